Source: an optimization exercise on an open RTL-to-GDS flow (aim: small area). Production flows keep margins and buffers that such runs may drop.
Function was checked by simulation only, so behaviour that the tests miss may differ from the original.
The runs stand in the order in which they began. Some may have run side by side, so a run need not build on the results above it, and the first need not be the original design.
Not every run is shown, and edits may drop behaviour that the tests do not exercise.

==> run.sh <==
#!/bin/bash
# synth_recipe.tcl (not shown) runs the flow's synth.tcl, then flattens the netlist and writes it again
# the make line also repeats each setting of config.mk as NAME=value (left out here)
make -C /OpenROAD-flow-scripts/flow DESIGN_CONFIG=/design/flow/config.mk WORK_HOME=/design/flow/orfs CLKGATE_MAP_FILE= SYNTH_SCRIPT=/design/flow/synth_recipe.tcl finish
==> config.mk <==
export PLATFORM = sky130hd
export DESIGN_NAME = memoria_fpga_top
export DESIGN_NICKNAME = memoria_fpga_top
export VERILOG_FILES = /design/flow/design.v
export SDC_FILE = /design/flow/constraint.sdc
export NUM_CORES = 4
export LEC_CHECK = 0
export CAP_MARGIN = 20
export CORE_MARGIN = 2
export CORE_UTILIZATION = 40
export SLEW_MARGIN = 20
==> constraint.sdc <==
create_clock -name core_clock -period 80.0 [get_ports {clk50}]
set_input_delay 16.0000 -clock core_clock [delete_from_list [all_inputs] [get_ports {clk50}]]
set_output_delay 16.0000 -clock core_clock [all_outputs]
set_load 0.01 [all_outputs]
==> design.v <==
module hex7seg_active_low (
    input  logic [3:0] hex,
    output logic [6:0] seg    
);
    always_comb begin
        unique case (hex)
            4'h0: seg = 7'b100_0000;
            4'h1: seg = 7'b111_1001;
            4'h2: seg = 7'b010_0100;
            4'h3: seg = 7'b011_0000;
            4'h4: seg = 7'b001_1001;
            4'h5: seg = 7'b001_0010;
            4'h6: seg = 7'b000_0010;
            4'h7: seg = 7'b111_1000;
            4'h8: seg = 7'b000_0000;
            4'h9: seg = 7'b001_0000;
            4'hA: seg = 7'b000_1000;
            4'hB: seg = 7'b000_0011;
            4'hC: seg = 7'b100_0110;
            4'hD: seg = 7'b010_0001;
            4'hE: seg = 7'b000_0110;
            4'hF: seg = 7'b000_1110;
            default: seg = 7'b111_1111;  
        endcase
    end
endmodule
module btn_debouncer #(
  parameter integer CNTR_BITS = 18        
)(
  input  logic clk,
  input  logic rst_n,
  input  logic btn_n_raw,                 
  output logic level,                     
  output logic rising_edge                
);
  logic        btn_sync0, btn_sync1;
  logic [CNTR_BITS-1:0] cnt_q;
  logic        stable_q;
  always_ff @(posedge clk or negedge rst_n) begin
    if (!rst_n) begin
      btn_sync0 <= 1'b1;
      btn_sync1 <= 1'b1;
    end else begin
      btn_sync0 <= btn_n_raw;
      btn_sync1 <= btn_sync0;
    end
  end
  always_ff @(posedge clk or negedge rst_n) begin
    if (!rst_n) begin
      cnt_q    <= '0;
      stable_q <= 1'b1;
    end else begin
      if (btn_sync1 != stable_q) begin
        cnt_q <= cnt_q + 1'b1;
        if (&cnt_q) begin
          stable_q <= btn_sync1;
          cnt_q    <= '0;
        end
      end else begin
        cnt_q <= '0;
      end
    end
  end
  logic level_q, level_d;
  always_comb level_d = ~stable_q;
  always_ff @(posedge clk or negedge rst_n) begin
    if (!rst_n) begin
      level_q <= 1'b0;
    end else begin
      level_q <= level_d;
    end
  end
  assign level       = level_q;
  assign rising_edge = level_d & ~level_q;  
endmodule
module turn_leds #(
  parameter int DIV_BITS = 26
) (
  input  logic clk,
  input  logic rst_n,
  input  logic game_active,      
  input  logic current_player,   
  output logic led_p1,
  output logic led_p2
);
  logic [DIV_BITS-1:0] div_q;   
  logic        blink;
  always_ff @(posedge clk or negedge rst_n) begin
    if (!rst_n) div_q <= '0;
    else        div_q <= div_q + 1'b1;
  end
  assign blink = div_q[DIV_BITS-1];
  always_comb begin
    led_p1 = 1'b0;
    led_p2 = 1'b0;
    if (game_active) begin
      if (current_player == 1'b0) led_p1 = blink;
      else                        led_p2 = blink;
    end
  end
endmodule
module scoreboard_pairs (
  input  logic       clk,
  input  logic       rst_n,
  input  logic       start_game,        
  input  logic       update_score,      
  input  logic       current_player,    
  input  logic       show_winner,       
  output logic [3:0] p1_pairs,
  output logic [3:0] p2_pairs
);
  always_ff @(posedge clk or negedge rst_n) begin
    if (!rst_n) begin
      p1_pairs <= 4'd0;
      p2_pairs <= 4'd0;
    end else begin
      if (start_game) begin
        p1_pairs <= 4'd0;
        p2_pairs <= 4'd0;
      end else begin
        if (update_score && !show_winner) begin
          if (!current_player) begin
            if (p1_pairs != 4'd15) p1_pairs <= p1_pairs + 4'd1;  
          end else begin
            if (p2_pairs != 4'd15) p2_pairs <= p2_pairs + 4'd1;  
          end
        end
      end
    end
  end
endmodule
module pair_check_rom (
    input  logic       clk,
    input  logic       rst_n,
    input  logic       start,       
    input  logic [3:0] idx_a,
    input  logic [3:0] idx_b,
    output logic       done,        
    output logic       is_match	   
);		
    function automatic logic [3:0] SYM_ROM(input logic [3:0] i);
        SYM_ROM = {1'b0, i[2:0]};
    endfunction
    logic start_q;
    always_ff @(posedge clk or negedge rst_n) begin
        if (!rst_n) begin
            start_q  <= 1'b0;
            done     <= 1'b0;
            is_match <= 1'b0;
        end else begin
            start_q <= start;
            done    <= 1'b0;           
            if (start & ~start_q) begin
                is_match <= (SYM_ROM(idx_a) == SYM_ROM(idx_b));
                done     <= 1'b1;      
            end
        end
    end
endmodule
module board_core #(
    parameter int N_CARDS = 16
) (
    input  logic        clk,
    input  logic        rst_n,
    input  logic [3:0]  sel_idx,       
    input  logic [3:0]  act_idx,       
    input  logic        req_flip,          
    input  logic        req_unflip,        
    input  logic        req_remove_pair,   
    output logic        can_flip_sel,      
    output logic        flip_ack,          
    output logic        unflip_ack,        
    output logic        remove_ack,        
    output logic        all_pairs_done,    
    input  logic [3:0]  idx_chk,          
    output logic        can_flip_idx,     
    output logic [15:0] card_faceup,
    output logic [15:0] card_removed
);
    function automatic logic [3:0] SYM_ROM(input logic [3:0] i);
        SYM_ROM = {1'b0, i[2:0]};
    endfunction
    localparam logic [1:0] HIDDEN=2'b00, FACEUP=2'b01, REMOVED=2'b10;
    logic [31:0] state_q;
    logic [4:0]  n_faceup, n_removed;
    always_comb begin
        card_faceup  = '0;
        card_removed = '0;
        for (int k = 0; k < 16; k++) begin
            card_faceup[k]  = (state_q[2*k +: 2] == FACEUP);
            card_removed[k] = (state_q[2*k +: 2] == REMOVED);
        end
    end
    always_comb begin
        n_faceup  = 5'd0;
        n_removed = 5'd0;
        for (int i = 0; i < 16; i++) begin
            n_faceup  = n_faceup  + {4'd0, card_faceup[i]};
            n_removed = n_removed + {4'd0, card_removed[i]};
        end
    end
    logic [1:0] s_sel, s_chk, s_act;
    always_comb begin
        s_sel = state_q[2*sel_idx +: 2];
        s_chk = state_q[2*idx_chk +: 2];
        s_act = state_q[2*act_idx +: 2];
        can_flip_sel = (s_sel == HIDDEN) && (n_faceup < 5'd2);
        can_flip_idx = (s_chk == HIDDEN) && (n_faceup < 5'd2);
    end
    always_comb begin
        all_pairs_done = (n_removed == 5'd16);
    end
    always_ff @(posedge clk or negedge rst_n) begin
        if (!rst_n) begin
            state_q    <= '0;
            flip_ack   <= 1'b0;
            unflip_ack <= 1'b0;
            remove_ack <= 1'b0;
        end else begin
            flip_ack   <= 1'b0;
            unflip_ack <= 1'b0;
            remove_ack <= 1'b0;
            if (req_flip) begin
                if (s_act == HIDDEN && n_faceup < 5'd2) begin
                    state_q[2*act_idx +: 2] <= FACEUP;
                    flip_ack                <= 1'b1;
                end
            end else if (req_unflip) begin
                if (s_act == FACEUP) begin
                    state_q[2*act_idx +: 2] <= HIDDEN;
                    unflip_ack              <= 1'b1;  
                end
            end else if (req_remove_pair) begin
                if (s_act == FACEUP) begin
                    state_q[2*act_idx +: 2] <= REMOVED;
                    remove_ack              <= 1'b1;
                end
            end
        end
    end
endmodule
module memory_game_fsm_bc (
    input  logic        clk,
    input  logic        reset,
    input  logic        start_game,      
    input  logic        select_e,        
    input  logic [3:0]  sel_idx,         
    input  logic        timer_done,      
    input  logic        all_pairs_done,
    input  logic [3:0]  rnd_idx,				 
    input  logic        rnd_valid,			 
	 input  logic        can_flip_idx_any,  
    input  logic        can_flip_sel,    
    input  logic        flip_ack,		 
    input  logic        unflip_ack,		 
    input  logic        remove_ack,		 
    output logic        req_flip,		 
    output logic        req_unflip,		 
    output logic        req_remove_pair,  
    output logic [3:0]  act_idx,
    output logic        pair_start,     
    input  logic        pair_done,      
    input  logic        pair_match,      
    output logic [3:0]  idx_a_out,       
    output logic [3:0]  idx_b_out,
    output logic        turn_load_15,
    output logic        turn_start,
    output logic        turn_pause,
    output logic        turn_reset,
    output logic        game_active,
    output logic        current_player,  
    output logic        enable_random,   
    output logic        validate_cards,  
    output logic        update_score,    
    output logic        show_winner,	 
    output logic [5:0]  state
);
    typedef enum logic [5:0] {
        S_IDLE          = 6'd0,
        S_WAIT_START    = 6'd1,
        S_NEW_TURN      = 6'd2,
        S_PICK1         = 6'd3,
        S_AUTO1         = 6'd4,
        S_PREP_FLIP1    = 6'd5,
        S_DO_FLIP1      = 6'd6,
        S_WAIT_FLIP1    = 6'd7,
        S_PICK2         = 6'd8,
        S_AUTO2         = 6'd9,
        S_PREP_FLIP2    = 6'd10,
        S_DO_FLIP2      = 6'd11,
        S_WAIT_FLIP2    = 6'd12,
        S_CHECK         = 6'd13,
        S_MATCH_REM_A   = 6'd14,
        S_MATCH_WAIT_A  = 6'd15,
        S_MATCH_REM_B   = 6'd16,
        S_MATCH_WAIT_B  = 6'd17,
        S_NEXT_SAME     = 6'd18,
        S_MISS_UNF_A    = 6'd19,
        S_MISS_WAIT_A   = 6'd20,
        S_MISS_UNF_B    = 6'd21,
        S_MISS_WAIT_B   = 6'd22,
        S_NEXT_PLAYER   = 6'd23,
        S_GAMEOVER      = 6'd24
    } state_t;
    state_t s, ns;
    logic        cur_player;       
    logic [3:0]  idx_a, idx_b;     
    logic [3:0]  idx_target;       
    logic        last_match;       
    assign current_player = cur_player;
    assign idx_a_out      = idx_a;
    assign idx_b_out      = idx_b;
    assign state          = s;
    assign game_active    = (s != S_IDLE) && (s != S_GAMEOVER);
    assign validate_cards = (s == S_CHECK);
    assign show_winner    = (s == S_GAMEOVER);
    always_comb begin
        turn_load_15 = (s == S_NEW_TURN);
        turn_start   = (s == S_NEW_TURN);
        turn_reset   = 1'b0;
        unique case (s)
            S_DO_FLIP1, S_WAIT_FLIP1,
            S_DO_FLIP2, S_WAIT_FLIP2,
            S_CHECK,
            S_MATCH_REM_A, S_MATCH_WAIT_A,
            S_MATCH_REM_B, S_MATCH_WAIT_B,
            S_MISS_UNF_A,  S_MISS_WAIT_A,
            S_MISS_UNF_B,  S_MISS_WAIT_B: turn_pause = 1'b1;
            default:                        turn_pause = 1'b0;
        endcase
    end
    always_comb begin
        req_flip        = 1'b0;
        req_unflip      = 1'b0;
        req_remove_pair = 1'b0;
        act_idx         = 4'd0;
        pair_start      = 1'b0;
        enable_random   = 1'b0;
        update_score    = 1'b0;
        ns = s;
        unique case (s)
            S_IDLE: begin
                if (start_game) ns = S_WAIT_START;
            end
            S_WAIT_START: begin
                ns = S_NEW_TURN;
            end
            S_NEW_TURN: begin
                ns = S_PICK1;
            end
            S_PICK1: begin
                if (select_e && can_flip_sel) ns = S_PREP_FLIP1;
                else if (timer_done)          ns = S_AUTO1;
            end
            S_AUTO1: begin
					enable_random = 1'b1;
					if (rnd_valid && can_flip_idx_any) ns = S_PREP_FLIP1;
				end
            S_PREP_FLIP1: begin
                ns = S_DO_FLIP1;
            end
            S_DO_FLIP1: begin
                act_idx  = idx_target;
                req_flip = 1'b1;
                ns       = S_WAIT_FLIP1;
            end
            S_WAIT_FLIP1: begin
                act_idx = idx_target;
                if (flip_ack) ns = S_PICK2;
            end
            S_PICK2: begin
                if (select_e && can_flip_sel && (sel_idx!=idx_a)) ns = S_PREP_FLIP2;
                else if (timer_done)                               ns = S_AUTO2;
            end
            S_AUTO2: begin
					enable_random = 1'b1;
					if (rnd_valid && (rnd_idx!=idx_a) && can_flip_idx_any) ns = S_PREP_FLIP2;
				end
            S_PREP_FLIP2: begin
                ns = S_DO_FLIP2;
            end
            S_DO_FLIP2: begin
                act_idx  = idx_target;
                req_flip = 1'b1;
                ns       = S_WAIT_FLIP2;
            end
            S_WAIT_FLIP2: begin
                act_idx = idx_target;
                if (flip_ack) ns = S_CHECK;
            end
            S_CHECK: begin
                pair_start = 1'b1;    
                ns = S_CHECK;
                if (pair_done) begin
                    if (pair_match) ns = S_MATCH_REM_A;
                    else            ns = S_MISS_UNF_A;
                end
            end
            S_MATCH_REM_A: begin
                act_idx          = idx_a;
                req_remove_pair  = 1'b1;
                ns               = S_MATCH_WAIT_A;
            end
            S_MATCH_WAIT_A: begin
                if (remove_ack) ns = S_MATCH_REM_B;
            end
            S_MATCH_REM_B: begin
                act_idx          = idx_b;
                req_remove_pair  = 1'b1;
                ns               = S_MATCH_WAIT_B;
            end
            S_MATCH_WAIT_B: begin
                if (remove_ack) ns = S_NEXT_SAME;
            end
            S_NEXT_SAME: begin
                update_score = 1'b1;
                if (all_pairs_done) ns = S_GAMEOVER;
                else                ns = S_NEW_TURN;
            end
            S_MISS_UNF_A: begin
                act_idx    = idx_a;
                req_unflip = 1'b1;
                ns         = S_MISS_WAIT_A;
            end
            S_MISS_WAIT_A: begin
                if (unflip_ack) ns = S_MISS_UNF_B;
            end
            S_MISS_UNF_B: begin
                act_idx    = idx_b;
                req_unflip = 1'b1;
                ns         = S_MISS_WAIT_B;
            end
            S_MISS_WAIT_B: begin
                if (unflip_ack) ns = S_NEXT_PLAYER;
            end
            S_NEXT_PLAYER: begin
                ns = S_NEW_TURN; 
            end
            S_GAMEOVER: begin
                ns = S_GAMEOVER;
                if (start_game) ns = S_IDLE; 
            end
            default: ns = S_IDLE;
        endcase
    end
    always_ff @(posedge clk or posedge reset) begin
        if (reset) begin
            s          <= S_IDLE;
            cur_player <= 1'b0;    
            idx_a      <= '0;
            idx_b      <= '0;
            idx_target <= '0;
            last_match <= 1'b0;
        end else begin
            s <= ns;
            if (ns == S_PREP_FLIP1) begin
                idx_target <= (s==S_AUTO1)	 ? rnd_idx : sel_idx;
            end
            if (ns == S_PREP_FLIP2) begin
                idx_target <= (s==S_AUTO2) ? rnd_idx : sel_idx;
            end
            if (s == S_WAIT_FLIP1 && flip_ack) begin
                idx_a <= idx_target;
            end
            if (s == S_WAIT_FLIP2 && flip_ack) begin
                idx_b <= idx_target;
            end
            if (s == S_CHECK && pair_done) begin
                last_match <= pair_match;
            end
            if (s == S_NEXT_PLAYER) begin
                cur_player <= ~cur_player;
            end
        end
    end
endmodule
module memory_game_top_bc #(
  parameter int TICKS_PER_TURN = 300,
  parameter int PS_MAX = 50_000_000 - 1
)(
  input  logic        clk,
  input  logic        rst_n,
  input  logic        start_btn,
  input  logic        click_e,
  input  logic [3:0]  sel_idx,
  output logic        show_winner_o,
  output logic [15:0] card_faceup_o,
  output logic [15:0] card_removed_o,
  output logic        current_player_o,
  output logic [3:0]  p1_pairs_o,
  output logic [3:0]  p2_pairs_o,
  output logic [1:0]  winner_code_o,    
  output logic [7:0]  seconds_left_o
);
  logic        timer_done;
  logic        all_pairs_done;
  logic        can_flip_sel;
  logic        game_active;
  logic        current_player;
  logic        enable_random;
  logic        validate_cards;
  logic        update_score;
  logic        show_winner;
  logic [5:0]  state_dbg;
  logic        req_flip, req_unflip, req_remove;
  logic [3:0]  act_idx;
  logic        flip_ack, unflip_ack, remove_ack;
  logic        pair_start, pair_done, pair_match;
  logic [3:0]  idx_a, idx_b;
  logic        turn_load_15, turn_start, turn_pause, turn_reset;
  logic        running_q;
  logic [7:0]  seconds_q;        
  assign seconds_left_o = seconds_q;
  logic [25:0] ps_cnt_q;
  logic        tick_1hz;
  always_ff @(posedge clk or negedge rst_n) begin
    if (!rst_n) begin
      ps_cnt_q <= '0;
      tick_1hz <= 1'b0;
    end else begin
      if (turn_pause || !running_q) begin
        ps_cnt_q <= '0;
        tick_1hz <= 1'b0;
      end else if (ps_cnt_q == PS_MAX) begin
        ps_cnt_q <= '0;
        tick_1hz <= 1'b1;
      end else begin
        ps_cnt_q <= ps_cnt_q + 26'd1;
        tick_1hz <= 1'b0;
      end
    end
  end
  always_ff @(posedge clk or negedge rst_n) begin
    if (!rst_n) begin
      running_q  <= 1'b0;
      seconds_q  <= 8'd0;
      timer_done <= 1'b0;
    end else begin
      timer_done <= 1'b0;
      if (turn_reset) begin
        running_q <= 1'b0;
        seconds_q <= 8'd0;
      end else if (turn_load_15) begin
        seconds_q <= 8'd15;
        running_q <= turn_start ? 1'b1 : running_q;
      end else begin
        if (turn_start) running_q <= 1'b1;
        if (running_q && !turn_pause && tick_1hz) begin
          if (seconds_q != 8'd0) begin
            seconds_q <= seconds_q - 8'd1;
            if (seconds_q == 8'd1) timer_done <= 1'b1;  
          end
        end
      end
    end
  end
  logic [3:0] lfsr_q, lfsr_d, rnd_idx;
  logic       rnd_valid;
  always_ff @(posedge clk or negedge rst_n) begin
    if (!rst_n) lfsr_q <= 4'hA;
    else        lfsr_q <= lfsr_d;
  end
  always_comb begin
    lfsr_d    = lfsr_q;
    rnd_idx   = lfsr_q;
    rnd_valid = 1'b0;
    if (enable_random) begin
      lfsr_d    = {lfsr_q[2:0], lfsr_q[3]^lfsr_q[1]};
      rnd_idx   = lfsr_d;
      rnd_valid = 1'b1;
    end
  end
  logic can_flip_idx; 
  board_core u_board (
    .clk            (clk),
    .rst_n          (rst_n),
    .sel_idx        (sel_idx),
    .act_idx        (act_idx),
    .req_flip       (req_flip),
    .req_unflip     (req_unflip),
    .req_remove_pair(req_remove),
    .can_flip_sel   (can_flip_sel),
    .flip_ack       (flip_ack),
    .unflip_ack     (unflip_ack),
    .remove_ack     (remove_ack),
    .all_pairs_done (all_pairs_done),
    .idx_chk        (rnd_idx),           
    .can_flip_idx   (can_flip_idx),     
    .card_faceup    (card_faceup_o),
    .card_removed   (card_removed_o)
  );
  pair_check_rom u_pair (
    .clk      (clk),
    .rst_n    (rst_n),
    .start    (pair_start),
    .idx_a    (idx_a),
    .idx_b    (idx_b),
    .done     (pair_done),
    .is_match (pair_match)
  );
  memory_game_fsm_bc u_fsm (
    .clk               (clk),
    .reset             (~rst_n),
    .start_game        (start_btn),
    .select_e          (click_e),
    .sel_idx           (sel_idx),
    .timer_done        (timer_done),
    .all_pairs_done    (all_pairs_done),
    .rnd_idx           (rnd_idx),
    .rnd_valid         (rnd_valid),
    .can_flip_sel      (can_flip_sel),
    .flip_ack          (flip_ack),
    .unflip_ack        (unflip_ack),
    .remove_ack        (remove_ack),
    .req_flip          (req_flip),
    .req_unflip        (req_unflip),
    .req_remove_pair   (req_remove),
    .act_idx           (act_idx),
    .pair_start        (pair_start),
    .pair_done         (pair_done),
    .pair_match        (pair_match),
    .idx_a_out         (idx_a),
    .idx_b_out         (idx_b),
    .turn_load_15      (turn_load_15),
    .turn_start        (turn_start),
    .turn_pause        (turn_pause),
    .turn_reset        (turn_reset),
    .game_active       (game_active),
    .current_player    (current_player),
    .enable_random     (enable_random),
    .validate_cards    (validate_cards),
    .update_score      (update_score),
    .show_winner       (show_winner),
    .state             (state_dbg),
    .can_flip_idx_any  (can_flip_idx)
  );
  scoreboard_pairs u_score (
    .clk           (clk),
    .rst_n         (rst_n),
    .start_game    (start_btn),
    .update_score  (update_score),
    .current_player(current_player),
    .show_winner   (show_winner),
    .p1_pairs      (p1_pairs_o),
    .p2_pairs      (p2_pairs_o)
  );
  always_comb begin
    if (!show_winner) begin
      winner_code_o = 2'd0;
    end else if (p1_pairs_o > p2_pairs_o) begin
      winner_code_o = 2'd1;
    end else if (p2_pairs_o > p1_pairs_o) begin
      winner_code_o = 2'd2;
    end else begin
      winner_code_o = 2'd3;
    end
  end
  assign show_winner_o    = show_winner;
  assign current_player_o = current_player;
endmodule
module vgaController #(
    parameter HACTIVE = 10'd640,
              HFP     = 10'd16,
              HSYN    = 10'd96,
              HBP     = 10'd48,
              HMAX    = HACTIVE + HFP + HSYN + HBP,  
              VBP     = 10'd33,
              VACTIVE = 10'd480,
              VFP     = 10'd10,
              VSYN    = 10'd2,
              VMAX    = VACTIVE + VFP + VSYN + VBP    
)(
    input  logic       clk,
    input  logic       rst_n,
    input  logic       pix_en,	 
    output logic       hsync, vsync,	 
    output logic       sync_b, blank_b,
    output logic [9:0] x, y
);
    always_ff @(posedge clk or negedge rst_n) begin
        if (!rst_n) begin
            x <= 10'd0;
            y <= 10'd0;
        end else if (!pix_en) begin
        end else if (x == HMAX-1) begin
            x <= 10'd0;
            y <= (y == VMAX-1) ? 10'd0 : (y + 10'd1);
        end else begin
            x <= x + 10'd1;
        end
    end
    assign hsync   = ~((x >= HACTIVE + HFP) && (x < HACTIVE + HFP + HSYN));  
    assign vsync   = ~((y >= VACTIVE + VFP) && (y < VACTIVE + VFP + VSYN));  
    assign sync_b  = hsync & vsync;
    assign blank_b = (x < HACTIVE) && (y < VACTIVE);  
endmodule
module cardGrid_game #(
    parameter int CARDS_X = 4,
    parameter int CARDS_Y = 4,
    parameter int SCR_W   = 640,
    parameter int SCR_H   = 480,
    parameter int MARGIN_L = 20,
    parameter int MARGIN_R = 20,
    parameter int MARGIN_T = 20,
    parameter int MARGIN_B = 20
)(
    input  logic        clk,
    input  logic        rst_n,
    input  logic        pix_en,
    input  logic        blank_b,
    input  logic [9:0]  x, y,
    input  logic [15:0] faceup_mask,     
    input  logic [15:0] removed_mask,    
    input  logic [3:0]  sel_idx,         
    input  logic        show_winner,     
    output logic [7:0]  r, g, b
);
    localparam int VP_X0 = MARGIN_L;
    localparam int VP_Y0 = MARGIN_T;
    localparam int VP_X1 = SCR_W - 1 - MARGIN_R;
    localparam int VP_Y1 = SCR_H - 1 - MARGIN_B;
    localparam int VP_W  = VP_X1 - VP_X0 + 1;
    localparam int VP_H  = VP_Y1 - VP_Y0 + 1;
    localparam int W  = VP_W / CARDS_X;
    localparam int H  = VP_H / CARDS_Y;
    localparam int GX0 = VP_X0;
    localparam int GY0 = VP_Y0;
    localparam int GX1 = GX0 + (W*CARDS_X) - 1;
    localparam int GY1 = GY0 + (H*CARDS_Y) - 1;
    localparam int BORDER = 3;
    localparam [7:0] BG_R = 8'd10,  BG_G = 8'd50,  BG_B = 8'd15;
    localparam [7:0] GM_R = 8'd32,  GM_G = 8'd32,  GM_B = 8'd32;
    localparam [7:0] BD_R = 8'd240, BD_G = 8'd240, BD_B = 8'd240;
    localparam [7:0] BK_R = 8'd20,  BK_G = 8'd80,  BK_B = 8'd20;
    localparam [7:0] RM_R = 8'd28,  RM_G = 8'd28,  RM_B = 8'd28;
    localparam [7:0] HL_R = 8'd255, HL_G = 8'd255, HL_B = 8'd60;
    logic in_vp, in_grid;
    always_comb begin
        in_vp   = (x >= VP_X0) && (x <= VP_X1) && (y >= VP_Y0) && (y <= VP_Y1);
        in_grid = (x >= GX0)   && (x <= GX1)   && (y >= GY0)   && (y <= GY1);
    end
    integer relx, rely;
    integer cell_x, cell_y;
    logic   [3:0] card_ix;
    always_comb begin
        relx    = x - GX0;
        rely    = y - GY0;
        cell_x  = relx / W;
        cell_y  = rely / H;
        card_ix = cell_y * CARDS_X + cell_x;  
    end
    integer x0, y0, ux, uy;
    logic in_card, in_border;
    always_comb begin
        x0 = GX0 + cell_x * W;
        y0 = GY0 + cell_y * H;
        ux = x - x0;
        uy = y - y0;
        in_card   = in_grid && (ux >= 0) && (ux < W) && (uy >= 0) && (uy < H);
        in_border = in_card && ((ux < BORDER) || (ux >= W-BORDER) || (uy < BORDER) || (uy >= H-BORDER));
    end
    logic [3:0] ix_safe;
    logic is_face, is_removed, is_hidden;
    always_comb ix_safe = in_card ? card_ix : 4'd0;
    always_comb begin
        is_face    = in_card ? faceup_mask[ix_safe]  : 1'b0;
        is_removed = in_card ? removed_mask[ix_safe] : 1'b0;
        is_hidden  = ~(is_face | is_removed);
    end
    logic [3:0] sym;
    always_comb sym = (card_ix < 8) ? card_ix : (card_ix - 8);
    logic [1:0] sym_sel;
    logic [7:0] col_r, col_g, col_b;
    always_comb begin
        sym_sel = sym[1:0];
        unique case (sym)
          4'd0: begin col_r=8'd200; col_g=8'd120; col_b=8'd20;  end
          4'd1: begin col_r=8'd40;  col_g=8'd200; col_b=8'd160; end
          4'd2: begin col_r=8'd180; col_g=8'd60;  col_b=8'd200; end
          4'd3: begin col_r=8'd230; col_g=8'd210; col_b=8'd40;  end
          4'd4: begin col_r=8'd80;  col_g=8'd230; col_b=8'd80;  end
          4'd5: begin col_r=8'd60;  col_g=8'd120; col_b=8'd240; end
          4'd6: begin col_r=8'd240; col_g=8'd120; col_b=8'd60;  end
          default: begin col_r=8'd180; col_g=8'd180; col_b=8'd210; end
        endcase
    end
    integer lcx, lcy, dx, dy, adx, ady;
    always_comb begin
        lcx = W/2; lcy = H/2;
        dx  = ux - lcx;
        dy  = uy - lcy;
        adx = (dx < 0) ? -dx : dx;
        ady = (dy < 0) ? -dy : dy;
    end
    localparam int R  = (H < W ? H : W) / 3;
    localparam int TH = 6;
    integer d2_tmp, man_tmp, d1abs_tmp, d2abs_tmp;
    logic draw_symbol;
    always_comb begin
        draw_symbol = 1'b0;
        d2_tmp    = dx*dx + dy*dy;
        man_tmp   = adx + ady;
        d1abs_tmp = dx - dy; if (d1abs_tmp < 0) d1abs_tmp = -d1abs_tmp;
        d2abs_tmp = dx + dy; if (d2abs_tmp < 0) d2abs_tmp = -d2abs_tmp;
        if (in_card && (is_face || is_removed)) begin
            unique case (sym_sel)
              2'd0: if ((d2_tmp <= (R*R)) && (d2_tmp >= (R-TH)*(R-TH))) draw_symbol = 1'b1;  
              2'd1: if ((man_tmp >= (R-TH)) && (man_tmp <= R))          draw_symbol = 1'b1;  
              2'd2: if ((adx <= TH && ady <= R) || (ady <= TH && adx <= R)) draw_symbol = 1'b1;  
              default: if ((d1abs_tmp <= TH) || (d2abs_tmp <= TH))      draw_symbol = 1'b1;  
            endcase
        end
    end
    logic sel_border;
    always_comb sel_border = in_card && (card_ix == sel_idx) && !is_removed &&
                             ((ux < BORDER+2) || (ux >= W-(BORDER+2)) || (uy < BORDER+2) || (uy >= H-(BORDER+2)));
    always_ff @(posedge clk or negedge rst_n) begin
        if (!rst_n) begin
            r <= 8'd0; g <= 8'd0; b <= 8'd0;
        end else if (pix_en) begin
        if (!blank_b) begin
            r <= 8'd0; g <= 8'd0; b <= 8'd0;
        end else if (!in_vp) begin
            r <= BG_R; g <= BG_G; b <= BG_B;
        end else if (!in_grid) begin
            r <= GM_R; g <= GM_G; b <= GM_B;
        end else if (is_removed) begin
            r <= RM_R; g <= RM_G; b <= RM_B;
        end else if (sel_border) begin
            r <= HL_R; g <= HL_G; b <= HL_B;
        end else if (in_border) begin
            r <= BD_R; g <= BD_G; b <= BD_B;
        end else if (is_hidden) begin
            r <= BK_R; g <= BK_G; b <= BK_B;
        end else if (draw_symbol) begin
            r <= col_r; g <= col_g; b <= col_b;
        end else begin
            r <= 8'd16; g <= 8'd60; b <= 8'd16;
        end
        if (show_winner && in_vp) begin
            r <= (r>>1) + 8'd80;
            g <= (g>>1) + 8'd10;
            b <= (b>>1) + 8'd10;
        end
        end
    end
endmodule
module videoGen_game(
    input  logic        clk,
    input  logic        rst_n,
    input  logic        pix_en,
    input  logic        blank_b,
    input  logic [9:0]  x, y,
    input  logic [15:0] faceup_mask,
    input  logic [15:0] removed_mask,
    input  logic [3:0]  sel_idx,
    input  logic        show_winner,
    input  logic [1:0]  winner_code,    
    output logic [7:0]  r, g, b
);
    logic [7:0] r_base, g_base, b_base;
    cardGrid_game u_grid (
        .clk         (clk),
        .rst_n       (rst_n),
        .pix_en      (pix_en),
        .blank_b     (blank_b),
        .x           (x),
        .y           (y),
        .faceup_mask (faceup_mask),
        .removed_mask(removed_mask),
        .sel_idx     (sel_idx),
        .show_winner (show_winner),
        .r           (r_base),
        .g           (g_base),
        .b           (b_base)
    );
    localparam int DW   = 200;                     
    localparam int DH   = 300;                     
    localparam int DX0  = (640 - DW)/2;            
    localparam int DY0  = (480 - DH)/2;            
    localparam int DX1  = DX0 + DW - 1;
    localparam int DY1  = DY0 + DH - 1;
    localparam int PAD  = 16;                      
    localparam int TH   = 22;                      
    logic [3:0] digit;
    always_comb begin
        unique case (winner_code)
            2'd1: digit = 4'd1;
            2'd2: digit = 4'd2;
            2'd3: digit = 4'd0;
            default: digit = 4'd15;  
        endcase
    end
    logic in_digit;
    int   ux, uy;
    always_comb begin
        in_digit = 1'b0;
        ux = 0; uy = 0;
        if (show_winner && blank_b &&
            x >= DX0 && x <= DX1 && y >= DY0 && y <= DY1) begin
            in_digit = 1'b1;
            ux = x - DX0;
            uy = y - DY0;
        end
    end
    logic inA, inB, inC, inD, inE, inF, inG;
    always_comb begin
        inA = 1'b0; inB = 1'b0; inC = 1'b0;
        inD = 1'b0; inE = 1'b0; inF = 1'b0; inG = 1'b0;
        if (in_digit) begin
            inA = (uy >= PAD) && (uy < PAD + TH) &&
                  (ux >= PAD) && (ux < DW - PAD);
            inG = (uy >= (DH/2 - TH/2)) && (uy < (DH/2 + TH/2)) &&
                  (ux >= PAD) && (ux < DW - PAD);
            inD = (uy >= (DH - PAD - TH)) && (uy < (DH - PAD)) &&
                  (ux >= PAD) && (ux < DW - PAD);
            inF = (ux >= PAD) && (ux < PAD + TH) &&
                  (uy >= PAD + TH) && (uy < (DH/2 - TH/2));
            inE = (ux >= PAD) && (ux < PAD + TH) &&
                  (uy >= (DH/2 + TH/2)) && (uy < (DH - PAD - TH));
            inB = (ux >= (DW - PAD - TH)) && (ux < (DW - PAD)) &&
                  (uy >= PAD + TH) && (uy < (DH/2 - TH/2));
            inC = (ux >= (DW - PAD - TH)) && (ux < (DW - PAD)) &&
                  (uy >= (DH/2 + TH/2)) && (uy < (DH - PAD - TH));
        end
    end
    logic segA_on, segB_on, segC_on, segD_on, segE_on, segF_on, segG_on;
    always_comb begin
        segA_on = 1'b0; segB_on = 1'b0; segC_on = 1'b0;
        segD_on = 1'b0; segE_on = 1'b0; segF_on = 1'b0; segG_on = 1'b0;
        unique case (digit)
            4'd0: begin segA_on=1; segB_on=1; segC_on=1; segD_on=1; segE_on=1; segF_on=1; segG_on=0; end
            4'd1: begin segA_on=0; segB_on=1; segC_on=1; segD_on=0; segE_on=0; segF_on=0; segG_on=0; end
            4'd2: begin segA_on=1; segB_on=1; segC_on=0; segD_on=1; segE_on=1; segF_on=0; segG_on=1; end
            default: begin  
                segA_on=0; segB_on=0; segC_on=0; segD_on=0; segE_on=0; segF_on=0; segG_on=0;
            end
        endcase
    end
    logic draw_digit;
    always_comb begin
        draw_digit = 1'b0;
        if (in_digit) begin
            draw_digit =
                (segA_on && inA) ||
                (segB_on && inB) ||
                (segC_on && inC) ||
                (segD_on && inD) ||
                (segE_on && inE) ||
                (segF_on && inF) ||
                (segG_on && inG);
        end
    end
    localparam [7:0] DIG_R = 8'd255, DIG_G = 8'd255, DIG_B = 8'd255;
    always_ff @(posedge clk or negedge rst_n) begin
        if (!rst_n) begin
            r <= 8'd0; g <= 8'd0; b <= 8'd0;
        end else if (!pix_en) begin
        end else if (!blank_b) begin
            r <= 8'd0; g <= 8'd0; b <= 8'd0;
        end else if (draw_digit) begin
            r <= DIG_R; g <= DIG_G; b <= DIG_B;
        end else begin
            r <= r_base; g <= g_base; b <= b_base;
        end
    end
endmodule
module memoria_fpga_top (
    input  logic        clk50,
    input  logic [3:0]  SW,            
    input  logic        KEY0_n,        
    input  logic        KEY1_n,        
    input  logic        RESET_n,       
    output logic        vgaclk,
    output logic        hsync, vsync,
    output logic        sync_b, blank_b,
    output logic [7:0]  r, g, b,
    output logic        LED_P1,
    output logic        LED_P2,
    output logic [3:0]  P1_PAIRS,
    output logic [3:0]  P2_PAIRS,
    output logic [6:0]  HEX0,
    output logic [6:0]  HEX1,
    output logic [6:0]  HEX2
);
    logic [7:0] seconds_left_o;  
    logic pix_tgl_q;
    always_ff @(posedge clk50 or negedge RESET_n) begin
        if (!RESET_n) pix_tgl_q <= 1'b0;
        else          pix_tgl_q <= ~pix_tgl_q;
    end
    assign vgaclk = pix_tgl_q;
    logic pix_en;
    assign pix_en = ~pix_tgl_q;
    logic [9:0] x, y;
    vgaController u_vgac (
        .clk    (clk50),
        .rst_n  (RESET_n),
        .pix_en (pix_en),
        .hsync  (hsync),
        .vsync  (vsync),
        .sync_b (sync_b),
        .blank_b(blank_b),
        .x      (x),
        .y      (y)
    );
    logic start_level, start_pulse;
    logic click_level, click_pulse;
    btn_debouncer #(.CNTR_BITS(4)) u_db_start (
        .clk        (clk50),
        .rst_n      (RESET_n),
        .btn_n_raw  (KEY0_n),
        .level      (start_level),
        .rising_edge(start_pulse)
    );
    btn_debouncer #(.CNTR_BITS(4)) u_db_click (
        .clk        (clk50),
        .rst_n      (RESET_n),
        .btn_n_raw  (KEY1_n),
        .level      (click_level),
        .rising_edge(click_pulse)
    );
    logic        show_winner_o;
    logic [15:0] card_faceup_o, card_removed_o;
    logic        current_player_o;
    logic [3:0]  p1_pairs_o, p2_pairs_o;
    logic [1:0]  winner_code_o;
    memory_game_top_bc #(
      .TICKS_PER_TURN(300),  
      .PS_MAX(4095)
    ) u_game (
      .clk              (clk50),
      .rst_n            (RESET_n),
      .start_btn        (start_pulse),
      .click_e          (click_pulse),
      .sel_idx          (SW[3:0]),
      .show_winner_o    (show_winner_o),
      .card_faceup_o    (card_faceup_o),
      .card_removed_o   (card_removed_o),
      .current_player_o (current_player_o),
      .p1_pairs_o       (p1_pairs_o),
      .p2_pairs_o       (p2_pairs_o),
      .winner_code_o    (winner_code_o),
      .seconds_left_o   (seconds_left_o)
    );
    turn_leds #(.DIV_BITS(11)) u_leds (
      .clk            (clk50),
      .rst_n          (RESET_n),
      .game_active    (!show_winner_o),
      .current_player (current_player_o),
      .led_p1         (LED_P1),
      .led_p2         (LED_P2)
    );
    assign P1_PAIRS = p1_pairs_o;
    assign P2_PAIRS = p2_pairs_o;
    hex7seg_active_low u_hex_p1 (
      .hex (p1_pairs_o),
      .seg (HEX0)
    );
    hex7seg_active_low u_hex_p2 (
      .hex (p2_pairs_o),
      .seg (HEX1)
    );
    logic [3:0] sec_hex;
    always_comb begin
      if (seconds_left_o[7:4] != 4'd0) sec_hex = 4'hF;   
      else                               sec_hex = seconds_left_o[3:0];
    end
    hex7seg_active_low u_hex_timer (
      .hex (sec_hex),
      .seg (HEX2)
    );
    videoGen_game u_vgen (
        .clk           (clk50),
        .rst_n         (RESET_n),
        .pix_en        (pix_en),
        .blank_b       (blank_b),
        .x             (x),
        .y             (y),
        .faceup_mask   (card_faceup_o),
        .removed_mask  (card_removed_o),
        .sel_idx       (SW[3:0]),
        .show_winner   (show_winner_o),
        .winner_code   (winner_code_o),
        .r             (r),
        .g             (g),
        .b             (b)
    );
endmodule
==> flow_summary.toml, run 1 <==
[worst_setup_path]
cp_max_fo = 17
arrival_ps = 25400
startpoint_type = "flop"
critPathKind = "flop to flop"
slowest_delay_ps = 710
timing.rr.end = "u_vgen.u_grid.g[3]$_DFFE_PN0N_"
cp_common_cell = "fa_1"
reg2regPathDepth = 82
r2r_start = "u_vgac.y[4]$_DFFE_PN0P_"
end_kind = "flop"
worstPathRequired_ps = 80420
crit_slowest_cell = "nand3_1"
r2r_slack_ps = 55030

[clock_network]
root_buffer = "clkbuf_16"
cts.clk_slew.worst_paths_ps = 70
insertion_delay_ps = 560
hold_buffers = 0
cts_buffers = 20
cts_tree = "yes"
cts_setup_buffers = 0
cts_sinks = 202
cts_max_level = 1
cts_buffer_depth = 3
cts_resized = 0

[drt]
wl_per_cell_um = 21.4
drc = 0
wl_um = 224000
vias = 59500
drtAntennaViolNets = 0
first_pass_iters = 10
viasPerCell = 5.68
initialDrtViolationCount = 5134

[final_layout]
area_growth_pct = 6.09
instances_no_fill = 10500
layout_commonest_cell = "inv_1"
final_cell_mix = "inv_1 (1573), fa_1 (952), nor2_1 (729), nand2_1 (676), ha_1 (657)"
seq_area_um2 = 5070
multi_input_area_um2 = 55200
fin_nets = 9874
drive_gt1_share_pct = 4.24
nFillCells = 17000

[synth]
yosysTopAreaCell = "fa_1"
syn_area_um2 = 67200
avgSynthCellArea_um2 = 8.07
async_flop_share_pct = 100
ys_types = 115
synth_area_leaders = "fa_1 (28%), ha_1 (12%), inv_1 (8.8%)"
yosys_most_used_dff = "dfrtp_1"
synthCells = 8333
synth.ff_latch_count = 202
synth_edf_count = 0
ys_seq_area_share_pct = 7.54
synth_warnings = 12
yosys.area.top_type_share_pct = 28.4

[floorplan]
die_area_um2 = 171000
core_area_um2 = 167000
die_w_um = 414
initial_utilization_pct = 40.2
num_io_pins = 68
die_h_um = 414
num_rows = 150

[timing]
relSlewSlack_pct = 25.1
maxSlewViolCount = 0
finalSetupTns_ps = 0
setup_viol = 0
fmax_ghz = 0.0400
finalCritPeriodShare_pct = 31.2
hold_viol = 0
rsz0062_at_grt = "no"
finalCriticalPeriod_ps = 24970
skew_ps = 27.3
worstMarginPinSlew_ps = 1120

[grt]
grt_pass1_vias = 60600
grt_max_degree = 99
grt.total_usage_pct = 26.1
grt_pass1_wl_um = 349000
antenna_found_initial = 7
grt-ovfl-total = 0

[hold_path]
min_to = "u_db_start.btn_sync1$_DFF_PN1_"
min_from = "u_db_start.btn_sync0$_DFF_PN1_"
hold_path.class = "flop to flop"
min_path_cells = 0

[place]
port_buffers = 67
hpwl_um = 181000
place_inst = 10400
gp_congestion = 0.983

[flow_run]
max-cap-violations = 0

[run_status]
status = "complete, no violations"
==> worst max-delay path: cells and delay by family (launching register included) <==
kind,cells,cell delay (ps)
compound gates,26,7440
xor+xnor,3,1070
fa+ha+maj,20,8980
buf+inv,12,1510
flops,1,680
simple gates,21,5170
==> cells in the mapped netlist, types with 58 or more instances <==
cell type and n:
dfrtp_1 194, xor2_1 116, a21oi_1 370, nand2b_1 82, and3_1 58, ha_1 657
nand4_1 81, o21a_1 59, nor4_1 80, a211oi_1 67, o21ai_0 348, nand2_1 676
a21o_1 103, nor3_1 190, clkbuf_1 255, nor2_1 729, inv_1 1574, fa_1 952
nor2b_1 74, xnor2_1 370, a31oi_1 62, or3_1 69, nand3_1 179
==> cells by family (layout without fill, tap and decap cells) <==
logic type | count (synthesis) | in the layout | share of synthesized area (%)
and+or+nand+nor | 2487 | 2487 | 17.8
adders and majority gates | 1613 | 1613 | 40.6
xor gates and xnor gates | 492 | 492 | 6.51
buffers and inverters | 1892 | 1828 | 10.6
AOI/OAI and AO/OA | 1556 | 1556 | 15.4
muxes | 90 | 90 | 1.52
other | 1 | 3 | 0.00558
DFF | 202 | 202 | 7.54
==> state kept, by name (all words and copies together) (netlist names), 4 cells and up <==
signal,count
u_game.u_score.p1_pairs,4
u_game.seconds_q,8
u_game.u_fsm.idx_a,4
u_leds.div_q,11
u_game.u_fsm.s,6
u_db_start.cnt_q,4
u_game.u_fsm.idx_target,4
u_game.lfsr_q,4
u_vgac.x,10
u_game.ps_cnt_q,26
u_vgen.r,8
u_vgac.y,10
u_vgen.u_grid.g,8
u_vgen.u_grid.b,8
u_game.u_score.p2_pairs,4
u_vgen.b,8
u_vgen.g,8
u_game.u_fsm.idx_b,4
u_db_click.cnt_q,4
u_game.u_board.state_q,32
u_vgen.u_grid.r,8
==> metrics by stage <==
step / utilization (%) / setup WS (ps) / hold slack, ps / instance area (um^2)
after floorplan: - / 59100 / 345 / 67200
after global placement: 42.3 / 55970 / 347 / 70600
after detailed placement: 42.3 / 55460 / 352 / 70600
after CTS: 42.7 / 55430 / 361 / 71300
after global routing: 42.7 / 53260 / 364 / 71300
final: 42.7 / 55030 / 359 / 71300
==> layout make-up <==
cell class                      instances  area share, %
Multi-Input combinational cell       6240           77.4
Inverter                             1609           8.48
Antenna cell                            1        0.00351
Tap cell                             2204           3.87
Clock inverter                          7          0.139
Sequential cell                       202           7.11
Clock buffer                           28          0.786
Timing Repair Buffer                  184           2.18
==> worst max-delay path by stage <==
stage,startpoint,to,slack [ps],depth (start not counted)
after floorplan,u_vgac.y[7]$_DFFE_PN0P_,u_vgen.u_grid.g[3]$_DFFE_PN0N_,59100,87
after global placement,u_vgac.y[4]$_DFFE_PN0P_,u_vgen.u_grid.g[3]$_DFFE_PN0N_,55970,82
after detailed placement,u_vgac.y[4]$_DFFE_PN0P_,u_vgen.u_grid.g[3]$_DFFE_PN0N_,55460,82
after CTS,u_vgac.y[4]$_DFFE_PN0P_,u_vgen.u_grid.g[3]$_DFFE_PN0N_,55430,82
after global routing,u_vgac.y[2]$_DFFE_PN0P_,u_vgen.u_grid.g[3]$_DFFE_PN0N_,53260,84
final,u_vgac.y[4]$_DFFE_PN0P_,u_vgen.u_grid.g[3]$_DFFE_PN0N_,55030,82
==> per-layer routing <==
| metal | part of all wire [%] | GRT usage, % |
|---|---|---|
| met4 | 5.6 | 12.3 |
| met3 | 7.0 | 3.16 |
| met1 | 40 | 33.0 |
| met5 | 0.012 | 0 |
| met2 | 47 | 44.4 |
Power of run 1 is not shown: the default activity estimate is doubtful for this run.
==> run 2, diff against run 1 <==
==> design.v (replaced) <==
module memoria_fpga_top (
    input  logic        clk50,
    input  logic [3:0]  SW,
    input  logic        KEY0_n,
    input  logic        KEY1_n,
    input  logic        RESET_n,
    output logic        vgaclk,
    output logic        hsync, vsync,
    output logic        sync_b, blank_b,
    output logic [7:0]  r, g, b,
    output logic        LED_P1,
    output logic        LED_P2,
    output logic [3:0]  P1_PAIRS,
    output logic [3:0]  P2_PAIRS,
    output logic [6:0]  HEX0,
    output logic [6:0]  HEX1,
    output logic [6:0]  HEX2
);
    logic [3:0] xs;
    logic [6:0] xc;
    logic       ph;
    logic       x_end;
    logic [6:0] x_start;
    logic [3:0] xs_n;
    assign xs_n  = xs + 4'd1;
    assign x_end = ph & ((xs[3] == 1'b0 && xs[0] == 1'b1) ? (xc == 7'd74) : (&xc));
    always_comb begin
        if (xs_n[3] == 1'b0) x_start = xs_n[0] ? 7'd1 : 7'd52;
        else case (xs_n[2:0])
            3'b000:  x_start = 7'd108;
            3'b001:  x_start = 7'd112;
            3'b010:  x_start = 7'd32;
            3'b111:  x_start = 7'd108;
            default: x_start = 7'd116;
        endcase
    end
    always_ff @(posedge clk50 or negedge RESET_n) begin
        if (!RESET_n) begin
            xs <= 4'b1111; xc <= 7'd108; ph <= 1'b1;
        end else begin
            ph <= ~ph;
            if (x_end) begin
                xs <= xs_n; xc <= x_start;
            end else if (ph) begin
                xc <= xc + 7'd1;
            end
        end
    end
    logic [3:0] ys;
    logic [5:0] yc;
    logic       line_end, y_end;
    logic [5:0] y_start;
    logic [3:0] ys_n;
    assign line_end = x_end & (xs == 4'b1110);
    assign ys_n  = ys + 4'd1;
    assign y_end = (ys[3] == 1'b0 && ys[0] == 1'b1) ? (yc == 6'd54) : (&yc);
    always_comb begin
        if (ys_n[3] == 1'b0) y_start = ys_n[0] ? 6'd1 : 6'd8;
        else case (ys_n[2:0])
            3'b000:  y_start = 6'd44;
            3'b001:  y_start = 6'd54;
            3'b010:  y_start = 6'd62;
            3'b011:  y_start = 6'd55;
            3'b111:  y_start = 6'd44;
            default: y_start = 6'd56;
        endcase
    end
    always_ff @(posedge clk50 or negedge RESET_n) begin
        if (!RESET_n) begin
            ys <= 4'b1111; yc <= 6'd44;
        end else if (line_end) begin
            if (y_end) begin
                ys <= ys_n; yc <= y_start;
            end else begin
                yc <= yc + 6'd1;
            end
        end
    end
    logic x_vis, y_vis, in_vp;
    assign x_vis   = ~xs[3] | (xs == 4'b1000) | (xs == 4'b1111);
    assign y_vis   = ~ys[3] | (ys == 4'b1000) | (ys == 4'b1111);
    assign in_vp   = ~xs[3] & ~ys[3];
    assign vgaclk  = ~ph;
    assign hsync   = ~(xs == 4'b1010);
    assign vsync   = ~(ys == 4'b1010);
    assign sync_b  = hsync & vsync;
    assign blank_b = x_vis & y_vis;
    logic [1:0] cx, cy;
    logic       hx, hy;
    logic [6:0] adx;
    logic [5:0] ady;
    assign cx  = xs[2:1];
    assign hx  = xs[0];
    assign cy  = ys[2:1];
    assign hy  = ys[0];
    assign adx = hx ? xc : ~xc;
    assign ady = hy ? yc : ~yc;
    logic s0a, s1a, sta, lva; logic [3:0] cna;
    logic s0b, s1b, stb, lvb; logic [3:0] cnb;
    logic start_pulse, click_pulse;
    always_ff @(posedge clk50 or negedge RESET_n) begin
        if (!RESET_n) begin
            s0a <= 1'b1; s1a <= 1'b1; sta <= 1'b1; cna <= 4'd0; lva <= 1'b0;
            s0b <= 1'b1; s1b <= 1'b1; stb <= 1'b1; cnb <= 4'd0; lvb <= 1'b0;
        end else begin
            s0a <= KEY0_n; s1a <= s0a; lva <= ~sta;
            if (s1a != sta) begin
                cna <= cna + 4'd1;
                if (&cna) sta <= s1a;
            end else cna <= 4'd0;
            s0b <= KEY1_n; s1b <= s0b; lvb <= ~stb;
            if (s1b != stb) begin
                cnb <= cnb + 4'd1;
                if (&cnb) stb <= s1b;
            end else cnb <= 4'd0;
        end
    end
    assign start_pulse = ~sta & ~lva;
    assign click_pulse = ~stb & ~lvb;
    localparam logic [4:0]
        S_IDLE  = 5'd0,  S_WST   = 5'd1,  S_NEWT  = 5'd2,
        S_PICK1 = 5'd3,  S_AUTO1 = 5'd4,  S_PREP1 = 5'd5,  S_DO1 = 5'd6,  S_WAIT1 = 5'd7,
        S_PICK2 = 5'd8,  S_AUTO2 = 5'd9,  S_PREP2 = 5'd10, S_DO2 = 5'd11, S_WAIT2 = 5'd12,
        S_CHK1  = 5'd13, S_CHK2  = 5'd14,
        S_X0    = 5'd15, S_X1    = 5'd16, S_X2    = 5'd17, S_X3  = 5'd18,
        S_NEXT  = 5'd19, S_GOVER = 5'd20;
    logic [4:0] s, ns;
    logic       cur;
    logic [3:0] ia, ib;
    logic [7:0] pr;         
    logic [3:0] lfsr, lfsr_n;
    logic [3:0] p1, p2;
    logic       running, tick, tdone;
    logic [11:0] ps;
    logic [3:0] sec;
    logic pause, is_auto, stage2, match, all_done, cand_ok, take;
    logic [3:0] cand;
    assign pause   = (s == S_DO1) | (s == S_WAIT1) | (s == S_DO2) | (s == S_WAIT2) |
                     (s == S_CHK1) | (s == S_CHK2) | (s == S_X0) | (s == S_X1) |
                     (s == S_X2) | (s == S_X3);
    assign is_auto = (s == S_AUTO1) | (s == S_AUTO2);
    assign stage2  = (s == S_PICK2) | (s == S_AUTO2);
    assign lfsr_n  = {lfsr[2:0], lfsr[3] ^ lfsr[1]};
    assign cand    = is_auto ? lfsr_n : SW;
    assign cand_ok = ~pr[cand[2:0]] & ~(stage2 & (cand == ia));
    assign take    = cand_ok & (is_auto | click_pulse);
    assign match   = (ia[2:0] == ib[2:0]);
    assign all_done = &pr;
    always_comb begin
        ns = s;
        case (s)
            S_IDLE:  if (start_pulse) ns = S_WST;
            S_WST:   ns = S_NEWT;
            S_NEWT:  ns = S_PICK1;
            S_PICK1: if (take) ns = S_PREP1; else if (tdone) ns = S_AUTO1;
            S_AUTO1: if (take) ns = S_PREP1;
            S_PREP1: ns = S_DO1;
            S_DO1:   ns = S_WAIT1;
            S_WAIT1: ns = S_PICK2;
            S_PICK2: if (take) ns = S_PREP2; else if (tdone) ns = S_AUTO2;
            S_AUTO2: if (take) ns = S_PREP2;
            S_PREP2: ns = S_DO2;
            S_DO2:   ns = S_WAIT2;
            S_WAIT2: ns = S_CHK1;
            S_CHK1:  ns = S_CHK2;
            S_CHK2:  ns = S_X0;
            S_X0:    ns = S_X1;
            S_X1:    ns = S_X2;
            S_X2:    ns = S_X3;
            S_X3:    ns = S_NEXT;
            S_NEXT:  ns = (match & all_done) ? S_GOVER : S_NEWT;
            S_GOVER: if (start_pulse) ns = S_IDLE;
            default: ns = S_IDLE;
        endcase
    end
    always_ff @(posedge clk50 or negedge RESET_n) begin
        if (!RESET_n) begin
            s <= S_IDLE; cur <= 1'b0; ia <= 4'd0; ib <= 4'd0; pr <= 8'd0;
            lfsr <= 4'hA; p1 <= 4'd0; p2 <= 4'd0;
        end else begin
            s <= ns;
            if (is_auto) lfsr <= lfsr_n;
            if (take & ~stage2 & ((s == S_PICK1) | (s == S_AUTO1))) ia <= cand;
            if (take & stage2) ib <= cand;
            if ((s == S_X2) & match) pr[ib[2:0]] <= 1'b1;
            if ((s == S_NEXT) & ~match) cur <= ~cur;
            if (start_pulse) begin
                p1 <= 4'd0; p2 <= 4'd0;
            end else if ((s == S_NEXT) & match) begin
                if (cur) p2 <= p2 + 4'd1; else p1 <= p1 + 4'd1;
            end
        end
    end
    always_ff @(posedge clk50 or negedge RESET_n) begin
        if (!RESET_n) begin
            ps <= 12'd0; tick <= 1'b0; running <= 1'b0; sec <= 4'd0; tdone <= 1'b0;
        end else begin
            if (pause | ~running) begin
                ps <= 12'd0; tick <= 1'b0;
            end else begin
                ps <= ps + 12'd1; tick <= &ps;
            end
            tdone <= 1'b0;
            if (s == S_NEWT) begin
                sec <= 4'd15; running <= 1'b1;
            end else if (running & ~pause & tick & (sec != 4'd0)) begin
                sec <= sec - 4'd1;
                if (sec == 4'd1) tdone <= 1'b1;
            end
        end
    end
    logic [10:0] div;
    always_ff @(posedge clk50 or negedge RESET_n) begin
        if (!RESET_n) div <= 11'd0;
        else          div <= div + 11'd1;
    end
    logic gover;
    assign gover  = (s == S_GOVER);
    assign LED_P1 = ~gover & ~cur & div[10];
    assign LED_P2 = ~gover &  cur & div[10];
    assign P1_PAIRS = p1;
    assign P2_PAIRS = p2;
    function automatic logic [6:0] seg7(input logic [3:0] h);
        case (h)
            4'h0: seg7 = 7'b100_0000;
            4'h1: seg7 = 7'b111_1001;
            4'h2: seg7 = 7'b010_0100;
            4'h3: seg7 = 7'b011_0000;
            4'h4: seg7 = 7'b001_1001;
            4'h5: seg7 = 7'b001_0010;
            4'h6: seg7 = 7'b000_0010;
            4'h7: seg7 = 7'b111_1000;
            4'h8: seg7 = 7'b000_0000;
            4'h9: seg7 = 7'b001_0000;
            4'hA: seg7 = 7'b000_1000;
            4'hB: seg7 = 7'b000_0011;
            4'hC: seg7 = 7'b100_0110;
            4'hD: seg7 = 7'b010_0001;
            4'hE: seg7 = 7'b000_0110;
            default: seg7 = 7'b000_1110;
        endcase
    endfunction
    assign HEX0 = seg7(p1);
    assign HEX1 = seg7(p2);
    assign HEX2 = seg7(sec);
    logic [3:0] ci;
    logic a_up, b_up, a_gone, is_rem, is_face, sel_hit;
    logic bord3, bord5, shape;
    assign ci      = {cy, cx};
    assign a_up    = (s == S_WAIT1) | (s == S_PICK2) | (s == S_AUTO2) | (s == S_PREP2) |
                     (s == S_DO2) | (s == S_WAIT2) | (s == S_CHK1) | (s == S_CHK2) | (s == S_X0);
    assign b_up    = (s == S_WAIT2) | (s == S_CHK1) | (s == S_CHK2) | (s == S_X0) |
                     (s == S_X1) | (s == S_X2);
    assign a_gone  = match & ((s == S_X1) | (s == S_X2));
    assign is_rem  = pr[ci[2:0]] | (a_gone & (ci == ia));
    assign is_face = (a_up & (ci == ia)) | (b_up & (ci == ib));
    assign sel_hit = (ci == SW);
    assign bord3 = (~hx & (adx >= 7'd73)) | (hx & (adx >= 7'd72)) |
                   (~hy & (ady >= 6'd53)) | (hy & (ady >= 6'd52));
    assign bord5 = (~hx & (adx >= 7'd71)) | (hx & (adx >= 7'd70)) |
                   (~hy & (ady >= 6'd51)) | (hy & (ady >= 6'd50));
    logic [13:0] d2;
    logic [7:0]  man;
    logic        sh_ring, sh_dia, sh_cross, sh_x;
    assign d2       = adx * adx + ady * ady;
    assign man      = adx + ady;
    assign sh_ring  = (d2 <= 14'd1296) & (d2 >= 14'd900);
    assign sh_dia   = (man >= 8'd30) & (man <= 8'd36);
    assign sh_cross = ((adx <= 7'd6) & (ady <= 6'd36)) | ((ady <= 6'd6) & (adx <= 7'd36));
    assign sh_x     = ({1'b0, adx} <= {2'b0, ady} + 8'd6) & ({2'b0, ady} <= {1'b0, adx} + 8'd6);
    always_comb begin
        case (cx)
            2'd0: shape = sh_ring;
            2'd1: shape = sh_dia;
            2'd2: shape = sh_cross;
            default: shape = sh_x;
        endcase
    end
    logic colAGD, colFE, colBC, rowA, rowG, rowD, rowFB, rowEC, dig;
    logic p1_gt, p2_gt;
    assign colAGD = ((cx == 2'd1) & (hx | (adx <= 7'd9))) | ((cx == 2'd2) & (~hx | (adx <= 7'd8)));
    assign colFE  = (cx == 2'd1) & (hx ? (adx <= 7'd12) : (adx <= 7'd9));
    assign colBC  = (cx == 2'd2) & (hx ? (adx <= 7'd8) : (adx <= 7'd13));
    assign rowA   = (cy == 2'd0) & hy & (ady >= 6'd31) & (ady <= 6'd52);
    assign rowG   = ((cy == 2'd1) & hy & (ady >= 6'd44)) | ((cy == 2'd2) & ~hy & (ady >= 6'd45));
    assign rowD   = (cy == 2'd3) & ~hy & (ady >= 6'd32) & (ady <= 6'd53);
    assign rowFB  = ((cy == 2'd0) & hy & (ady >= 6'd53)) | ((cy == 2'd1) & (~hy | (ady <= 6'd43)));
    assign rowEC  = ((cy == 2'd2) & (hy | (ady <= 6'd44))) | ((cy == 2'd3) & ~hy & (ady >= 6'd54));
    assign p1_gt  = p1 > p2;
    assign p2_gt  = p2 > p1;
    always_comb begin
        if (p1_gt)      dig = colBC & (rowFB | rowEC);
        else if (p2_gt) dig = (colAGD & (rowA | rowD | rowG)) | (colBC & rowFB) | (colFE & rowEC);
        else            dig = (colAGD & (rowA | rowD)) | ((colBC | colFE) & (rowFB | rowEC));
        dig = dig & in_vp & gover;
    end
    logic [3:0] cls;
    always_comb begin
        if (!blank_b)            cls = 4'd0;
        else if (!in_vp)         cls = 4'd1;
        else if (is_rem)         cls = 4'd2;
        else if (sel_hit & bord5) cls = 4'd3;
        else if (bord3)          cls = 4'd4;
        else if (!is_face)       cls = 4'd5;
        else if (shape)          cls = {1'b1, ci[2:0]};
        else                     cls = 4'd6;
    end
    logic [3:0]  cls_q;
    logic        dim_q, vis_q, dig_q;
    logic [23:0] bl;
    logic [23:0] pal;
    always_comb begin
        case (cls_q)
            4'd0:  pal = 24'h000000;
            4'd1:  pal = {8'd10,  8'd50,  8'd15};
            4'd2:  pal = {8'd28,  8'd28,  8'd28};
            4'd3:  pal = {8'd255, 8'd255, 8'd60};
            4'd4:  pal = {8'd240, 8'd240, 8'd240};
            4'd5:  pal = {8'd20,  8'd80,  8'd20};
            4'd6:  pal = {8'd16,  8'd60,  8'd16};
            4'd7:  pal = 24'h000000;
            4'd8:  pal = {8'd200, 8'd120, 8'd20};
            4'd9:  pal = {8'd40,  8'd200, 8'd160};
            4'd10: pal = {8'd180, 8'd60,  8'd200};
            4'd11: pal = {8'd230, 8'd210, 8'd40};
            4'd12: pal = {8'd80,  8'd230, 8'd80};
            4'd13: pal = {8'd60,  8'd120, 8'd240};
            4'd14: pal = {8'd240, 8'd120, 8'd60};
            default: pal = {8'd180, 8'd180, 8'd210};
        endcase
    end
    always_ff @(posedge clk50 or negedge RESET_n) begin
        if (!RESET_n) begin
            cls_q <= 4'd0; dim_q <= 1'b0; vis_q <= 1'b0;
        end else if (ph) begin
            cls_q <= cls; dim_q <= gover & in_vp; vis_q <= blank_b;
        end
    end
    always_ff @(posedge clk50) begin
        if (ph) begin
            dig_q <= dig;
            if (dim_q) bl <= {{1'b0, bl[23:17]} + 8'd80, {1'b0, bl[15:9]} + 8'd10, {1'b0, bl[7:1]} + 8'd10};
            else       bl <= pal;
        end
    end
    assign r = vis_q ? (dig_q ? 8'hFF : bl[23:16]) : 8'h00;
    assign g = vis_q ? (dig_q ? 8'hFF : bl[15:8])  : 8'h00;
    assign b = vis_q ? (dig_q ? 8'hFF : bl[7:0])   : 8'h00;
endmodule
--- a/config.mk
+++ b/config.mk
@@ -5,6 +5,7 @@
 export SDC_FILE = /design/flow/constraint.sdc
 export NUM_CORES = 4
 export LEC_CHECK = 0
+export ABC_AREA = 1
 export CAP_MARGIN = 20
 export CORE_MARGIN = 2
 export CORE_UTILIZATION = 40
==> flow_summary.toml, run 2 <==
[run_status]
status = "complete, no violations"

[final_layout]
multi_input_area_um2 = 7550
final_cell_mix = "nand2_1 (354), inv_1 (268), nor2_1 (189), ha_1 (117), nand3_1 (91)"
layout_commonest_cell = "nand2_1"
top_regs = "bl: 24 flops, ps: 12 flops, div: 11 flops"
seq_area_um2 = 3480
n_antenna_cell = 0
largest_reg_flops = 24
nFillCells = 3070
area_growth_pct = 12.7
fin_nets = 1883
regMostFlops = "bl"
drive_gt1_share_pct = 6.42

[synth]
yosys_most_used_dff = "dfrtp_1"
synthCells = 1667
synth_warnings = 1
ys_seq_area_share_pct = 28.4
synth_edf_count = 25
syn_area_um2 = 12300
ys_top_cells_by_count = "nand2_1 (354), inv_1 (268), nor2_1 (189), ha_1 (117), nand3_1 (91)"
synth_area_leaders = "dfrtp_1 (17%), ha_1 (12%), nand2_1 (11%)"
yosysTopAreaCell = "dfrtp_1"
yosys.area.top_type_share_pct = 17.1
ys_types = 68
synthMostInstantiatedCell = "nand2_1"
async_flop_share_pct = 81.2
synth.ff_latch_count = 133
avgSynthCellArea_um2 = 7.37

[clock_network]
cts.clk_slew.worst_paths_ps = 60
root_buffer = "clkbuf_16"
cts_max_level = 4
insertion_delay_ps = 420
hold_buffers = 0
cts_setup_buffers = 0
cts_resized = 0
cts_buffers = 17
cts_tree = "yes"
cts_sinks = 133
cts_buffer_depth = 2

[timing]
setup_viol = 0
worstMarginPinSlew_ps = 890
hold_viol = 0
finalCritPeriodShare_pct = 23.1
maxSlewViolCount = 0
relSlewSlack_pct = 40.3
fmax_ghz = 0.0540
finalCriticalPeriod_ps = 18510
rsz0062_at_grt = "no"
worst_slack_ps = 61490
skew_ps = 14.0
finalSetupTns_ps = 0
holdWs_ps = 355

[grt]
grt_max_degree = 59
grt-ovfl-total = 0
grt.total_usage_pct = 19.3
grt_pass1_wl_um = 50300
antenna_found_initial = 0
grt_pass1_vias = 10300

[worst_setup_path]
r2r_start = "ys[0]$_DFFE_PN1P_"
cp_max_fo = 18
worstPathRequired_ps = 64000
startpoint = "xs[0]$_DFFE_PN1P_"
timing.rr.end = "cls_q[2]$_DFFE_PN0P_"
worstPathCellList = "inv_2 > ha_1 > nand3_1 > and2_1 > clkdlybuf4s50_1"
startpoint_type = "flop"
slowest_delay_ps = 760
cpLargestDelayFamily = "flip-flops"
critical_path.endpoint = "sync_b"
crit_buf_inv = 2
arrival_ps = 2510
r2r_slack_ps = 73010
end_kind = "primary output"
critPathKind = "flop to primary output"
reg2regPathDepth = 34
crit_slowest_cell = "dfstp_2"
cp.depth = 5

[place]
hpwl_um = 23100
gp_congestion = 0.889
port_buffers = 67
pre_cts_ws_ps = 61960

[drt]
drtAntennaViolNets = 0
wl_per_cell_um = 14.0
wl_um = 29700
drc = 0
viasPerCell = 5.08
vias = 10800
first_pass_iters = 6
initialDrtViolationCount = 909

[floorplan]
core_area_um2 = 30400
die_w_um = 179
initial_utilization_pct = 40.4
num_rows = 64
die_area_um2 = 32100
num_io_pins = 68
die_h_um = 179

[flow_run]
max-cap-violations = 0

[hold_path]
hold_path.class = "flop to flop"
## run 2: per-layer routing
metal	global-route usage, %	share of wire [%]	vias up
li1	-	-	5500
met1	27.1	48	5015
met2	31.3	47	248
met3	2.33	3.9	32
met4	5.41	1.6	0
met5	0	0	-
## run 2: how the worst min path moves through the flow
| stage | start | cells past startpoint | endpoint | slack (ps) |
|---|---|---|---|---|
| 4_1_cts | s0a$_DFF_PN1_ | 0 | s1a$_DFF_PN1_ | 360 |
| 3_5_place_dp | s0a$_DFF_PN1_ | 0 | s1a$_DFF_PN1_ | 350 |
| 2_1_floorplan | s0a$_DFF_PN1_ | 0 | s1a$_DFF_PN1_ | 350 |
| 3_3_place_gp | s0b$_DFF_PN1_ | 0 | s1b$_DFF_PN1_ | 350 |
| 5_1_grt | s0a$_DFF_PN1_ | 0 | s1a$_DFF_PN1_ | 360 |
| 6_report | s0a$_DFF_PN1_ | 0 | s1a$_DFF_PN1_ | 360 |
## run 2: kinds of logic (layout without fill, tap and decap cells)
family / after synthesis / after routing / share of synthesized area [%]
buf+inv: 321 / 384 / 10.2
fa+ha+maj: 158 / 158 / 18.6
flops: 133 / 133 / 28.4
compound gates: 266 / 266 / 12.8
simple gates: 730 / 730 / 25.7
mux: 2 / 2 / 0.173
other cells: 1 / 1 / 0.0305
xor+xnor: 56 / 56 / 4.12
## run 2: cell type report
cell class | count | area share, %
multi-input combinational | 1213 | 54.5
sequential | 133 | 25.2
inverter | 283 | 7.69
timing repair buffer | 69 | 4.93
tap | 396 | 3.58
clock buffer | 18 | 3.17
clock inverter | 14 | 0.967
## run 2: metrics by stage
stage	instance area, um^2	std cells	util (%)
2_1_floorplan	12300	1667	-
3_3_place_gp	13300	2094	43.6
3_5_place_dp	13300	2094	43.6
4_1_cts	13800	2126	45.5
5_1_grt	13800	2126	45.5
6_report	13800	2126	45.5
Power of run 2 is not shown: the default activity estimate is doubtful for this run.
==> run 3, diff against run 2 <==
==> design.v (replaced) <==
module hex7seg_active_low (
    input  logic [3:0] hex,
    output logic [6:0] seg
);
    always_comb begin
        case (hex)
            4'h0: seg = 7'b100_0000;
            4'h1: seg = 7'b111_1001;
            4'h2: seg = 7'b010_0100;
            4'h3: seg = 7'b011_0000;
            4'h4: seg = 7'b001_1001;
            4'h5: seg = 7'b001_0010;
            4'h6: seg = 7'b000_0010;
            4'h7: seg = 7'b111_1000;
            4'h8: seg = 7'b000_0000;
            4'h9: seg = 7'b001_0000;
            4'hA: seg = 7'b000_1000;
            4'hB: seg = 7'b000_0011;
            4'hC: seg = 7'b100_0110;
            4'hD: seg = 7'b010_0001;
            4'hE: seg = 7'b000_0110;
            default: seg = 7'b000_1110;
        endcase
    end
endmodule
module hex7seg_pairs (
    input  logic [3:0] hex,
    output logic [6:0] seg
);
    logic h3, h2, h1, h0;
    assign {h3, h2, h1, h0} = hex;
    assign seg[0] = ~h1 & (h2 ^ h0);                          
    assign seg[1] = h2 & (h1 ^ h0);                           
    assign seg[2] = ~h2 & h1 & ~h0;                           
    assign seg[3] = (~h1 & (h2 ^ h0)) | (h2 & h1 & h0);       
    assign seg[4] = h0 | (h2 & ~h1);                          
    assign seg[5] = (~h2 & (h1 | h0)) | (h1 & h0);            
    assign seg[6] = (~h3 & ~h2 & ~h1) | (h2 & h1 & h0);       
endmodule
module btn_debouncer (
    input  logic clk,
    input  logic rst_n,
    input  logic btn_n_raw,
    output logic press
);
    logic sync0, sync1, stable, stable_d;
    logic [3:0] cnt;
    always_ff @(posedge clk or negedge rst_n) begin
        if (!rst_n) begin
            sync0 <= 1'b1; sync1 <= 1'b1; stable <= 1'b1;
        end else begin
            sync0 <= btn_n_raw;
            sync1 <= sync0;
            if ((sync1 != stable) & (&cnt)) stable <= sync1;
        end
    end
    always_ff @(posedge clk) begin
        stable_d <= stable;
        if (sync1 != stable) cnt <= cnt + 4'd1;
        else                 cnt <= 4'd0;
    end
    assign press = ~stable & stable_d;
endmodule
module turn_leds (
    input  logic clk,
    input  logic rst_n,
    input  logic ph,
    input  logic game_active,
    input  logic current_player,
    output logic led_p1,
    output logic led_p2
);
    logic [9:0] div_hi;
    always_ff @(posedge clk or negedge rst_n) begin
        if (!rst_n)   div_hi <= 10'd0;
        else          div_hi <= div_hi + {9'd0, ~ph};
    end
    assign led_p1 = game_active & ~current_player & div_hi[9];
    assign led_p2 = game_active &  current_player & div_hi[9];
endmodule
module memory_game_fsm_bc (
    input  logic       clk,
    input  logic       rst_n,
    input  logic       start,         
    input  logic       click,         
    input  logic [3:0] sel_idx,       
    output logic       gover,         
    output logic       cur,           
    output logic [3:0] ia, ib,        
    output logic [7:0] pr,            
    output logic       a_up, b_up,    
    output logic       a_gone,        
    output logic [3:0] p1, p2,        
    output logic [3:0] sec            
);
    localparam logic [4:0]
        S_IDLE  = 5'd0,  S_WST   = 5'd1,  S_NEWT  = 5'd2,
        S_PICK1 = 5'd3,  S_PREP1 = 5'd4,  S_DO1   = 5'd5,  S_WAIT1 = 5'd6,
        S_PICK2 = 5'd7,  S_PREP2 = 5'd8,  S_DO2   = 5'd9,  S_WAIT2 = 5'd10,
        S_CHK1  = 5'd11, S_CHK2  = 5'd12,
        S_X0    = 5'd13, S_X1    = 5'd14, S_X2    = 5'd15, S_X3    = 5'd16,
        S_NEXT  = 5'd17, S_GOVER = 5'd18, S_AUTO1 = 5'd19, S_AUTO2 = 5'd23;
    logic [4:0]  s, ns;
    logic [3:0]  lfsr, lfsr_n, cand;
    logic        running, tick, tdone;
    logic [11:0] ps;
    logic        pause, is_auto, stage2, match, cand_ok, take;
    assign pause   = (s == S_DO1) | (s == S_WAIT1) | ((s >= S_DO2) & (s <= S_X3));
    assign is_auto = (s == S_AUTO1) | (s == S_AUTO2);
    assign stage2  = (s == S_PICK2) | (s == S_AUTO2);
    assign lfsr_n  = {lfsr[2:0], lfsr[3] ^ lfsr[1]};
    assign cand    = is_auto ? lfsr_n : sel_idx;
    assign cand_ok = ~pr[cand[2:0]] & ~(stage2 & (cand == ia));
    assign take    = cand_ok & (is_auto | click);
    assign match   = (ia[2:0] == ib[2:0]);
    assign gover   = (s == S_GOVER);
    assign a_up    = ((s >= S_WAIT1) & (s <= S_X0)) | (s == S_AUTO2);
    assign b_up    = (s >= S_WAIT2) & (s <= S_X2);
    assign a_gone  = match & ((s == S_X1) | (s == S_X2));
    always_comb begin
        ns = s;
        case (s)
            S_IDLE:  if (start) ns = S_WST;
            S_WST:   ns = S_NEWT;
            S_NEWT:  ns = S_PICK1;
            S_PICK1: if (take) ns = S_PREP1; else if (tdone) ns = S_AUTO1;
            S_AUTO1: if (take) ns = S_PREP1;
            S_PREP1: ns = S_DO1;
            S_DO1:   ns = S_WAIT1;
            S_WAIT1: ns = S_PICK2;
            S_PICK2: if (take) ns = S_PREP2; else if (tdone) ns = S_AUTO2;
            S_AUTO2: if (take) ns = S_PREP2;
            S_PREP2: ns = S_DO2;
            S_DO2:   ns = S_WAIT2;
            S_WAIT2: ns = S_CHK1;
            S_CHK1:  ns = S_CHK2;
            S_CHK2:  ns = S_X0;
            S_X0:    ns = S_X1;
            S_X1:    ns = S_X2;
            S_X2:    ns = S_X3;
            S_X3:    ns = S_NEXT;
            S_NEXT:  ns = (match & (&pr)) ? S_GOVER : S_NEWT;
            S_GOVER: if (start) ns = S_IDLE;
            default: ns = S_IDLE;
        endcase
    end
    always_ff @(posedge clk or negedge rst_n) begin
        if (!rst_n) begin
            s <= S_IDLE; cur <= 1'b0; pr <= 8'd0;
            lfsr <= 4'hA; p1 <= 4'd0; p2 <= 4'd0;
        end else begin
            s <= ns;
            if (is_auto) lfsr <= lfsr_n;
            if ((s == S_X2) & match) pr[ib[2:0]] <= 1'b1;
            if ((s == S_NEXT) & ~match) cur <= ~cur;
            if (start) begin
                p1 <= 4'd0; p2 <= 4'd0;
            end else if ((s == S_NEXT) & match) begin
                if (cur) p2 <= p2 + 4'd1; else p1 <= p1 + 4'd1;
            end
        end
    end
    always_ff @(posedge clk) begin
        if (take & ((s == S_PICK1) | (s == S_AUTO1))) ia <= cand;
        if (take & stage2) ib <= cand;
    end
    always_ff @(posedge clk) begin
        if (pause | ~running) begin
            ps <= 12'd0; tick <= 1'b0;
        end else begin
            ps <= ps + 12'd1; tick <= &ps;
        end
        tdone <= running & ~pause & tick & (s != S_NEWT) & (sec == 4'd1);
    end
    always_ff @(posedge clk or negedge rst_n) begin
        if (!rst_n) begin
            running <= 1'b0; sec <= 4'd0;
        end else begin
            if (s == S_NEWT) begin
                sec <= 4'd15; running <= 1'b1;
            end else if (running & ~pause & tick & (sec != 4'd0)) begin
                sec <= sec - 4'd1;
            end
        end
    end
endmodule
module vgaController (
    input  logic       clk,
    input  logic       rst_n,
    output logic       ph,
    output logic [3:0] xs,
    output logic [6:0] xc,
    output logic [3:0] ys,
    output logic [5:0] yc
);
    logic       x_end, y_end, line_end;
    logic [3:0] xs_n, ys_n;
    logic [6:0] x_start;
    logic [5:0] y_start;
    assign xs_n  = xs + 4'd1;
    assign x_end = ph & ((~xs[3] & xs[0]) ? (xc[6] & xc[3] & xc[1]) : (&xc));
    always_comb begin
        if (!xs_n[3]) x_start = xs_n[0] ? 7'd1 : 7'd52;
        else case (xs_n[2:0])
            3'b000:  x_start = 7'd108;
            3'b001:  x_start = 7'd112;
            3'b010:  x_start = 7'd32;
            3'b111:  x_start = 7'd108;
            default: x_start = 7'd116;
        endcase
    end
    assign line_end = x_end & (xs == 4'b1110);
    assign ys_n  = ys + 4'd1;
    assign y_end = (~ys[3] & ys[0]) ? (yc[5] & yc[4] & yc[2] & yc[1]) : (&yc);
    always_comb begin
        if (!ys_n[3]) y_start = ys_n[0] ? 6'd1 : 6'd8;
        else case (ys_n[2:0])
            3'b000:  y_start = 6'd44;
            3'b001:  y_start = 6'd54;
            3'b010:  y_start = 6'd62;
            3'b011:  y_start = 6'd55;
            3'b111:  y_start = 6'd44;
            default: y_start = 6'd56;
        endcase
    end
    logic [7:0] xcp;
    assign xcp = {xc, ph} + 8'd1;
    always_ff @(posedge clk or negedge rst_n) begin
        if (!rst_n) begin
            ph <= 1'b1; xs <= 4'b1111; xc <= 7'd108; ys <= 4'b1111; yc <= 6'd44;
        end else begin
            if (x_end) begin
                xs <= xs_n; {xc, ph} <= {x_start, 1'b0};
            end else begin
                {xc, ph} <= xcp;
            end
            if (line_end) begin
                if (y_end) begin
                    ys <= ys_n; yc <= y_start;
                end else begin
                    yc <= yc + 6'd1;
                end
            end
        end
    end
endmodule
module videoGen_game (
    input  logic        clk,
    input  logic        rst_n,
    input  logic        ph,
    input  logic [3:0]  xs,
    input  logic [6:0]  xc,
    input  logic [3:0]  ys,
    input  logic [5:0]  yc,
    input  logic [3:0]  sel_idx,
    input  logic [3:0]  ia, ib,
    input  logic [7:0]  pr,
    input  logic        a_up, b_up, a_gone,
    input  logic        gover,
    input  logic [3:0]  p1, p2,
    output logic        blank_b,
    output logic [7:0]  r, g, b
);
    logic x_vis, y_vis, in_vp;
    assign x_vis   = ~xs[3] | (xs == 4'b1000) | (xs == 4'b1111);
    assign y_vis   = ~ys[3] | (ys == 4'b1000) | (ys == 4'b1111);
    assign in_vp   = ~xs[3] & ~ys[3];
    assign blank_b = x_vis & y_vis;
    logic [1:0] cx, cy;
    logic       hx, hy;        
    logic [6:0] adx;           
    logic [5:0] ady;           
    logic [3:0] ci;
    assign cx  = xs[2:1];
    assign hx  = xs[0];
    assign cy  = ys[2:1];
    assign hy  = ys[0];
    assign adx = hx ? xc : ~xc;
    assign ady = hy ? yc : ~yc;
    assign ci  = {cy, cx};
    logic is_rem, is_face, sel_hit, bord3, bord5;
    assign is_rem  = pr[ci[2:0]] | (a_gone & (ci == ia));
    assign is_face = (a_up & (ci == ia)) | (b_up & (ci == ib));
    assign sel_hit = (ci == sel_idx);
    assign bord3 = (~hx & (adx >= 7'd73)) | (hx & (adx >= 7'd72)) |
                   (~hy & (ady >= 6'd53)) | (hy & (ady >= 6'd52));
    assign bord5 = (~hx & (adx >= 7'd71)) | (hx & (adx >= 7'd70)) |
                   (~hy & (ady >= 6'd51)) | (hy & (ady >= 6'd50));
    function automatic logic [5:0] ring_lo(input logic [5:0] v);
        case (v)
            6'd0: ring_lo = 6'd30;
            6'd1: ring_lo = 6'd30;
            6'd2: ring_lo = 6'd30;
            6'd3: ring_lo = 6'd30;
            6'd4: ring_lo = 6'd30;
            6'd5: ring_lo = 6'd30;
            6'd6: ring_lo = 6'd30;
            6'd7: ring_lo = 6'd30;
            6'd8: ring_lo = 6'd29;
            6'd9: ring_lo = 6'd29;
            6'd10: ring_lo = 6'd29;
            6'd11: ring_lo = 6'd28;
            6'd12: ring_lo = 6'd28;
            6'd13: ring_lo = 6'd28;
            6'd14: ring_lo = 6'd27;
            6'd15: ring_lo = 6'd26;
            6'd16: ring_lo = 6'd26;
            6'd17: ring_lo = 6'd25;
            6'd18: ring_lo = 6'd24;
            6'd19: ring_lo = 6'd24;
            6'd20: ring_lo = 6'd23;
            6'd21: ring_lo = 6'd22;
            6'd22: ring_lo = 6'd21;
            6'd23: ring_lo = 6'd20;
            6'd24: ring_lo = 6'd18;
            6'd25: ring_lo = 6'd17;
            6'd26: ring_lo = 6'd15;
            6'd27: ring_lo = 6'd14;
            6'd28: ring_lo = 6'd11;
            6'd29: ring_lo = 6'd8;
            6'd30: ring_lo = 6'd0;
            6'd31: ring_lo = 6'd0;
            6'd32: ring_lo = 6'd0;
            6'd33: ring_lo = 6'd0;
            6'd34: ring_lo = 6'd0;
            6'd35: ring_lo = 6'd0;
            6'd36: ring_lo = 6'd0;
            default: ring_lo = 6'd63;
        endcase
    endfunction
    function automatic logic [5:0] ring_hi(input logic [5:0] v);
        case (v)
            6'd0: ring_hi = 6'd36;
            6'd1: ring_hi = 6'd35;
            6'd2: ring_hi = 6'd35;
            6'd3: ring_hi = 6'd35;
            6'd4: ring_hi = 6'd35;
            6'd5: ring_hi = 6'd35;
            6'd6: ring_hi = 6'd35;
            6'd7: ring_hi = 6'd35;
            6'd8: ring_hi = 6'd35;
            6'd9: ring_hi = 6'd34;
            6'd10: ring_hi = 6'd34;
            6'd11: ring_hi = 6'd34;
            6'd12: ring_hi = 6'd33;
            6'd13: ring_hi = 6'd33;
            6'd14: ring_hi = 6'd33;
            6'd15: ring_hi = 6'd32;
            6'd16: ring_hi = 6'd32;
            6'd17: ring_hi = 6'd31;
            6'd18: ring_hi = 6'd31;
            6'd19: ring_hi = 6'd30;
            6'd20: ring_hi = 6'd29;
            6'd21: ring_hi = 6'd29;
            6'd22: ring_hi = 6'd28;
            6'd23: ring_hi = 6'd27;
            6'd24: ring_hi = 6'd26;
            6'd25: ring_hi = 6'd25;
            6'd26: ring_hi = 6'd24;
            6'd27: ring_hi = 6'd23;
            6'd28: ring_hi = 6'd22;
            6'd29: ring_hi = 6'd21;
            6'd30: ring_hi = 6'd19;
            6'd31: ring_hi = 6'd18;
            6'd32: ring_hi = 6'd16;
            6'd33: ring_hi = 6'd14;
            6'd34: ring_hi = 6'd11;
            6'd35: ring_hi = 6'd8;
            6'd36: ring_hi = 6'd0;
            default: ring_hi = 6'd0;
        endcase
    endfunction
    logic [7:0] t;
    logic sh_ring, sh_dia, sh_cross, sh_x, shape;
    assign sh_ring  = ~adx[6] & (adx[5:0] >= ring_lo(ady)) & (adx[5:0] <= ring_hi(ady));
    assign t        = {1'b0, adx} + ({2'b0, ady} ^ {8{cx[1]}}) + {7'd0, cx[1]};
    assign sh_dia   = (t >= 8'd30) & (t <= 8'd36);
    assign sh_x     = (t <= 8'd6) | (t >= 8'd250);
    assign sh_cross = ((adx <= 7'd6) & (ady <= 6'd36)) | ((ady <= 6'd6) & (adx <= 7'd36));
    always_comb begin
        case (cx)
            2'd0:    shape = sh_ring;
            2'd1:    shape = sh_dia;
            2'd2:    shape = sh_cross;
            default: shape = sh_x;
        endcase
    end
    logic colAGD, colFE, colBC, rowA, rowG, rowD, rowFB, rowEC, dig;
    assign colAGD = ((cx == 2'd1) & (hx | (adx <= 7'd9))) | ((cx == 2'd2) & (~hx | (adx <= 7'd8)));
    assign colFE  = (cx == 2'd1) & (hx ? (adx <= 7'd12) : (adx <= 7'd9));
    assign colBC  = (cx == 2'd2) & (hx ? (adx <= 7'd8) : (adx <= 7'd13));
    assign rowA   = (cy == 2'd0) & hy & (ady >= 6'd31) & (ady <= 6'd52);
    assign rowG   = ((cy == 2'd1) & hy & (ady >= 6'd44)) | ((cy == 2'd2) & ~hy & (ady >= 6'd45));
    assign rowD   = (cy == 2'd3) & ~hy & (ady >= 6'd32) & (ady <= 6'd53);
    assign rowFB  = ((cy == 2'd0) & hy & (ady >= 6'd53)) | ((cy == 2'd1) & (~hy | (ady <= 6'd43)));
    assign rowEC  = ((cy == 2'd2) & (hy | (ady <= 6'd44))) | ((cy == 2'd3) & ~hy & (ady >= 6'd54));
    always_comb begin
        if (p1 > p2)      dig = colBC & (rowFB | rowEC);
        else if (p2 > p1) dig = (colAGD & (rowA | rowD | rowG)) | (colBC & rowFB) | (colFE & rowEC);
        else              dig = (colAGD & (rowA | rowD)) | ((colBC | colFE) & (rowFB | rowEC));
        dig = dig & in_vp & gover;
    end
    logic [3:0] cls;
    always_comb begin
        if (!blank_b)             cls = 4'd0;
        else if (!in_vp)          cls = 4'd1;
        else if (is_rem)          cls = 4'd2;
        else if (sel_hit & bord5) cls = 4'd3;
        else if (bord3)           cls = 4'd4;
        else if (!is_face)        cls = 4'd5;
        else if (shape)           cls = {1'b1, ci[2:0]};
        else                      cls = 4'd6;
    end
    logic [3:0]  cls_q;
    logic        dim_q, vis_q, dig_q;
    logic [23:0] bl, pal;
    always_comb begin
        case (cls_q)
            4'd0:  pal = 24'h000000;
            4'd1:  pal = {8'd10,  8'd50,  8'd15};
            4'd2:  pal = {8'd28,  8'd28,  8'd28};
            4'd3:  pal = {8'd255, 8'd255, 8'd60};
            4'd4:  pal = {8'd240, 8'd240, 8'd240};
            4'd5:  pal = {8'd20,  8'd80,  8'd20};
            4'd6:  pal = {8'd16,  8'd60,  8'd16};
            4'd7:  pal = 24'h000000;
            4'd8:  pal = {8'd200, 8'd120, 8'd20};
            4'd9:  pal = {8'd40,  8'd200, 8'd160};
            4'd10: pal = {8'd180, 8'd60,  8'd200};
            4'd11: pal = {8'd230, 8'd210, 8'd40};
            4'd12: pal = {8'd80,  8'd230, 8'd80};
            4'd13: pal = {8'd60,  8'd120, 8'd240};
            4'd14: pal = {8'd240, 8'd120, 8'd60};
            default: pal = {8'd180, 8'd180, 8'd210};
        endcase
    end
    always_ff @(posedge clk or negedge rst_n) begin
        if (!rst_n) begin
            cls_q <= 4'd0; dim_q <= 1'b0; vis_q <= 1'b0;
        end else if (ph) begin
            cls_q <= cls; dim_q <= gover & in_vp; vis_q <= blank_b;
        end
    end
    always_ff @(posedge clk) begin
        if (ph) begin
            dig_q <= dig;
            if (dim_q) bl <= {{1'b0, bl[23:17]} + 8'd80, {1'b0, bl[15:9]} + 8'd10, {1'b0, bl[7:1]} + 8'd10};
            else       bl <= pal;
        end
    end
    assign r = vis_q ? (dig_q ? 8'hFF : bl[23:16]) : 8'h00;
    assign g = vis_q ? (dig_q ? 8'hFF : bl[15:8])  : 8'h00;
    assign b = vis_q ? (dig_q ? 8'hFF : bl[7:0])   : 8'h00;
endmodule
module memoria_fpga_top (
    input  logic        clk50,
    input  logic [3:0]  SW,
    input  logic        KEY0_n,
    input  logic        KEY1_n,
    input  logic        RESET_n,
    output logic        vgaclk,
    output logic        hsync, vsync,
    output logic        sync_b, blank_b,
    output logic [7:0]  r, g, b,
    output logic        LED_P1,
    output logic        LED_P2,
    output logic [3:0]  P1_PAIRS,
    output logic [3:0]  P2_PAIRS,
    output logic [6:0]  HEX0,
    output logic [6:0]  HEX1,
    output logic [6:0]  HEX2
);
    logic       ph;
    logic [3:0] xs, ys;
    logic [6:0] xc;
    logic [5:0] yc;
    vgaController u_vgac (
        .clk(clk50), .rst_n(RESET_n), .ph(ph), .xs(xs), .xc(xc), .ys(ys), .yc(yc)
    );
    assign vgaclk = ~ph;
    assign hsync  = ~(xs == 4'b1010);
    assign vsync  = ~(ys == 4'b1010);
    assign sync_b = hsync & vsync;
    logic start_pulse, click_pulse;
    btn_debouncer u_db_start (.clk(clk50), .rst_n(RESET_n), .btn_n_raw(KEY0_n), .press(start_pulse));
    btn_debouncer u_db_click (.clk(clk50), .rst_n(RESET_n), .btn_n_raw(KEY1_n), .press(click_pulse));
    logic       gover, cur, a_up, b_up, a_gone;
    logic [3:0] ia, ib, p1, p2, sec;
    logic [7:0] pr;
    memory_game_fsm_bc u_game (
        .clk(clk50), .rst_n(RESET_n), .start(start_pulse), .click(click_pulse), .sel_idx(SW),
        .gover(gover), .cur(cur), .ia(ia), .ib(ib), .pr(pr), .a_up(a_up), .b_up(b_up),
        .a_gone(a_gone), .p1(p1), .p2(p2), .sec(sec)
    );
    turn_leds u_leds (
        .clk(clk50), .rst_n(RESET_n), .ph(ph), .game_active(~gover), .current_player(cur),
        .led_p1(LED_P1), .led_p2(LED_P2)
    );
    assign P1_PAIRS = p1;
    assign P2_PAIRS = p2;
    hex7seg_pairs      u_hex_p1 (.hex(p1),  .seg(HEX0));
    hex7seg_pairs      u_hex_p2 (.hex(p2),  .seg(HEX1));
    hex7seg_active_low u_hex_tm (.hex(sec), .seg(HEX2));
    videoGen_game u_vgen (
        .clk(clk50), .rst_n(RESET_n), .ph(ph), .xs(xs), .xc(xc), .ys(ys), .yc(yc),
        .sel_idx(SW), .ia(ia), .ib(ib), .pr(pr), .a_up(a_up), .b_up(b_up), .a_gone(a_gone),
        .gover(gover), .p1(p1), .p2(p2), .blank_b(blank_b), .r(r), .g(g), .b(b)
    );
endmodule
==> flow_summary.toml, run 3 <==
[flow_run]
max-cap-violations = 0

[timing]
finalCritPeriodShare_pct = 23.4
finalCriticalPeriod_ps = 18690
fmax_ghz = 0.0535
maxSlewViolCount = 0
worstMarginPinSlew_ps = 803
rsz0062_at_grt = "no"
relSlewSlack_pct = 46.4
setup_viol = 0
hold_viol = 0
skew_ps = 17.5
finalSetupTns_ps = 0
worst_slack_ps = 61310

[floorplan]
num_rows = 57
initial_utilization_pct = 40.4
die_h_um = 160
num_io_pins = 68
core_area_um2 = 24200
die_area_um2 = 25700
die_w_um = 160

[grt]
grt_pass1_vias = 8366
grt_util_met1_pct = 26.5
antenna_found_initial = 0
grt-busiest-layer = "met2"
grt_pass1_wl_um = 40700
grt-ovfl-total = 0
met3_usage_pct = 3.17
met2_usage_pct = 31.2
grt_max_degree = 76
grt.total_usage_pct = 19.0

[synth]
synth_warnings = 6
yosysTopAreaCell = "dfrtp_1"
yosys_most_used_dff = "dfrtp_1"
avgSynthCellArea_um2 = 7.31
yosys.area.top_type_share_pct = 13.1
ys_top_cells_by_count = "nand2_1 (248), inv_1 (207), nor2_1 (146), o21ai_0 (87), nand3_1 (83)"
synth_edf_count = 33
synth.ff_latch_count = 132
synthCells = 1336
syn_area_um2 = 9760
synthMostInstantiatedCell = "nand2_1"
ys_types = 62
synth_area_leaders = "dfrtp_1 (13%), edfxtp_1 (10%), nand2_1 (9.5%)"
ys_seq_area_share_pct = 34.6
async_flop_share_pct = 56.8

[place]
place_inst = 1696
pre_cts_ws_ps = 61710
gp_congestion = 0.962
port_buffers = 67
hpwl_um = 18100

[clock_network]
hold_buffers = 0
cts_sinks = 132
cts_resized = 0
root_buffer = "clkbuf_16"
cts_tree = "yes"
cts.clk_slew.worst_paths_ps = 60
insertion_delay_ps = 420
cts_max_level = 4
cts_buffer_depth = 2
cts_buffers = 17
cts_setup_buffers = 0

[worst_setup_path]
reg2regPathDepth = 23
worstPathRequired_ps = 64000
arrival_ps = 2690
critical_path.endpoint = "blank_b"
r2r_slack_ps = 75730
startpoint = "u_vgac.xs[2]$_DFFE_PN1P_"
timing.rr.end = "u_vgen.cls_q[2]$_DFFE_PN0P_"
end_kind = "primary output"
startpoint_type = "flop"
critPathKind = "flop to primary output"
cp_max_fo = 15
r2r_start = "u_vgac.ys[0]$_DFFE_PN1P_"

[final_layout]
multi_input_area_um2 = 5420
drive_gt1_share_pct = 6.55
largest_reg_flops = 24
final_cell_mix = "nand2_1 (248), inv_1 (207), nor2_1 (146), o21ai_0 (87), nand3_1 (83)"
instances_no_fill = 1729
top_regs = "u_vgen.bl: 24 flops, u_game.ps: 12 flops, u_leds.div_hi: 10 flops"
fin_nets = 1472
nFillCells = 2350
regMostFlops = "u_vgen.bl"
area_growth_pct = 15.4
seq_area_um2 = 3380
n_antenna_cell = 0
layout_commonest_cell = "nand2_1"

[drt]
drc = 0
viasPerCell = 5.10
vias = 8826
first_pass_iters = 5
wl_per_cell_um = 14.0
wl_um = 24200
drtAntennaViolNets = 0
initialDrtViolationCount = 664

[hold_path]
hold_path.class = "flop to flop"

[run_status]
status = "complete, no violations"
==> run 3: cell count changes after synthesis, moves of 7 or more <==
cell and delta:
nor2_1 -43, dfrtp_1 -33, ha_1 -46, fa_1 -40, inv_1 -61, nand2_1 -106, a31oi_1 +7, nand4_1 -7
dfxtp_1 +24, nand2_2 -8, nand3_1 -8, o21ai_1 -9, edfxtp_1 +8
==> run 3: area by class of cell <==
class                           count  area share, %
Multi-Input combinational cell    950           48.1
Tap cell                          324           3.60
Inverter                          219           7.30
Clock inverter                     14          0.811
Sequential cell                   132           30.0
Clock buffer                       18           3.81
Timing Repair Buffer               72           6.37
==> run 3: stage by stage <==
stage               utilization (%)  hold WS, ps  instance area, um^2
finish                         46.6          354                11300
floorplan                         -          345                 9760
detailed placement             44.4          347                10700
global route                   46.6          364                11300
global placement               44.4          346                10700
CTS                            46.5          355                11200
==> run 3: worst min-delay path by stage <==
stage	from	to	slack (ps)	cells after the start
3_5_place_dp	u_db_start.sync0$_DFF_PN1_	u_db_start.sync1$_DFF_PN1_	350	0
2_1_floorplan	u_db_click.sync0$_DFF_PN1_	u_db_click.sync1$_DFF_PN1_	350	0
3_3_place_gp	u_db_click.sync0$_DFF_PN1_	u_db_click.sync1$_DFF_PN1_	350	0
5_1_grt	u_db_start.sync0$_DFF_PN1_	u_db_start.sync1$_DFF_PN1_	360	0
6_report	u_db_start.sync0$_DFF_PN1_	u_db_start.sync1$_DFF_PN1_	350	0
4_1_cts	u_db_start.sync0$_DFF_PN1_	u_db_start.sync1$_DFF_PN1_	360	0
==> run 3: logic make-up (layout without fill, tap and decap cells) <==
group / after synthesis / count (layout) / share of synthesized area, %
AO/OA/AOI/OAI: 274 / 274 / 16.8
XOR/XNOR: 57 / 57 / 5.11
adder cells (fa/ha/maj): 72 / 72 / 9.30
buffers and inverters: 254 / 323 / 9.87
flip-flops: 132 / 132 / 34.6
multiplexers: 2 / 2 / 0.205
AND/OR/NAND/NOR: 545 / 545 / 24.1
==> run 3: worst max-delay path, stage by stage, from the launching register on <==
cell and delay [ps]:
dfstp_2 740, inv_1 360, or2_2 400, o21ai_0 80
nand2_1 60, nand2_1 80, inv_1 40, clkdlybuf4s50_1 510
==> run 3: per-layer routing <==
metal  wire (um)  vias to the layer above
li1            -                     4553
met1       11700                     4031
met2       11300                      224
met3        1050                       18
met4         187                        0
met5           0                        -
Power of run 3 is not shown: the default activity estimate is doubtful for this run.
==> run 4, diff against run 3 <==
--- a/design.v
+++ b/design.v
@@ -103,7 +103,7 @@
     logic [4:0]  s, ns;
     logic [3:0]  lfsr, lfsr_n, cand;
     logic        running, tick, tdone;
-    logic [11:0] ps;
+    logic [12:0] ps;
     logic        pause, is_auto, stage2, match, cand_ok, take;
     assign pause   = (s == S_DO1) | (s == S_WAIT1) | ((s >= S_DO2) & (s <= S_X3));
     assign is_auto = (s == S_AUTO1) | (s == S_AUTO2);
@@ -164,12 +164,12 @@
         if (take & ((s == S_PICK1) | (s == S_AUTO1))) ia <= cand;
         if (take & stage2) ib <= cand;
     end
+    logic ps_end;
+    assign ps_end = (ps == 13'd2713);
     always_ff @(posedge clk) begin
-        if (pause | ~running) begin
-            ps <= 12'd0; tick <= 1'b0;
-        end else begin
-            ps <= ps + 12'd1; tick <= &ps;
-        end
+        if (pause | ~running | ps_end) ps <= 13'd0;
+        else ps <= {ps[11:0], ~(ps[12] ^ ps[3] ^ ps[2] ^ ps[0])};
+        tick <= ~pause & running & ps_end;
         tdone <= running & ~pause & tick & (s != S_NEWT) & (sec == 4'd1);
     end
     always_ff @(posedge clk or negedge rst_n) begin
@@ -267,9 +267,9 @@
     assign in_vp   = ~xs[3] & ~ys[3];
     assign blank_b = x_vis & y_vis;
     logic [1:0] cx, cy;
-    logic       hx, hy;        
-    logic [6:0] adx;           
-    logic [5:0] ady;           
+    logic       hx, hy;
+    logic [6:0] adx;
+    logic [5:0] ady;
     logic [3:0] ci;
     assign cx  = xs[2:1];
     assign hx  = xs[0];
@@ -278,105 +278,48 @@
     assign adx = hx ? xc : ~xc;
     assign ady = hy ? yc : ~yc;
     assign ci  = {cy, cx};
-    logic is_rem, is_face, sel_hit, bord3, bord5;
+    logic bx3, bx5, by3, by5, colAGD, colFE, colBC, rowA, rowG, rowD, rowFB, rowEC;
+    logic ax6, ax36, ay6, ay36;
+    logic [5:0] rlo, rhi;
+    assign bx3 = (xc[3] & xc[6] & hx) | (~xc[1] & ~xc[3] & ~xc[6] & ~hx) | (~xc[0] & ~xc[3] & ~xc[6] & ~hx);
+    assign bx5 = (xc[1] & xc[2] & xc[6] & hx) | (xc[3] & xc[6] & hx) | (~xc[3] & ~xc[6] & ~hx) | (~xc[0] & ~xc[1] & ~xc[2] & ~xc[6] & ~hx);
+    assign by3 = (~yc[1] & ~yc[2] & ~yc[4] & ~yc[5] & ~hy) | (~yc[0] & ~yc[2] & ~yc[4] & ~yc[5] & ~hy) | (yc[2] & yc[4] & yc[5] & hy);
+    assign by5 = (~yc[2] & ~yc[4] & ~yc[5] & ~hy) | (~yc[0] & ~yc[1] & ~yc[4] & ~yc[5] & ~hy) | (yc[1] & yc[4] & yc[5] & hy) | (yc[2] & yc[4] & yc[5] & hy);
+    assign colAGD = (~hx & ~cx[0] & cx[1]) | (~xc[3] & ~xc[4] & ~xc[5] & ~xc[6] & ~cx[0] & cx[1]) | (~xc[0] & ~xc[1] & ~xc[2] & ~xc[4] & ~xc[5] & ~xc[6] & ~cx[0] & cx[1]) | (xc[1] & xc[2] & xc[4] & xc[5] & xc[6] & cx[0] & ~cx[1]) | (xc[3] & xc[4] & xc[5] & xc[6] & cx[0] & ~cx[1]) | (hx & cx[0] & ~cx[1]);
+    assign colFE = (~xc[3] & ~xc[4] & ~xc[5] & ~xc[6] & cx[0] & ~cx[1]) | (~xc[2] & ~xc[4] & ~xc[5] & ~xc[6] & cx[0] & ~cx[1]) | (xc[1] & xc[2] & xc[4] & xc[5] & xc[6] & cx[0] & ~cx[1]) | (xc[3] & xc[4] & xc[5] & xc[6] & cx[0] & ~cx[1]) | (~xc[0] & ~xc[1] & ~xc[4] & ~xc[5] & ~xc[6] & cx[0] & ~cx[1]);
+    assign colBC = (~xc[3] & ~xc[4] & ~xc[5] & ~xc[6] & ~cx[0] & cx[1]) | (~xc[0] & ~xc[1] & ~xc[2] & ~xc[4] & ~xc[5] & ~xc[6] & ~cx[0] & cx[1]) | (xc[2] & xc[4] & xc[5] & xc[6] & ~cx[0] & cx[1]) | (xc[3] & xc[4] & xc[5] & xc[6] & ~cx[0] & cx[1]) | (xc[1] & xc[4] & xc[5] & xc[6] & ~cx[0] & cx[1]);
+    assign rowA = (yc[0] & yc[1] & yc[2] & yc[3] & yc[4] & hy & ~cy[0] & ~cy[1]) | (~yc[4] & yc[5] & hy & ~cy[0] & ~cy[1]) | (~yc[2] & yc[5] & hy & ~cy[0] & ~cy[1]) | (~yc[0] & ~yc[1] & yc[5] & hy & ~cy[0] & ~cy[1]);
+    assign rowG = (~yc[4] & ~yc[5] & ~hy & ~cy[0] & cy[1]) | (~yc[1] & ~yc[2] & ~yc[3] & ~yc[5] & ~hy & ~cy[0] & cy[1]) | (~yc[0] & ~yc[2] & ~yc[3] & ~yc[5] & ~hy & ~cy[0] & cy[1]) | (yc[2] & yc[3] & yc[5] & hy & cy[0] & ~cy[1]) | (yc[4] & yc[5] & hy & cy[0] & ~cy[1]);
+    assign rowD = (yc[1] & ~yc[5] & ~hy & cy[0] & cy[1]) | (yc[2] & ~yc[5] & ~hy & cy[0] & cy[1]) | (yc[4] & ~yc[5] & ~hy & cy[0] & cy[1]);
+    assign rowFB = (yc[0] & yc[2] & yc[4] & yc[5] & hy & ~cy[0] & ~cy[1]) | (yc[1] & yc[2] & yc[4] & yc[5] & hy & ~cy[0] & ~cy[1]) | (~hy & cy[0] & ~cy[1]) | (~yc[5] & cy[0] & ~cy[1]) | (~yc[3] & ~yc[4] & cy[0] & ~cy[1]) | (~yc[2] & ~yc[4] & cy[0] & ~cy[1]);
+    assign rowEC = (yc[3] & yc[4] & ~cy[0] & cy[1]) | (yc[5] & ~cy[0] & cy[1]) | (~yc[1] & ~yc[2] & ~yc[4] & ~yc[5] & ~hy & cy[0] & cy[1]) | (hy & ~cy[0] & cy[1]) | (yc[2] & yc[4] & ~cy[0] & cy[1]) | (yc[0] & yc[1] & ~yc[3] & ~cy[0] & cy[1]);
+    assign ax6 = (xc[2] & xc[3] & xc[4] & xc[5] & xc[6]) | (~xc[2] & ~xc[3] & ~xc[4] & ~xc[5] & ~xc[6]) | (~xc[1] & ~xc[3] & ~xc[4] & ~xc[5] & ~xc[6]) | (~xc[0] & ~xc[3] & ~xc[4] & ~xc[5] & ~xc[6]) | (xc[0] & xc[3] & xc[4] & xc[5] & xc[6]) | (xc[1] & xc[3] & xc[4] & xc[5] & xc[6]);
+    assign ax36 = (xc[5] & xc[6]) | (~xc[5] & ~xc[6]) | (~xc[2] & ~xc[3] & ~xc[4] & ~xc[6]) | (xc[2] & xc[3] & xc[4] & xc[6]) | (~xc[0] & ~xc[1] & ~xc[3] & ~xc[4] & xc[5]) | (xc[0] & xc[1] & xc[3] & xc[4] & xc[6]);
+    assign ay6 = (yc[2] & yc[3] & yc[4] & yc[5]) | (yc[0] & yc[3] & yc[4] & yc[5]) | (yc[1] & yc[3] & yc[4] & yc[5]) | (~yc[2] & ~yc[3] & ~yc[4] & ~yc[5]) | (~yc[1] & ~yc[3] & ~yc[4] & ~yc[5]) | (~yc[0] & ~yc[3] & ~yc[4] & ~yc[5]);
+    assign ay36 = (yc[0] & yc[1] & yc[3] & yc[4]) | (yc[2] & yc[3] & yc[4]) | (yc[5] & ~hy) | (~yc[5] & hy) | (~yc[0] & ~yc[1] & ~yc[3] & ~yc[4]) | (~yc[2] & ~yc[3] & ~yc[4]);
+    assign rlo[0] = (~ady[0] & ady[1] & ady[3] & ~ady[4]) | (ady[0] & ~ady[1] & ~ady[2] & ady[4]) | (~ady[0] & ady[2] & ~ady[3] & ady[4]) | (~ady[0] & ady[1] & ~ady[2] & ady[3]) | (~ady[0] & ~ady[1] & ady[2] & ady[4]) | (~ady[1] & ~ady[2] & ady[3] & ~ady[4]);
+    assign rlo[1] = (~ady[3] & ~ady[4] & ~ady[5]) | (ady[1] & ady[2] & ~ady[4]) | (ady[1] & ~ady[2] & ady[3] & ady[4]) | (~ady[0] & ~ady[1] & ady[4]) | (~ady[1] & ady[2] & ~ady[3] & ady[4]);
+    assign rlo[2] = (ady[1] & ~ady[2] & ady[3]) | (~ady[3] & ~ady[4] & ~ady[5]) | (ady[2] & ~ady[3] & ~ady[5]) | (~ady[1] & ~ady[4] & ~ady[5]);
+    assign rlo[3] = (~ady[4] & ~ady[5]) | (~ady[1] & ady[2] & ady[3]) | (~ady[2] & ~ady[3] & ady[4]) | (ady[1] & ~ady[2] & ady[3]);
+    assign rlo[4] = (~ady[3] & ~ady[5]) | (ady[3] & ~ady[4]) | (~ady[1] & ~ady[2] & ady[3]);
+    assign rlo[5] = 1'b0;
+    assign rhi[0] = (~ady[0] & ~ady[1] & ady[3] & ~ady[4]) | (~ady[0] & ady[1] & ~ady[2] & ~ady[3]) | (ady[0] & ady[2] & ~ady[3]) | (ady[0] & ~ady[2] & ady[3] & ady[4]) | (~ady[0] & ady[1] & ady[2] & ady[3]) | (ady[0] & ~ady[1] & ady[2]) | (ady[2] & ~ady[3] & ~ady[4] & ~ady[5]) | (ady[0] & ~ady[1] & ~ady[3] & ~ady[5]) | (ady[0] & ~ady[3] & ~ady[4] & ~ady[5]) | (~ady[1] & ady[2] & ~ady[3] & ady[4]);
+    assign rhi[1] = (ady[2] & ~ady[3] & ~ady[4] & ~ady[5]) | (~ady[2] & ady[3] & ~ady[4]) | (ady[0] & ady[1] & ady[4]) | (~ady[0] & ady[1] & ~ady[2] & ~ady[3]) | (ady[0] & ~ady[2] & ~ady[3] & ~ady[5]) | (~ady[0] & ~ady[1] & ady[3] & ady[4]) | (ady[0] & ~ady[1] & ady[5]) | (ady[1] & ady[2] & ady[3] & ady[4]);
+    assign rhi[2] = (~ady[0] & ~ady[1] & ~ady[2] & ~ady[3] & ~ady[4] & ~ady[5]) | (ady[0] & ~ady[1] & ady[5]) | (ady[0] & ady[1] & ~ady[2] & ady[4]) | (~ady[1] & ady[2] & ady[4]) | (~ady[0] & ady[1] & ~ady[3] & ady[4]) | (ady[0] & ~ady[1] & ~ady[3] & ady[4]);
+    assign rhi[3] = (ady[0] & ady[5]) | (ady[1] & ady[5]) | (ady[2] & ~ady[3] & ady[4]) | (ady[0] & ~ady[3] & ady[4]) | (~ady[1] & ~ady[2] & ady[3] & ady[4]) | (~ady[0] & ady[1] & ~ady[2] & ady[4]);
+    assign rhi[4] = (ady[0] & ady[4]) | (ady[1] & ady[4]) | (ady[2] & ady[4]) | (ady[3] & ady[4]) | (~ady[0] & ~ady[1] & ~ady[2] & ady[5]);
+    assign rhi[5] = (~ady[4] & ~ady[5]) | (~ady[0] & ~ady[1] & ~ady[2] & ~ady[3] & ~ady[5]);
+    logic is_rem, is_face, sel_hit;
     assign is_rem  = pr[ci[2:0]] | (a_gone & (ci == ia));
     assign is_face = (a_up & (ci == ia)) | (b_up & (ci == ib));
     assign sel_hit = (ci == sel_idx);
-    assign bord3 = (~hx & (adx >= 7'd73)) | (hx & (adx >= 7'd72)) |
-                   (~hy & (ady >= 6'd53)) | (hy & (ady >= 6'd52));
-    assign bord5 = (~hx & (adx >= 7'd71)) | (hx & (adx >= 7'd70)) |
-                   (~hy & (ady >= 6'd51)) | (hy & (ady >= 6'd50));
-    function automatic logic [5:0] ring_lo(input logic [5:0] v);
-        case (v)
-            6'd0: ring_lo = 6'd30;
-            6'd1: ring_lo = 6'd30;
-            6'd2: ring_lo = 6'd30;
-            6'd3: ring_lo = 6'd30;
-            6'd4: ring_lo = 6'd30;
-            6'd5: ring_lo = 6'd30;
-            6'd6: ring_lo = 6'd30;
-            6'd7: ring_lo = 6'd30;
-            6'd8: ring_lo = 6'd29;
-            6'd9: ring_lo = 6'd29;
-            6'd10: ring_lo = 6'd29;
-            6'd11: ring_lo = 6'd28;
-            6'd12: ring_lo = 6'd28;
-            6'd13: ring_lo = 6'd28;
-            6'd14: ring_lo = 6'd27;
-            6'd15: ring_lo = 6'd26;
-            6'd16: ring_lo = 6'd26;
-            6'd17: ring_lo = 6'd25;
-            6'd18: ring_lo = 6'd24;
-            6'd19: ring_lo = 6'd24;
-            6'd20: ring_lo = 6'd23;
-            6'd21: ring_lo = 6'd22;
-            6'd22: ring_lo = 6'd21;
-            6'd23: ring_lo = 6'd20;
-            6'd24: ring_lo = 6'd18;
-            6'd25: ring_lo = 6'd17;
-            6'd26: ring_lo = 6'd15;
-            6'd27: ring_lo = 6'd14;
-            6'd28: ring_lo = 6'd11;
-            6'd29: ring_lo = 6'd8;
-            6'd30: ring_lo = 6'd0;
-            6'd31: ring_lo = 6'd0;
-            6'd32: ring_lo = 6'd0;
-            6'd33: ring_lo = 6'd0;
-            6'd34: ring_lo = 6'd0;
-            6'd35: ring_lo = 6'd0;
-            6'd36: ring_lo = 6'd0;
-            default: ring_lo = 6'd63;
-        endcase
-    endfunction
-    function automatic logic [5:0] ring_hi(input logic [5:0] v);
-        case (v)
-            6'd0: ring_hi = 6'd36;
-            6'd1: ring_hi = 6'd35;
-            6'd2: ring_hi = 6'd35;
-            6'd3: ring_hi = 6'd35;
-            6'd4: ring_hi = 6'd35;
-            6'd5: ring_hi = 6'd35;
-            6'd6: ring_hi = 6'd35;
-            6'd7: ring_hi = 6'd35;
-            6'd8: ring_hi = 6'd35;
-            6'd9: ring_hi = 6'd34;
-            6'd10: ring_hi = 6'd34;
-            6'd11: ring_hi = 6'd34;
-            6'd12: ring_hi = 6'd33;
-            6'd13: ring_hi = 6'd33;
-            6'd14: ring_hi = 6'd33;
-            6'd15: ring_hi = 6'd32;
-            6'd16: ring_hi = 6'd32;
-            6'd17: ring_hi = 6'd31;
-            6'd18: ring_hi = 6'd31;
-            6'd19: ring_hi = 6'd30;
-            6'd20: ring_hi = 6'd29;
-            6'd21: ring_hi = 6'd29;
-            6'd22: ring_hi = 6'd28;
-            6'd23: ring_hi = 6'd27;
-            6'd24: ring_hi = 6'd26;
-            6'd25: ring_hi = 6'd25;
-            6'd26: ring_hi = 6'd24;
-            6'd27: ring_hi = 6'd23;
-            6'd28: ring_hi = 6'd22;
-            6'd29: ring_hi = 6'd21;
-            6'd30: ring_hi = 6'd19;
-            6'd31: ring_hi = 6'd18;
-            6'd32: ring_hi = 6'd16;
-            6'd33: ring_hi = 6'd14;
-            6'd34: ring_hi = 6'd11;
-            6'd35: ring_hi = 6'd8;
-            6'd36: ring_hi = 6'd0;
-            default: ring_hi = 6'd0;
-        endcase
-    endfunction
     logic [7:0] t;
     logic sh_ring, sh_dia, sh_cross, sh_x, shape;
-    assign sh_ring  = ~adx[6] & (adx[5:0] >= ring_lo(ady)) & (adx[5:0] <= ring_hi(ady));
+    assign sh_ring  = ay36 & ax36 & (adx[5:0] >= rlo) & (adx[5:0] <= rhi);
     assign t        = {1'b0, adx} + ({2'b0, ady} ^ {8{cx[1]}}) + {7'd0, cx[1]};
     assign sh_dia   = (t >= 8'd30) & (t <= 8'd36);
     assign sh_x     = (t <= 8'd6) | (t >= 8'd250);
-    assign sh_cross = ((adx <= 7'd6) & (ady <= 6'd36)) | ((ady <= 6'd6) & (adx <= 7'd36));
+    assign sh_cross = (ax6 & ay36) | (ay6 & ax36);
     always_comb begin
         case (cx)
             2'd0:    shape = sh_ring;
@@ -385,15 +328,7 @@
             default: shape = sh_x;
         endcase
     end
-    logic colAGD, colFE, colBC, rowA, rowG, rowD, rowFB, rowEC, dig;
-    assign colAGD = ((cx == 2'd1) & (hx | (adx <= 7'd9))) | ((cx == 2'd2) & (~hx | (adx <= 7'd8)));
-    assign colFE  = (cx == 2'd1) & (hx ? (adx <= 7'd12) : (adx <= 7'd9));
-    assign colBC  = (cx == 2'd2) & (hx ? (adx <= 7'd8) : (adx <= 7'd13));
-    assign rowA   = (cy == 2'd0) & hy & (ady >= 6'd31) & (ady <= 6'd52);
-    assign rowG   = ((cy == 2'd1) & hy & (ady >= 6'd44)) | ((cy == 2'd2) & ~hy & (ady >= 6'd45));
-    assign rowD   = (cy == 2'd3) & ~hy & (ady >= 6'd32) & (ady <= 6'd53);
-    assign rowFB  = ((cy == 2'd0) & hy & (ady >= 6'd53)) | ((cy == 2'd1) & (~hy | (ady <= 6'd43)));
-    assign rowEC  = ((cy == 2'd2) & (hy | (ady <= 6'd44))) | ((cy == 2'd3) & ~hy & (ady >= 6'd54));
+    logic dig;
     always_comb begin
         if (p1 > p2)      dig = colBC & (rowFB | rowEC);
         else if (p2 > p1) dig = (colAGD & (rowA | rowD | rowG)) | (colBC & rowFB) | (colFE & rowEC);
@@ -402,17 +337,17 @@
     end
     logic [3:0] cls;
     always_comb begin
-        if (!blank_b)             cls = 4'd0;
-        else if (!in_vp)          cls = 4'd1;
-        else if (is_rem)          cls = 4'd2;
-        else if (sel_hit & bord5) cls = 4'd3;
-        else if (bord3)           cls = 4'd4;
-        else if (!is_face)        cls = 4'd5;
-        else if (shape)           cls = {1'b1, ci[2:0]};
-        else                      cls = 4'd6;
+        if (!blank_b)                       cls = 4'd0;
+        else if (!in_vp)                    cls = 4'd1;
+        else if (is_rem)                    cls = 4'd2;
+        else if (sel_hit & (bx5 | by5))     cls = 4'd3;
+        else if (bx3 | by3)                 cls = 4'd4;
+        else if (!is_face)                  cls = 4'd5;
+        else if (shape)                     cls = {1'b1, ci[2:0]};
+        else                                cls = 4'd6;
     end
     logic [3:0]  cls_q;
-    logic        dim_q, vis_q, dig_q;
+    logic        dim_q, dig_q, live;
     logic [23:0] bl, pal;
     always_comb begin
         case (cls_q)
@@ -436,21 +371,25 @@
     end
     always_ff @(posedge clk or negedge rst_n) begin
         if (!rst_n) begin
-            cls_q <= 4'd0; dim_q <= 1'b0; vis_q <= 1'b0;
-        end else if (ph) begin
-            cls_q <= cls; dim_q <= gover & in_vp; vis_q <= blank_b;
+            cls_q <= 4'd0; dim_q <= 1'b0; live <= 1'b0;
+        end else begin
+            live <= 1'b1;
+            if (ph) begin
+                cls_q <= cls; dim_q <= gover & in_vp;
+            end
         end
     end
     always_ff @(posedge clk) begin
         if (ph) begin
             dig_q <= dig;
-            if (dim_q) bl <= {{1'b0, bl[23:17]} + 8'd80, {1'b0, bl[15:9]} + 8'd10, {1'b0, bl[7:1]} + 8'd10};
-            else       bl <= pal;
+            if (dim_q)         bl <= {{1'b0, bl[23:17]} + 8'd80, {1'b0, bl[15:9]} + 8'd10, {1'b0, bl[7:1]} + 8'd10};
+            else if (blank_b)  bl <= pal;
+            else               bl <= 24'h000000;
         end
     end
-    assign r = vis_q ? (dig_q ? 8'hFF : bl[23:16]) : 8'h00;
-    assign g = vis_q ? (dig_q ? 8'hFF : bl[15:8])  : 8'h00;
-    assign b = vis_q ? (dig_q ? 8'hFF : bl[7:0])   : 8'h00;
+    assign r = {8{live}} & (bl[23:16] | {8{dig_q}});
+    assign g = {8{live}} & (bl[15:8]  | {8{dig_q}});
+    assign b = {8{live}} & (bl[7:0]   | {8{dig_q}});
 endmodule
 module memoria_fpga_top (
     input  logic        clk50,
--- a/config.mk
+++ b/config.mk
@@ -8,5 +8,7 @@
 export ABC_AREA = 1
 export CAP_MARGIN = 20
 export CORE_MARGIN = 2
-export CORE_UTILIZATION = 40
+export CORE_UTILIZATION = 70
+export CTS_BUF_LIST = sky130_fd_sc_hd__clkbuf_4
+export PLACE_DENSITY = 0.85
 export SLEW_MARGIN = 20
==> flow_summary.toml, run 4 <==
[place]
hpwl_um = 17700
port_buffers = 67
gp_congestion = 1.03

[timing]
setup_viol = 0
finalSetupTns_ps = 0
skew_ps = 19.0
hold_viol = 0
relSlewSlack_pct = 35.7
finalCriticalPeriod_ps = 18820
maxSlewViolCount = 0
finalCritPeriodShare_pct = 23.5
fmax_ghz = 0.0531
rsz0062_at_grt = "no"
worstMarginPinSlew_ps = 964

[clock_network]
cts_buffer_depth = 2
insertion_delay_ps = 570
cts.clk_slew.worst_paths_ps = 120
cts_max_level = 4
cts_setup_buffers = 0
cts_buffers = 17
cts_tree = "yes"
cts_sinks = 133
hold_buffers = 0
root_buffer = "clkbuf_4"
cts_resized = 0

[floorplan]
num_io_pins = 68
core_area_um2 = 13300
initial_utilization_pct = 72.4
num_rows = 42
die_h_um = 122
die_w_um = 122
die_area_um2 = 14800

[synth]
ys_seq_area_share_pct = 35.1
synth_area_leaders = "dfrtp_1 (13%), edfxtp_1 (10%), ha_1 (8.9%)"
synth.ff_latch_count = 133
yosysTopAreaCell = "dfrtp_1"
yosys_most_used_dff = "dfrtp_1"
syn_area_um2 = 9670
avgSynthCellArea_um2 = 7.42
ys_types = 66
ys_top_cells_by_count = "nand2_1 (215), inv_1 (192), nor2_1 (172), o21ai_0 (92), nand3_1 (79)"
yosys.area.top_type_share_pct = 13.2
synth_warnings = 6
async_flop_share_pct = 56.4
synth_edf_count = 33
synthMostInstantiatedCell = "nand2_1"
synthCells = 1303

[final_layout]
top_regs = "u_vgen.bl: 24 flops, u_game.ps: 13 flops, u_leds.div_hi: 10 flops"
seq_area_um2 = 3400
area_growth_pct = 10.0
largest_reg_flops = 24
final_core_util_pct = 79.7
multi_input_area_um2 = 5330
layout_commonest_cell = "nand2_1"
final_cell_mix = "nand2_1 (215), inv_1 (192), nor2_1 (172), o21ai_0 (92), nand3_1 (79)"
fin_nets = 1429
regMostFlops = "u_vgen.bl"
drive_gt1_share_pct = 7.18
nFillCells = 964

[hold_path]
min_to = "u_db_start.sync1$_DFF_PN1_"
hold_path.class = "flop to flop"
min_from = "u_db_start.sync0$_DFF_PN1_"
min_path_cells = 0

[worst_setup_path]
cp_max_fo = 16
r2r_slack_ps = 75620
slowest_delay_ps = 680
worstPathRequired_ps = 64000
arrival_ps = 2820
timing.rr.end = "u_vgen.cls_q[2]$_DFFE_PN0P_"
worstPathCellList = "inv_1 > ha_1 > a21oi_1 > nand2_1 > nand2_1 > inv_1 > clkdlybuf4s50_1"
critPathKind = "flop to primary output"
reg2regPathDepth = 21
startpoint_type = "flop"
crit_slowest_cell = "dfstp_2"
end_kind = "primary output"
r2r_start = "u_vgac.ys[0]$_DFFE_PN1P_"
startpoint = "u_vgac.xs[1]$_DFFE_PN1P_"

[drt]
drc = 0
vias = 9028
initialDrtViolationCount = 911
wl_um = 23500
drtAntennaViolNets = 0
viasPerCell = 5.86
wl_per_cell_um = 15.2
first_pass_iters = 8

[grt]
grt-ovfl-total = 0
grt_max_degree = 76
grt.total_usage_pct = 32.9
antenna_found_initial = 1
grt_pass1_wl_um = 38900
grt_pass1_vias = 8233

[flow_run]
max-cap-violations = 0

[run_status]
status = "complete, no violations"
## run 4: critical path, delay by kind of cell, from the launching register on
family / cells / cell delay, ps
buf+inv: 3 / 870
compound gates: 1 / 140
simple gates: 2 / 250
flops: 1 / 680
fa+ha+maj: 1 / 300
## run 4: kinds of logic (layout without fill, tap and decap cells)
group / count (synthesis) / count (layout) / share of synthesized area [%]
xor+xnor: 49 / 49 / 4.52
compound gates: 265 / 265 / 16.7
buf+inv: 240 / 301 / 9.76
flops: 133 / 133 / 35.1
other cells: 1 / 2 / 0.0388
mux: 2 / 2 / 0.207
simple gates: 543 / 543 / 24.5
fa+ha+maj: 70 / 70 / 9.14
## run 4: cell type report
type,instances,area share [%]
inverters,202,7.24
flip-flops and latches,133,31.9
clock buffers,22,1.55
repair buffers,67,6.28
clock inverters,10,0.811
well taps,176,2.07
multi-input cells,930,50.1
diodes,1,0.0235
## run 4: how the worst max path moves through the flow
| stage | cells past startpoint | to |
|---|---|---|
| 3_5_place_dp | 9 | u_game.ia[0]$_DFFE_PP_ |
| 6_report | 7 | blank_b |
| 2_1_floorplan | 8 | blank_b |
| 3_3_place_gp | 9 | u_game.ia[0]$_DFFE_PP_ |
| 4_1_cts | 7 | blank_b |
| 5_1_grt | 7 | blank_b |
## run 4: through the flow
stage	setup slack, ps	area [um^2]	hold WS [ps]	std cells
final	61180	10600	369	1541
after global routing	61020	10600	377	1541
after CTS	61170	10600	370	1540
after detailed placement	61730	10400	353	1508
after global placement	61810	10400	346	1508
after floorplan	62380	9670	345	1303
## run 4: per-layer routing
| metal | GRT usage [%] | up-vias | wire length (um) |
|---|---|---|---|
| li1 | - | 4451 | - |
| met5 | 0 | - | 0 |
| met2 | 54.0 | 421 | 11200 |
| met3 | 5.81 | 45 | 1760 |
| met1 | 44.4 | 4111 | 10100 |
| met4 | 11.1 | 0 | 437 |
Power of run 4 is not shown: the default activity estimate is doubtful for this run.
==> run 5, diff against run 4 <==
--- a/config.mk
+++ b/config.mk
@@ -9,6 +9,8 @@
 export CAP_MARGIN = 20
 export CORE_MARGIN = 2
 export CORE_UTILIZATION = 70
-export CTS_BUF_LIST = sky130_fd_sc_hd__clkbuf_4
+export CTS_BUF_LIST = sky130_fd_sc_hd__clkbuf_8
+export CTS_CLUSTER_DIAMETER = 100
+export CTS_CLUSTER_SIZE = 40
 export PLACE_DENSITY = 0.85
 export SLEW_MARGIN = 20
==> flow_summary.toml, run 5 <==
[drt]
route.met3.wl_um = 1700
first_pass_iters = 6
drtAntennaViolNets = 0
route.met2.wl_um = 11400
wl_per_cell_um = 15.5
routed.top_layer = "met4"
vias = 9033
initialDrtViolationCount = 965
wl_met1_um = 10300
drc = 0
wl_um = 23800
viasPerCell = 5.87

[floorplan]
die_w_um = 122
core_area_um2 = 13300
num_rows = 42
num_io_pins = 68
initial_utilization_pct = 72.4
die_h_um = 122
die_area_um2 = 14800

[timing]
relSlewSlack_pct = 34.9
skew_ps = 15.1
finalCritPeriodShare_pct = 23.4
finalCriticalPeriod_ps = 18700
hold_viol = 0
setup_viol = 0
rsz0062_at_grt = "no"
maxSlewViolCount = 0
worstMarginPinSlew_ps = 977
fmax_ghz = 0.0535
finalSetupTns_ps = 0
worst_slack_ps = 61300

[synth]
yosys_most_used_dff = "dfrtp_1"
avgSynthCellArea_um2 = 7.42
synth.ff_latch_count = 133
ys_top_cells_by_count = "nand2_1 (215), inv_1 (192), nor2_1 (172), o21ai_0 (92), nand3_1 (79)"
synth_area_leaders = "dfrtp_1 (13%), edfxtp_1 (10%), ha_1 (8.9%)"
syn_area_um2 = 9670
synth_edf_count = 33
async_flop_share_pct = 56.4
yosys.area.top_type_share_pct = 13.2
ys_types = 66
yosysTopAreaCell = "dfrtp_1"
synthMostInstantiatedCell = "nand2_1"
synth_warnings = 6
ys_seq_area_share_pct = 35.1
synthCells = 1303

[clock_network]
root_buffer = "clkbuf_8"
cts_sinks = 133
cts_max_level = 4
hold_buffers = 0
insertion_delay_ps = 460
cts.clk_slew.worst_paths_ps = 80
cts_buffers = 17
cts_tree = "yes"
cts_resized = 0
cts_buffer_depth = 2
cts_setup_buffers = 0

[final_layout]
regMostFlops = "u_vgen.bl"
drive_gt1_share_pct = 6.89
largest_reg_flops = 24
fin_nets = 1429
top_regs = "u_vgen.bl: 24 flops, u_game.ps: 13 flops, u_leds.div_hi: 10 flops"
n_antenna_cell = 0
final_cell_mix = "nand2_1 (215), inv_1 (197), nor2_1 (172), o21ai_0 (92), nand3_1 (79)"
layout_commonest_cell = "nand2_1"
area_growth_pct = 11.0

[grt]
grt_pass1_vias = 8291
grt_pass1_wl_um = 39400
grt_max_degree = 76
grt-ovfl-total = 0
grt.total_usage_pct = 33.4
antenna_found_initial = 0

[worst_setup_path]
critPathKind = "flop to primary output"
worstPathRequired_ps = 64000
startpoint_type = "flop"
cp_max_fo = 16
end_kind = "primary output"
arrival_ps = 2700

[place]
hpwl_um = 17700
gp_congestion = 1.03
port_buffers = 67
pre_cts_ws_ps = 61730

[run_status]
status = "complete, no violations"

[hold_path]
hold_path.class = "flop to flop"

[flow_run]
max-cap-violations = 0
run 5: cell families after synthesis:
| family | share of synthesized area [%] |
|---|---|
| and+or+nand+nor | 24.5 |
| AOI/OAI and AO/OA | 16.7 |
| buffers and inverters | 9.76 |
| DFF | 35.1 |
| adders and majority gates | 9.14 |
| xor gates and xnor gates | 4.52 |
| muxes | 0.207 |
| other | 0.0388 |
run 5: cell type report:
type / instances / area [um^2]
fillers: 952 / 2610
flip-flops and latches: 133 / 3400
well taps: 176 / 220
clock inverters: 14 / 101
repair buffers: 67 / 668
clock buffers: 18 / 248
multi-input cells: 930 / 5330
inverters: 202 / 771
run 5: per-stage QoR:
step                util [%]  instances  hold slack (ps)  area, um^2
global placement        77.8       1508              346       10400
floorplan                  -       1303              345        9670
detailed placement      77.8       1508              353       10400
finish                  80.4       1540              364       10700
global route            80.4       1540              370       10700
CTS                     80.4       1540              364       10700
run 5: worst paths after layout:
| check | from | endpoint | slack, ps | cells past startpoint |
|---|---|---|---|---|
| setup / recovery | u_vgac.xs[1]$_DFFE_PN1P_ | blank_b | 61300 | 7 |
| hold / removal | u_db_start.sync0$_DFF_PN1_ | u_db_start.sync1$_DFF_PN1_ | 360 | 0 |
| setup reg to reg | u_vgac.ys[0]$_DFFE_PN1P_ | u_vgen.cls_q[2]$_DFFE_PN0P_ | 75620 | 21 |
| hold reg to reg | u_db_start.sync0$_DFF_PN1_ | u_db_start.sync1$_DFF_PN1_ | 360 | 0 |
| max in group asynchronous | RESET_n | u_leds.div_hi[7]$_DFF_PN0_ | 63670 | 1 |
| min in group asynchronous | RESET_n | u_game.lfsr[0]$_DFFE_PN0N_ | 15690 | 1 |
run 5: layer usage:
metal | up-vias | GRT usage (%)
met5 | - | 0
met4 | 0 | 11.7
met3 | 43 | 5.15
met2 | 402 | 55.1
met1 | 4134 | 45.3
li1 | 4454 | -
run 5: worst max-delay path: stages, from the launching register on:
cell             delay (ps)
dfstp_2                 670
inv_1                   270
ha_1                    300
a21oi_1                 140
nand2_1                  60
nand2_1                 190
inv_1                   120
clkdlybuf4s50_1         490
Power of run 5 is not shown: the default activity estimate is doubtful for this run.
==> run 6, diff against run 5 <==
--- a/config.mk
+++ b/config.mk
@@ -8,9 +8,9 @@
 export ABC_AREA = 1
 export CAP_MARGIN = 20
 export CORE_MARGIN = 2
-export CORE_UTILIZATION = 70
+export CORE_UTILIZATION = 80
 export CTS_BUF_LIST = sky130_fd_sc_hd__clkbuf_8
-export CTS_CLUSTER_DIAMETER = 100
-export CTS_CLUSTER_SIZE = 40
-export PLACE_DENSITY = 0.85
+export CTS_CLUSTER_DIAMETER = 60
+export CTS_CLUSTER_SIZE = 25
+export PLACE_DENSITY = 0.9
 export SLEW_MARGIN = 20
==> flow_summary.toml, run 6 <==
[run_status]
status = "complete, no violations"

[final_layout]
top_regs = "u_vgen.bl: 24 flops, u_game.ps: 13 flops, u_leds.div_hi: 10 flops"
layout_commonest_cell = "nand2_1"
drive_gt1_share_pct = 7.04
regMostFlops = "u_vgen.bl"
multi_input_area_um2 = 5330
largest_reg_flops = 24
final_cell_mix = "nand2_1 (215), inv_1 (195), nor2_1 (172), o21ai_0 (92), nand3_1 (79)"
nFillCells = 546
seq_area_um2 = 3400
area_growth_pct = 11.1
n_antenna_cell = 0
fin_nets = 1429

[drt]
vias = 9867
drtAntennaViolNets = 0
drc = 0
wl_per_cell_um = 18.3
first_pass_iters = 9
viasPerCell = 6.53
wl_um = 27700
initialDrtViolationCount = 1447

[worst_setup_path]
crit_slowest_cell = "dfstp_2"
r2r_start = "u_vgac.ys[0]$_DFFE_PN1P_"
slowest_delay_ps = 710
cp_max_fo = 16
timing.rr.end = "u_vgen.cls_q[2]$_DFFE_PN0P_"
arrival_ps = 2840
worstPathCellList = "inv_1 > ha_1 > a21oi_1 > nand2_1 > nand2_1 > inv_1 > clkdlybuf4s50_1"
r2r_slack_ps = 75670
critPathKind = "flop to primary output"
worstPathRequired_ps = 64000
startpoint_type = "flop"
end_kind = "primary output"
reg2regPathDepth = 21

[place]
hpwl_um = 18400
port_buffers = 67
gp_congestion = 1.04

[floorplan]
core_area_um2 = 11900
die_area_um2 = 13000
initial_utilization_pct = 81.2
die_h_um = 114
die_w_um = 114
num_rows = 40
num_io_pins = 68

[hold_path]
min_from = "u_db_click.sync0$_DFF_PN1_"
min_path_cells = 0
min_to = "u_db_click.sync1$_DFF_PN1_"
hold_path.class = "flop to flop"

[synth]
synth_edf_count = 33
synthCells = 1303
yosysTopAreaCell = "dfrtp_1"
avgSynthCellArea_um2 = 7.42
synth_area_leaders = "dfrtp_1 (13%), edfxtp_1 (10%), ha_1 (8.9%)"
synth_xor_area_share_pct = 4.52
ys_top_cells_by_count = "nand2_1 (215), inv_1 (192), nor2_1 (172), o21ai_0 (92), nand3_1 (79)"
synthAdderAreaFrac_pct = 9.14
synth_mux_area_share_pct = 0.207
syn_area_um2 = 9670
ys_types = 66
yosys_most_used_dff = "dfrtp_1"
yosys.area.top_type_share_pct = 13.2
yosys.area_share.simple_pct = 24.5
synthMostInstantiatedCell = "nand2_1"
synth_warnings = 6
synth_compound_area_share_pct = 16.7
ys_seq_area_share_pct = 35.1
synth_top_family_by_area = "simple AND/OR/NAND/NOR gates"
async_flop_share_pct = 56.4
synth.ff_latch_count = 133

[timing]
finalCritPeriodShare_pct = 23.6
maxSlewViolCount = 0
finalCriticalPeriod_ps = 18840
worstMarginPinSlew_ps = 966
relSlewSlack_pct = 35.6
hold_viol = 0
fmax_ghz = 0.0531
rsz0062_at_grt = "no"
skew_ps = 20.4
setup_viol = 0
finalSetupTns_ps = 0

[flow_run]
max-cap-violations = 0

[clock_network]
cts.clk_slew.worst_paths_ps = 90
cts_buffer_depth = 2
hold_buffers = 0
root_buffer = "clkbuf_8"
cts_sinks = 133
cts_tree = "yes"
cts_resized = 0
cts_max_level = 4
insertion_delay_ps = 480
cts_buffers = 17
cts_setup_buffers = 0

[grt]
grt_pass1_vias = 9416
grt_max_degree = 76
grt.total_usage_pct = 43.5
grt-ovfl-total = 0
antenna_found_initial = 0
grt_pass1_wl_um = 45200
-- run 6: cell counts after synthesis --
Identical to the previous run, type by type.
-- run 6: how the worst max path moves through the flow --
stage / start / end / slack [ps] / cells past startpoint
3_3_place_gp: SW[0] / u_game.ia[0]$_DFFE_PP_ / 61830 / 9
4_1_cts: u_vgac.xs[1]$_DFFE_PN1P_ / blank_b / 61270 / 7
3_5_place_dp: SW[0] / u_game.ia[0]$_DFFE_PP_ / 61660 / 9
5_1_grt: u_vgac.xs[1]$_DFFE_PN1P_ / blank_b / 61130 / 7
6_report: u_vgac.xs[1]$_DFFE_PN1P_ / blank_b / 61160 / 7
2_1_floorplan: u_vgac.xs[1]$_DFFE_PN1P_ / blank_b / 62380 / 8
-- run 6: cell type report --
cell class,instances,share of cell area (%)
sequential,133,31.6
timing repair buffer,67,6.22
multi-input combinational,930,49.6
tap,147,1.71
clock inverter,13,1.23
inverter,202,7.17
clock buffer,19,2.43
-- run 6: worst max-delay path: cells and delay by family (launching register included) --
| kind | cells | cell delay [ps] |
|---|---|---|
| simple gates | 2 | 260 |
| buf+inv | 3 | 930 |
| flops | 1 | 710 |
| compound gates | 1 | 150 |
| fa+ha+maj | 1 | 310 |
-- run 6: cell families (layout without fill, tap and decap cells) --
kind of cell / after synthesis / count (layout)
other: 1 / 1
flip-flops: 133 / 133
AO/OA/AOI/OAI: 265 / 265
adder cells (fa/ha/maj): 70 / 70
XOR/XNOR: 49 / 49
AND/OR/NAND/NOR: 543 / 543
multiplexers: 2 / 2
buffers and inverters: 240 / 301
-- run 6: layer usage --
layer  wire length, um  part of all wire, %  track usage [%]
met5                 0                    0                0
met4              1520                  5.5             23.0
met3              3050                   11             8.71
met2             13000                   47             71.5
met1             10100                   37             54.6
-- run 6: stage by stage --
stage               setup slack, ps  instances  hold slack, ps  utilization [%]  cell area (um^2)
floorplan                     62380       1303             345                -              9670
global placement              61830       1479             346             86.9             10300
detailed placement            61660       1479             347             86.9             10300
CTS                           61270       1511             364             90.2             10700
global route                  61130       1511             366             90.2             10700
finish                        61160       1511             362             90.2             10700
Power of run 6 is not shown: the default activity estimate is doubtful for this run.
==> run 7, diff against run 6 <==
--- a/config.mk
+++ b/config.mk
@@ -8,9 +8,7 @@
 export ABC_AREA = 1
 export CAP_MARGIN = 20
 export CORE_MARGIN = 2
-export CORE_UTILIZATION = 80
+export CORE_UTILIZATION = 70
 export CTS_BUF_LIST = sky130_fd_sc_hd__clkbuf_8
-export CTS_CLUSTER_DIAMETER = 60
-export CTS_CLUSTER_SIZE = 25
-export PLACE_DENSITY = 0.9
+export PLACE_DENSITY = 0.85
 export SLEW_MARGIN = 20
==> flow_summary.toml, run 7 <==
[timing]
hold_viol = 0
skew_ps = 15.1
relSlewSlack_pct = 34.9
rsz0062_at_grt = "no"
worstMarginPinSlew_ps = 977
maxSlewViolCount = 0
finalCritPeriodShare_pct = 23.4
finalCriticalPeriod_ps = 18700
fmax_ghz = 0.0535
setup_viol = 0
finalSetupTns_ps = 0

[floorplan]
core_area_um2 = 13300
num_io_pins = 68
initial_utilization_pct = 72.4
num_rows = 42
die_area_um2 = 14800
die_w_um = 122
die_h_um = 122

[clock_network]
cts_max_level = 4
root_buffer = "clkbuf_8"
cts_resized = 0
cts_tree = "yes"
hold_buffers = 0
cts_buffer_depth = 2
insertion_delay_ps = 460
cts_buffers = 17
cts_setup_buffers = 0
cts.clk_slew.worst_paths_ps = 80
cts_sinks = 133

[synth]
yosys.area.top_type_share_pct = 13.2
yosysTopAreaCell = "dfrtp_1"
synth_warnings = 6
synthCells = 1303
synth_area_leaders = "dfrtp_1 (13%), edfxtp_1 (10%), ha_1 (8.9%)"
synthMostInstantiatedCell = "nand2_1"
ys_types = 66
ys_top_cells_by_count = "nand2_1 (215), inv_1 (192), nor2_1 (172), o21ai_0 (92), nand3_1 (79)"
yosys_most_used_dff = "dfrtp_1"
syn_area_um2 = 9670
ys_seq_area_share_pct = 35.1
async_flop_share_pct = 56.4
synth.ff_latch_count = 133
avgSynthCellArea_um2 = 7.42
synth_edf_count = 33

[final_layout]
drive_gt1_share_pct = 6.89
final_core_util_pct = 80.4
layout_commonest_cell = "nand2_1"
top_regs = "u_vgen.bl: 24 flops, u_game.ps: 13 flops, u_leds.div_hi: 10 flops"
nFillCells = 952
area_growth_pct = 11.0
regMostFlops = "u_vgen.bl"
instances_no_fill = 1540
fin_nets = 1429
n_antenna_cell = 0
largest_reg_flops = 24
final_cell_mix = "nand2_1 (215), inv_1 (197), nor2_1 (172), o21ai_0 (92), nand3_1 (79)"

[worst_setup_path]
startpoint_type = "flop"
cp_max_fo = 16
arrival_ps = 2700
end_kind = "primary output"
critPathKind = "flop to primary output"
worstPathRequired_ps = 64000

[grt]
grt_pass1_wl_um = 39400
grt_util_met1_pct = 45.3
grt-ovfl-total = 0
grt-busiest-layer = "met2"
met2_usage_pct = 55.1
met3_usage_pct = 5.15
grt.total_usage_pct = 33.4
grt_max_degree = 76
antenna_found_initial = 0
grt_pass1_vias = 8291

[drt]
first_pass_iters = 6
drc = 0
drtAntennaViolNets = 0
initialDrtViolationCount = 965
wl_per_cell_um = 15.5
viasPerCell = 5.87
vias = 9033
wl_um = 23800

[run_status]
status = "complete, no violations"

[flow_run]
max-cap-violations = 0

[place]
port_buffers = 67
place_inst = 1508
hpwl_um = 17700
gp_congestion = 1.03

[hold_path]
hold_path.class = "flop to flop"
-- run 7: area by class of cell --
class                      count  area (um^2)  share of cell area (%)
clock buffer                  18          248                    2.31
timing repair buffer          67          668                    6.22
multi-input combinational    930         5330                    49.6
tap                          176          220                    2.05
inverter                     202          771                    7.18
clock inverter                14          101                   0.944
sequential                   133         3400                    31.7
-- run 7: metal layers --
layer | share of wire (%) | routed length (um) | up-vias
li1 | - | - | 4454
met1 | 43 | 10300 | 4134
met2 | 48 | 11400 | 402
met3 | 7.1 | 1700 | 43
met4 | 1.9 | 459 | 0
met5 | 0 | 0 | -
-- run 7: cells by family (layout without fill, tap and decap cells) --
group                    after synthesis  in the layout  share of synthesized area, %
multiplexers                           2              2                         0.207
buffers and inverters                240            301                          9.76
other                                  1              1                        0.0388
AO/OA/AOI/OAI                        265            265                          16.7
flip-flops                           133            133                          35.1
XOR/XNOR                              49             49                          4.52
adder cells (fa/ha/maj)               70             70                          9.14
AND/OR/NAND/NOR                      543            543                          24.5
-- run 7: metrics by stage --
step                setup WS [ps]  cell area [um^2]  hold WS, ps
floorplan                   62380              9670          345
global placement            61810             10400          346
detailed placement          61730             10400          353
CTS                         61310             10700          364
global route                61170             10700          370
finish                      61300             10700          364
-- run 7: worst max-delay path: stages (launching register included) --
cell and delay, ps:
dfstp_2 670, inv_1 270, ha_1 300, a21oi_1 140, nand2_1 60, nand2_1 190, inv_1 120, clkdlybuf4s50_1 490
-- run 7: path summary, 6_finish.rpt --
check | cells past startpoint | endpoint | slack, ps | startpoint
max reg2reg | 21 | u_vgen.cls_q[2]$_DFFE_PN0P_ | 75620 | u_vgac.ys[0]$_DFFE_PN1P_
max | 7 | blank_b | 61300 | u_vgac.xs[1]$_DFFE_PN1P_
min reg2reg | 0 | u_db_start.sync1$_DFF_PN1_ | 360 | u_db_start.sync0$_DFF_PN1_
max in group asynchronous | 1 | u_leds.div_hi[7]$_DFF_PN0_ | 63670 | RESET_n
min in group asynchronous | 1 | u_game.lfsr[0]$_DFFE_PN0N_ | 15690 | RESET_n
min | 0 | u_db_start.sync1$_DFF_PN1_ | 360 | u_db_start.sync0$_DFF_PN1_
Power of run 7 is not shown: the default activity estimate is doubtful for this run.
==> run 8, diff against run 7 <==
==> flow/run.sh (new file) <==
#!/bin/bash
# Own layout flow:
#  1. the standard synthesis (standard.sh synth), unchanged;
#  2. the combinational logic of that netlist re-mapped by ABC with an
#     area-oriented script (flow/remap.tcl); every register instance is kept
#     with its name and cell;
#  3. the standard floorplan, placement, CTS and routing (standard.sh) on
#     the re-mapped netlist, with the port buffers made from buf_1.
# Each step's full output goes to a log file of its own in this folder
# (ORFS's own per-step logs are under orfs/logs/).
set -euo pipefail
W=$(pwd)
R=$W/orfs/results/$FLOW_PLATFORM/memoria_fpga_top/base
YOSYS=$FLOW_HOME/../tools/install/yosys/bin/yosys

bash standard.sh synth > log_1_standard_synth.txt 2>&1

cp "$R/1_2_yosys.v" "$W/synth_standard.v"
LIB=$FLOW_HOME/platforms/$FLOW_PLATFORM/lib/sky130_fd_sc_hd__tt_025C_1v80.lib \
IN=$W/synth_standard.v OUT=$R/1_2_yosys.v TOP=$FLOW_TOP \
DONT_USE="$(cat flow/dont_use.txt)" \
    "$YOSYS" -c flow/remap.tcl > log_2_remap.txt 2>&1
rm -f "$R/1_synth.odb" "$R/1_synth.sdc"

BUFFER_PORTS_ARGS="-buffer_cell sky130_fd_sc_hd__buf_1" \
    bash standard.sh > log_3_standard_layout.txt 2>&1
==> flow/dont_use.txt (new file) <==
sky130_fd_sc_hd__probe_p_8 sky130_fd_sc_hd__probec_p_8 sky130_fd_sc_hd__lpflow_bleeder_1 sky130_fd_sc_hd__lpflow_clkbufkapwr_1 sky130_fd_sc_hd__lpflow_clkbufkapwr_16 sky130_fd_sc_hd__lpflow_clkbufkapwr_2 sky130_fd_sc_hd__lpflow_clkbufkapwr_4 sky130_fd_sc_hd__lpflow_clkbufkapwr_8 sky130_fd_sc_hd__lpflow_clkinvkapwr_1 sky130_fd_sc_hd__lpflow_clkinvkapwr_16 sky130_fd_sc_hd__lpflow_clkinvkapwr_2 sky130_fd_sc_hd__lpflow_clkinvkapwr_4 sky130_fd_sc_hd__lpflow_clkinvkapwr_8 sky130_fd_sc_hd__lpflow_decapkapwr_12 sky130_fd_sc_hd__lpflow_decapkapwr_3 sky130_fd_sc_hd__lpflow_decapkapwr_4 sky130_fd_sc_hd__lpflow_decapkapwr_6 sky130_fd_sc_hd__lpflow_decapkapwr_8 sky130_fd_sc_hd__lpflow_inputiso0n_1 sky130_fd_sc_hd__lpflow_inputiso0p_1 sky130_fd_sc_hd__lpflow_inputiso1n_1 sky130_fd_sc_hd__lpflow_inputiso1p_1 sky130_fd_sc_hd__lpflow_inputisolatch_1 sky130_fd_sc_hd__lpflow_isobufsrc_1 sky130_fd_sc_hd__lpflow_isobufsrc_16 sky130_fd_sc_hd__lpflow_isobufsrc_2 sky130_fd_sc_hd__lpflow_isobufsrc_4 sky130_fd_sc_hd__lpflow_isobufsrc_8 sky130_fd_sc_hd__lpflow_isobufsrckapwr_16 sky130_fd_sc_hd__lpflow_lsbuf_lh_hl_isowell_tap_1 sky130_fd_sc_hd__lpflow_lsbuf_lh_hl_isowell_tap_2 sky130_fd_sc_hd__lpflow_lsbuf_lh_hl_isowell_tap_4 sky130_fd_sc_hd__lpflow_lsbuf_lh_isowell_4 sky130_fd_sc_hd__lpflow_lsbuf_lh_isowell_tap_1 sky130_fd_sc_hd__lpflow_lsbuf_lh_isowell_tap_2 sky130_fd_sc_hd__lpflow_lsbuf_lh_isowell_tap_4 sky130_fd_sc_hd__fill_1 sky130_fd_sc_hd__fill_2 sky130_fd_sc_hd__fill_4 sky130_fd_sc_hd__fill_8 
==> flow/remap.tcl (new file) <==
# Re-maps the combinational logic of the standard synthesis netlist with an
# area-oriented ABC script. Every register instance is kept as it is (same
# name, same cell). Environment: LIB, IN, OUT, TOP, DONT_USE.
yosys -import
read_liberty -ignore_miss_func $::env(LIB)
read_verilog $::env(IN)
hierarchy -top $::env(TOP)
setattr -mod -set keep_hierarchy 1 sky130_fd_sc_hd__df* sky130_fd_sc_hd__edf* sky130_fd_sc_hd__sdf* sky130_fd_sc_hd__dl*
flatten
opt_clean -purge
techmap
opt -fast
set du {}
foreach c $::env(DONT_USE) { lappend du -dont_use $c }
set script "+strash;&get,-n;&deepsyn,-T,60;&put;&get,-n;&dch,-f;&nf,-R,1000,-p;&put;topo"
if {[info exists ::env(ABC_SCRIPT)]} { set script $::env(ABC_SCRIPT) }
abc -liberty $::env(LIB) {*}$du -script $script
opt_clean -purge
hilomap -singleton -hicell sky130_fd_sc_hd__conb_1 HI -locell sky130_fd_sc_hd__conb_1 LO
insbuf -buf sky130_fd_sc_hd__buf_1 A X
splitnets
opt_clean -purge
# plain names for the internal nets (ports keep theirs)
yosys rename -hide w:* i:* o:* %u %d
tee -o $::env(OUT).stat stat -liberty $::env(LIB) $::env(TOP)
select $::env(TOP)
write_verilog -noattr -nohex -nodec -selected $::env(OUT)
==> standard.sh (new file) <==
#!/bin/bash
# synth_recipe.tcl (not shown) runs the flow's synth.tcl, then flattens the netlist and writes it again
# the make line also repeats each setting of config.mk as NAME=value (left out here)
make -C /OpenROAD-flow-scripts/flow DESIGN_CONFIG=/design/flow/config.mk WORK_HOME=/design/flow/orfs CLKGATE_MAP_FILE= SYNTH_SCRIPT=/design/flow/synth_recipe.tcl "${@:-finish}"
removed: run.sh
==> flow_summary.toml, run 8 <==
[drt]
drtAntennaViolNets = 0
wl_per_cell_um = 17.4
viasPerCell = 6.54
initialDrtViolationCount = 855
wl_um = 19800
first_pass_iters = 6
vias = 7451
drc = 0

[timing]
worst_slack_ps = 61470
finalSetupTns_ps = 0
fmax_ghz = 0.0540
hold_viol = 0
finalCriticalPeriod_ps = 18530
maxSlewViolCount = 0
relSlewSlack_pct = 36.3
skew_ps = 16.3
worstMarginPinSlew_ps = 946
setup_viol = 0
rsz0062_at_grt = "no"
finalCritPeriodShare_pct = 23.2

[final_layout]
drive_gt1_share_pct = 6.01
final_cell_mix = "nor2_1 (115), nand2_1 (99), buf_1 (66), o21ai_0 (60), a21oi_1 (53)"
fin_nets = 994
largest_reg_flops = 24
layout_commonest_cell = "nor2_1"
regMostFlops = "u_vgen.bl"
n_antenna_cell = 0
area_growth_pct = 10.6
top_regs = "u_vgen.bl: 24 flops, u_game.ps: 13 flops, u_leds.div_hi: 10 flops"

[grt]
grt_pass1_vias = 6862
grt_max_degree = 76
grt-ovfl-total = 0
grt-busiest-layer = "met2"
met2_usage_pct = 56.9
met3_usage_pct = 6.94
grt_pass1_wl_um = 32500
grt.total_usage_pct = 33.8
antenna_found_initial = 0
grt_util_met1_pct = 44.0

[hold_path]
hold_path.class = "flop to flop"

[clock_network]
cts.clk_slew.worst_paths_ps = 80
cts_max_level = 4
cts_buffers = 17
cts_sinks = 133
hold_buffers = 0
cts_resized = 0
cts_buffer_depth = 2
cts_tree = "yes"
insertion_delay_ps = 440
cts_setup_buffers = 0
root_buffer = "clkbuf_8"

[synth]
syn_area_um2 = 7890
synthCells = 907
avgSynthCellArea_um2 = 8.70
synth_warnings = 6

[worst_setup_path]
worstPathCellList = "nor2_1 > nand2_1 > a31oi_1 > a21oi_1 > a31oi_1 > nand2_1 > a21oi_1 > mux2i_1 > buf_1"
slowest_delay_ps = 490
critPathKind = "flop to primary output"
cp_max_fo = 9
startpoint_type = "flop"
worstPathRequired_ps = 64000
end_kind = "primary output"
arrival_ps = 2530
crit_slowest_cell = "dfrtp_1"

[flow_run]
max-cap-violations = 0

[floorplan]
core_area_um2 = 10900
die_w_um = 110
initial_utilization_pct = 72.1
num_rows = 38
die_h_um = 110
die_area_um2 = 12100
num_io_pins = 68

[place]
gp_congestion = 0.914
pre_cts_ws_ps = 61500
port_buffers = 67
hpwl_um = 13900

[run_status]
status = "complete, no violations"
==> run 8: layout make-up <==
cell class | count | area, um^2
Inverter | 25 | 93.8
Timing Repair Buffer | 68 | 263
Clock buffer | 17 | 234
Sequential cell | 133 | 3400
Fill cell | 712 | 2210
Tap cell | 140 | 175
Clock inverter | 15 | 194
Multi-Input combinational cell | 741 | 4370
==> run 8: final timing paths <==
kind | slack, ps | startpoint | end | cells past startpoint
max in group asynchronous | 63690 | RESET_n | u_vgac.yc[4]$_DFFE_PN0P_ | 1
worst min-delay path | 360 | u_db_click.sync0$_DFF_PN1_ | u_db_click.sync1$_DFF_PN1_ | 0
worst max register to register | 75410 | u_vgac.ys[0]$_DFFE_PN1P_ | u_vgen.cls_q[0]$_DFFE_PN0P_ | 17
min in group asynchronous | 15690 | RESET_n | u_game.sec[3]$_DFFE_PN0P_ | 1
worst max-delay path | 61470 | u_game.sec[1]$_DFFE_PN0P_ | HEX2[0] | 9
worst min register to register | 360 | u_db_click.sync0$_DFF_PN1_ | u_db_click.sync1$_DFF_PN1_ | 0
==> run 8: metrics by stage <==
| stage | hold slack, ps | utilization, % | instances | area (um^2) |
|---|---|---|---|---|
| finish | 360 | 79.8 | 1139 | 8720 |
| floorplan | 345 | - | 907 | 7890 |
| global placement | 347 | 75.9 | 1107 | 8300 |
| CTS | 361 | 79.8 | 1139 | 8720 |
| global route | 364 | 79.8 | 1139 | 8720 |
| detailed placement | 350 | 75.9 | 1107 | 8300 |
==> run 8: critical path, delay by kind of cell (launching register included) <==
| family | cells | cell delay [ps] |
|---|---|---|
| buffers and inverters | 1 | 160 |
| AND/OR/NAND/NOR | 3 | 420 |
| multiplexers | 1 | 200 |
| AO/OA/AOI/OAI | 4 | 820 |
| flip-flops | 1 | 490 |
==> run 8: per-layer routing <==
layer | vias to the layer above | wire, um | share of wire (%)
met3 | 60 | 1430 | 7.2
met4 | 0 | 488 | 2.5
met5 | - | 0 | 0
met1 | 3538 | 8100 | 41
met2 | 369 | 9830 | 50
li1 | 3484 | - | -
Power of run 8 is not shown: the default activity estimate is doubtful for this run.
==> run 9, diff against run 8 <==
--- a/flow/run.sh
+++ b/flow/run.sh
@@ -5,7 +5,8 @@
 #     area-oriented script (flow/remap.tcl); every register instance is kept
 #     with its name and cell;
 #  3. the standard floorplan, placement, CTS and routing (standard.sh) on
-#     the re-mapped netlist, with the port buffers made from buf_1.
+#     the re-mapped netlist, with the port buffers made from buf_1 and a
+#     clock tree of clkbuf_8 leaf clusters without dummy balancing loads.
 # Each step's full output goes to a log file of its own in this folder
 # (ORFS's own per-step logs are under orfs/logs/).
 set -euo pipefail
@@ -23,4 +24,5 @@
 rm -f "$R/1_synth.odb" "$R/1_synth.sdc"
 
 BUFFER_PORTS_ARGS="-buffer_cell sky130_fd_sc_hd__buf_1" \
+CTS_ARGS="-sink_clustering_enable -repair_clock_nets -buf_list sky130_fd_sc_hd__clkbuf_8 -dont_use_dummy_load -sink_clustering_size 30 -sink_clustering_max_diameter 100" \
     bash standard.sh > log_3_standard_layout.txt 2>&1
==> flow_summary.toml, run 9 <==
[place]
gp_congestion = 0.914
place_inst = 1107
hpwl_um = 13900
port_buffers = 67

[worst_setup_path]
startpoint_type = "flop"
critPathKind = "flop to primary output"
slowest_delay_ps = 480
r2r_slack_ps = 75480
worstPathCellList = "nor2_1 > nand2_1 > a31oi_1 > a21oi_1 > a31oi_1 > nand2_1 > a21oi_1 > mux2i_1 > buf_1"
arrival_ps = 2460
r2r_start = "u_vgac.ys[0]$_DFFE_PN1P_"
crit_slowest_cell = "dfrtp_1"
end_kind = "primary output"
reg2regPathDepth = 17
cp_max_fo = 9
worstPathRequired_ps = 64000
timing.rr.end = "u_vgen.cls_q[0]$_DFFE_PN0P_"

[flow_run]
max-cap-violations = 0

[drt]
wl_um = 19500
viasPerCell = 6.56
drtAntennaViolNets = 0
drc = 0
first_pass_iters = 7
initialDrtViolationCount = 730
vias = 7375
wl_per_cell_um = 17.3

[hold_path]
min_path_cells = 0
min_from = "u_db_click.sync0$_DFF_PN1_"
min_to = "u_db_click.sync1$_DFF_PN1_"
hold_path.class = "flop to flop"

[floorplan]
initial_utilization_pct = 72.1
core_area_um2 = 10900
die_h_um = 110
die_w_um = 110
num_io_pins = 68
num_rows = 38
die_area_um2 = 12100

[grt]
grt_max_degree = 76
grt_pass1_vias = 6813
grt.total_usage_pct = 33.5
grt-ovfl-total = 0
antenna_found_initial = 0
grt_pass1_wl_um = 32200

[timing]
skew_ps = 34.7
finalCriticalPeriod_ps = 18460
fmax_ghz = 0.0542
hold_viol = 0
holdWs_ps = 358
setup_viol = 0
finalCritPeriodShare_pct = 23.1
rsz0062_at_grt = "no"
maxSlewViolCount = 0
finalSetupTns_ps = 0
relSlewSlack_pct = 34.3
worstMarginPinSlew_ps = 977

[final_layout]
drive_gt1_share_pct = 4.57
seq_area_um2 = 3400
regMostFlops = "u_vgen.bl"
layout_commonest_cell = "nor2_1"
fin_nets = 994
instances_no_fill = 1124
final_cell_mix = "nor2_1 (115), nand2_1 (99), buf_1 (66), o21ai_0 (60), a21oi_1 (53)"
multi_input_area_um2 = 4370
n_antenna_cell = 0
nFillCells = 756
largest_reg_flops = 24
area_growth_pct = 8.14
top_regs = "u_vgen.bl: 24 flops, u_game.ps: 13 flops, u_leds.div_hi: 10 flops"

[run_status]
status = "complete, no violations"

[synth]
synthCells = 907
synth_warnings = 6
syn_area_um2 = 7890
avgSynthCellArea_um2 = 8.70

[clock_network]
cts_buffer_depth = 2
cts.clk_slew.worst_paths_ps = 70
cts_setup_buffers = 0
insertion_delay_ps = 440
cts_buffers = 17
root_buffer = "clkbuf_8"
cts_tree = "yes"
cts_sinks = 133
hold_buffers = 0
cts_max_level = 4
cts_resized = 0
[run 9: cell types whose count changed in the layout (fill, tap and decap cells not counted), sizes merged]
cell,delta
clkinv,-5
inv,-5
bufinv,-3
clkinvlp,-2
[run 9: layout make-up]
class | instances | area share (%)
timing repair buffer | 68 | 3.08
inverter | 25 | 1.10
tap | 140 | 2.05
clock buffer | 17 | 2.74
sequential | 133 | 39.8
multi-input combinational | 741 | 51.2
[run 9: worst max path at each step]
stage / from / endpoint / slack, ps / cells past startpoint
2_1_floorplan: SW[1] / u_game.ia[0]$_DFFE_PP_ / 61930 / 5
3_3_place_gp: SW[1] / u_game.ia[0]$_DFFE_PP_ / 61650 / 6
3_5_place_dp: SW[1] / u_game.ia[0]$_DFFE_PP_ / 61500 / 6
4_1_cts: u_game.sec[1]$_DFFE_PN0P_ / HEX2[0] / 61580 / 9
5_1_grt: u_game.sec[1]$_DFFE_PN0P_ / HEX2[0] / 61330 / 9
6_report: u_game.sec[1]$_DFFE_PN0P_ / HEX2[0] / 61540 / 9
[run 9: layer usage]
layer  share of wire [%]  track usage, %  up-vias
met1                  41            43.8     3475
li1                    -               -     3465
met4                 2.4            11.9        0
met3                 7.0            5.29       50
met5                   0               0        -
met2                  50            56.7      385
[run 9: through the flow]
step           setup slack, ps  area (um^2)  utilization [%]
5_1_grt                  61330         8530             78.0
3_5_place_dp             61500         8300             75.9
2_1_floorplan            61930         7890                -
3_3_place_gp             61650         8300             75.9
6_report                 61540         8530             78.0
4_1_cts                  61580         8530             78.0
[run 9: critical path: cells and delay by family (launching register included)]
kind            cells  cell delay, ps
compound gates      4             790
mux                 1             200
flops               1             480
simple gates        3             390
buf+inv             1             160
Power of run 9 is not shown: the default activity estimate is doubtful for this run.
==> run 10, diff against run 9 <==
--- a/design.v
+++ b/design.v
@@ -155,8 +155,9 @@
             if ((s == S_NEXT) & ~match) cur <= ~cur;
             if (start) begin
                 p1 <= 4'd0; p2 <= 4'd0;
-            end else if ((s == S_NEXT) & match) begin
-                if (cur) p2 <= p2 + 4'd1; else p1 <= p1 + 4'd1;
+            end else begin
+                p1 <= p1 + {3'd0, (s == S_NEXT) & match & ~cur};
+                p2 <= p2 + {3'd0, (s == S_NEXT) & match &  cur};
             end
         end
     end
@@ -178,8 +179,8 @@
         end else begin
             if (s == S_NEWT) begin
                 sec <= 4'd15; running <= 1'b1;
-            end else if (running & ~pause & tick & (sec != 4'd0)) begin
-                sec <= sec - 4'd1;
+            end else begin
+                sec <= sec - {3'd0, running & ~pause & tick & (sec != 4'd0)};
             end
         end
     end
@@ -229,18 +230,12 @@
         if (!rst_n) begin
             ph <= 1'b1; xs <= 4'b1111; xc <= 7'd108; ys <= 4'b1111; yc <= 6'd44;
         end else begin
-            if (x_end) begin
-                xs <= xs_n; {xc, ph} <= {x_start, 1'b0};
-            end else begin
-                {xc, ph} <= xcp;
-            end
-            if (line_end) begin
-                if (y_end) begin
-                    ys <= ys_n; yc <= y_start;
-                end else begin
-                    yc <= yc + 6'd1;
-                end
-            end
+            xs <= xs + {3'd0, x_end};
+            if (x_end) {xc, ph} <= {x_start, 1'b0};
+            else       {xc, ph} <= xcp;
+            ys <= ys + {3'd0, line_end & y_end};
+            if (line_end & y_end) yc <= y_start;
+            else                  yc <= yc + {5'd0, line_end};
         end
     end
 endmodule
==> flow/run.sh (replaced) <==
#!/bin/bash
# Own layout flow:
#  1. the standard synthesis (standard.sh synth), unchanged;
#  2. the combinational logic of that netlist re-mapped by ABC with an
#     area-oriented script (flow/remap.tcl, &deepsyn then &nf), four runs
#     with different random seeds in parallel, keeping the smallest result;
#     every register instance is kept with its name and cell;
#  3. the standard floorplan, placement, CTS and routing (standard.sh) on
#     the re-mapped netlist, with the port buffers made from buf_1 and a
#     clock tree of clkbuf_4 buffers without dummy balancing loads.
# Each step's full output goes to a log file of its own in this folder
# (ORFS's own per-step logs are under orfs/logs/).
set -euo pipefail
W=$(pwd)
R=$W/orfs/results/$FLOW_PLATFORM/memoria_fpga_top/base
YOSYS=$FLOW_HOME/../tools/install/yosys/bin/yosys
LIB=$FLOW_HOME/platforms/$FLOW_PLATFORM/lib/sky130_fd_sc_hd__tt_025C_1v80.lib

bash standard.sh synth > log_1_standard_synth.txt 2>&1
cp "$R/1_2_yosys.v" "$W/synth_standard.v"

for s in 1 2 3 4; do
    ABC_SCRIPT="+strash;&get,-n;&deepsyn,-T,90,-S,$s;&put;&get,-n;&dch,-f;&nf,-R,1000,-p;&put;topo" \
    LIB=$LIB IN=$W/synth_standard.v OUT=$W/remap_$s.v TOP=$FLOW_TOP \
    DONT_USE="$(cat flow/dont_use.txt)" \
        "$YOSYS" -c flow/remap.tcl > log_2_remap_$s.txt 2>&1 &
done
wait
best=""; besta=""
for s in 1 2 3 4; do
    a=$(awk '/Chip area/ {print $NF}' "$W/remap_$s.v.stat")
    echo "seed $s: area $a" >> log_2_remap_pick.txt
    if [[ -z "$best" ]] || awk -v a="$a" -v b="$besta" 'BEGIN {exit !(a < b)}'; then best=$s; besta=$a; fi
done
echo "picked seed $best" >> log_2_remap_pick.txt
cp "$W/remap_$best.v" "$R/1_2_yosys.v"
rm -f "$R/1_synth.odb" "$R/1_synth.sdc"

BUFFER_PORTS_ARGS="-buffer_cell sky130_fd_sc_hd__buf_1" \
CTS_ARGS="-sink_clustering_enable -repair_clock_nets -buf_list sky130_fd_sc_hd__clkbuf_4 -dont_use_dummy_load" \
    bash standard.sh > log_3_standard_layout.txt 2>&1
--- a/config.mk
+++ b/config.mk
@@ -9,6 +9,5 @@
 export CAP_MARGIN = 20
 export CORE_MARGIN = 2
 export CORE_UTILIZATION = 70
-export CTS_BUF_LIST = sky130_fd_sc_hd__clkbuf_8
 export PLACE_DENSITY = 0.85
 export SLEW_MARGIN = 20
==> flow_summary.toml, run 10 <==
[run_status]
status = "complete, no violations"

[final_layout]
layout_commonest_cell = "nor2_1"
final_cell_mix = "nor2_1 (98), nand2_1 (93), a21oi_1 (81), o21ai_0 (66), buf_1 (66)"
largest_reg_flops = 24
fin_nets = 1005
drive_gt1_share_pct = 4.62
nFillCells = 771
regMostFlops = "u_vgen.bl"
top_regs = "u_vgen.bl: 24 flops, u_game.ps: 13 flops, u_leds.div_hi: 10 flops"
n_antenna_cell = 0
final_area_um2 = 8440
area_growth_pct = 6.88

[worst_setup_path]
critPathKind = "flop to primary output"
worstPathCellList = "nor2b_1 > nor2_1 > nand2_1 > a32o_1 > clkinv_1 > buf_1"
crit_slowest_cell = "dfstp_2"
cpLargestDelayFamily = "flip-flops"
cp_max_fo = 21
slowest_delay_ps = 870
arrival_ps = 2420
startpoint_type = "flop"
end_kind = "primary output"
worstPathRequired_ps = 64000
crit_buf_inv = 2

[synth]
synth_warnings = 6
synthCells = 917
avgSynthCellArea_um2 = 8.61
syn_area_um2 = 7900

[hold_path]
hold_path.class = "flop to flop"

[floorplan]
initial_utilization_pct = 72.2
num_io_pins = 68
core_area_um2 = 10900
die_h_um = 110
die_w_um = 110
num_rows = 38
die_area_um2 = 12100

[timing]
worstMarginPinSlew_ps = 977
fmax_ghz = 0.0543
skew_ps = 35.9
finalSetupTns_ps = 0
setup_viol = 0
relSlewSlack_pct = 34.9
maxSlewViolCount = 0
finalCriticalPeriod_ps = 18420
worst_slack_ps = 61580
finalCritPeriodShare_pct = 23.0
rsz0062_at_grt = "no"
hold_viol = 0

[clock_network]
hold_buffers = 0
cts_resized = 0
cts_tree = "yes"
root_buffer = "clkbuf_4"
cts_setup_buffers = 0
cts_max_level = 4
cts.clk_slew.worst_paths_ps = 110
cts_buffers = 17
insertion_delay_ps = 540
cts_buffer_depth = 2
cts_sinks = 133

[drt]
drc = 0
initialDrtViolationCount = 658
wl_um = 19500
vias = 7371
drtAntennaViolNets = 0
wl_per_cell_um = 17.1
first_pass_iters = 7
viasPerCell = 6.49

[place]
gp_congestion = 0.922
hpwl_um = 13800
port_buffers = 67
place_area_um2 = 8310
pre_cts_ws_ps = 61570

[grt]
grt.total_usage_pct = 33.1
grt_pass1_wl_um = 31800
grt-ovfl-total = 0
grt_max_degree = 76
antenna_found_initial = 0
grt_pass1_vias = 6991

[flow_run]
max-cap-violations = 0
## run 10: cell type report
| cell class | instances | area (um^2) | area share, % |
|---|---|---|---|
| Inverter | 32 | 120 | 1.42 |
| Sequential cell | 133 | 3400 | 40.3 |
| Multi-Input combinational cell | 744 | 4350 | 51.5 |
| Tap cell | 140 | 175 | 2.08 |
| Clock buffer | 17 | 128 | 1.51 |
| Timing Repair Buffer | 69 | 270 | 3.20 |
## run 10: worst reg2reg max path, cell delays in order, from the launching register on
cell      delay, ps
dfstp_2         890
xnor2_1         410
o21ai_0         300
maj3_1          450
maj3_1          480
nor2_1          150
a21oi_1          50
o21ai_0         270
o21ai_0         200
a22oi_1         230
a31oi_1          80
a311oi_1        300
a41o_1          200
clkinv_1         80
a21oi_1         130
o21ai_0          90
a21boi_0        210
o22ai_1         110
## run 10: stage by stage
stage,hold WS (ps),util (%),std cells
after floorplan,345,-,917
after global placement,348,76.0,1118
after detailed placement,349,76.0,1118
after CTS,343,77.2,1135
after global routing,340,77.2,1135
final,336,77.2,1135
## run 10: layer usage
| metal | GRT usage [%] | part of all wire, % | vias to the layer above |
|---|---|---|---|
| met5 | 0 | 0 | - |
| met3 | 5.70 | 6.0 | 57 |
| li1 | - | - | 3499 |
| met2 | 57.4 | 50 | 339 |
| met4 | 13.0 | 2.5 | 0 |
| met1 | 41.2 | 42 | 3476 |
## run 10: path summary, 6_finish.rpt
check	depth (start not counted)	start	end	slack (ps)
worst min register to register	0	u_db_click.sync0$_DFF_PN1_	u_db_click.sync1$_DFF_PN1_	340
worst min-delay path	0	u_db_click.sync0$_DFF_PN1_	u_db_click.sync1$_DFF_PN1_	340
worst max register to register	17	u_vgac.ys[0]$_DFF_PN1_	u_vgen.cls_q[0]$_DFFE_PN0P_	75270
worst max-delay path	6	u_vgac.xs[2]$_DFF_PN1_	blank_b	61580
max in group asynchronous	1	RESET_n	u_leds.div_hi[3]$_DFF_PN0_	63740
min in group asynchronous	1	RESET_n	u_game.pr[4]$_DFFE_PN0P_	15610
Power of run 10 is not shown: the default activity estimate is doubtful for this run.
==> run 11, diff against run 10 <==
--- a/flow/run.sh
+++ b/flow/run.sh
@@ -7,7 +7,7 @@
 #     every register instance is kept with its name and cell;
 #  3. the standard floorplan, placement, CTS and routing (standard.sh) on
 #     the re-mapped netlist, with the port buffers made from buf_1 and a
-#     clock tree of clkbuf_4 buffers without dummy balancing loads.
+#     clock tree of clkbuf_8 buffers without dummy balancing loads.
 # Each step's full output goes to a log file of its own in this folder
 # (ORFS's own per-step logs are under orfs/logs/).
 set -euo pipefail
@@ -37,5 +37,5 @@
 rm -f "$R/1_synth.odb" "$R/1_synth.sdc"
 
 BUFFER_PORTS_ARGS="-buffer_cell sky130_fd_sc_hd__buf_1" \
-CTS_ARGS="-sink_clustering_enable -repair_clock_nets -buf_list sky130_fd_sc_hd__clkbuf_4 -dont_use_dummy_load" \
+CTS_ARGS="-sink_clustering_enable -repair_clock_nets -buf_list sky130_fd_sc_hd__clkbuf_8 -dont_use_dummy_load" \
     bash standard.sh > log_3_standard_layout.txt 2>&1
==> flow_summary.toml, run 11 <==
[hold_path]
hold_path.class = "flop to flop"

[drt]
first_pass_iters = 5
vias = 7393
drc = 0
wl_um = 19700
initialDrtViolationCount = 734
drtAntennaViolNets = 0
viasPerCell = 6.51
wl_per_cell_um = 17.4
route.met2.wl_um = 9880
routed.top_layer = "met4"
wl_met1_um = 8030
route.met3.wl_um = 1370

[place]
port_buffers = 67
hpwl_um = 13800
gp_congestion = 0.922

[timing]
fmax_ghz = 0.0545
hold_viol = 0
relSlewSlack_pct = 36.2
finalCritPeriodShare_pct = 22.9
worstMarginPinSlew_ps = 957
maxSlewViolCount = 0
rsz0062_at_grt = "no"
finalCriticalPeriod_ps = 18340
skew_ps = 18.9
holdWs_ps = 345
finalSetupTns_ps = 0
setup_viol = 0

[final_layout]
drive_gt1_share_pct = 4.62
final_core_util_pct = 78.2
nFillCells = 749
regMostFlops = "u_vgen.bl"
top_regs = "u_vgen.bl: 24 flops, u_game.ps: 13 flops, u_leds.div_hi: 10 flops"
largest_reg_flops = 24
area_growth_pct = 8.22
n_antenna_cell = 0
final_cell_mix = "nor2_1 (98), nand2_1 (93), a21oi_1 (81), o21ai_0 (66), buf_1 (66)"
layout_commonest_cell = "nor2_1"
fin_nets = 1005

[clock_network]
cts.clk_slew.worst_paths_ps = 70
cts_setup_buffers = 0
cts_buffer_depth = 2
root_buffer = "clkbuf_8"
cts_max_level = 4
cts_resized = 0
cts_tree = "yes"
hold_buffers = 0
insertion_delay_ps = 430
cts_buffers = 17
cts_sinks = 133

[grt]
antenna_found_initial = 0
grt.total_usage_pct = 33.6
grt_pass1_wl_um = 32300
grt_pass1_vias = 7109
grt-ovfl-total = 0
grt_max_degree = 76

[floorplan]
die_area_um2 = 12100
die_h_um = 110
core_area_um2 = 10900
initial_utilization_pct = 72.2
num_rows = 38
num_io_pins = 68
die_w_um = 110

[worst_setup_path]
critPathKind = "flop to primary output"
arrival_ps = 2340
startpoint_type = "flop"
cp_max_fo = 21
end_kind = "primary output"
worstPathRequired_ps = 64000

[synth]
synth_warnings = 6
avgSynthCellArea_um2 = 8.61
syn_area_um2 = 7900
synthCells = 917

[run_status]
status = "complete, no violations"

[flow_run]
max-cap-violations = 0
[run 11: metrics by stage]
step | area, um^2 | setup slack [ps] | cells
2_1_floorplan | 7900 | 61970 | 917
3_3_place_gp | 8310 | 61710 | 1118
3_5_place_dp | 8310 | 61570 | 1118
4_1_cts | 8550 | 61700 | 1135
5_1_grt | 8550 | 61540 | 1135
6_report | 8550 | 61660 | 1135
[run 11: final cells by class]
cell class	count	area, um^2	area share, %
multi-input combinational	744	4350	50.9
sequential	133	3400	39.8
timing repair buffer	69	270	3.16
clock buffer	17	234	2.74
tap	140	175	2.05
inverter	32	120	1.41
[run 11: routing by layer]
metal	up-vias	global-route usage, %
li1	3498	-
met1	3475	41.6
met2	368	58.3
met3	52	6.58
met4	0	12.7
met5	-	0
[run 11: worst paths after layout]
check                      slack [ps]  cells after the start                     endpoint                       start
min in group asynchronous       15720                      1     u_game.pr[4]$_DFFE_PN0P_                     RESET_n
max in group asynchronous       63660                      1   u_game.running$_DFFE_PN0P_                     RESET_n
max reg2reg                     75250                     17  u_vgen.cls_q[0]$_DFFE_PN0P_      u_vgac.ys[0]$_DFF_PN1_
min reg2reg                       340                      0   u_db_click.sync1$_DFF_PN1_  u_db_click.sync0$_DFF_PN1_
max                             61660                      6                      blank_b      u_vgac.xs[2]$_DFF_PN1_
min                               340                      0   u_db_click.sync1$_DFF_PN1_  u_db_click.sync0$_DFF_PN1_
[run 11: critical path: stages (launching register included)]
cell      delay (ps)
dfstp_2          860
nor2b_1          370
nor2_1           120
nand2_1          100
a32o_1           160
clkinv_1         150
buf_1            170
Power of run 11 is not shown: the default activity estimate is doubtful for this run.
==> run 12, diff against run 11 <==
--- a/flow/run.sh
+++ b/flow/run.sh
@@ -37,5 +37,5 @@
 rm -f "$R/1_synth.odb" "$R/1_synth.sdc"
 
 BUFFER_PORTS_ARGS="-buffer_cell sky130_fd_sc_hd__buf_1" \
-CTS_ARGS="-sink_clustering_enable -repair_clock_nets -buf_list sky130_fd_sc_hd__clkbuf_8 -dont_use_dummy_load" \
+CTS_ARGS="-sink_clustering_enable -repair_clock_nets -buf_list sky130_fd_sc_hd__clkbuf_8 -dont_use_dummy_load -sink_buffer_max_cap_derate 1.0" \
     bash standard.sh > log_3_standard_layout.txt 2>&1
==> flow_summary.toml, run 12 <==
[timing]
skew_ps = 18.9
maxSlewViolCount = 0
setup_viol = 0
fmax_ghz = 0.0545
rsz0062_at_grt = "no"
worstMarginPinSlew_ps = 957
hold_viol = 0
finalSetupTns_ps = 0
finalCriticalPeriod_ps = 18340
finalCritPeriodShare_pct = 22.9
relSlewSlack_pct = 36.2
worst_slack_ps = 61660

[floorplan]
initial_utilization_pct = 72.2
num_rows = 38
die_w_um = 110
die_h_um = 110
num_io_pins = 68
die_area_um2 = 12100
core_area_um2 = 10900

[clock_network]
cts_setup_buffers = 0
insertion_delay_ps = 430
cts_buffer_depth = 2
root_buffer = "clkbuf_8"
hold_buffers = 0
cts_max_level = 4
cts.clk_slew.worst_paths_ps = 70
cts_tree = "yes"
cts_resized = 0
cts_buffers = 17
cts_sinks = 133

[grt]
antenna_found_initial = 0
grt-ovfl-total = 0
grt.total_usage_pct = 33.6
grt_max_degree = 76
grt_pass1_vias = 7109
grt_pass1_wl_um = 32300

[drt]
initialDrtViolationCount = 734
drc = 0
drtAntennaViolNets = 0
wl_per_cell_um = 17.4
viasPerCell = 6.51
vias = 7393
wl_um = 19700
first_pass_iters = 5

[flow_run]
max-cap-violations = 0

[worst_setup_path]
end_kind = "primary output"
arrival_ps = 2340
worstPathRequired_ps = 64000
critPathKind = "flop to primary output"
startpoint_type = "flop"
cp_max_fo = 21

[final_layout]
final_cell_mix = "nor2_1 (98), nand2_1 (93), a21oi_1 (81), o21ai_0 (66), buf_1 (66)"
area_growth_pct = 8.22
layout_commonest_cell = "nor2_1"
largest_reg_flops = 24
regMostFlops = "u_vgen.bl"
top_regs = "u_vgen.bl: 24 flops, u_game.ps: 13 flops, u_leds.div_hi: 10 flops"
fin_nets = 1005
n_antenna_cell = 0
drive_gt1_share_pct = 4.62

[synth]
synth_warnings = 6
synthCells = 917
avgSynthCellArea_um2 = 8.61
syn_area_um2 = 7900

[place]
pre_cts_ws_ps = 61570
hpwl_um = 13800
gp_congestion = 0.922
port_buffers = 67

[hold_path]
hold_path.class = "flop to flop"

[run_status]
status = "complete, no violations"
run 12: layout make-up:
class,instances,area [um^2]
Fill cell,749,2390
Sequential cell,133,3400
Timing Repair Buffer,69,270
Tap cell,140,175
Clock buffer,17,234
Inverter,32,120
Multi-Input combinational cell,744,4350
run 12: per-layer routing:
metal	routed length (um)	share of wire (%)	global-route usage, %	vias to the layer above
li1	-	-	-	3498
met1	8030	41	41.6	3475
met2	9880	50	58.3	368
met3	1370	7.0	6.58	52
met4	404	2.1	12.7	0
met5	0	0	0	-
run 12: metrics by stage:
step                      hold WS, ps  util, %  cell area, um^2  instances
after global routing              349     78.2             8550       1135
after floorplan                   345        -             7900        917
after CTS                         351     78.2             8550       1135
final                             345     78.2             8550       1135
after global placement            348     76.0             8310       1118
after detailed placement          349     76.0             8310       1118
run 12: worst paths after layout:
kind / depth (start not counted) / endpoint / slack [ps] / startpoint
worst max-delay path: 6 / blank_b / 61660 / u_vgac.xs[2]$_DFF_PN1_
min in group asynchronous: 1 / u_game.pr[4]$_DFFE_PN0P_ / 15720 / RESET_n
worst min register to register: 0 / u_db_click.sync1$_DFF_PN1_ / 340 / u_db_click.sync0$_DFF_PN1_
worst min-delay path: 0 / u_db_click.sync1$_DFF_PN1_ / 340 / u_db_click.sync0$_DFF_PN1_
worst max register to register: 17 / u_vgen.cls_q[0]$_DFFE_PN0P_ / 75250 / u_vgac.ys[0]$_DFF_PN1_
max in group asynchronous: 1 / u_game.running$_DFFE_PN0P_ / 63660 / RESET_n
run 12: critical path, cell delays in order, from the launching register on:
cell,delay (ps)
dfstp_2,860
nor2b_1,370
nor2_1,120
nand2_1,100
a32o_1,160
clkinv_1,150
buf_1,170
Power of run 12 is not shown: the default activity estimate is doubtful for this run.
==> run 13, diff against run 12 <==
--- a/design.v
+++ b/design.v
@@ -51,12 +51,12 @@
         end else begin
             sync0 <= btn_n_raw;
             sync1 <= sync0;
-            if ((sync1 != stable) & (&cnt)) stable <= sync1;
+            if ((sync1 != stable) & cnt[3] & (cnt[2:0] == 3'd0)) stable <= sync1;
         end
     end
     always_ff @(posedge clk) begin
         stable_d <= stable;
-        if (sync1 != stable) cnt <= cnt + 4'd1;
+        if (sync1 != stable) cnt <= {cnt[2:0], cnt[3] ^ cnt[2] ^ (cnt[2:0] == 3'd0)};
         else                 cnt <= 4'd0;
     end
     assign press = ~stable & stable_d;
@@ -70,13 +70,19 @@
     output logic led_p1,
     output logic led_p2
 );
-    logic [9:0] div_hi;
+    logic [9:0] db;
+    logic       blink, low0;
+    assign low0 = (db[8:0] == 9'd0);
     always_ff @(posedge clk or negedge rst_n) begin
-        if (!rst_n)   div_hi <= 10'd0;
-        else          div_hi <= div_hi + {9'd0, ~ph};
+        if (!rst_n) begin
+            db <= 10'd0; blink <= 1'b0;
+        end else begin
+            db <= {db[8:0], db[9] ^ db[6] ^ low0};
+            if (db[9] & low0) blink <= ~blink;
+        end
     end
-    assign led_p1 = game_active & ~current_player & div_hi[9];
-    assign led_p2 = game_active &  current_player & div_hi[9];
+    assign led_p1 = game_active & ~current_player & blink;
+    assign led_p2 = game_active &  current_player & blink;
 endmodule
 module memory_game_fsm_bc (
     input  logic       clk,
@@ -103,7 +109,7 @@
     logic [4:0]  s, ns;
     logic [3:0]  lfsr, lfsr_n, cand;
     logic        running, tick, tdone;
-    logic [12:0] ps;
+    logic [11:0] ps;
     logic        pause, is_auto, stage2, match, cand_ok, take;
     assign pause   = (s == S_DO1) | (s == S_WAIT1) | ((s >= S_DO2) & (s <= S_X3));
     assign is_auto = (s == S_AUTO1) | (s == S_AUTO2);
@@ -165,11 +171,12 @@
         if (take & ((s == S_PICK1) | (s == S_AUTO1))) ia <= cand;
         if (take & stage2) ib <= cand;
     end
-    logic ps_end;
-    assign ps_end = (ps == 13'd2713);
+    logic ps_end, ps_low0;
+    assign ps_low0 = (ps[10:0] == 11'd0);
+    assign ps_end  = ps[11] & ps_low0;
     always_ff @(posedge clk) begin
-        if (pause | ~running | ps_end) ps <= 13'd0;
-        else ps <= {ps[11:0], ~(ps[12] ^ ps[3] ^ ps[2] ^ ps[0])};
+        if (pause | ~running) ps <= 12'd0;
+        else ps <= {ps[10:0], ps[11] ^ ps[5] ^ ps[3] ^ ps[0] ^ ps_low0};
         tick <= ~pause & running & ps_end;
         tdone <= running & ~pause & tick & (s != S_NEWT) & (sec == 4'd1);
     end
--- a/flow/run.sh
+++ b/flow/run.sh
@@ -2,8 +2,9 @@
 # Own layout flow:
 #  1. the standard synthesis (standard.sh synth), unchanged;
 #  2. the combinational logic of that netlist re-mapped by ABC with an
-#     area-oriented script (flow/remap.tcl, &deepsyn then &nf), four runs
-#     with different random seeds in parallel, keeping the smallest result;
+#     area-oriented script (flow/remap.tcl: two rounds of &deepsyn then
+#     &nf), four runs with different random seeds in parallel, keeping the
+#     smallest result;
 #     every register instance is kept with its name and cell;
 #  3. the standard floorplan, placement, CTS and routing (standard.sh) on
 #     the re-mapped netlist, with the port buffers made from buf_1 and a
@@ -20,7 +21,7 @@
 cp "$R/1_2_yosys.v" "$W/synth_standard.v"
 
 for s in 1 2 3 4; do
-    ABC_SCRIPT="+strash;&get,-n;&deepsyn,-T,90,-S,$s;&put;&get,-n;&dch,-f;&nf,-R,1000,-p;&put;topo" \
+    ABC_SCRIPT="+strash;&get,-n;&deepsyn,-T,90,-S,$s;&put;&get,-n;&dch,-f;&nf,-R,1000,-p;&put;strash;&get,-n;&deepsyn,-T,90,-S,$s;&put;&get,-n;&dch,-f;&nf,-R,1000,-p;&put;topo" \
     LIB=$LIB IN=$W/synth_standard.v OUT=$W/remap_$s.v TOP=$FLOW_TOP \
     DONT_USE="$(cat flow/dont_use.txt)" \
         "$YOSYS" -c flow/remap.tcl > log_2_remap_$s.txt 2>&1 &
@@ -37,5 +38,5 @@
 rm -f "$R/1_synth.odb" "$R/1_synth.sdc"
 
 BUFFER_PORTS_ARGS="-buffer_cell sky130_fd_sc_hd__buf_1" \
-CTS_ARGS="-sink_clustering_enable -repair_clock_nets -buf_list sky130_fd_sc_hd__clkbuf_8 -dont_use_dummy_load -sink_buffer_max_cap_derate 1.0" \
+CTS_ARGS="-sink_clustering_enable -repair_clock_nets -buf_list sky130_fd_sc_hd__clkbuf_8 -dont_use_dummy_load" \
     bash standard.sh > log_3_standard_layout.txt 2>&1
==> flow_summary.toml, run 13 <==
[floorplan]
initial_utilization_pct = 71.6
num_io_pins = 68
core_area_um2 = 10800
num_rows = 38
die_w_um = 109
die_h_um = 109
die_area_um2 = 11900

[worst_setup_path]
reg2regPathDepth = 21
cp_max_fo = 10
r2r_slack_ps = 75190
end_kind = "primary output"
r2r_start = "u_vgac.ys[0]$_DFF_PN1_"
arrival_ps = 2270
startpoint_type = "flop"
worstPathRequired_ps = 64000
timing.rr.end = "u_vgen.cls_q[0]$_DFFE_PN0P_"
critPathKind = "flop to primary output"

[drt]
drc = 0
initialDrtViolationCount = 934
viasPerCell = 6.65
wl_um = 19500
drtAntennaViolNets = 0
vias = 7263
wl_per_cell_um = 17.8
first_pass_iters = 8

[place]
gp_congestion = 0.952
place_area_um2 = 8140
place_inst = 1076
hpwl_um = 13800
port_buffers = 67

[clock_network]
cts_buffers = 17
cts_buffer_depth = 2
insertion_delay_ps = 450
root_buffer = "clkbuf_8"
cts_sinks = 133
hold_buffers = 0
cts.clk_slew.worst_paths_ps = 70
cts_tree = "yes"
cts_max_level = 4
cts_setup_buffers = 0
cts_resized = 0

[synth]
synth_warnings = 6
syn_area_um2 = 7730
avgSynthCellArea_um2 = 8.82
synthCells = 876

[final_layout]
largest_reg_flops = 24
n_antenna_cell = 0
final_cell_mix = "nand2_1 (100), nor2_1 (74), o21ai_0 (71), buf_1 (66), a21oi_1 (55)"
regMostFlops = "u_vgen.bl"
drive_gt1_share_pct = 4.72
top_regs = "u_vgen.bl: 24 flops, u_game.ps: 12 flops, u_leds.db: 10 flops"
fin_nets = 963
layout_commonest_cell = "nand2_1"
final_area_um2 = 8370
area_growth_pct = 8.31
instances_no_fill = 1093

[timing]
maxSlewViolCount = 0
finalCritPeriodShare_pct = 22.8
setup_viol = 0
fmax_ghz = 0.0547
holdWs_ps = 350
finalSetupTns_ps = 0
worstMarginPinSlew_ps = 930
skew_ps = 21.5
hold_viol = 0
finalCriticalPeriod_ps = 18270
rsz0062_at_grt = "no"
relSlewSlack_pct = 37.6

[flow_run]
max-cap-violations = 0

[grt]
antenna_found_initial = 0
grt-ovfl-total = 0
grt_pass1_wl_um = 31600
grt.total_usage_pct = 33.9
grt_max_degree = 77
grt_pass1_vias = 6689

[hold_path]
min_from = "u_db_start.sync0$_DFF_PN1_"
min_path_cells = 0
min_to = "u_db_start.sync1$_DFF_PN1_"
hold_path.class = "flop to flop"

[run_status]
status = "complete, no violations"
## run 13: routing by layer
metal / routed length, um / share of wire, % / global-route usage [%]
met3: 1470 / 7.6 / 6.99
met5: 0 / 0 / 0
met2: 9530 / 49 / 55.4
met4: 469 / 2.4 / 12.9
met1: 7980 / 41 / 44.5
## run 13: worst max-delay path: stages, from the launching register on
cell      delay [ps]
dfrtp_1          490
nand2b_1         250
and2_0           200
o21ai_0          290
nor2_1            80
o22ai_1          240
o22ai_1          130
buf_1            140
## run 13: layout make-up
class                   instances  area (um^2)
clock buffers                  17          234
fillers                       776         2420
inverters                      28          105
multi-input cells             707         4190
flip-flops and latches        133         3400
well taps                     140          175
repair buffers                 68          263
## run 13: worst max-delay path by stage
stage / startpoint / endpoint / slack (ps) / cells past startpoint
6_report: u_game.sec[2]$_DFF_PN0_ / HEX2[1] / 61730 / 7
5_1_grt: u_vgac.xs[0]$_DFF_PN1_ / blank_b / 61570 / 5
4_1_cts: u_vgac.xs[0]$_DFF_PN1_ / blank_b / 61750 / 5
3_5_place_dp: SW[2] / u_game.ia[0]$_DFFE_PP_ / 61380 / 7
3_3_place_gp: SW[2] / u_game.ia[0]$_DFFE_PP_ / 61520 / 7
2_1_floorplan: SW[2] / u_game.ia[0]$_DFFE_PP_ / 61790 / 6
## run 13: per-stage QoR
stage / util [%] / worst slack, ps
finish: 77.6 / 61730
global route: 77.6 / 61570
CTS: 77.6 / 61750
detailed placement: 75.4 / 61380
global placement: 75.4 / 61520
floorplan: - / 61790
Power of run 13 is not shown: the default activity estimate is doubtful for this run.
==> run 14, diff against run 13 <==
--- a/flow/run.sh
+++ b/flow/run.sh
@@ -8,7 +8,7 @@
 #     every register instance is kept with its name and cell;
 #  3. the standard floorplan, placement, CTS and routing (standard.sh) on
 #     the re-mapped netlist, with the port buffers made from buf_1 and a
-#     clock tree of clkbuf_8 buffers without dummy balancing loads.
+#     clock tree of clkbuf_4 buffers without dummy balancing loads.
 # Each step's full output goes to a log file of its own in this folder
 # (ORFS's own per-step logs are under orfs/logs/).
 set -euo pipefail
@@ -38,5 +38,5 @@
 rm -f "$R/1_synth.odb" "$R/1_synth.sdc"
 
 BUFFER_PORTS_ARGS="-buffer_cell sky130_fd_sc_hd__buf_1" \
-CTS_ARGS="-sink_clustering_enable -repair_clock_nets -buf_list sky130_fd_sc_hd__clkbuf_8 -dont_use_dummy_load" \
+CTS_ARGS="-sink_clustering_enable -repair_clock_nets -buf_list sky130_fd_sc_hd__clkbuf_4 -dont_use_dummy_load" \
     bash standard.sh > log_3_standard_layout.txt 2>&1
==> flow_summary.toml, run 14 <==
[final_layout]
area_growth_pct = 6.93
largest_reg_flops = 24
fin_nets = 963
nFillCells = 798
regMostFlops = "u_vgen.bl"
drive_gt1_share_pct = 4.72
top_regs = "u_vgen.bl: 24 flops, u_game.ps: 12 flops, u_leds.db: 10 flops"
final_core_util_pct = 76.6
n_antenna_cell = 0
final_cell_mix = "nand2_1 (100), nor2_1 (74), o21ai_0 (71), buf_1 (66), a21oi_1 (55)"
final_area_um2 = 8260
layout_commonest_cell = "nand2_1"

[grt]
grt_max_degree = 77
grt_pass1_vias = 6643
grt.total_usage_pct = 33.2
antenna_found_initial = 0
grt_pass1_wl_um = 31200
grt-ovfl-total = 0

[timing]
rsz0062_at_grt = "no"
finalSetupTns_ps = 0
worstMarginPinSlew_ps = 928
hold_viol = 0
relSlewSlack_pct = 38.1
finalCritPeriodShare_pct = 22.9
finalCriticalPeriod_ps = 18350
setup_viol = 0
holdWs_ps = 343
skew_ps = 34.7
fmax_ghz = 0.0545
maxSlewViolCount = 0

[worst_setup_path]
cp_max_fo = 10
critPathKind = "flop to primary output"
arrival_ps = 2350
worstPathRequired_ps = 64000
startpoint = "u_game.sec[2]$_DFF_PN0_"
r2r_start = "u_vgac.ys[0]$_DFF_PN1_"
r2r_slack_ps = 75170
startpoint_type = "flop"
end_kind = "primary output"

[clock_network]
insertion_delay_ps = 530
cts_tree = "yes"
cts_max_level = 4
cts_buffers = 17
cts_buffer_depth = 2
hold_buffers = 0
cts_resized = 0
cts.clk_slew.worst_paths_ps = 110
root_buffer = "clkbuf_4"
cts_sinks = 133
cts_setup_buffers = 0

[synth]
syn_area_um2 = 7730
synth_warnings = 6
avgSynthCellArea_um2 = 8.82
synthCells = 876

[drt]
initialDrtViolationCount = 901
first_pass_iters = 12
drc = 0
drtAntennaViolNets = 0
wl_per_cell_um = 17.6
vias = 7225
viasPerCell = 6.61
wl_um = 19200

[place]
place_area_um2 = 8140
port_buffers = 67
gp_congestion = 0.952
hpwl_um = 13800

[floorplan]
die_h_um = 109
initial_utilization_pct = 71.6
num_rows = 38
num_io_pins = 68
die_area_um2 = 11900
die_w_um = 109
core_area_um2 = 10800

[hold_path]
min_from = "u_db_start.sync0$_DFF_PN1_"
hold_path.class = "flop to flop"

[run_status]
status = "complete, no violations"

[flow_run]
max-cap-violations = 0
-- run 14: worst max-delay path, stage by stage (launching register included) --
cell and delay, ps:
dfrtp_1 510, nand2b_1 250, and2_0 190, o21ai_0 280, nor2_1 80, o22ai_1 240, o22ai_1 140, buf_1 140
-- run 14: routing by layer --
layer,part of all wire (%),global-route usage (%)
met5,0,0
met4,2.0,10.9
met3,8.1,7.17
met2,49,54.7
met1,41,43.7
-- run 14: stage by stage --
stage | cells | setup WS [ps]
floorplan | 876 | 61790
global placement | 1076 | 61520
detailed placement | 1076 | 61380
CTS | 1093 | 61660
global route | 1093 | 61470
finish | 1093 | 61650
-- run 14: layout make-up --
type	instances	area (um^2)	area share (%)
clock buffers	17	128	1.54
inverters	28	105	1.27
multi-input cells	707	4190	50.7
flip-flops and latches	133	3400	41.2
well taps	140	175	2.12
repair buffers	68	263	3.18
-- run 14: worst paths after layout --
| check | end | cells after the start |
|---|---|---|
| min in group asynchronous | u_game.lfsr[0]$_DFFE_PN0N_ | 1 |
| hold reg to reg | u_db_start.sync1$_DFF_PN1_ | 0 |
| setup / recovery | HEX2[1] | 7 |
| max in group asynchronous | u_game.s[3]$_DFFE_PN0P_ | 1 |
| hold / removal | u_db_start.sync1$_DFF_PN1_ | 0 |
| setup reg to reg | u_vgen.cls_q[0]$_DFFE_PN0P_ | 21 |
Power of run 14 is not shown: the default activity estimate is doubtful for this run.
==> run 15, diff against run 14 <==
==> flow/run.sh (replaced) <==
#!/bin/bash
# Own layout flow:
#  1. the standard synthesis (standard.sh synth), unchanged;
#  2. the combinational logic of that netlist re-mapped by ABC with an
#     area-oriented script (flow/remap.tcl: three rounds of &deepsyn then
#     &nf with SAT-based area recovery), eight runs with different random seeds, four at a time, keeping the
#     smallest result;
#     every register instance is kept with its name and cell;
#  3. the standard floorplan, placement, CTS and routing (standard.sh) on
#     the re-mapped netlist, with the port buffers made from buf_1 and a
#     clock tree of clkbuf_4 buffers without dummy balancing loads.
# Each step's full output goes to a log file of its own in this folder
# (ORFS's own per-step logs are under orfs/logs/).
set -euo pipefail
W=$(pwd)
R=$W/orfs/results/$FLOW_PLATFORM/memoria_fpga_top/base
YOSYS=$FLOW_HOME/../tools/install/yosys/bin/yosys
LIB=$FLOW_HOME/platforms/$FLOW_PLATFORM/lib/sky130_fd_sc_hd__tt_025C_1v80.lib

bash standard.sh synth > log_1_standard_synth.txt 2>&1
cp "$R/1_2_yosys.v" "$W/synth_standard.v"

MAP="&get,-n;&dch,-f;&nf,-R,1000,-p,-F,8,-A,4,-a;&put"
for batch in "1 2 3 4" "5 6 7 8"; do
    for s in $batch; do
        SYN="&get,-n;&deepsyn,-T,90,-S,$s;&put"
        ABC_SCRIPT="+strash;$SYN;$MAP;strash;$SYN;$MAP;strash;$SYN;$MAP;topo" \
        LIB=$LIB IN=$W/synth_standard.v OUT=$W/remap_$s.v TOP=$FLOW_TOP \
        DONT_USE="$(cat flow/dont_use.txt)" \
            "$YOSYS" -c flow/remap.tcl > log_2_remap_$s.txt 2>&1 &
    done
    wait
done
best=""; besta=""
for s in 1 2 3 4 5 6 7 8; do
    [[ -f "$W/remap_$s.v.stat" && -s "$W/remap_$s.v" ]] || { echo "seed $s: failed" >> log_2_remap_pick.txt; continue; }
    a=$(awk '/Chip area/ {print $NF}' "$W/remap_$s.v.stat")
    echo "seed $s: area $a" >> log_2_remap_pick.txt
    if [[ -z "$best" ]] || awk -v a="$a" -v b="$besta" 'BEGIN {exit !(a < b)}'; then best=$s; besta=$a; fi
done
if [[ -n "$best" ]]; then
    echo "picked seed $best" >> log_2_remap_pick.txt
    cp "$W/remap_$best.v" "$R/1_2_yosys.v"
    rm -f "$R/1_synth.odb" "$R/1_synth.sdc"
else
    echo "no re-mapped netlist; keeping the standard one" >> log_2_remap_pick.txt
fi

BUFFER_PORTS_ARGS="-buffer_cell sky130_fd_sc_hd__buf_1" \
CTS_ARGS="-sink_clustering_enable -repair_clock_nets -buf_list sky130_fd_sc_hd__clkbuf_4 -dont_use_dummy_load" \
    bash standard.sh > log_3_standard_layout.txt 2>&1
==> flow_summary.toml, run 15 <==
[run_status]
status = "complete, no violations"

[drt]
wl_um = 18600
first_pass_iters = 5
drc = 0
wl_per_cell_um = 17.1
vias = 7063
drtAntennaViolNets = 0
viasPerCell = 6.47
initialDrtViolationCount = 634

[timing]
worst_slack_ps = 61700
worstMarginPinSlew_ps = 1080
finalCritPeriodShare_pct = 22.9
maxSlewViolCount = 0
rsz0062_at_grt = "no"
finalSetupTns_ps = 0
finalCriticalPeriod_ps = 18300
hold_viol = 0
fmax_ghz = 0.0546
skew_ps = 37.0
relSlewSlack_pct = 27.2
setup_viol = 0

[grt]
grt-ovfl-total = 0
grt_pass1_wl_um = 30600
grt_max_degree = 77
grt_pass1_vias = 6595
antenna_found_initial = 0
grt.total_usage_pct = 32.7

[worst_setup_path]
worstPathCellList = "and2_0 > o22ai_1 > a31oi_1 > buf_1"
startpoint_type = "flop"
slowest_delay_ps = 710
cp_max_fo = 12
arrival_ps = 2300
end_kind = "primary output"
reg2regPathDepth = 19
worstPathRequired_ps = 64000
critPathKind = "flop to primary output"
crit_slowest_cell = "dfstp_2"
timing.rr.end = "u_vgen.cls_q[0]$_DFFE_PN0P_"
r2r_slack_ps = 74940
r2r_start = "u_vgac.ys[0]$_DFF_PN1_"

[synth]
synth_warnings = 6
syn_area_um2 = 7680
synthCells = 875
avgSynthCellArea_um2 = 8.78

[clock_network]
cts.clk_slew.worst_paths_ps = 120
hold_buffers = 0
cts_buffer_depth = 2
insertion_delay_ps = 530
root_buffer = "clkbuf_4"
cts_max_level = 4
cts_buffers = 17
cts_tree = "yes"
cts_resized = 0
cts_setup_buffers = 0
cts_sinks = 133

[final_layout]
final_cell_mix = "nand2_1 (97), a21oi_1 (77), o21ai_0 (75), nor2_1 (71), buf_1 (66)"
fin_nets = 962
layout_commonest_cell = "nand2_1"
drive_gt1_share_pct = 4.73
area_growth_pct = 6.97
largest_reg_flops = 24
nFillCells = 796
top_regs = "u_vgen.bl: 24 flops, u_game.ps: 12 flops, u_leds.db: 10 flops"
n_antenna_cell = 0
regMostFlops = "u_vgen.bl"

[floorplan]
die_w_um = 109
core_area_um2 = 10800
num_io_pins = 68
die_area_um2 = 11800
die_h_um = 109
num_rows = 38
initial_utilization_pct = 71.2

[place]
gp_congestion = 0.962
hpwl_um = 13300
port_buffers = 67
pre_cts_ws_ps = 61440

[hold_path]
min_from = "u_db_click.sync0$_DFF_PN1_"
min_to = "u_db_click.sync1$_DFF_PN1_"
hold_path.class = "flop to flop"
min_path_cells = 0

[flow_run]
max-cap-violations = 0
==> run 15: cell count changes in the layout (fill, tap and decap cells not counted), moves of 4 or more <==
cell,before,now
a211oi_1,5,1
a21o_1,5,10
a21oi_1,55,77
and3_1,16,23
nand3_1,39,33
nor2b_1,10,22
o2111ai_1,7,3
o21ai_0,71,75
o22ai_1,18,14
o31ai_1,13,8
==> run 15: area by class of cell <==
type	count	area, um^2	share of cell area, %
Inverter	25	93.8	1.14
Multi-Input combinational cell	709	4160	50.6
Timing Repair Buffer	68	263	3.20
Clock buffer	17	128	1.55
Tap cell	140	175	2.13
Sequential cell	133	3400	41.4
==> run 15: metrics by stage <==
stage          hold slack [ps]  util (%)  std cells  instance area, um^2
6_report                   331      76.2       1092                 8220
5_1_grt                    330      76.2       1092                 8220
3_5_place_dp               349      75.0       1075                 8090
2_1_floorplan              345         -        875                 7680
3_3_place_gp               347      75.0       1075                 8090
4_1_cts                    333      76.2       1092                 8220
==> run 15: worst max-delay path, delay by kind of cell (launching register included) <==
| kind | cells | cell delay (ps) |
|---|---|---|
| AND/OR/NAND/NOR | 1 | 330 |
| buffers and inverters | 1 | 200 |
| flip-flops | 1 | 710 |
| AO/OA/AOI/OAI | 2 | 570 |
==> run 15: how the worst max path moves through the flow <==
| stage | startpoint | to | slack [ps] | cells after the start |
|---|---|---|---|---|
| 2_1_floorplan | SW[1] | u_game.ia[0]$_DFFE_PP_ | 62010 | 6 |
| 3_3_place_gp | SW[1] | u_game.ia[1]$_DFFE_PP_ | 61600 | 7 |
| 3_5_place_dp | SW[1] | u_game.ia[1]$_DFFE_PP_ | 61440 | 7 |
| 4_1_cts | u_vgac.xs[0]$_DFF_PN1_ | blank_b | 61730 | 4 |
| 5_1_grt | u_vgac.xs[0]$_DFF_PN1_ | blank_b | 61590 | 4 |
| 6_report | u_vgac.xs[2]$_DFF_PN1_ | blank_b | 61700 | 4 |
==> run 15: per-layer routing <==
layer / part of all wire [%] / track usage (%)
met1: 41 / 42.4
met2: 50 / 55.4
met3: 6.6 / 5.98
met4: 1.7 / 11.6
met5: 0 / 0
Power of run 15 is not shown: the default activity estimate is doubtful for this run.
==> run 16, diff against run 15 <==
--- a/flow/run.sh
+++ b/flow/run.sh
@@ -8,7 +8,7 @@
 #     every register instance is kept with its name and cell;
 #  3. the standard floorplan, placement, CTS and routing (standard.sh) on
 #     the re-mapped netlist, with the port buffers made from buf_1 and a
-#     clock tree of clkbuf_4 buffers without dummy balancing loads.
+#     clock tree of clkbuf_8 buffers without dummy balancing loads.
 # Each step's full output goes to a log file of its own in this folder
 # (ORFS's own per-step logs are under orfs/logs/).
 set -euo pipefail
@@ -47,5 +47,5 @@
 fi
 
 BUFFER_PORTS_ARGS="-buffer_cell sky130_fd_sc_hd__buf_1" \
-CTS_ARGS="-sink_clustering_enable -repair_clock_nets -buf_list sky130_fd_sc_hd__clkbuf_4 -dont_use_dummy_load" \
+CTS_ARGS="-sink_clustering_enable -repair_clock_nets -buf_list sky130_fd_sc_hd__clkbuf_8 -dont_use_dummy_load" \
     bash standard.sh > log_3_standard_layout.txt 2>&1
==> flow_summary.toml, run 16 <==
[grt]
grt_pass1_vias = 6595
grt_max_degree = 77
antenna_found_initial = 0
grt-ovfl-total = 0
grt.total_usage_pct = 33.5
grt_pass1_wl_um = 31100

[clock_network]
cts_sinks = 133
cts_resized = 0
hold_buffers = 0
cts_buffer_depth = 2
cts_max_level = 4
cts_buffers = 17
root_buffer = "clkbuf_8"
cts.clk_slew.worst_paths_ps = 70
insertion_delay_ps = 440
cts_setup_buffers = 0
cts_tree = "yes"

[hold_path]
min_path_cells = 0
min_from = "u_db_start.sync0$_DFF_PN1_"
hold_path.class = "flop to flop"
min_to = "u_db_start.sync1$_DFF_PN1_"

[worst_setup_path]
reg2regPathDepth = 23
end_kind = "primary output"
r2r_start = "u_vgac.yc[1]$_DFF_PN0_"
critPathKind = "flop to primary output"
cp_max_fo = 9
timing.rr.end = "u_vgen.cls_q[0]$_DFFE_PN0P_"
r2r_slack_ps = 74960
worstPathRequired_ps = 64000
arrival_ps = 2090
startpoint_type = "flop"

[timing]
finalCritPeriodShare_pct = 22.6
relSlewSlack_pct = 36.5
finalSetupTns_ps = 0
finalCriticalPeriod_ps = 18090
worstMarginPinSlew_ps = 952
skew_ps = 25.5
fmax_ghz = 0.0553
hold_viol = 0
setup_viol = 0
rsz0062_at_grt = "no"
maxSlewViolCount = 0

[drt]
first_pass_iters = 5
vias = 7164
wl_per_cell_um = 17.6
drc = 0
viasPerCell = 6.55
drtAntennaViolNets = 0
initialDrtViolationCount = 761
wl_um = 19200

[run_status]
status = "complete, no violations"

[final_layout]
fin_nets = 963
final_cell_mix = "nand2_1 (105), nor2_1 (78), a21oi_1 (66), o21ai_0 (66), buf_1 (66)"
drive_gt1_share_pct = 4.62
regMostFlops = "u_vgen.bl"
layout_commonest_cell = "nand2_1"
top_regs = "u_vgen.bl: 24 flops, u_game.ps: 12 flops, u_leds.db: 10 flops"
area_growth_pct = 8.39
largest_reg_flops = 24
n_antenna_cell = 0

[floorplan]
die_area_um2 = 11800
die_w_um = 109
core_area_um2 = 10700
initial_utilization_pct = 71.2
num_io_pins = 68
die_h_um = 109
num_rows = 38

[synth]
avgSynthCellArea_um2 = 8.74
syn_area_um2 = 7650
synth_warnings = 6
synthCells = 876

[flow_run]
max-cap-violations = 0

[place]
port_buffers = 67
gp_congestion = 0.951
hpwl_um = 13500
==> run 16: routing by layer <==
| layer | vias up | share of wire, % | GRT usage (%) |
|---|---|---|---|
| met1 | 3388 | 40 | 43.1 |
| met5 | - | 0 | 0 |
| met3 | 60 | 7.0 | 6.45 |
| met4 | 0 | 2.4 | 12.2 |
| li1 | 3358 | - | - |
| met2 | 358 | 50 | 56.6 |
==> run 16: how the worst max path moves through the flow <==
stage	start	endpoint	slack, ps
after floorplan	SW[2]	u_game.s[4]$_DFFE_PN0P_	62010
after global placement	SW[2]	u_game.s[4]$_DFFE_PN0P_	61670
after detailed placement	SW[2]	u_game.s[4]$_DFFE_PN0P_	61300
after CTS	SW[2]	u_game.s[4]$_DFFE_PN0P_	61710
after global routing	SW[2]	u_game.s[2]$_DFFE_PN0P_	61750
final	u_game.sec[2]$_DFF_PN0_	HEX2[1]	61910
==> run 16: per-stage QoR <==
stage	std cells	setup slack (ps)	util, %	hold WS, ps	cell area, um^2
after global routing	1093	61750	77.2	367	8290
after detailed placement	1076	61300	75.0	349	8060
after floorplan	876	62010	-	345	7650
final	1093	61910	77.2	362	8290
after global placement	1076	61670	75.0	345	8060
after CTS	1093	61710	77.2	364	8290
==> run 16: critical path, stage by stage, from the launching register on <==
cell,delay (ps)
dfrtp_1,480
nor2_1,140
nor4b_1,520
a21o_1,160
or2_0,130
mux2i_1,80
buf_1,150
==> run 16: final cells by class <==
class / count / area [um^2]
multi-input combinational: 711 / 4130
timing repair buffer: 68 / 263
fill: 783 / 2450
sequential: 133 / 3400
tap: 140 / 175
clock buffer: 17 / 234
inverter: 24 / 90.1
Power of run 16 is not shown: the default activity estimate is doubtful for this run.

-- port drivers added, routing unchanged --
The flow's constraints put no driver on any port. The routed layouts listed below were extracted and timed again, unchanged, in two steps. Step 1: set_driving_cell puts a clkbuf_16 on clk50 and a buf_2 on each other input, an assumption about the parent block. Step 2 also shifts input and output timing later by t, the mid clock arrival at the registers, as if the neighbouring blocks saw the same clock. Slacks: ideal / step 1 / step 2; pairs: ideal / step 1.
run	t (ns)	setup WS [ns]	hold WS [ns]	worst setup path after step 2	slew at the worst register clock pin (ns)
run 1	0.605	55.027 / 55.027 / 55.027	0.359 / 0.359 / 0.359	register to register	0.08 / 0.08
run 2	0.466	61.493 / 61.445 / 61.911	0.355 / 0.355 / 0.355	register to output	0.07 / 0.07
run 3	0.453	61.309 / 61.264 / 61.706	0.354 / 0.354 / 0.354	input to register	0.06 / 0.06
run 4	0.596	61.183 / 61.148 / 61.709	0.369 / 0.369 / 0.369	input to register	0.12 / 0.12
run 5	0.494	61.304 / 61.266 / 61.714	0.364 / 0.364 / 0.364	input to register	0.08 / 0.08
run 6	0.513	61.155 / 61.116 / 61.366	0.362 / 0.362 / 0.362	input to register	0.09 / 0.09
run 7	0.494	61.304 / 61.266 / 61.714	0.364 / 0.364 / 0.364	input to register	0.08 / 0.08
run 8	0.472	61.468 / 61.431 / 61.407	0.360 / 0.360 / 0.360	input to register	0.09 / 0.09
run 9	0.461	61.543 / 61.508 / 61.432	0.358 / 0.358 / 0.358	input to register	0.08 / 0.08
run 10	0.556	61.576 / 61.543 / 61.465	0.336 / 0.336 / 0.336	input to register	0.12 / 0.12
run 11	0.463	61.659 / 61.623 / 61.426	0.345 / 0.345 / 0.345	input to register	0.08 / 0.08
run 12	0.463	61.659 / 61.623 / 61.426	0.345 / 0.345 / 0.345	input to register	0.08 / 0.08
run 13	0.472	61.733 / 61.696 / 61.347	0.350 / 0.350 / 0.350	input to register	0.07 / 0.07
run 14	0.544	61.651 / 61.615 / 61.309	0.343 / 0.343 / 0.343	input to register	0.11 / 0.11
run 15	0.551	61.697 / 61.660 / 61.326	0.331 / 0.331 / 0.331	input to register	0.12 / 0.12
run 16	0.461	61.913 / 61.879 / 61.504	0.362 / 0.362 / 0.362	input to register	0.08 / 0.08
After both steps every run listed still meets setup and hold. The setup slack of run 16, which loses most, moves by -0.034 ns with the drivers and by -0.409 ns with both steps.
